Source: an optimization exercise on an open RTL-to-GDS flow (aim: small area and a short achievable clock period). Production flows keep margins and buffers that such runs may drop. RTL that was checked went through simulation tests only; none was proved equivalent to the original. The runs stand in the order in which they began. Some may have run side by side, so a run need not build on the results above it, and the first need not be the original design. Not every run is shown, and edits may drop behaviour that the tests do not exercise. No functional check of the RTL was part of runs 1 to 3. No activity file was given, so power comes from the tool's default toggle rates.

$ cat design/flow/run.sh
#!/bin/bash
# synth_recipe.tcl (not shown) runs the flow's synth.tcl, then flattens the netlist and writes it again
# the make line also repeats each setting of config.mk as NAME=value (left out here)
make -C /OpenROAD-flow-scripts/flow DESIGN_CONFIG=/design/flow/config.mk WORK_HOME=/design/flow/orfs CLKGATE_MAP_FILE= SYNTH_SCRIPT=/design/flow/synth_recipe.tcl finish
$ cat design/flow/config.mk
export PLATFORM = sky130hd
export DESIGN_NAME = ALU
export DESIGN_NICKNAME = ALU
export VERILOG_FILES = /design/flow/design.v
export SDC_FILE = /design/flow/constraint.sdc
export NUM_CORES = 4
export LEC_CHECK = 0
export CAP_MARGIN = 20
export CORE_MARGIN = 2
export CORE_UTILIZATION = 40
export PLACE_DENSITY = 0.6
export SLEW_MARGIN = 20
$ cat design/flow/constraint.sdc
create_clock -name core_clock -period 9.5 [get_ports {clk_fake}]
set_input_delay 1.9000 -clock core_clock [delete_from_list [all_inputs] [get_ports {clk_fake}]]
set_output_delay 1.9000 -clock core_clock [all_outputs]
set_load 0.01 [all_outputs]
$ cat design/flow/design.v
module ALU(clk_fake, opCode, inA, inB, dataOut);
  parameter dataWidth = 128;
  localparam wordWidth = dataWidth / 4, hwordWidth = wordWidth / 2, dwordWidth = wordWidth * 2;
  input clk_fake;
  input [5: 0] opCode;
  input [dataWidth - 1: 0] inA, inB;
  output logic [dataWidth - 1: 0] dataOut;
  logic [dataWidth - 1: 0] dataOutReg1, dataOutReg2;
  always_ff @(posedge clk_fake)
  begin
    if(opCode == 6'd0)  
      begin
        dataOut[hwordWidth - 1: 0] <=
                inB[hwordWidth- 1: 0];
        dataOut[hwordWidth * 2 - 1: hwordWidth] <= 0;
        dataOut[hwordWidth * 3 - 1: hwordWidth *  2] <=
                inB[hwordWidth- 1: 0];
        dataOut[hwordWidth * 4 - 1: hwordWidth *  3] <= 0;
        dataOut[hwordWidth * 5 - 1: hwordWidth *  4] <=
                inB[hwordWidth- 1: 0];
        dataOut[hwordWidth * 6 - 1: hwordWidth *  5] <= 0;
        dataOut[hwordWidth * 7 - 1: hwordWidth *  6] <=
                inB[hwordWidth- 1: 0];
        dataOut[hwordWidth * 8 - 1: hwordWidth *  7] <= 0;
      end
    else if(opCode == 6'd2)  
      begin
        dataOut[wordWidth - 1: 0] <=
                inB[wordWidth- 1: 0];
        dataOut[wordWidth * 2 - 1: wordWidth] <=
                inB[wordWidth- 1: 0];
        dataOut[wordWidth * 3 - 1: wordWidth * 2] <=
                inB[wordWidth- 1: 0];
        dataOut[wordWidth * 4 - 1: wordWidth * 3] <=
                inB[wordWidth- 1: 0];
      end
    else if(opCode == 6'd4)  
      begin
        dataOut[hwordWidth - 1: 0] <= 
                inB[hwordWidth- 1: 0] + inA[hwordWidth - 1: 0];
        dataOut[hwordWidth * 2 - 1: hwordWidth] <= 
                inB[hwordWidth * 2 - 1: hwordWidth] + inA[hwordWidth * 2 - 1: hwordWidth];
        dataOut[hwordWidth * 3 - 1: hwordWidth *  2] <= 
                inB[hwordWidth * 3 - 1: hwordWidth *  2] + inA[hwordWidth * 3 - 1: hwordWidth *  2];
        dataOut[hwordWidth * 4 - 1: hwordWidth *  3] <= 
                inB[hwordWidth * 4 - 1: hwordWidth *  3] + inA[hwordWidth * 4 - 1: hwordWidth *  3];
        dataOut[hwordWidth * 5 - 1: hwordWidth *  4] <= 
                inB[hwordWidth * 5 - 1: hwordWidth *  4] + inA[hwordWidth * 5 - 1: hwordWidth *  4];
        dataOut[hwordWidth * 6 - 1: hwordWidth *  5] <= 
                inB[hwordWidth * 6 - 1: hwordWidth *  5] + inA[hwordWidth * 6 - 1: hwordWidth *  5];
        dataOut[hwordWidth * 7 - 1: hwordWidth *  6] <= 
                inB[hwordWidth * 7 - 1: hwordWidth *  6] + inA[hwordWidth * 7 - 1: hwordWidth *  6];
        dataOut[hwordWidth * 8 - 1: hwordWidth *  7] <= 
                inB[hwordWidth * 8 - 1: hwordWidth *  7] + inA[hwordWidth * 8 - 1: hwordWidth *  7];
      end
    else if(opCode == 6'd6)  
      begin
        dataOut[hwordWidth - 1: 0] <= 
                inB[hwordWidth- 1: 0] + inA[hwordWidth - 1: 0];
        dataOut[hwordWidth * 2 - 1: hwordWidth] <= 
                inB[hwordWidth- 1: 0] + inA[hwordWidth * 2 - 1: hwordWidth];
        dataOut[hwordWidth * 3 - 1: hwordWidth *  2] <= 
                inB[hwordWidth- 1: 0] + inA[hwordWidth * 3 - 1: hwordWidth *  2];
        dataOut[hwordWidth * 4 - 1: hwordWidth *  3] <= 
                inB[hwordWidth- 1: 0] + inA[hwordWidth * 4 - 1: hwordWidth *  3];
        dataOut[hwordWidth * 5 - 1: hwordWidth *  4] <= 
                inB[hwordWidth- 1: 0] + inA[hwordWidth * 5 - 1: hwordWidth *  4];
        dataOut[hwordWidth * 6 - 1: hwordWidth *  5] <= 
                inB[hwordWidth- 1: 0] + inA[hwordWidth * 6 - 1: hwordWidth *  5];
        dataOut[hwordWidth * 7 - 1: hwordWidth *  6] <= 
                inB[hwordWidth- 1: 0] + inA[hwordWidth * 7 - 1: hwordWidth *  6];
        dataOut[hwordWidth * 8 - 1: hwordWidth *  7] <= 
                inB[hwordWidth- 1: 0] + inA[hwordWidth * 8 - 1: hwordWidth *  7];
      end
    else if(opCode == 6'd12)  
      begin
        dataOut[hwordWidth - 1: 0] <= 
                inB[hwordWidth- 1: 0] - inA[hwordWidth - 1: 0];
        dataOut[hwordWidth * 2 - 1: hwordWidth] <= 
                inB[hwordWidth * 2 - 1: hwordWidth] - inA[hwordWidth * 2 - 1: hwordWidth];
        dataOut[hwordWidth * 3 - 1: hwordWidth *  2] <= 
                inB[hwordWidth * 3 - 1: hwordWidth *  2] - inA[hwordWidth * 3 - 1: hwordWidth *  2];
        dataOut[hwordWidth * 4 - 1: hwordWidth *  3] <= 
                inB[hwordWidth * 4 - 1: hwordWidth *  3] - inA[hwordWidth * 4 - 1: hwordWidth *  3];
        dataOut[hwordWidth * 5 - 1: hwordWidth *  4] <= 
                inB[hwordWidth * 5 - 1: hwordWidth *  4] - inA[hwordWidth * 5 - 1: hwordWidth *  4];
        dataOut[hwordWidth * 6 - 1: hwordWidth *  5] <= 
                inB[hwordWidth * 6 - 1: hwordWidth *  5] - inA[hwordWidth * 6 - 1: hwordWidth *  5];
        dataOut[hwordWidth * 7 - 1: hwordWidth *  6] <= 
                inB[hwordWidth * 7 - 1: hwordWidth *  6] - inA[hwordWidth * 7 - 1: hwordWidth *  6];
        dataOut[hwordWidth * 8 - 1: hwordWidth *  7] <= 
                inB[hwordWidth * 8 - 1: hwordWidth *  7] - inA[hwordWidth * 8 - 1: hwordWidth *  7];
      end
    else if(opCode == 6'd20)  
      begin
        dataOutReg1[wordWidth - 1: 0] <= 
                inB[hwordWidth- 1: 0] * inA[hwordWidth - 1: 0];
        dataOutReg1[wordWidth * 2 - 1: wordWidth] <= 
                inB[hwordWidth * 3 - 1: hwordWidth *  2] * inA[hwordWidth * 3 - 1: hwordWidth *  2];
        dataOutReg1[wordWidth * 3 - 1: wordWidth *  2] <= 
                inB[hwordWidth * 5 - 1: hwordWidth *  4] * inA[hwordWidth * 5 - 1: hwordWidth *  4];
        dataOutReg1[wordWidth * 4 - 1: wordWidth *  3] <= 
                inB[hwordWidth * 7 - 1: hwordWidth *  6] * inA[hwordWidth * 7 - 1: hwordWidth *  6];
        dataOut <= dataOutReg1;
      end
    else if(opCode == 6'd28)  
      begin
        dataOut <= inA | inB;
      end
    else if(opCode == 6'd30)  
      begin
        dataOut <= inA & inB;
      end
    else if(opCode == 4'b0101)  
      begin
      end
    else if(opCode == 4'b0110)  
      begin
      end
    else if(opCode == 4'b0111)  
      begin
      end
    else if(opCode == 4'b1000)  
      begin
      end
    else  
      begin
      end
  end
endmodule
==> results.cfg, run 1 <==
[status]
status = no timing/DRC/antenna violations

[grt]
grt_first_pass_wirelength_mm = 383
gr-usage-all-layers = 0.320
overflow = 0
grt_max_degree = 101
grt_pass1_vias = 57400
antenna_found_initial = 39

[logic_synthesis]
yosysMostFrequentCell = inv_1
synthTopCellsByCount = inv_1 (1297), ha_1 (897), nand2_1 (844)
ys.flop_type = edfxtp_1
syn_area_per_cell_um2 = 8.19
synth_area_um2 = 63000
synth_fp_nets = 9647
netlist_instances = 7688
ys_seq_area_frac = 0.112
yosysTopAreaCell = fa_1
synth_edf_count = 192
ys_types = 92
yosys_warnings = 1
ys_seq_elements = 256
synth.top_cell.area_share = 0.254
synthTopCellsByArea = fa_1 (25%), ha_1 (18%), edfxtp_1 (9.2%), inv_1 (7.7%), nand2_1 (5.0%)
async_flop_share = 0

[sta]
rsz0062_at_grt = false
max_slew.worst_pin.slew_ns = 1.22
finalHoldViolCount = 0
relSlewSlack = 0.188
fin_worst_skew_ns = 0.0590
setup_tns_ns = 0
clock.fmax_mhz = 114
finalMaxSlewViolations = 0
fin_crit_ns = 8.77
min_period_over_period = 0.923
setup_viol = 0

[place]
gp_congestion = 1.02
io_buffers = 390
placed_area_um2 = 70000
dp_hpwl_mm = 212

[clock_network]
numCtsBuffers = 42
insertion_delay_ns = 0.65
cts.hold.buffers_added = 0
cts_buffer_depth = 3
cts_root_buf = clkbuf_16
post_cts_buffers = 0
htree_levels = 2
cts_tree = built
clk_pin_slew_ns = 0.06
cts_resized = 0
cts.sinks = 256

[die]
pin_count = 391
core_um2 = 156000
fp.dieH_um = 401
fp.dieW_um = 401
dieArea_um2 = 161000
rows = 145
start_util = 0.403

[cells_and_area]
area_growth_pct = 13.5
fin_area_um2 = 71500
drive_above_1_share = 0.0484
finalNetCount = 9975
fillers = 15400

[detailed_routing]
ant_nets = 0
drt_iter0_drc = 6303
first_pass_iters = 6
vias = 58200
drt-total-wl_mm = 261
routedWlPerCell_um = 25.8
vias_per_cell = 5.75
drc_errors = 0

[critical_path]
worstSetupStartpointType = input port
arrival_ns = 9.15
crit_fanout = 9
critPathRequiredTime_ns = 9.89
critPathCaptureType = flip-flop
crit_type = in2reg
reg2regPathDepth = 4

[pwr]
combinationalPowerShare = 0.818
vdd_drop_max_uv = 470
p_int_w = 0.0102
leakage_nw = 34.1
powerDensity_nw_per_um2 = 305
pwr-share-seq = 0.105
netSwitchingPower_w = 0.0116
swShare = 0.534
p_clk_frac = 0.078

[min_path]
whs_path_depth = 1
min_path_type = reg2reg

[job]
maxCapViolations = 0
==> layout by cell type (no fill, tap or decap), drive strengths merged, types with 14 or more instances in the layout <==
master	instances
nand2b	56
clkdlybuf4s50	377
o21bai	57
nand2	844
o31a	17
nor4	14
clkinv	48
nor3	113
or3	32
fa	799
o21a	26
edfxtp	192
buf	239
nor2b	38
xor2	109
o21ai	358
and3	37
nor2	796
or2	21
nand4	20
o22ai	25
a31oi	54
a21oi	452
clkbuf	53
ha	897
a22oi	19
a211oi	103
o221ai	28
diode	21
nand3	79
o211ai	174
o31ai	18
inv	1310
a21o	94
dfxtp	64
xnor2	256
a221oi	26
==> power by group through the flow <==
| stage | clock [W] | sequential (W) | combinational, W |
|---|---|---|---|
| after floorplan | 0 | 0.00222 | 0.0121 |
| after global routing | 0.00175 | 0.00228 | 0.0198 |
| after global placement | 0 | 0.00229 | 0.0174 |
| after detailed placement | 0 | 0.00229 | 0.0175 |
| final | 0.00169 | 0.00228 | 0.0178 |
| after CTS | 0.00172 | 0.00227 | 0.0177 |
==> worst max-delay path: stages <==
cell	delay [ns]
clkdlybuf4s50_1	0.80
ha_1	0.45
fa_1	0.48
inv_1	0.08
fa_1	0.43
fa_1	0.53
inv_1	0.06
fa_1	0.49
fa_1	0.50
inv_1	0.05
fa_1	0.47
inv_1	0.04
ha_1	0.37
and3_1	0.18
nand4_1	0.14
a2111oi_1	0.60
o211ai_1	0.35
a21oi_1	0.32
a41oi_1	0.18
a211oi_1	0.35
a21o_1	0.17
a21oi_1	0.08
xnor2_1	0.13
==> cell families (layout without fill, tap and decap cells) <==
| family | count (synthesis) | in the layout | synth area share |
|---|---|---|---|
| and+or+nand+nor | 2092 | 2092 | 0.140 |
| adders and majority gates | 1696 | 1696 | 0.432 |
| buffers and inverters | 1670 | 2032 | 0.100 |
| AOI/OAI and AO/OA | 1595 | 1595 | 0.162 |
| xor gates and xnor gates | 365 | 365 | 0.0508 |
| DFF | 256 | 256 | 0.112 |
| muxes | 14 | 14 | 0.00227 |
| other | 0 | 21 | 0 |
==> worst paths after layout <==
| kind | slack [ns] | start | endpoint |
|---|---|---|---|
| setup reg to reg | 7.25 | dataOutReg1[75] | dataOut[75] |
| hold reg to reg | 0.52 | dataOut[85] | dataOut[85] |
| setup / recovery | 0.73 | inB[38] | dataOutReg1[63] |
| hold / removal | 0.52 | dataOut[85] | dataOut[85] |
==> state kept, by name, indices dropped and copies added (netlist names) <==
signal,count
dataOut,128
dataOutReg1,128
==> cell type report <==
class                           instances  area [um2]  share of cell area
Antenna cell                           21        52.6            0.000735
Sequential cell                       256        7050              0.0986
Inverter                             1338        5030              0.0704
Tap cell                             2058        2570              0.0360
Timing Repair Buffer                  616        5590              0.0782
Multi-Input combinational cell       5762       49700               0.696
Clock buffer                           53        1210              0.0169
Clock inverter                         25         239             0.00334
==> metrics by stage <==
stage | setup slack (ns) | util | hold WS, ns | instances | power [W]
2_1_floorplan | 1.42 | - | 0.467 | 7688 | 0.0143
3_3_place_gp | 0.453 | 0.448 | 0.484 | 10000 | 0.0197
3_5_place_dp | 0.224 | 0.448 | 0.499 | 10000 | 0.0198
4_1_cts | 0.877 | 0.457 | 0.524 | 10100 | 0.0217
5_1_grt | 0.302 | 0.457 | 0.532 | 10100 | 0.0238
6_report | 0.733 | 0.457 | 0.519 | 10100 | 0.0218
==> metal layers <==
| layer | wire [um] | vias to the layer above | global-route usage |
|---|---|---|---|
| met5 | 109 | - | 0 |
| met4 | 12900 | 20 | 0.142 |
| met3 | 27700 | 522 | 0.0710 |
| met2 | 110000 | 3032 | 0.471 |
| met1 | 111000 | 28800 | 0.449 |
| li1 | - | 25900 | - |
--- run 2: outline of the changes from run 1 ---
design/flow/design.v: 130 -> 1637 lines; modules unchanged: 0
  ALU: edited, 130 -> 1637 lines, shown in part
==> module ALU as of run 2, first 38 of 1637 lines <==
module ALU(clk_fake, opCode, inA, inB, dataOut);
  input clk_fake;
  input [5:0] opCode;
  input [127:0] inA, inB;
  output logic [127:0] dataOut;
  wire [15:0] ma0 = inA[15:0];
  wire [15:0] mb0 = inB[15:0];
  wire [15:0] ma1 = inA[47:32];
  wire [15:0] mb1 = inB[47:32];
  wire [15:0] ma2 = inA[79:64];
  wire [15:0] mb2 = inB[79:64];
  wire [15:0] ma3 = inA[111:96];
  wire [15:0] mb3 = inB[111:96];
  wire bn0_0 = mb0[1];
  wire bo0_0 = mb0[0] ^ 1'b0;
  wire bt0_0 = (mb0[1] & ~mb0[0] & ~1'b0) | (~mb0[1] & mb0[0] & 1'b0);
  wire pp0_0_0 = ((bo0_0 & ma0[0])) ^ bn0_0;
  wire pp0_0_1 = ((bo0_0 & ma0[1]) | (bt0_0 & ma0[0])) ^ bn0_0;
  wire pp0_0_2 = ((bo0_0 & ma0[2]) | (bt0_0 & ma0[1])) ^ bn0_0;
  wire pp0_0_3 = ((bo0_0 & ma0[3]) | (bt0_0 & ma0[2])) ^ bn0_0;
  wire pp0_0_4 = ((bo0_0 & ma0[4]) | (bt0_0 & ma0[3])) ^ bn0_0;
  wire pp0_0_5 = ((bo0_0 & ma0[5]) | (bt0_0 & ma0[4])) ^ bn0_0;
  wire pp0_0_6 = ((bo0_0 & ma0[6]) | (bt0_0 & ma0[5])) ^ bn0_0;
  wire pp0_0_7 = ((bo0_0 & ma0[7]) | (bt0_0 & ma0[6])) ^ bn0_0;
  wire pp0_0_8 = ((bo0_0 & ma0[8]) | (bt0_0 & ma0[7])) ^ bn0_0;
  wire pp0_0_9 = ((bo0_0 & ma0[9]) | (bt0_0 & ma0[8])) ^ bn0_0;
  wire pp0_0_10 = ((bo0_0 & ma0[10]) | (bt0_0 & ma0[9])) ^ bn0_0;
  wire pp0_0_11 = ((bo0_0 & ma0[11]) | (bt0_0 & ma0[10])) ^ bn0_0;
  wire pp0_0_12 = ((bo0_0 & ma0[12]) | (bt0_0 & ma0[11])) ^ bn0_0;
  wire pp0_0_13 = ((bo0_0 & ma0[13]) | (bt0_0 & ma0[12])) ^ bn0_0;
  wire pp0_0_14 = ((bo0_0 & ma0[14]) | (bt0_0 & ma0[13])) ^ bn0_0;
  wire pp0_0_15 = ((bo0_0 & ma0[15]) | (bt0_0 & ma0[14])) ^ bn0_0;
  wire pp0_0_16 = ((bt0_0 & ma0[15])) ^ bn0_0;
  wire ns0_0 = ~bn0_0;
  wire bn0_1 = mb0[3];
  wire bo0_1 = mb0[2] ^ mb0[1];
  wire bt0_1 = (mb0[3] & ~mb0[2] & ~mb0[1]) | (~mb0[3] & mb0[2] & mb0[1]);
  wire pp0_1_0 = ((bo0_1 & ma0[0])) ^ bn0_1;
==> results.cfg, run 2 <==
[clock_network]
cts.sinks = 496
cts_buffer_depth = 3
insertion_delay_ns = 0.71
htree_levels = 2
cts.hold.buffers_added = 0
post_cts_buffers = 0
cts_root_buf = clkbuf_16
cts_resized = 0
numCtsBuffers = 61
cts_tree = built
clk_pin_slew_ns = 0.07

[sta]
clock.fmax_mhz = 164
setup_viol = 0
min_period_over_period = 0.641
finalHoldViolCount = 0
rsz0062_at_grt = false
setup_tns_ns = 0
fin_crit_ns = 6.09
fin_worst_skew_ns = 0.0282
max_slew.worst_pin.slew_ns = 1.28
finalMaxSlewViolations = 0
relSlewSlack = 0.147
setup_ws_ns = 3.41

[die]
fp.dieH_um = 375
core_um2 = 137000
start_util = 0.401
dieArea_um2 = 140000
rows = 136
fp.dieW_um = 375
pin_count = 391

[detailed_routing]
vias = 54500
drt_iter0_drc = 6841
drc_errors = 0
routedWlPerCell_um = 26.6
ant_nets = 0
first_pass_iters = 6
vias_per_cell = 6.12
drt-total-wl_mm = 237

[cells_and_area]
finalCoreUtilization = 0.450
fin_area_um2 = 61600
area_growth_pct = 12.0
final_cell_mix = nand2_1 (890), a21oi_1 (733), o21ai_0 (681)
finalNetCount = 7969
largest_reg_flops = 128
drive_above_1_share = 0.0524
regMostFlops = dataOut
final_cell_count_no_fill = 8912
fillers = 13700
final_common_cell = nand2_1

[critical_path]
arrival_ns = 6.51
crit_type = in2reg
crit_fanout = 83
critPathRequiredTime_ns = 9.92
critPathCaptureType = flip-flop
worstSetupStartpointType = input port

[pwr]
vdd_drop_max_uv = 188
leakage_nw = 24.5
powerDensity_nw_per_um2 = 221

[grt]
gr-usage-all-layers = 0.326
antenna_found_initial = 12
grt_pass1_vias = 50200
grt_max_degree = 228
overflow = 0
grt_first_pass_wirelength_mm = 346

[logic_synthesis]
synth_edf_count = 128
async_flop_share = 0
ys_seq_area_frac = 0.204
syn_area_per_cell_um2 = 7.61
synth_fp_nets = 8137
synthTopCellsByCount = nand2_1 (892), a21oi_1 (733), o21ai_0 (681)
yosys_warnings = 1
ys.flop_type = dfxtp_1
ys_seq_elements = 496
ys_types = 87
yosysTopAreaCell = fa_1
netlist_instances = 7230
yosysMostFrequentCell = nand2_1
synthTopCellsByArea = fa_1 (16%), dfxtp_1 (13%), edfxtp_1 (7.0%), a21oi_1 (6.7%), o21ai_0 (6.2%)
synth.top_cell.area_share = 0.160
synth_area_um2 = 55000

[place]
dp_cells = 8792
placed_area_um2 = 59400
dpl_worst_slack_ns = 2.80
dp_hpwl_mm = 170
gp_congestion = 0.961
io_buffers = 390

[min_path]
min_path_type = reg2reg

[job]
maxCapViolations = 0

[status]
status = no timing/DRC/antenna violations
==> run 2: changes by cell type in the layout (fill, tap and decap cells not counted), sizes merged, moves of 214 or more <==
cell,change
dfxtp,+304
fa,-359
a221oi,+216
a21oi,+283
ha,-693
o21ai,+355
inv,-897
o22ai,+214
==> run 2: where the power goes <==
| group | internal [W] | total [W] | leakage, nW | switching (W) |
|---|---|---|---|---|
| clock network | 0.00152 | 0.00260 | 1.08 | 0.00108 |
| logic | 0.00307 | 0.00784 | 19.1 | 0.00477 |
| registers | 0.00284 | 0.00319 | 4.30 | 0.000345 |
==> run 2: per-stage QoR <==
stage,power (W),hold slack (ns)
after global routing,0.0145,1.12
after floorplan,0.00819,0.954
after CTS,0.0135,1.08
final,0.0136,1.08
after global placement,0.0109,1.03
after detailed placement,0.0109,1.06
==> run 2: routing by layer <==
metal	wire length [um]	global-route usage
met4	8780	0.107
met5	29	0
met3	25200	0.0774
met1	101000	0.463
met2	102000	0.486
==> run 2: critical path, stage by stage <==
cell	delay [ns]
buf_4	0.63
inv_6	0.44
nor2_2	0.96
a21oi_1	0.06
o21ai_0	0.21
ha_1	0.34
and2_1	0.23
a221o_1	0.35
and2b_4	0.18
nor3_2	0.20
o21a_2	0.23
o21a_4	0.17
o21ai_4	0.07
a31oi_1	0.22
xor2_1	0.16
o21ai_1	0.08
==> run 2: cells by family (layout without fill, tap and decap cells) <==
group | count (synthesis) | after routing | share of synthesized area
AOI/OAI and AO/OA | 2505 | 2505 | 0.279
and+or+nand+nor | 1871 | 1871 | 0.141
buffers and inverters | 1205 | 1090 | 0.0836
adders and majority gates | 787 | 787 | 0.233
DFF | 496 | 496 | 0.204
xor gates and xnor gates | 315 | 315 | 0.0502
muxes | 51 | 51 | 0.00965
other | 0 | 3 | 0
==> run 2: cell type report <==
type	count	area [um2]	share of cell area
Sequential cell	496	11200	0.182
Timing Repair Buffer	565	5170	0.0840
Tap cell	1794	2240	0.0364
Clock buffer	76	1740	0.0283
Inverter	409	1540	0.0250
Clock inverter	40	440	0.00715
Antenna cell	3	7.51	0.000122
Multi-Input combinational cell	5529	39200	0.637
==> run 2: worst paths after layout <==
check,start,to,slack (ns),cells after the start
min,mr3_1[31],dataOut[127],1.08,5
max,opCode[1],dataOut[62],3.41,16
max reg2reg,mr0_0[2],dataOut[30],5.24,14
min reg2reg,mr3_1[31],dataOut[127],1.08,5
==> run 3, diff against run 2 <==
--- a/design/flow/design.v
+++ b/design/flow/design.v
@@ -399,9 +399,68 @@
   wire fc0_202 = (ns0_6 & pp0_8_13) | (ns0_6 & hc0_150) | (pp0_8_13 & hc0_150);
   wire hs0_203 = 1'b1 ^ pp0_8_14;
   wire hc0_204 = 1'b1 & pp0_8_14;
-  wire [31:0] mt0_0 = {hc0_204, fc0_202, fc0_200, fc0_198, fc0_196, fc0_194, fc0_192, fc0_190, fc0_188, fc0_186, fc0_184, fc0_182, fc0_180, fc0_178, fc0_176, fc0_174, fc0_172, fc0_170, fc0_168, fc0_166, fc0_164, fc0_162, fc0_160, fc0_158, fc0_156, hc0_154, hc0_152, hs0_151, pp0_0_3, bn0_1, pp0_0_1, bn0_0};
-  wire [31:0] mt0_1 = {ns0_7, hs0_203, fs0_201, fs0_199, fs0_197, fs0_195, fs0_193, fs0_191, fs0_189, fs0_187, fs0_185, fs0_183, fs0_181, fs0_179, fs0_177, fs0_175, fs0_173, fs0_171, fs0_169, fs0_167, fs0_165, fs0_163, fs0_161, fs0_159, fs0_157, fs0_155, hs0_153, pp0_1_2, pp0_1_1, pp0_0_2, 1'b0, pp0_0_0};
-  wire [31:0] mt0_2 = {pp0_8_15, pp0_7_16, pp0_7_15, fc0_148, fs0_147, fs0_143, fc0_138, fs0_137, fs0_133, fs0_129, fs0_125, fs0_121, fs0_117, fs0_113, fs0_109, fs0_105, fs0_101, fs0_97, fs0_93, fs0_89, fs0_85, fs0_81, fs0_75, fs0_71, hs0_69, hs0_67, pp0_2_1, pp0_2_0, 1'b0, pp0_1_0, 1'b0, 1'b0};
+  wire hs0_205 = bn0_1 ^ pp0_0_2;
+  wire hc0_206 = bn0_1 & pp0_0_2;
+  wire hs0_207 = pp0_0_3 ^ pp0_1_1;
+  wire hc0_208 = pp0_0_3 & pp0_1_1;
+  wire fs0_209 = pp0_1_2 ^ pp0_2_0 ^ hs0_151;
+  wire fc0_210 = (pp0_1_2 & pp0_2_0) | (pp0_1_2 & hs0_151) | (pp0_2_0 & hs0_151);
+  wire fs0_211 = pp0_2_1 ^ hc0_152 ^ hs0_153;
+  wire fc0_212 = (pp0_2_1 & hc0_152) | (pp0_2_1 & hs0_153) | (hc0_152 & hs0_153);
+  wire fs0_213 = hc0_154 ^ hs0_67 ^ fs0_155;
+  wire fc0_214 = (hc0_154 & hs0_67) | (hc0_154 & fs0_155) | (hs0_67 & fs0_155);
+  wire fs0_215 = hs0_69 ^ fc0_156 ^ fs0_157;
+  wire fc0_216 = (hs0_69 & fc0_156) | (hs0_69 & fs0_157) | (fc0_156 & fs0_157);
+  wire fs0_217 = fs0_71 ^ fc0_158 ^ fs0_159;
+  wire fc0_218 = (fs0_71 & fc0_158) | (fs0_71 & fs0_159) | (fc0_158 & fs0_159);
+  wire fs0_219 = fs0_75 ^ fc0_160 ^ fs0_161;
+  wire fc0_220 = (fs0_75 & fc0_160) | (fs0_75 & fs0_161) | (fc0_160 & fs0_161);
+  wire fs0_221 = fs0_81 ^ fc0_162 ^ fs0_163;
+  wire fc0_222 = (fs0_81 & fc0_162) | (fs0_81 & fs0_163) | (fc0_162 & fs0_163);
+  wire fs0_223 = fs0_85 ^ fc0_164 ^ fs0_165;
+  wire fc0_224 = (fs0_85 & fc0_164) | (fs0_85 & fs0_165) | (fc0_164 & fs0_165);
+  wire fs0_225 = fs0_89 ^ fc0_166 ^ fs0_167;
+  wire fc0_226 = (fs0_89 & fc0_166) | (fs0_89 & fs0_167) | (fc0_166 & fs0_167);
+  wire fs0_227 = fs0_93 ^ fc0_168 ^ fs0_169;
+  wire fc0_228 = (fs0_93 & fc0_168) | (fs0_93 & fs0_169) | (fc0_168 & fs0_169);
+  wire fs0_229 = fs0_97 ^ fc0_170 ^ fs0_171;
+  wire fc0_230 = (fs0_97 & fc0_170) | (fs0_97 & fs0_171) | (fc0_170 & fs0_171);
+  wire fs0_231 = fs0_101 ^ fc0_172 ^ fs0_173;
+  wire fc0_232 = (fs0_101 & fc0_172) | (fs0_101 & fs0_173) | (fc0_172 & fs0_173);
+  wire fs0_233 = fs0_105 ^ fc0_174 ^ fs0_175;
+  wire fc0_234 = (fs0_105 & fc0_174) | (fs0_105 & fs0_175) | (fc0_174 & fs0_175);
+  wire fs0_235 = fs0_109 ^ fc0_176 ^ fs0_177;
+  wire fc0_236 = (fs0_109 & fc0_176) | (fs0_109 & fs0_177) | (fc0_176 & fs0_177);
+  wire fs0_237 = fs0_113 ^ fc0_178 ^ fs0_179;
+  wire fc0_238 = (fs0_113 & fc0_178) | (fs0_113 & fs0_179) | (fc0_178 & fs0_179);
+  wire fs0_239 = fs0_117 ^ fc0_180 ^ fs0_181;
+  wire fc0_240 = (fs0_117 & fc0_180) | (fs0_117 & fs0_181) | (fc0_180 & fs0_181);
+  wire fs0_241 = fs0_121 ^ fc0_182 ^ fs0_183;
+  wire fc0_242 = (fs0_121 & fc0_182) | (fs0_121 & fs0_183) | (fc0_182 & fs0_183);
+  wire fs0_243 = fs0_125 ^ fc0_184 ^ fs0_185;
+  wire fc0_244 = (fs0_125 & fc0_184) | (fs0_125 & fs0_185) | (fc0_184 & fs0_185);
+  wire fs0_245 = fs0_129 ^ fc0_186 ^ fs0_187;
+  wire fc0_246 = (fs0_129 & fc0_186) | (fs0_129 & fs0_187) | (fc0_186 & fs0_187);
+  wire fs0_247 = fs0_133 ^ fc0_188 ^ fs0_189;
+  wire fc0_248 = (fs0_133 & fc0_188) | (fs0_133 & fs0_189) | (fc0_188 & fs0_189);
+  wire fs0_249 = fs0_137 ^ fc0_190 ^ fs0_191;
+  wire fc0_250 = (fs0_137 & fc0_190) | (fs0_137 & fs0_191) | (fc0_190 & fs0_191);
+  wire fs0_251 = fc0_138 ^ fs0_193 ^ fc0_192;
+  wire fc0_252 = (fc0_138 & fs0_193) | (fc0_138 & fc0_192) | (fs0_193 & fc0_192);
+  wire fs0_253 = fs0_143 ^ fc0_194 ^ fs0_195;
+  wire fc0_254 = (fs0_143 & fc0_194) | (fs0_143 & fs0_195) | (fc0_194 & fs0_195);
+  wire fs0_255 = fs0_147 ^ fc0_196 ^ fs0_197;
+  wire fc0_256 = (fs0_147 & fc0_196) | (fs0_147 & fs0_197) | (fc0_196 & fs0_197);
+  wire fs0_257 = fc0_148 ^ fs0_199 ^ fc0_198;
+  wire fc0_258 = (fc0_148 & fs0_199) | (fc0_148 & fc0_198) | (fs0_199 & fc0_198);
+  wire fs0_259 = pp0_7_15 ^ fs0_201 ^ fc0_200;
+  wire fc0_260 = (pp0_7_15 & fs0_201) | (pp0_7_15 & fc0_200) | (fs0_201 & fc0_200);
+  wire fs0_261 = hs0_203 ^ pp0_7_16 ^ fc0_202;
+  wire fc0_262 = (hs0_203 & pp0_7_16) | (hs0_203 & fc0_202) | (pp0_7_16 & fc0_202);
+  wire fs0_263 = ns0_7 ^ pp0_8_15 ^ hc0_204;
+  wire fc0_264 = (ns0_7 & pp0_8_15) | (ns0_7 & hc0_204) | (pp0_8_15 & hc0_204);
+  wire [31:0] mt0_0 = {fc0_262, fc0_260, fc0_258, fc0_256, fc0_254, fc0_252, fc0_250, fc0_248, fc0_246, fc0_244, fc0_242, fc0_240, fc0_238, fc0_236, fc0_234, fc0_232, fc0_230, fc0_228, fc0_226, fc0_224, fc0_222, fc0_220, fc0_218, fc0_216, fc0_214, fc0_212, fc0_210, hc0_208, hc0_206, hs0_205, pp0_0_1, bn0_0};
+  wire [31:0] mt0_1 = {fs0_263, fs0_261, fs0_259, fs0_257, fs0_255, fs0_253, fs0_251, fs0_249, fs0_247, fs0_245, fs0_243, fs0_241, fs0_239, fs0_237, fs0_235, fs0_233, fs0_231, fs0_229, fs0_227, fs0_225, fs0_223, fs0_221, fs0_219, fs0_217, fs0_215, fs0_213, fs0_211, fs0_209, hs0_207, pp0_1_0, 1'b0, pp0_0_0};
   wire bn1_0 = mb1[1];
   wire bo1_0 = mb1[0] ^ 1'b0;
   wire bt1_0 = (mb1[1] & ~mb1[0] & ~1'b0) | (~mb1[1] & mb1[0] & 1'b0);
@@ -790,9 +849,68 @@
   wire fc1_202 = (ns1_6 & pp1_8_13) | (ns1_6 & hc1_150) | (pp1_8_13 & hc1_150);
   wire hs1_203 = 1'b1 ^ pp1_8_14;
   wire hc1_204 = 1'b1 & pp1_8_14;
-  wire [31:0] mt1_0 = {hc1_204, fc1_202, fc1_200, fc1_198, fc1_196, fc1_194, fc1_192, fc1_190, fc1_188, fc1_186, fc1_184, fc1_182, fc1_180, fc1_178, fc1_176, fc1_174, fc1_172, fc1_170, fc1_168, fc1_166, fc1_164, fc1_162, fc1_160, fc1_158, fc1_156, hc1_154, hc1_152, hs1_151, pp1_0_3, bn1_1, pp1_0_1, bn1_0};
-  wire [31:0] mt1_1 = {ns1_7, hs1_203, fs1_201, fs1_199, fs1_197, fs1_195, fs1_193, fs1_191, fs1_189, fs1_187, fs1_185, fs1_183, fs1_181, fs1_179, fs1_177, fs1_175, fs1_173, fs1_171, fs1_169, fs1_167, fs1_165, fs1_163, fs1_161, fs1_159, fs1_157, fs1_155, hs1_153, pp1_1_2, pp1_1_1, pp1_0_2, 1'b0, pp1_0_0};
-  wire [31:0] mt1_2 = {pp1_8_15, pp1_7_16, pp1_7_15, fc1_148, fs1_147, fs1_143, fc1_138, fs1_137, fs1_133, fs1_129, fs1_125, fs1_121, fs1_117, fs1_113, fs1_109, fs1_105, fs1_101, fs1_97, fs1_93, fs1_89, fs1_85, fs1_81, fs1_75, fs1_71, hs1_69, hs1_67, pp1_2_1, pp1_2_0, 1'b0, pp1_1_0, 1'b0, 1'b0};
+  wire hs1_205 = bn1_1 ^ pp1_0_2;
+  wire hc1_206 = bn1_1 & pp1_0_2;
+  wire hs1_207 = pp1_0_3 ^ pp1_1_1;
+  wire hc1_208 = pp1_0_3 & pp1_1_1;
+  wire fs1_209 = pp1_1_2 ^ pp1_2_0 ^ hs1_151;
+  wire fc1_210 = (pp1_1_2 & pp1_2_0) | (pp1_1_2 & hs1_151) | (pp1_2_0 & hs1_151);
+  wire fs1_211 = pp1_2_1 ^ hc1_152 ^ hs1_153;
+  wire fc1_212 = (pp1_2_1 & hc1_152) | (pp1_2_1 & hs1_153) | (hc1_152 & hs1_153);
+  wire fs1_213 = hc1_154 ^ hs1_67 ^ fs1_155;
+  wire fc1_214 = (hc1_154 & hs1_67) | (hc1_154 & fs1_155) | (hs1_67 & fs1_155);
+  wire fs1_215 = hs1_69 ^ fc1_156 ^ fs1_157;
+  wire fc1_216 = (hs1_69 & fc1_156) | (hs1_69 & fs1_157) | (fc1_156 & fs1_157);
+  wire fs1_217 = fs1_71 ^ fc1_158 ^ fs1_159;
+  wire fc1_218 = (fs1_71 & fc1_158) | (fs1_71 & fs1_159) | (fc1_158 & fs1_159);
+  wire fs1_219 = fs1_75 ^ fc1_160 ^ fs1_161;
+  wire fc1_220 = (fs1_75 & fc1_160) | (fs1_75 & fs1_161) | (fc1_160 & fs1_161);
+  wire fs1_221 = fs1_81 ^ fc1_162 ^ fs1_163;
+  wire fc1_222 = (fs1_81 & fc1_162) | (fs1_81 & fs1_163) | (fc1_162 & fs1_163);
+  wire fs1_223 = fs1_85 ^ fc1_164 ^ fs1_165;
+  wire fc1_224 = (fs1_85 & fc1_164) | (fs1_85 & fs1_165) | (fc1_164 & fs1_165);
+  wire fs1_225 = fs1_89 ^ fc1_166 ^ fs1_167;
+  wire fc1_226 = (fs1_89 & fc1_166) | (fs1_89 & fs1_167) | (fc1_166 & fs1_167);
+  wire fs1_227 = fs1_93 ^ fc1_168 ^ fs1_169;
+  wire fc1_228 = (fs1_93 & fc1_168) | (fs1_93 & fs1_169) | (fc1_168 & fs1_169);
+  wire fs1_229 = fs1_97 ^ fc1_170 ^ fs1_171;
+  wire fc1_230 = (fs1_97 & fc1_170) | (fs1_97 & fs1_171) | (fc1_170 & fs1_171);
+  wire fs1_231 = fs1_101 ^ fc1_172 ^ fs1_173;
+  wire fc1_232 = (fs1_101 & fc1_172) | (fs1_101 & fs1_173) | (fc1_172 & fs1_173);
+  wire fs1_233 = fs1_105 ^ fc1_174 ^ fs1_175;
+  wire fc1_234 = (fs1_105 & fc1_174) | (fs1_105 & fs1_175) | (fc1_174 & fs1_175);
+  wire fs1_235 = fs1_109 ^ fc1_176 ^ fs1_177;
+  wire fc1_236 = (fs1_109 & fc1_176) | (fs1_109 & fs1_177) | (fc1_176 & fs1_177);
+  wire fs1_237 = fs1_113 ^ fc1_178 ^ fs1_179;
+  wire fc1_238 = (fs1_113 & fc1_178) | (fs1_113 & fs1_179) | (fc1_178 & fs1_179);
+  wire fs1_239 = fs1_117 ^ fc1_180 ^ fs1_181;
+  wire fc1_240 = (fs1_117 & fc1_180) | (fs1_117 & fs1_181) | (fc1_180 & fs1_181);
+  wire fs1_241 = fs1_121 ^ fc1_182 ^ fs1_183;
+  wire fc1_242 = (fs1_121 & fc1_182) | (fs1_121 & fs1_183) | (fc1_182 & fs1_183);
+  wire fs1_243 = fs1_125 ^ fc1_184 ^ fs1_185;
+  wire fc1_244 = (fs1_125 & fc1_184) | (fs1_125 & fs1_185) | (fc1_184 & fs1_185);
+  wire fs1_245 = fs1_129 ^ fc1_186 ^ fs1_187;
+  wire fc1_246 = (fs1_129 & fc1_186) | (fs1_129 & fs1_187) | (fc1_186 & fs1_187);
+  wire fs1_247 = fs1_133 ^ fc1_188 ^ fs1_189;
+  wire fc1_248 = (fs1_133 & fc1_188) | (fs1_133 & fs1_189) | (fc1_188 & fs1_189);
+  wire fs1_249 = fs1_137 ^ fc1_190 ^ fs1_191;
+  wire fc1_250 = (fs1_137 & fc1_190) | (fs1_137 & fs1_191) | (fc1_190 & fs1_191);
+  wire fs1_251 = fc1_138 ^ fs1_193 ^ fc1_192;
+  wire fc1_252 = (fc1_138 & fs1_193) | (fc1_138 & fc1_192) | (fs1_193 & fc1_192);
+  wire fs1_253 = fs1_143 ^ fc1_194 ^ fs1_195;
+  wire fc1_254 = (fs1_143 & fc1_194) | (fs1_143 & fs1_195) | (fc1_194 & fs1_195);
+  wire fs1_255 = fs1_147 ^ fc1_196 ^ fs1_197;
+  wire fc1_256 = (fs1_147 & fc1_196) | (fs1_147 & fs1_197) | (fc1_196 & fs1_197);
+  wire fs1_257 = fc1_148 ^ fs1_199 ^ fc1_198;
+  wire fc1_258 = (fc1_148 & fs1_199) | (fc1_148 & fc1_198) | (fs1_199 & fc1_198);
+  wire fs1_259 = pp1_7_15 ^ fs1_201 ^ fc1_200;
+  wire fc1_260 = (pp1_7_15 & fs1_201) | (pp1_7_15 & fc1_200) | (fs1_201 & fc1_200);
+  wire fs1_261 = hs1_203 ^ pp1_7_16 ^ fc1_202;
+  wire fc1_262 = (hs1_203 & pp1_7_16) | (hs1_203 & fc1_202) | (pp1_7_16 & fc1_202);
+  wire fs1_263 = ns1_7 ^ pp1_8_15 ^ hc1_204;
+  wire fc1_264 = (ns1_7 & pp1_8_15) | (ns1_7 & hc1_204) | (pp1_8_15 & hc1_204);
+  wire [31:0] mt1_0 = {fc1_262, fc1_260, fc1_258, fc1_256, fc1_254, fc1_252, fc1_250, fc1_248, fc1_246, fc1_244, fc1_242, fc1_240, fc1_238, fc1_236, fc1_234, fc1_232, fc1_230, fc1_228, fc1_226, fc1_224, fc1_222, fc1_220, fc1_218, fc1_216, fc1_214, fc1_212, fc1_210, hc1_208, hc1_206, hs1_205, pp1_0_1, bn1_0};
+  wire [31:0] mt1_1 = {fs1_263, fs1_261, fs1_259, fs1_257, fs1_255, fs1_253, fs1_251, fs1_249, fs1_247, fs1_245, fs1_243, fs1_241, fs1_239, fs1_237, fs1_235, fs1_233, fs1_231, fs1_229, fs1_227, fs1_225, fs1_223, fs1_221, fs1_219, fs1_217, fs1_215, fs1_213, fs1_211, fs1_209, hs1_207, pp1_1_0, 1'b0, pp1_0_0};
   wire bn2_0 = mb2[1];
   wire bo2_0 = mb2[0] ^ 1'b0;
   wire bt2_0 = (mb2[1] & ~mb2[0] & ~1'b0) | (~mb2[1] & mb2[0] & 1'b0);
@@ -1181,9 +1299,68 @@
   wire fc2_202 = (ns2_6 & pp2_8_13) | (ns2_6 & hc2_150) | (pp2_8_13 & hc2_150);
   wire hs2_203 = 1'b1 ^ pp2_8_14;
   wire hc2_204 = 1'b1 & pp2_8_14;
-  wire [31:0] mt2_0 = {hc2_204, fc2_202, fc2_200, fc2_198, fc2_196, fc2_194, fc2_192, fc2_190, fc2_188, fc2_186, fc2_184, fc2_182, fc2_180, fc2_178, fc2_176, fc2_174, fc2_172, fc2_170, fc2_168, fc2_166, fc2_164, fc2_162, fc2_160, fc2_158, fc2_156, hc2_154, hc2_152, hs2_151, pp2_0_3, bn2_1, pp2_0_1, bn2_0};
-  wire [31:0] mt2_1 = {ns2_7, hs2_203, fs2_201, fs2_199, fs2_197, fs2_195, fs2_193, fs2_191, fs2_189, fs2_187, fs2_185, fs2_183, fs2_181, fs2_179, fs2_177, fs2_175, fs2_173, fs2_171, fs2_169, fs2_167, fs2_165, fs2_163, fs2_161, fs2_159, fs2_157, fs2_155, hs2_153, pp2_1_2, pp2_1_1, pp2_0_2, 1'b0, pp2_0_0};
-  wire [31:0] mt2_2 = {pp2_8_15, pp2_7_16, pp2_7_15, fc2_148, fs2_147, fs2_143, fc2_138, fs2_137, fs2_133, fs2_129, fs2_125, fs2_121, fs2_117, fs2_113, fs2_109, fs2_105, fs2_101, fs2_97, fs2_93, fs2_89, fs2_85, fs2_81, fs2_75, fs2_71, hs2_69, hs2_67, pp2_2_1, pp2_2_0, 1'b0, pp2_1_0, 1'b0, 1'b0};
+  wire hs2_205 = bn2_1 ^ pp2_0_2;
+  wire hc2_206 = bn2_1 & pp2_0_2;
+  wire hs2_207 = pp2_0_3 ^ pp2_1_1;
+  wire hc2_208 = pp2_0_3 & pp2_1_1;
+  wire fs2_209 = pp2_1_2 ^ pp2_2_0 ^ hs2_151;
+  wire fc2_210 = (pp2_1_2 & pp2_2_0) | (pp2_1_2 & hs2_151) | (pp2_2_0 & hs2_151);
+  wire fs2_211 = pp2_2_1 ^ hc2_152 ^ hs2_153;
+  wire fc2_212 = (pp2_2_1 & hc2_152) | (pp2_2_1 & hs2_153) | (hc2_152 & hs2_153);
+  wire fs2_213 = hc2_154 ^ hs2_67 ^ fs2_155;
+  wire fc2_214 = (hc2_154 & hs2_67) | (hc2_154 & fs2_155) | (hs2_67 & fs2_155);
+  wire fs2_215 = hs2_69 ^ fc2_156 ^ fs2_157;
+  wire fc2_216 = (hs2_69 & fc2_156) | (hs2_69 & fs2_157) | (fc2_156 & fs2_157);
+  wire fs2_217 = fs2_71 ^ fc2_158 ^ fs2_159;
+  wire fc2_218 = (fs2_71 & fc2_158) | (fs2_71 & fs2_159) | (fc2_158 & fs2_159);
+  wire fs2_219 = fs2_75 ^ fc2_160 ^ fs2_161;
+  wire fc2_220 = (fs2_75 & fc2_160) | (fs2_75 & fs2_161) | (fc2_160 & fs2_161);
+  wire fs2_221 = fs2_81 ^ fc2_162 ^ fs2_163;
+  wire fc2_222 = (fs2_81 & fc2_162) | (fs2_81 & fs2_163) | (fc2_162 & fs2_163);
+  wire fs2_223 = fs2_85 ^ fc2_164 ^ fs2_165;
+  wire fc2_224 = (fs2_85 & fc2_164) | (fs2_85 & fs2_165) | (fc2_164 & fs2_165);
+  wire fs2_225 = fs2_89 ^ fc2_166 ^ fs2_167;
+  wire fc2_226 = (fs2_89 & fc2_166) | (fs2_89 & fs2_167) | (fc2_166 & fs2_167);
+  wire fs2_227 = fs2_93 ^ fc2_168 ^ fs2_169;
+  wire fc2_228 = (fs2_93 & fc2_168) | (fs2_93 & fs2_169) | (fc2_168 & fs2_169);
+  wire fs2_229 = fs2_97 ^ fc2_170 ^ fs2_171;
+  wire fc2_230 = (fs2_97 & fc2_170) | (fs2_97 & fs2_171) | (fc2_170 & fs2_171);
+  wire fs2_231 = fs2_101 ^ fc2_172 ^ fs2_173;
+  wire fc2_232 = (fs2_101 & fc2_172) | (fs2_101 & fs2_173) | (fc2_172 & fs2_173);
+  wire fs2_233 = fs2_105 ^ fc2_174 ^ fs2_175;
+  wire fc2_234 = (fs2_105 & fc2_174) | (fs2_105 & fs2_175) | (fc2_174 & fs2_175);
+  wire fs2_235 = fs2_109 ^ fc2_176 ^ fs2_177;
+  wire fc2_236 = (fs2_109 & fc2_176) | (fs2_109 & fs2_177) | (fc2_176 & fs2_177);
+  wire fs2_237 = fs2_113 ^ fc2_178 ^ fs2_179;
+  wire fc2_238 = (fs2_113 & fc2_178) | (fs2_113 & fs2_179) | (fc2_178 & fs2_179);
+  wire fs2_239 = fs2_117 ^ fc2_180 ^ fs2_181;
+  wire fc2_240 = (fs2_117 & fc2_180) | (fs2_117 & fs2_181) | (fc2_180 & fs2_181);
+  wire fs2_241 = fs2_121 ^ fc2_182 ^ fs2_183;
+  wire fc2_242 = (fs2_121 & fc2_182) | (fs2_121 & fs2_183) | (fc2_182 & fs2_183);
+  wire fs2_243 = fs2_125 ^ fc2_184 ^ fs2_185;
+  wire fc2_244 = (fs2_125 & fc2_184) | (fs2_125 & fs2_185) | (fc2_184 & fs2_185);
+  wire fs2_245 = fs2_129 ^ fc2_186 ^ fs2_187;
+  wire fc2_246 = (fs2_129 & fc2_186) | (fs2_129 & fs2_187) | (fc2_186 & fs2_187);
+  wire fs2_247 = fs2_133 ^ fc2_188 ^ fs2_189;
+  wire fc2_248 = (fs2_133 & fc2_188) | (fs2_133 & fs2_189) | (fc2_188 & fs2_189);
+  wire fs2_249 = fs2_137 ^ fc2_190 ^ fs2_191;
+  wire fc2_250 = (fs2_137 & fc2_190) | (fs2_137 & fs2_191) | (fc2_190 & fs2_191);
+  wire fs2_251 = fc2_138 ^ fs2_193 ^ fc2_192;
+  wire fc2_252 = (fc2_138 & fs2_193) | (fc2_138 & fc2_192) | (fs2_193 & fc2_192);
+  wire fs2_253 = fs2_143 ^ fc2_194 ^ fs2_195;
+  wire fc2_254 = (fs2_143 & fc2_194) | (fs2_143 & fs2_195) | (fc2_194 & fs2_195);
+  wire fs2_255 = fs2_147 ^ fc2_196 ^ fs2_197;
+  wire fc2_256 = (fs2_147 & fc2_196) | (fs2_147 & fs2_197) | (fc2_196 & fs2_197);
+  wire fs2_257 = fc2_148 ^ fs2_199 ^ fc2_198;
+  wire fc2_258 = (fc2_148 & fs2_199) | (fc2_148 & fc2_198) | (fs2_199 & fc2_198);
+  wire fs2_259 = pp2_7_15 ^ fs2_201 ^ fc2_200;
+  wire fc2_260 = (pp2_7_15 & fs2_201) | (pp2_7_15 & fc2_200) | (fs2_201 & fc2_200);
+  wire fs2_261 = hs2_203 ^ pp2_7_16 ^ fc2_202;
+  wire fc2_262 = (hs2_203 & pp2_7_16) | (hs2_203 & fc2_202) | (pp2_7_16 & fc2_202);
+  wire fs2_263 = ns2_7 ^ pp2_8_15 ^ hc2_204;
+  wire fc2_264 = (ns2_7 & pp2_8_15) | (ns2_7 & hc2_204) | (pp2_8_15 & hc2_204);
+  wire [31:0] mt2_0 = {fc2_262, fc2_260, fc2_258, fc2_256, fc2_254, fc2_252, fc2_250, fc2_248, fc2_246, fc2_244, fc2_242, fc2_240, fc2_238, fc2_236, fc2_234, fc2_232, fc2_230, fc2_228, fc2_226, fc2_224, fc2_222, fc2_220, fc2_218, fc2_216, fc2_214, fc2_212, fc2_210, hc2_208, hc2_206, hs2_205, pp2_0_1, bn2_0};
+  wire [31:0] mt2_1 = {fs2_263, fs2_261, fs2_259, fs2_257, fs2_255, fs2_253, fs2_251, fs2_249, fs2_247, fs2_245, fs2_243, fs2_241, fs2_239, fs2_237, fs2_235, fs2_233, fs2_231, fs2_229, fs2_227, fs2_225, fs2_223, fs2_221, fs2_219, fs2_217, fs2_215, fs2_213, fs2_211, fs2_209, hs2_207, pp2_1_0, 1'b0, pp2_0_0};
   wire bn3_0 = mb3[1];
   wire bo3_0 = mb3[0] ^ 1'b0;
   wire bt3_0 = (mb3[1] & ~mb3[0] & ~1'b0) | (~mb3[1] & mb3[0] & 1'b0);
@@ -1572,40 +1749,87 @@
   wire fc3_202 = (ns3_6 & pp3_8_13) | (ns3_6 & hc3_150) | (pp3_8_13 & hc3_150);
   wire hs3_203 = 1'b1 ^ pp3_8_14;
   wire hc3_204 = 1'b1 & pp3_8_14;
-  wire [31:0] mt3_0 = {hc3_204, fc3_202, fc3_200, fc3_198, fc3_196, fc3_194, fc3_192, fc3_190, fc3_188, fc3_186, fc3_184, fc3_182, fc3_180, fc3_178, fc3_176, fc3_174, fc3_172, fc3_170, fc3_168, fc3_166, fc3_164, fc3_162, fc3_160, fc3_158, fc3_156, hc3_154, hc3_152, hs3_151, pp3_0_3, bn3_1, pp3_0_1, bn3_0};
-  wire [31:0] mt3_1 = {ns3_7, hs3_203, fs3_201, fs3_199, fs3_197, fs3_195, fs3_193, fs3_191, fs3_189, fs3_187, fs3_185, fs3_183, fs3_181, fs3_179, fs3_177, fs3_175, fs3_173, fs3_171, fs3_169, fs3_167, fs3_165, fs3_163, fs3_161, fs3_159, fs3_157, fs3_155, hs3_153, pp3_1_2, pp3_1_1, pp3_0_2, 1'b0, pp3_0_0};
-  wire [31:0] mt3_2 = {pp3_8_15, pp3_7_16, pp3_7_15, fc3_148, fs3_147, fs3_143, fc3_138, fs3_137, fs3_133, fs3_129, fs3_125, fs3_121, fs3_117, fs3_113, fs3_109, fs3_105, fs3_101, fs3_97, fs3_93, fs3_89, fs3_85, fs3_81, fs3_75, fs3_71, hs3_69, hs3_67, pp3_2_1, pp3_2_0, 1'b0, pp3_1_0, 1'b0, 1'b0};
-  logic [31:0] mr0_0, mr0_1, mr0_2, mr1_0, mr1_1, mr1_2, mr2_0, mr2_1, mr2_2, mr3_0, mr3_1, mr3_2;
+  wire hs3_205 = bn3_1 ^ pp3_0_2;
+  wire hc3_206 = bn3_1 & pp3_0_2;
+  wire hs3_207 = pp3_0_3 ^ pp3_1_1;
+  wire hc3_208 = pp3_0_3 & pp3_1_1;
+  wire fs3_209 = pp3_1_2 ^ pp3_2_0 ^ hs3_151;
+  wire fc3_210 = (pp3_1_2 & pp3_2_0) | (pp3_1_2 & hs3_151) | (pp3_2_0 & hs3_151);
+  wire fs3_211 = pp3_2_1 ^ hc3_152 ^ hs3_153;
+  wire fc3_212 = (pp3_2_1 & hc3_152) | (pp3_2_1 & hs3_153) | (hc3_152 & hs3_153);
+  wire fs3_213 = hc3_154 ^ hs3_67 ^ fs3_155;
+  wire fc3_214 = (hc3_154 & hs3_67) | (hc3_154 & fs3_155) | (hs3_67 & fs3_155);
+  wire fs3_215 = hs3_69 ^ fc3_156 ^ fs3_157;
+  wire fc3_216 = (hs3_69 & fc3_156) | (hs3_69 & fs3_157) | (fc3_156 & fs3_157);
+  wire fs3_217 = fs3_71 ^ fc3_158 ^ fs3_159;
+  wire fc3_218 = (fs3_71 & fc3_158) | (fs3_71 & fs3_159) | (fc3_158 & fs3_159);
+  wire fs3_219 = fs3_75 ^ fc3_160 ^ fs3_161;
+  wire fc3_220 = (fs3_75 & fc3_160) | (fs3_75 & fs3_161) | (fc3_160 & fs3_161);
+  wire fs3_221 = fs3_81 ^ fc3_162 ^ fs3_163;
+  wire fc3_222 = (fs3_81 & fc3_162) | (fs3_81 & fs3_163) | (fc3_162 & fs3_163);
+  wire fs3_223 = fs3_85 ^ fc3_164 ^ fs3_165;
+  wire fc3_224 = (fs3_85 & fc3_164) | (fs3_85 & fs3_165) | (fc3_164 & fs3_165);
+  wire fs3_225 = fs3_89 ^ fc3_166 ^ fs3_167;
+  wire fc3_226 = (fs3_89 & fc3_166) | (fs3_89 & fs3_167) | (fc3_166 & fs3_167);
+  wire fs3_227 = fs3_93 ^ fc3_168 ^ fs3_169;
+  wire fc3_228 = (fs3_93 & fc3_168) | (fs3_93 & fs3_169) | (fc3_168 & fs3_169);
+  wire fs3_229 = fs3_97 ^ fc3_170 ^ fs3_171;
+  wire fc3_230 = (fs3_97 & fc3_170) | (fs3_97 & fs3_171) | (fc3_170 & fs3_171);
+  wire fs3_231 = fs3_101 ^ fc3_172 ^ fs3_173;
+  wire fc3_232 = (fs3_101 & fc3_172) | (fs3_101 & fs3_173) | (fc3_172 & fs3_173);
+  wire fs3_233 = fs3_105 ^ fc3_174 ^ fs3_175;
+  wire fc3_234 = (fs3_105 & fc3_174) | (fs3_105 & fs3_175) | (fc3_174 & fs3_175);
+  wire fs3_235 = fs3_109 ^ fc3_176 ^ fs3_177;
+  wire fc3_236 = (fs3_109 & fc3_176) | (fs3_109 & fs3_177) | (fc3_176 & fs3_177);
+  wire fs3_237 = fs3_113 ^ fc3_178 ^ fs3_179;
+  wire fc3_238 = (fs3_113 & fc3_178) | (fs3_113 & fs3_179) | (fc3_178 & fs3_179);
+  wire fs3_239 = fs3_117 ^ fc3_180 ^ fs3_181;
+  wire fc3_240 = (fs3_117 & fc3_180) | (fs3_117 & fs3_181) | (fc3_180 & fs3_181);
+  wire fs3_241 = fs3_121 ^ fc3_182 ^ fs3_183;
+  wire fc3_242 = (fs3_121 & fc3_182) | (fs3_121 & fs3_183) | (fc3_182 & fs3_183);
+  wire fs3_243 = fs3_125 ^ fc3_184 ^ fs3_185;
+  wire fc3_244 = (fs3_125 & fc3_184) | (fs3_125 & fs3_185) | (fc3_184 & fs3_185);
+  wire fs3_245 = fs3_129 ^ fc3_186 ^ fs3_187;
+  wire fc3_246 = (fs3_129 & fc3_186) | (fs3_129 & fs3_187) | (fc3_186 & fs3_187);
+  wire fs3_247 = fs3_133 ^ fc3_188 ^ fs3_189;
+  wire fc3_248 = (fs3_133 & fc3_188) | (fs3_133 & fs3_189) | (fc3_188 & fs3_189);
+  wire fs3_249 = fs3_137 ^ fc3_190 ^ fs3_191;
+  wire fc3_250 = (fs3_137 & fc3_190) | (fs3_137 & fs3_191) | (fc3_190 & fs3_191);
+  wire fs3_251 = fc3_138 ^ fs3_193 ^ fc3_192;
+  wire fc3_252 = (fc3_138 & fs3_193) | (fc3_138 & fc3_192) | (fs3_193 & fc3_192);
+  wire fs3_253 = fs3_143 ^ fc3_194 ^ fs3_195;
+  wire fc3_254 = (fs3_143 & fc3_194) | (fs3_143 & fs3_195) | (fc3_194 & fs3_195);
+  wire fs3_255 = fs3_147 ^ fc3_196 ^ fs3_197;
+  wire fc3_256 = (fs3_147 & fc3_196) | (fs3_147 & fs3_197) | (fc3_196 & fs3_197);
+  wire fs3_257 = fc3_148 ^ fs3_199 ^ fc3_198;
+  wire fc3_258 = (fc3_148 & fs3_199) | (fc3_148 & fc3_198) | (fs3_199 & fc3_198);
+  wire fs3_259 = pp3_7_15 ^ fs3_201 ^ fc3_200;
+  wire fc3_260 = (pp3_7_15 & fs3_201) | (pp3_7_15 & fc3_200) | (fs3_201 & fc3_200);
+  wire fs3_261 = hs3_203 ^ pp3_7_16 ^ fc3_202;
+  wire fc3_262 = (hs3_203 & pp3_7_16) | (hs3_203 & fc3_202) | (pp3_7_16 & fc3_202);
+  wire fs3_263 = ns3_7 ^ pp3_8_15 ^ hc3_204;
+  wire fc3_264 = (ns3_7 & pp3_8_15) | (ns3_7 & hc3_204) | (pp3_8_15 & hc3_204);
+  wire [31:0] mt3_0 = {fc3_262, fc3_260, fc3_258, fc3_256, fc3_254, fc3_252, fc3_250, fc3_248, fc3_246, fc3_244, fc3_242, fc3_240, fc3_238, fc3_236, fc3_234, fc3_232, fc3_230, fc3_228, fc3_226, fc3_224, fc3_222, fc3_220, fc3_218, fc3_216, fc3_214, fc3_212, fc3_210, hc3_208, hc3_206, hs3_205, pp3_0_1, bn3_0};
+  wire [31:0] mt3_1 = {fs3_263, fs3_261, fs3_259, fs3_257, fs3_255, fs3_253, fs3_251, fs3_249, fs3_247, fs3_245, fs3_243, fs3_241, fs3_239, fs3_237, fs3_235, fs3_233, fs3_231, fs3_229, fs3_227, fs3_225, fs3_223, fs3_221, fs3_219, fs3_217, fs3_215, fs3_213, fs3_211, fs3_209, hs3_207, pp3_1_0, 1'b0, pp3_0_0};
+  logic [31:0] mr0_0, mr0_1, mr1_0, mr1_1, mr2_0, mr2_1, mr3_0, mr3_1;
   always_ff @(posedge clk_fake) begin
     mr0_0 <= mt0_0;
     mr0_1 <= mt0_1;
-    mr0_2 <= mt0_2;
     mr1_0 <= mt1_0;
     mr1_1 <= mt1_1;
-    mr1_2 <= mt1_2;
     mr2_0 <= mt2_0;
     mr2_1 <= mt2_1;
-    mr2_2 <= mt2_2;
     mr3_0 <= mt3_0;
     mr3_1 <= mt3_1;
-    mr3_2 <= mt3_2;
   end
-  wire [31:0] mq0_0s = mr0_0 ^ mr0_1 ^ mr0_2;
-  wire [31:0] mq0_0c = {(mr0_0[30:0] & mr0_1[30:0]) | (mr0_0[30:0] & mr0_2[30:0]) | (mr0_1[30:0] & mr0_2[30:0]), 1'b0};
-  wire [31:0] ms0 = mq0_0s;
-  wire [31:0] mc0 = mq0_0c;
-  wire [31:0] mq1_0s = mr1_0 ^ mr1_1 ^ mr1_2;
-  wire [31:0] mq1_0c = {(mr1_0[30:0] & mr1_1[30:0]) | (mr1_0[30:0] & mr1_2[30:0]) | (mr1_1[30:0] & mr1_2[30:0]), 1'b0};
-  wire [31:0] ms1 = mq1_0s;
-  wire [31:0] mc1 = mq1_0c;
-  wire [31:0] mq2_0s = mr2_0 ^ mr2_1 ^ mr2_2;
-  wire [31:0] mq2_0c = {(mr2_0[30:0] & mr2_1[30:0]) | (mr2_0[30:0] & mr2_2[30:0]) | (mr2_1[30:0] & mr2_2[30:0]), 1'b0};
-  wire [31:0] ms2 = mq2_0s;
-  wire [31:0] mc2 = mq2_0c;
-  wire [31:0] mq3_0s = mr3_0 ^ mr3_1 ^ mr3_2;
-  wire [31:0] mq3_0c = {(mr3_0[30:0] & mr3_1[30:0]) | (mr3_0[30:0] & mr3_2[30:0]) | (mr3_1[30:0] & mr3_2[30:0]), 1'b0};
-  wire [31:0] ms3 = mq3_0s;
-  wire [31:0] mc3 = mq3_0c;
+  wire [31:0] ms0 = mr0_0;
+  wire [31:0] mc0 = mr0_1;
+  wire [31:0] ms1 = mr1_0;
+  wire [31:0] mc1 = mr1_1;
+  wire [31:0] ms2 = mr2_0;
+  wire [31:0] mc2 = mr2_1;
+  wire [31:0] ms3 = mr3_0;
+  wire [31:0] mc3 = mr3_1;
   wire op_sub = opCode[3];
   wire op_imm = opCode[1];
   wire op_mul = opCode[4];
==> results.cfg, run 3 <==
[grt]
antenna_found_initial = 15
grt_pass1_vias = 50300
grt_first_pass_wirelength_mm = 340
grt_max_degree = 194
gr-usage-all-layers = 0.331
overflow = 0

[die]
start_util = 0.404
fp.dieW_um = 369
rows = 133
core_um2 = 132000
pin_count = 391
dieArea_um2 = 136000
fp.dieH_um = 369

[critical_path]
reg2reg_from = mr0_0[11]
arrival_ns = 6.68
crit_fanout = 54
crit_type = in2reg
reg2regPathDepth = 12
regToRegSetupSlack_ns = 5.75
cp-endpoint = dataOut[62]
startpoint = inB[7]
worstSetupStartpointType = input port
regToRegEndpoint = dataOut[16]
critPathCaptureType = flip-flop
critPathRequiredTime_ns = 9.86

[clock_network]
htree_levels = 2
cts_buffer_depth = 3
cts_tree = built
cts.hold.buffers_added = 0
numCtsBuffers = 51
clk_pin_slew_ns = 0.07
cts.sinks = 380
cts_root_buf = clkbuf_16
cts_resized = 0
insertion_delay_ns = 0.69
post_cts_buffers = 0

[sta]
fin_crit_ns = 6.32
relSlewSlack = 0.0969
rsz0062_at_grt = false
min_period_over_period = 0.665
setup_viol = 0
finalMaxSlewViolations = 0
max_slew.worst_pin.slew_ns = 1.35
fin_worst_skew_ns = 0.0451
finalHoldViolCount = 0
setup_tns_ns = 0
clock.fmax_mhz = 158

[detailed_routing]
vias = 55500
drt_iter0_drc = 7605
drt-total-wl_mm = 233
drc_errors = 0
vias_per_cell = 6.16
ant_nets = 0
routedWlPerCell_um = 25.8
first_pass_iters = 7

[place]
dp_hpwl_mm = 169
io_buffers = 390
gp_congestion = 0.995

[cells_and_area]
regArea_um2 = 8890
finalNetCount = 8112
final_cell_mix = nand2_1 (950), a21oi_1 (799), o21ai_0 (761)
final_common_cell = nand2_1
regMostFlops = dataOut
fillers = 13400
largest_reg_flops = 128
area_growth_pct = 11.7
multi_input_area_um2 = 39400
drive_above_1_share = 0.0492

[logic_synthesis]
synth.top_cell.area_share = 0.164
syn_area_per_cell_um2 = 7.20
synth_fp_nets = 8295
ys.flop_type = dfxtp_1
ys_seq_elements = 380
ys_seq_area_frac = 0.167
yosysMostFrequentCell = nand2_1
synth_edf_count = 128
ys_types = 89
async_flop_share = 0
yosys_warnings = 1
synth_area_um2 = 53200
netlist_instances = 7392
yosysTopAreaCell = fa_1
synthTopCellsByCount = nand2_1 (952), a21oi_1 (799), nor2_1 (766)
synthTopCellsByArea = fa_1 (16%), dfxtp_1 (9.5%), a21oi_1 (7.5%), edfxtp_1 (7.2%), o21ai_0 (7.2%)

[pwr]
vdd_drop_max_uv = 137
fin_total_pwr_w = 0.0115
powerDensity_nw_per_um2 = 194
leakage_nw = 23.8

[job]
maxCapViolations = 0

[min_path]
min_path_type = reg2reg

[status]
status = no timing/DRC/antenna violations
==> run 3: report_power, final <==
group	internal [W]	total, W	switching, W
Combinational	0.00263	0.00678	0.00415
Sequential	0.00229	0.00252	0.000228
Clock	0.00130	0.00220	0.000907
==> run 3: routing by layer <==
metal  GRT usage  wire (um)  vias to the layer above
li1            -          -                    25100
met1       0.459      97000                    26900
met2       0.488      98800                     3071
met3      0.0801      25600                      443
met4       0.143      11400                        4
met5           0         21                        -
==> run 3: critical path: stages <==
cell	delay, ns
buf_2	0.07
buf_4	0.47
clkinv_1	0.55
nor2_2	0.98
a21oi_1	0.06
o21ai_0	0.22
ha_1	0.31
and4_1	0.24
a21oi_1	0.14
nand2_1	0.06
a21oi_1	0.46
o2111ai_1	0.28
a31oi_1	0.42
o21ai_0	0.16
xnor2_1	0.16
o221ai_1	0.12
==> run 3: worst min path at each step <==
stage,start,to,slack [ns],cells after the start
detailed placement,mr0_0[29],dataOut[30],0.93,5
floorplan,mr3_1[31],dataOut[127],0.80,5
global placement,mr0_0[31],dataOut[31],0.93,5
finish,mr0_1[29],dataOut[30],0.97,5
CTS,mr3_1[31],dataOut[127],0.96,4
global route,mr3_1[31],dataOut[127],1.04,4
==> run 3: per-stage QoR <==
stage / area (um2) / utilization / cells / hold slack [ns] / setup slack, ns
2_1_floorplan: 53200 / - / 7392 / 0.801 / 1.14
3_3_place_gp: 57500 / 0.436 / 8909 / 0.926 / 2.77
3_5_place_dp: 57500 / 0.436 / 8909 / 0.928 / 2.76
4_1_cts: 59400 / 0.451 / 9004 / 0.958 / 3.41
5_1_grt: 59400 / 0.451 / 9006 / 1.04 / 2.93
6_report: 59400 / 0.451 / 9011 / 0.967 / 3.18
==> run 3: final cells by class <==
class                   instances  area share
repair buffers                564      0.0860
diodes                          5    0.000211
well taps                    1755      0.0369
clock buffers                  68      0.0268
inverters                     503      0.0319
flip-flops and latches        380       0.150
clock inverters                27     0.00495
multi-input cells            5709       0.664
==> run 3: logic make-up (layout without fill, tap and decap cells) <==
logic type      Yosys count  after routing  share of synthesized area
flops                   380            380                      0.167
mux                      30             30                    0.00588
buf+inv                1303           1162                     0.0928
simple gates           2020           2020                      0.155
xor+xnor                328            328                     0.0540
other cells               0              5                          0
fa+ha+maj               755            755                      0.234
compound gates         2576           2576                      0.292
--- run 4: outline of the changes from run 3 ---
design/flow/design.v: 1861 -> 2856 lines; modules unchanged: 0
  ALU: edited, 1861 -> 2856 lines, shown in part
==> module ALU as of run 4, first 53 of 2856 lines <==
module ALU(clk_fake, opCode, inA, inB, dataOut);
  input clk_fake;
  input [5:0] opCode;
  input [127:0] inA, inB;
  output logic [127:0] dataOut;
  wire [15:0] ma0 = inA[15:0];
  wire [15:0] mb0 = inB[15:0];
  wire [15:0] ma1 = inA[47:32];
  wire [15:0] mb1 = inB[47:32];
  wire [15:0] ma2 = inA[79:64];
  wire [15:0] mb2 = inB[79:64];
  wire [15:0] ma3 = inA[111:96];
  wire [15:0] mb3 = inB[111:96];
  wire pp0_0_0 = ma0[0] & mb0[0];
  wire pp0_0_1 = ma0[1] & mb0[0];
  wire pp0_0_2 = ma0[2] & mb0[0];
  wire pp0_0_3 = ma0[3] & mb0[0];
  wire pp0_0_4 = ma0[4] & mb0[0];
  wire pp0_0_5 = ma0[5] & mb0[0];
  wire pp0_0_6 = ma0[6] & mb0[0];
  wire pp0_0_7 = ma0[7] & mb0[0];
  wire pp0_0_8 = ma0[8] & mb0[0];
  wire pp0_0_9 = ma0[9] & mb0[0];
  wire pp0_0_10 = ma0[10] & mb0[0];
  wire pp0_0_11 = ma0[11] & mb0[0];
  wire pp0_0_12 = ma0[12] & mb0[0];
  wire pp0_0_13 = ma0[13] & mb0[0];
  wire pp0_0_14 = ma0[14] & mb0[0];
  wire pp0_0_15 = ma0[15] & mb0[0];
  wire pp0_1_0 = ma0[0] & mb0[1];
  wire pp0_1_1 = ma0[1] & mb0[1];
  wire pp0_1_2 = ma0[2] & mb0[1];
  wire pp0_1_3 = ma0[3] & mb0[1];
  wire pp0_1_4 = ma0[4] & mb0[1];
  wire pp0_1_5 = ma0[5] & mb0[1];
  wire pp0_1_6 = ma0[6] & mb0[1];
  wire pp0_1_7 = ma0[7] & mb0[1];
  wire pp0_1_8 = ma0[8] & mb0[1];
  wire pp0_1_9 = ma0[9] & mb0[1];
  wire pp0_1_10 = ma0[10] & mb0[1];
  wire pp0_1_11 = ma0[11] & mb0[1];
  wire pp0_1_12 = ma0[12] & mb0[1];
  wire pp0_1_13 = ma0[13] & mb0[1];
  wire pp0_1_14 = ma0[14] & mb0[1];
  wire pp0_1_15 = ma0[15] & mb0[1];
  wire pp0_2_0 = ma0[0] & mb0[2];
  wire pp0_2_1 = ma0[1] & mb0[2];
  wire pp0_2_2 = ma0[2] & mb0[2];
  wire pp0_2_3 = ma0[3] & mb0[2];
  wire pp0_2_4 = ma0[4] & mb0[2];
  wire pp0_2_5 = ma0[5] & mb0[2];
  wire pp0_2_6 = ma0[6] & mb0[2];
  wire pp0_2_7 = ma0[7] & mb0[2];
--- a/design/flow/config.mk
+++ b/design/flow/config.mk
@@ -9,4 +9,6 @@
 export CORE_MARGIN = 2
 export CORE_UTILIZATION = 40
 export PLACE_DENSITY = 0.6
+export SETUP_SLACK_MARGIN = 5
 export SLEW_MARGIN = 20
+export TNS_END_PERCENT = 0
==> results.cfg, run 4 <==
[clock_network]
cts.sinks = 372
insertion_delay_ns = 0.66
cts.hold.buffers_added = 0
cts_tree = built
htree_levels = 2
numCtsBuffers = 50
cts_buffer_depth = 3
clk_pin_slew_ns = 0.07
cts_root_buf = clkbuf_16

[logic_synthesis]
ys_seq_area_frac = 0.179
netlist_instances = 5487
synth.top_cell.area_share = 0.333
synthTopCellsByCount = fa_1 (812), inv_1 (795), and2_1 (757)
yosysTopAreaCell = fa_1
synth_edf_count = 128
syn_area_per_cell_um2 = 8.89
ys.flop_type = dfxtp_1
async_flop_share = 0
ys_seq_elements = 372
yosysMostFrequentCell = fa_1
synth_area_um2 = 48800
yosys_warnings = 1
synth_fp_nets = 6782
ys_types = 78
synthTopCellsByArea = fa_1 (33%), dfxtp_1 (10%), and2_1 (9.7%), edfxtp_1 (7.9%), inv_1 (6.1%)

[status]
status = no timing/DRC/antenna violations

[die]
fp.dieH_um = 353
pin_count = 391
dieArea_um2 = 125000
core_um2 = 121000
start_util = 0.402
fp.dieW_um = 353
rows = 128

[pwr]
powerDensity_nw_per_um2 = 191
vdd_drop_max_uv = 121
leakage_nw = 27.7
fin_total_pwr_w = 0.0117

[critical_path]
crit_type = in2reg
critPathRequiredTime_ns = 9.91
cp_slowest_stage_delay_ns = 0.56
arrival_ns = 5.11
cp_slowest_cell = or4b_4
worstSetupStartpointType = input port
regToRegSetupSlack_ns = 4.97
path_cells = clkbuf_16 -> buf_16 -> buf_6 -> buf_6 -> buf_4 -> xnor2_2 -> o21ai_2 -> ha_4 -> a21oi_2 -> inv_1 -> a221o_1 -> or4b_4 -> a31oi_4 -> xnor2_2 -> o21ai_1 -> mux2_4
critPathCaptureType = flip-flop
crit_fanout = 6

[sta]
rsz0062_at_grt = true
max_slew.worst_pin.slew_ns = 1.15
finalMaxSlewViolations = 0
min_period_over_period = 0.495
setup_tns_ns = 0
holdWs_ns = 0.883
setup_viol = 0
finalHoldViolCount = 0
fin_worst_skew_ns = 0.0320
fin_crit_ns = 4.70
clock.fmax_mhz = 213
relSlewSlack = 0.233

[grt]
grt_first_pass_wirelength_mm = 305
overflow = 0
grt_pass1_vias = 44400
gr-usage-all-layers = 0.334
antenna_found_initial = 23
grt_max_degree = 125

[place]
io_buffers = 390
dp_hpwl_mm = 135
placed_area_um2 = 54200
dp_cells = 7240
gp_congestion = 0.964

[job]
maxCapViolations = 0

[detailed_routing]
drc_errors = 0
drt-total-wl_mm = 210
vias_per_cell = 5.66
ant_nets = 0
drt_iter0_drc = 4453
vias = 43200
routedWlPerCell_um = 27.5
first_pass_iters = 7

[cells_and_area]
finalNetCount = 7255
largest_reg_flops = 128
final_cell_count_no_fill = 7633
final_cell_mix = inv_1 (787), fa_1 (760), and2_1 (748)
area_growth_pct = 25.2
drive_above_1_share = 0.121
final_common_cell = inv_1
regMostFlops = dataOut
fin_area_um2 = 61100
fillers = 11400

[min_path]
min_path_type = reg2reg
## run 4: cell count changes after synthesis, sizes merged, moves of 173 or more
cell / previous run / this run
fa: 436 / 812
inv: 493 / 795
a21oi: 799 / 345
a221oi: 178 / 5
nor2: 767 / 175
o22ai: 239 / 15
and2: 75 / 757
o21ai: 767 / 372
clkbuf: 660 / 337
nand2: 953 / 615
## run 4: worst max-delay path, delay by kind of cell
kind / cells / cell delay, ns
buffers and inverters: 6 / 0.83
multiplexers: 1 / 0.27
AO/OA/AOI/OAI: 5 / 1.03
adder cells (fa/ha/maj): 1 / 0.24
XOR/XNOR: 2 / 0.27
AND/OR/NAND/NOR: 1 / 0.56
## run 4: cells by family after synthesis
family	share of synthesized area
and+or+nand+nor	0.174
buffers and inverters	0.0895
AOI/OAI and AO/OA	0.114
adders and majority gates	0.397
xor gates and xnor gates	0.0425
DFF	0.179
muxes	0.00382
## run 4: final timing paths
| check | from | end | cells past startpoint |
|---|---|---|---|
| setup / recovery | opCode[3] | dataOut[79] | 16 |
| setup reg to reg | mr2_0[8] | dataOut[95] | 18 |
| hold reg to reg | mr0_1[30] | dataOut[31] | 4 |
| hold / removal | mr0_1[30] | dataOut[31] | 4 |
## run 4: area by class of cell
| class | instances | area [um2] | share of cell area |
|---|---|---|---|
| Antenna cell | 6 | 15.0 | 0.000246 |
| Clock buffer | 75 | 1460 | 0.0239 |
| Clock inverter | 19 | 183 | 0.00299 |
| Inverter | 796 | 3010 | 0.0493 |
| Multi-Input combinational cell | 3960 | 36400 | 0.595 |
| Sequential cell | 372 | 8730 | 0.143 |
| Tap cell | 1625 | 2030 | 0.0333 |
| Timing Repair Buffer | 778 | 9270 | 0.152 |
| Timing Repair inverter | 2 | 32.5 | 0.000532 |
## run 4: power breakdown
| group | internal (W) | total [W] | switching [W] |
|---|---|---|---|
| sequential | 0.00225 | 0.00248 | 0.000233 |
| clock | 0.00114 | 0.00197 | 0.000829 |
| combinational | 0.00307 | 0.00724 | 0.00417 |
## run 4: metal layers
layer  part of all wire  global-route usage  routed length (um)
met1               0.37               0.422               78000
met2               0.43               0.497               89700
met3               0.13               0.122               28300
met4              0.067               0.184               14100
met5            0.00069                   0                 144
## run 4: what timing repair did
action | CTS | global route
setup buffers | 204 | 33
endpoints found under the hold margin | 0 | 0
pin swaps | 79 | 54
gates cloned | 56 | 0
resized for setup | 721 | 95
endpoints found under the setup margin | 418 | 158
## run 4: through the flow
stage / utilization / setup slack [ns]
2_1_floorplan: - / 3.23
3_3_place_gp: 0.446 / 3.16
3_5_place_dp: 0.446 / 3.06
4_1_cts: 0.499 / 4.90
5_1_grt: 0.503 / 4.74
6_report: 0.503 / 4.80
==> run 5, diff against run 4 <==
==> design/flow/flow/run.sh (new file) <==
#!/bin/bash
# The standard layout (standard.sh, ORFS synthesis to finish), except that the
# port buffers are sky130_fd_sc_hd__buf_2 instead of the slow delay cell ORFS picks.
# Every port still gets its own buffer.  The full tool output goes to standard.log.
set -o pipefail
bash standard.sh "BUFFER_PORTS_ARGS=-buffer_cell sky130_fd_sc_hd__buf_2" finish > standard.log 2>&1
==> design/flow/standard.sh (new file) <==
#!/bin/bash
# synth_recipe.tcl (not shown) runs the flow's synth.tcl, then flattens the netlist and writes it again
# the make line also repeats each setting of config.mk as NAME=value (left out here)
make -C /OpenROAD-flow-scripts/flow DESIGN_CONFIG=/design/flow/config.mk WORK_HOME=/design/flow/orfs CLKGATE_MAP_FILE= SYNTH_SCRIPT=/design/flow/synth_recipe.tcl "${@:-finish}"
removed: design/flow/run.sh
==> results.cfg, run 5 <==
[cells_and_area]
largest_reg_flops = 128
multi_input_area_um2 = 36100
regMostFlops = dataOut
drive_above_1_share = 0.119
final_common_cell = fa_1
fillers = 11900
regArea_um2 = 8730
area_growth_pct = 13.1
final_cell_mix = fa_1 (807), inv_1 (793), and2_1 (750)
finalCoreUtilization = 0.455
finalNetCount = 6963

[detailed_routing]
vias = 41200
drt_iter0_drc = 3967
routedWlPerCell_um = 26.3
drt-total-wl_mm = 193
drc_errors = 0
first_pass_iters = 6
vias_per_cell = 5.61
ant_nets = 0

[clock_network]
cts_buffer_depth = 3
insertion_delay_ns = 0.64
cts_tree = built
htree_levels = 2
clk_pin_slew_ns = 0.06
cts.hold.buffers_added = 0
cts.sinks = 372
numCtsBuffers = 48
cts_root_buf = clkbuf_16

[status]
status = no timing/DRC/antenna violations

[logic_synthesis]
synth_edf_count = 128
synthTopCellsByArea = fa_1 (33%), dfxtp_1 (10%), and2_1 (9.7%), edfxtp_1 (7.9%), inv_1 (6.1%)
synth_fp_nets = 6782
synth.top_cell.area_share = 0.333
async_flop_share = 0
yosysTopAreaCell = fa_1
yosysMostFrequentCell = fa_1
syn_area_per_cell_um2 = 8.89
ys_types = 78
ys_seq_area_frac = 0.179
netlist_instances = 5487
synth_area_um2 = 48800
synthTopCellsByCount = fa_1 (812), inv_1 (795), and2_1 (757)
ys.flop_type = dfxtp_1
yosys_warnings = 1
ys_seq_elements = 372

[pwr]
powerDensity_nw_per_um2 = 202
vdd_drop_max_uv = 130
leakage_nw = 25.3

[grt]
grt_pass1_vias = 42400
antenna_found_initial = 31
gr-usage-all-layers = 0.307
grt_first_pass_wirelength_mm = 283
grt_max_degree = 125
overflow = 0

[place]
dp_hpwl_mm = 134
gp_congestion = 0.950
io_buffers = 390

[sta]
fin_worst_skew_ns = 0.0342
clock.fmax_mhz = 215
fin_crit_ns = 4.66
setup_viol = 0
setup_tns_ns = 0
finalHoldViolCount = 0
min_period_over_period = 0.490
finalMaxSlewViolations = 0
relSlewSlack = 0.304
rsz0062_at_grt = true
max_slew.worst_pin.slew_ns = 1.04

[critical_path]
crit_fanout = 10
critPathCaptureType = flip-flop
startpoint = opCode[1]
worstSetupStartpointType = input port
arrival_ns = 4.99
critPathRequiredTime_ns = 9.83
reg2reg_from = mr2_0[8]
crit_type = in2reg

[die]
rows = 128
dieArea_um2 = 125000
fp.dieH_um = 353
fp.dieW_um = 353
start_util = 0.402
core_um2 = 121000
pin_count = 391

[min_path]
min_from = mr3_0[30]
min_path_type = reg2reg

[job]
maxCapViolations = 0
## run 5: cell count changes in the layout (fill, tap and decap cells not counted), sizes merged
cell           before  now
clkinvlp            1    2
clkbuf             83   71
diode               6   18
dlygate4sd2        50    0
buf               380  466
dlymetal6s2s       10    0
inv               800  803
clkinv             13   15
clkdlybuf4s18       1    0
clkdlybuf4s15      28    0
bufbuf             51   14
clkdlybuf4s50     250    0
## run 5: path summary, 6_finish.rpt
| kind | to | slack [ns] | cells after the start |
|---|---|---|---|
| setup reg to reg | dataOut[95] | 5.09 | 18 |
| setup / recovery | dataOut[84] | 4.84 | 14 |
| hold reg to reg | dataOut[127] | 0.89 | 4 |
| hold / removal | dataOut[127] | 0.89 | 4 |
## run 5: per-stage QoR
| stage | area, um2 | power (W) | setup slack, ns | std cells | hold WS (ns) |
|---|---|---|---|---|---|
| after floorplan | 48900 | 0.00686 | 3.23 | 5487 | 0.821 |
| after global placement | 51700 | 0.00881 | 2.85 | 7174 | 0.862 |
| after detailed placement | 51700 | 0.00886 | 2.71 | 7174 | 0.882 |
| after CTS | 54700 | 0.0110 | 4.93 | 7303 | 0.893 |
| after global routing | 55200 | 0.0121 | 4.76 | 7339 | 0.969 |
| final | 55200 | 0.0112 | 4.84 | 7349 | 0.889 |
## run 5: timing repair
item,4_1_cts,5_1_grt
setup buffers,21,26
gates cloned,20,2
pin swaps,15,37
resized for setup,161,64
setup endpoints to repair,281,107
## run 5: cells by family (layout without fill, tap and decap cells)
kind of cell | count (synthesis) | count (layout) | share of synthesized area
simple gates | 1674 | 1674 | 0.174
buf+inv | 1155 | 1374 | 0.0895
fa+ha+maj | 1070 | 1070 | 0.397
compound gates | 962 | 962 | 0.114
flops | 372 | 372 | 0.179
xor+xnor | 237 | 237 | 0.0425
mux | 17 | 17 | 0.00382
other cells | 0 | 18 | 0
## run 5: critical path, cell delays in order
cell      delay [ns]
buf_16          0.15
buf_16          0.16
buf_4           0.23
o21ai_0         0.13
nor2_1          0.14
a21oi_1         0.08
ha_1            0.25
o41a_1          0.49
a21oi_1         0.26
o21bai_1        0.09
a21oi_1         0.22
xnor2_1         0.16
a21oi_1         0.15
o21ai_0         0.55
## run 5: final cells by class
| cell class | instances | share of cell area |
|---|---|---|
| Multi-Input combinational cell | 3960 | 0.654 |
| Sequential cell | 372 | 0.158 |
| Timing Repair Buffer | 488 | 0.0658 |
| Inverter | 796 | 0.0547 |
| Tap cell | 1625 | 0.0368 |
| Clock buffer | 63 | 0.0251 |
| Clock inverter | 25 | 0.00433 |
| Antenna cell | 18 | 0.000816 |
| Timing Repair inverter | 2 | 0.000589 |
## run 5: per-layer routing
layer	vias to the layer above	part of all wire	global-route usage	wire length [um]
li1	17500	-	-	-
met1	20800	0.39	0.397	75000
met2	2338	0.43	0.459	82600
met3	536	0.12	0.100	23900
met4	16	0.059	0.161	11500
met5	-	0.00055	0	107
## run 5: where the power goes
group / total [W] / switching, W / internal (W) / leakage [nW]
clock network: 0.00194 / 0.000827 / 0.00112 / 0.803
registers: 0.00248 / 0.000229 / 0.00225 / 3.24
logic: 0.00674 / 0.00398 / 0.00276 / 21.2
total: 0.0112 / 0.00504 / 0.00613 / 25.3
--- run 6: outline of the changes from run 5 ---
design/flow/design.v: 2856 -> 3014 lines; modules unchanged: 0
  ALU: edited, 2856 -> 3006 lines, shown in part
  fadd: new, 4 lines
  hadd: new, 4 lines
==> module ALU, changes in run 6, first 47 of 5803 lines <==
@@ -5,2815 +5,2967 @@
   output logic [127:0] dataOut;
   wire [15:0] ma0 = inA[15:0];
   wire [15:0] mb0 = inB[15:0];
+  wire pp0_0_0 = ~(ma0[0] & mb0[0]);
+  wire pp0_0_1 = ~(ma0[1] & mb0[0]);
+  wire pp0_0_2 = ~(ma0[2] & mb0[0]);
+  wire pp0_0_3 = ~(ma0[3] & mb0[0]);
+  wire pp0_0_4 = ~(ma0[4] & mb0[0]);
+  wire pp0_0_5 = ~(ma0[5] & mb0[0]);
+  wire pp0_0_6 = ~(ma0[6] & mb0[0]);
+  wire pp0_0_7 = ~(ma0[7] & mb0[0]);
+  wire pp0_0_8 = ~(ma0[8] & mb0[0]);
+  wire pp0_0_9 = ~(ma0[9] & mb0[0]);
+  wire pp0_0_10 = ~(ma0[10] & mb0[0]);
+  wire pp0_0_11 = ~(ma0[11] & mb0[0]);
+  wire pp0_0_12 = ~(ma0[12] & mb0[0]);
+  wire pp0_0_13 = ~(ma0[13] & mb0[0]);
+  wire pp0_0_14 = ~(ma0[14] & mb0[0]);
+  wire pp0_0_15 = ~(ma0[15] & mb0[0]);
+  wire pp0_1_0 = ~(ma0[0] & mb0[1]);
+  wire pp0_1_1 = ~(ma0[1] & mb0[1]);
+  wire pp0_1_2 = ~(ma0[2] & mb0[1]);
+  wire pp0_1_3 = ~(ma0[3] & mb0[1]);
+  wire pp0_1_4 = ~(ma0[4] & mb0[1]);
+  wire pp0_1_5 = ~(ma0[5] & mb0[1]);
+  wire pp0_1_6 = ~(ma0[6] & mb0[1]);
+  wire pp0_1_7 = ~(ma0[7] & mb0[1]);
+  wire pp0_1_8 = ~(ma0[8] & mb0[1]);
+  wire pp0_1_9 = ~(ma0[9] & mb0[1]);
+  wire pp0_1_10 = ~(ma0[10] & mb0[1]);
+  wire pp0_1_11 = ~(ma0[11] & mb0[1]);
+  wire pp0_1_12 = ~(ma0[12] & mb0[1]);
+  wire pp0_1_13 = ~(ma0[13] & mb0[1]);
+  wire pp0_1_14 = ~(ma0[14] & mb0[1]);
+  wire pp0_1_15 = ~(ma0[15] & mb0[1]);
+  wire pp0_2_0 = ~(ma0[0] & mb0[2]);
+  wire pp0_2_1 = ~(ma0[1] & mb0[2]);
+  wire pp0_2_2 = ~(ma0[2] & mb0[2]);
+  wire pp0_2_3 = ~(ma0[3] & mb0[2]);
+  wire pp0_2_4 = ~(ma0[4] & mb0[2]);
+  wire pp0_2_5 = ~(ma0[5] & mb0[2]);
+  wire pp0_2_6 = ~(ma0[6] & mb0[2]);
+  wire pp0_2_7 = ~(ma0[7] & mb0[2]);
+  wire pp0_2_8 = ~(ma0[8] & mb0[2]);
+  wire pp0_2_9 = ~(ma0[9] & mb0[2]);
+  wire pp0_2_10 = ~(ma0[10] & mb0[2]);
==> module fadd as of run 6 <==
module fadd(input a, input b, input c, output s, output co);
  assign s = a ^ b ^ c;
  assign co = (a & b) | (a & c) | (b & c);
endmodule
==> module hadd as of run 6 <==
module hadd(input a, input b, output s, output co);
  assign s = a ^ b;
  assign co = a & b;
endmodule
--- a/design/flow/config.mk
+++ b/design/flow/config.mk
@@ -7,8 +7,9 @@
 export LEC_CHECK = 0
 export CAP_MARGIN = 20
 export CORE_MARGIN = 2
-export CORE_UTILIZATION = 40
-export PLACE_DENSITY = 0.6
+export CORE_UTILIZATION = 55
+export PLACE_DENSITY = 0.7
 export SETUP_SLACK_MARGIN = 5
 export SLEW_MARGIN = 20
+export SYNTH_HIERARCHICAL = 1
 export TNS_END_PERCENT = 0
==> results.cfg, run 6 <==
[status]
status = no timing/DRC/antenna violations

[logic_synthesis]
synthMuxAreaShare = 0.00312
synthTopCellsByCount = nand2_1 (1220), fa_1 (812), a21oi_1 (398)
synth_fp_nets = 6118
yosys_warnings = 7
yosysMostFrequentCell = nand2_1
ys_seq_elements = 368
ys.flop_type = dfxtp_1
synth_edf_count = 128
synth_area_um2 = 44200
synthTopCellsByArea = fa_1 (37%), dfxtp_1 (11%), nand2_1 (10%), edfxtp_1 (8.7%), ha_1 (5.3%)
ys_types = 80
synth_xor_area_frac = 0.0474
ys_seq_area_frac = 0.196
syn_area_per_cell_um2 = 9.09
synth_top_family_by_area = adder cells
synth.top_cell.area_share = 0.368
async_flop_share = 0
yosysTopAreaCell = fa_1
synth_compound_area_frac = 0.128
synth_fa_ha_area_frac = 0.425
synth-simple-area-share = 0.150
netlist_instances = 4855

[grt]
grt_first_pass_wirelength_mm = 253
overflow = 0
grt_max_degree = 129
antenna_found_initial = 16
grt_pass1_vias = 40300
gr-usage-all-layers = 0.418

[clock_network]
cts_root_buf = clkbuf_16
insertion_delay_ns = 0.62
cts_tree = built
cts.hold.buffers_added = 0
cts.sinks = 368
htree_levels = 2
numCtsBuffers = 46
cts_buffer_depth = 3
clk_pin_slew_ns = 0.06

[sta]
fin_worst_skew_ns = 0.0214
rsz0062_at_grt = true
relSlewSlack = 0.156
clock.fmax_mhz = 218
setup_tns_ns = 0
setup_viol = 0
finalMaxSlewViolations = 0
min_period_over_period = 0.484
max_slew.worst_pin.slew_ns = 1.26
finalHoldViolCount = 0
fin_crit_ns = 4.60

[critical_path]
cp_slowest_stage_delay_ns = 0.48
path_cells = buf_2 -> nand2_1 -> fa_1 -> fa_1 -> fa_1 -> fa_1 -> fa_1 -> fa_1
crit_fanout = 18
critPathRequiredTime_ns = 9.98
cp-endpoint = mr1_21_0
cp_num_buf_inv = 1
reg2reg_from = mr0_10_1
crit_family = adder cells
path_depth = 8
worstSetupStartpointType = input port
crit_type = in2reg
path_common_cell = fa_1
reg2regPathDepth = 18
startpoint = inA[36]
cp_slowest_cell = fa_1
regToRegEndpoint = dataOut[31]
regToRegSetupSlack_ns = 5.06
arrival_ns = 5.08
critPathCaptureType = flip-flop

[cells_and_area]
regMostFlops = dataOut
final_common_cell = nand2_1
finalCoreUtilization = 0.618
finalNetCount = 6207
final_cell_mix = nand2_1 (1206), fa_1 (811), a21oi_1 (388)
area_growth_pct = 11.0
largest_reg_flops = 128
drive_above_1_share = 0.117

[pwr]
pwr-share-seq = 0.229
p_int_w = 0.00596
leakage_nw = 19.4
netSwitchingPower_w = 0.00469
powerDensity_nw_per_um2 = 217
combinationalPowerShare = 0.599
p_clk_frac = 0.173
swShare = 0.440
vdd_drop_max_uv = 141

[detailed_routing]
first_pass_iters = 9
vias_per_cell = 6.44
drc_errors = 0
ant_nets = 0
routedWlPerCell_um = 28.4
drt_iter0_drc = 4381
drt-total-wl_mm = 172
vias = 38900

[place]
io_buffers = 390
dp_hpwl_mm = 117
gp_congestion = 0.983

[die]
rows = 103
fp.dieH_um = 287
start_util = 0.557
core_um2 = 79300
fp.dieW_um = 287
dieArea_um2 = 82600
pin_count = 391

[job]
maxCapViolations = 0

[min_path]
min_path_type = reg2reg
-- run 6: cell count changes after synthesis, moves of 23 or more --
cell | previous run | this run
nand2_1 | 615 | 1220
o21ai_0 | 351 | 269
xnor2_1 | 180 | 105
and2_1 | 757 | 5
nor2_1 | 174 | 315
inv_1 | 795 | 182
ha_1 | 220 | 188
a21oi_1 | 336 | 398
clkbuf_1 | 337 | 314
buf_1 | 13 | 84
xor2_1 | 57 | 134
-- run 6: logic make-up (layout without fill, tap and decap cells) --
family | Yosys count | in the layout
xor gates and xnor gates | 239 | 239
other | 0 | 7
adders and majority gates | 1017 | 1017
DFF | 368 | 368
buffers and inverters | 586 | 712
and+or+nand+nor | 1669 | 1670
muxes | 13 | 13
AOI/OAI and AO/OA | 963 | 963
-- run 6: worst min path at each step --
stage	start	end	slack (ns)	depth (start not counted)
floorplan	mr1_30_1	dataOut[62]	0.87	4
global placement	mr2_25_0	dataOut[89]	0.98	4
detailed placement	mr0_27_1	dataOut[28]	0.99	4
CTS	mr2_30_0	dataOut[94]	1.01	4
global route	mr2_30_0	dataOut[94]	1.06	4
finish	mr2_25_0	dataOut[89]	1.01	4
-- run 6: through the flow --
stage	hold slack (ns)	std cells	worst slack, ns	total power, W	cell area (um2)
global placement	0.980	5914	3.10	0.00844	46200
CTS	1.01	6025	4.97	0.0105	48800
floorplan	0.872	4855	3.04	0.00668	44200
detailed placement	0.993	5914	3.17	0.00852	46200
global route	1.06	6032	4.81	0.0114	49000
finish	1.01	6039	4.90	0.0107	49000
-- run 6: what timing repair did --
item	CTS	global route
buffers inserted	9	4
pin swaps	5	8
setup endpoints to repair	256	143
gates cloned	16	1
gates resized for setup	168	36
-- run 6: metal layers --
| metal | vias up | routed length [um] | share of wire | GRT usage |
|---|---|---|---|---|
| met1 | 19100 | 59800 | 0.35 | 0.514 |
| met2 | 3128 | 74800 | 0.44 | 0.628 |
| met3 | 664 | 25400 | 0.15 | 0.162 |
| li1 | 16000 | - | - | - |
| met5 | - | 108 | 0.00063 | 0 |
| met4 | 16 | 11500 | 0.067 | 0.242 |
-- run 6: cell type report --
cell class	instances	area (um2)
fill	6695	30200
timing repair buffer	443	3230
clock inverter	20	173
tap	1050	1310
inverter	183	699
clock buffer	66	1360
antenna	7	17.5
sequential	368	8650
multi-input combinational	3902	33600
-- run 6: modules after synthesis (local to each module, per instance) --
module  flops+latches  copies in the design
ALU               368                     1
fadd                0                   804
-- run 6: worst reg2reg max path: cells and delay by family (launching register included) --
family / cells / cell delay (ns)
simple gates: 3 / 0.47
xor+xnor: 1 / 0.16
compound gates: 10 / 2.10
buf+inv: 1 / 0.04
flops: 1 / 0.32
fa+ha+maj: 3 / 1.08
-- run 6: power by group through the flow --
stage | Combinational, W | Sequential (W) | Clock, W
2_1_floorplan | 0.00429 | 0.00239 | 0
3_3_place_gp | 0.00598 | 0.00246 | 0
4_1_cts | 0.00621 | 0.00243 | 0.00185
3_5_place_dp | 0.00606 | 0.00246 | 0
5_1_grt | 0.00705 | 0.00248 | 0.00191
6_report | 0.00638 | 0.00244 | 0.00184
## Run 7: large edit since run 6, in outline
design/flow/design.v: 3014 -> 3023 lines; modules unchanged: 2
  ALU: edited, 3006 -> 3015 lines, shown in part
==> module ALU, changes in run 7, first 29 of 2832 lines <==
@@ -302,357 +302,353 @@
   wire fs0_39, fc0_40;
   fadd u_fs0_39 (.a(fc0_26), .b(fs0_35), .c(fs0_37), .s(fs0_39), .co(fc0_40));
   wire fs0_41, fc0_42;
-  fadd u_fs0_41 (.a(fc0_28), .b(fs0_39), .c(fc0_30), .s(fs0_41), .co(fc0_42));
+  fadd u_fs0_41 (.a(pp0_0_8), .b(pp0_1_7), .c(pp0_2_6), .s(fs0_41), .co(fc0_42));
   wire fs0_43, fc0_44;
-  fadd u_fs0_43 (.a(pp0_0_8), .b(pp0_1_7), .c(pp0_2_6), .s(fs0_43), .co(fc0_44));
+  fadd u_fs0_43 (.a(pp0_3_5), .b(pp0_4_4), .c(pp0_5_3), .s(fs0_43), .co(fc0_44));
   wire fs0_45, fc0_46;
-  fadd u_fs0_45 (.a(pp0_3_5), .b(pp0_4_4), .c(pp0_5_3), .s(fs0_45), .co(fc0_46));
+  fadd u_fs0_45 (.a(pp0_6_2), .b(pp0_7_1), .c(pp0_8_0), .s(fs0_45), .co(fc0_46));
   wire fs0_47, fc0_48;
-  fadd u_fs0_47 (.a(pp0_6_2), .b(pp0_7_1), .c(pp0_8_0), .s(fs0_47), .co(fc0_48));
+  fadd u_fs0_47 (.a(fc0_32), .b(fc0_34), .c(fs0_41), .s(fs0_47), .co(fc0_48));
   wire fs0_49, fc0_50;
-  fadd u_fs0_49 (.a(fc0_32), .b(fc0_34), .c(fs0_43), .s(fs0_49), .co(fc0_50));
+  fadd u_fs0_49 (.a(fs0_43), .b(fs0_45), .c(fc0_36), .s(fs0_49), .co(fc0_50));
   wire fs0_51, fc0_52;
-  fadd u_fs0_51 (.a(fs0_45), .b(fs0_47), .c(fc0_36), .s(fs0_51), .co(fc0_52));
+  fadd u_fs0_51 (.a(fc0_38), .b(fs0_47), .c(fs0_49), .s(fs0_51), .co(fc0_52));
   wire fs0_53, fc0_54;
-  fadd u_fs0_53 (.a(fc0_38), .b(fs0_49), .c(fs0_51), .s(fs0_53), .co(fc0_54));
+  fadd u_fs0_53 (.a(pp0_0_9), .b(pp0_1_8), .c(pp0_2_7), .s(fs0_53), .co(fc0_54));
   wire fs0_55, fc0_56;
-  fadd u_fs0_55 (.a(pp0_0_9), .b(pp0_1_8), .c(pp0_2_7), .s(fs0_55), .co(fc0_56));
+  fadd u_fs0_55 (.a(pp0_3_6), .b(pp0_4_5), .c(pp0_5_4), .s(fs0_55), .co(fc0_56));
   wire fs0_57, fc0_58;
-  fadd u_fs0_57 (.a(pp0_3_6), .b(pp0_4_5), .c(pp0_5_4), .s(fs0_57), .co(fc0_58));
==> results.cfg, run 7 <==
[logic_synthesis]
ys_types = 78
yosysTopAreaCell = fa_1
synth.top_cell.area_share = 0.364
ys_seq_area_frac = 0.198
async_flop_share = 0
syn_area_per_cell_um2 = 9.05
synth_edf_count = 128
synth_fp_nets = 6180
synth_area_um2 = 44500
yosys_warnings = 7
ys.flop_type = dfxtp_1
netlist_instances = 4913
ys_seq_elements = 376
synthTopCellsByCount = nand2_1 (1331), fa_1 (808), o21ai_0 (389)
yosysMostFrequentCell = nand2_1
synthTopCellsByArea = fa_1 (36%), nand2_1 (11%), dfxtp_1 (11%), edfxtp_1 (8.6%), ha_1 (5.5%)

[sta]
max_slew.worst_pin.slew_ns = 1.32
setup_viol = 0
fin_worst_skew_ns = 0.0213
setup_ws_ns = 4.77
rsz0062_at_grt = true
fin_crit_ns = 4.73
finalMaxSlewViolations = 0
min_period_over_period = 0.498
relSlewSlack = 0.118
setup_tns_ns = 0
finalHoldViolCount = 0
clock.fmax_mhz = 211

[critical_path]
crit_type = in2reg
critPathCaptureType = flip-flop
startpoint = opCode[4]
critPathRequiredTime_ns = 9.83
crit_fanout = 33
worstSetupStartpointType = input port
reg2reg_from = mr0_14_0
arrival_ns = 5.06

[cells_and_area]
fillers = 6825
regMostFlops = dataOut
area_growth_pct = 11.5
largest_reg_flops = 128
finalCoreUtilization = 0.618
finalNetCount = 6306
final_cell_mix = nand2_1 (1319), fa_1 (804), o21ai_0 (380)
final_common_cell = nand2_1
drive_above_1_share = 0.129

[detailed_routing]
drt-total-wl_mm = 169
drc_errors = 0
vias_per_cell = 6.36
drt_iter0_drc = 4829
vias = 39100
ant_nets = 0
first_pass_iters = 8
routedWlPerCell_um = 27.5

[clock_network]
clk_pin_slew_ns = 0.06
cts.sinks = 376
cts_buffer_depth = 3
numCtsBuffers = 46
cts_tree = built
htree_levels = 2
cts_root_buf = clkbuf_16
cts.hold.buffers_added = 0
insertion_delay_ns = 0.62

[place]
gp_congestion = 1.01
dp_hpwl_mm = 117
io_buffers = 390
dpl_worst_slack_ns = 3.12

[grt]
grt_first_pass_wirelength_mm = 249
grt_max_degree = 129
antenna_found_initial = 16
gr-usage-all-layers = 0.407
grt_pass1_vias = 39700
overflow = 0

[die]
fp.dieW_um = 288
pin_count = 391
start_util = 0.554
fp.dieH_um = 288
dieArea_um2 = 83200
core_um2 = 80300
rows = 104

[pwr]
swShare = 0.441
netSwitchingPower_w = 0.00482
p_clk_frac = 0.173
pwr-share-seq = 0.226
powerDensity_nw_per_um2 = 220
combinationalPowerShare = 0.601
vdd_drop_max_uv = 127
leakage_nw = 19.8
p_int_w = 0.00611

[status]
status = no timing/DRC/antenna violations

[min_path]
min_from = mr2_26_0
min_path_type = reg2reg

[job]
maxCapViolations = 0
==> run 7: final timing paths <==
check | depth (start not counted) | to | slack [ns]
setup / recovery | 17 | dataOut[31] | 4.77
hold / removal | 4 | dataOut[90] | 0.96
setup reg to reg | 19 | dataOut[31] | 5.09
hold reg to reg | 4 | dataOut[90] | 0.96
==> run 7: final cells by class <==
type,instances,area (um2),area share
multi-input combinational,3943,33800,0.682
timing repair buffer,478,3250,0.0655
clock inverter,21,205,0.00414
tap,1060,1330,0.0267
antenna,10,25.0,0.000505
clock buffer,64,1380,0.0277
sequential,376,8810,0.178
timing repair inverter,1,8.76,0.000177
inverter,193,753,0.0152
==> run 7: worst max-delay path, cell delays in order <==
cell       delay (ns)
buf_16           0.14
inv_16           0.08
a211oi_4         0.27
o2111ai_4        0.21
nand2_4          0.16
nor2_2           0.09
fa_2             0.38
a21o_1           0.19
a21o_1           0.21
a21oi_2          0.16
o21ai_2          0.09
a221o_1          0.37
nor3_2           0.22
o21bai_1         0.11
a21oi_2          0.17
xor2_1           0.16
o211ai_1         0.09
==> run 7: logic make-up (layout without fill, tap and decap cells) <==
group	Yosys count	after routing	share of synthesized area
other	0	10	0
AO/OA/AOI/OAI	982	982	0.129
adder cells (fa/ha/maj)	1022	1022	0.423
XOR/XNOR	240	240	0.0473
multiplexers	14	14	0.00340
buffers and inverters	594	757	0.0504
flip-flops	376	376	0.198
AND/OR/NAND/NOR	1685	1685	0.149
==> run 7: through the flow <==
stage | area, um2 | cells | total power (W) | hold WS (ns)
final | 49600 | 6146 | 0.0109 | 0.962
after global routing | 49600 | 6139 | 0.0117 | 1.02
after CTS | 49200 | 6114 | 0.0107 | 0.958
after detailed placement | 46600 | 5993 | 0.00865 | 0.943
after global placement | 46600 | 5993 | 0.00853 | 0.927
after floorplan | 44500 | 4913 | 0.00674 | 0.856
==> run 7: power groups by stage <==
stage          clock network, W  registers (W)  logic [W]
6_report                0.00189        0.00247    0.00657
5_1_grt                 0.00196        0.00251    0.00727
4_1_cts                 0.00190        0.00247    0.00637
3_5_place_dp                  0        0.00250    0.00615
3_3_place_gp                  0        0.00250    0.00604
2_1_floorplan                 0        0.00244    0.00430
==> run 7: per-module statistics from Yosys, one instance, submodules excluded <==
| module | cells | area, um2 | copies in the design |
|---|---|---|---|
| fadd | 1 | 20.0 | 800 |
| ALU | 4113 | 28500 | 1 |
==> run 7: what timing repair did <==
| action | 4_1_cts | 5_1_grt |
|---|---|---|
| buffers inserted | 21 | 21 |
| pin swaps | 14 | 27 |
| endpoints found under the setup margin | 246 | 212 |
| gates resized for setup | 117 | 38 |
| gates cloned | 15 | 0 |
==> run 7: metal layers <==
layer,global-route usage,vias to the layer above,part of all wire
li1,-,16200,-
met1,0.528,19200,0.36
met2,0.605,3131,0.43
met3,0.136,575,0.15
met4,0.220,10,0.064
met5,0,-,0.00041
--- run 8: outline of the changes from run 7 ---
design/flow/design.v: 3023 -> 3015 lines; modules unchanged: 2
  ALU: edited, 3015 -> 3007 lines, shown in part
==> module ALU, changes in run 8, first 29 of 2807 lines <==
@@ -302,353 +302,357 @@
   wire fs0_39, fc0_40;
   fadd u_fs0_39 (.a(fc0_26), .b(fs0_35), .c(fs0_37), .s(fs0_39), .co(fc0_40));
   wire fs0_41, fc0_42;
-  fadd u_fs0_41 (.a(pp0_0_8), .b(pp0_1_7), .c(pp0_2_6), .s(fs0_41), .co(fc0_42));
+  fadd u_fs0_41 (.a(fc0_28), .b(fs0_39), .c(fc0_30), .s(fs0_41), .co(fc0_42));
   wire fs0_43, fc0_44;
-  fadd u_fs0_43 (.a(pp0_3_5), .b(pp0_4_4), .c(pp0_5_3), .s(fs0_43), .co(fc0_44));
+  fadd u_fs0_43 (.a(pp0_0_8), .b(pp0_1_7), .c(pp0_2_6), .s(fs0_43), .co(fc0_44));
   wire fs0_45, fc0_46;
-  fadd u_fs0_45 (.a(pp0_6_2), .b(pp0_7_1), .c(pp0_8_0), .s(fs0_45), .co(fc0_46));
+  fadd u_fs0_45 (.a(pp0_3_5), .b(pp0_4_4), .c(pp0_5_3), .s(fs0_45), .co(fc0_46));
   wire fs0_47, fc0_48;
-  fadd u_fs0_47 (.a(fc0_32), .b(fc0_34), .c(fs0_41), .s(fs0_47), .co(fc0_48));
+  fadd u_fs0_47 (.a(pp0_6_2), .b(pp0_7_1), .c(pp0_8_0), .s(fs0_47), .co(fc0_48));
   wire fs0_49, fc0_50;
-  fadd u_fs0_49 (.a(fs0_43), .b(fs0_45), .c(fc0_36), .s(fs0_49), .co(fc0_50));
+  fadd u_fs0_49 (.a(fc0_32), .b(fc0_34), .c(fs0_43), .s(fs0_49), .co(fc0_50));
   wire fs0_51, fc0_52;
-  fadd u_fs0_51 (.a(fc0_38), .b(fs0_47), .c(fs0_49), .s(fs0_51), .co(fc0_52));
+  fadd u_fs0_51 (.a(fs0_45), .b(fs0_47), .c(fc0_36), .s(fs0_51), .co(fc0_52));
   wire fs0_53, fc0_54;
-  fadd u_fs0_53 (.a(pp0_0_9), .b(pp0_1_8), .c(pp0_2_7), .s(fs0_53), .co(fc0_54));
+  fadd u_fs0_53 (.a(fc0_38), .b(fs0_49), .c(fs0_51), .s(fs0_53), .co(fc0_54));
   wire fs0_55, fc0_56;
-  fadd u_fs0_55 (.a(pp0_3_6), .b(pp0_4_5), .c(pp0_5_4), .s(fs0_55), .co(fc0_56));
+  fadd u_fs0_55 (.a(pp0_0_9), .b(pp0_1_8), .c(pp0_2_7), .s(fs0_55), .co(fc0_56));
   wire fs0_57, fc0_58;
-  fadd u_fs0_57 (.a(pp0_6_3), .b(pp0_7_2), .c(pp0_8_1), .s(fs0_57), .co(fc0_58));
==> design/flow/flow/run.sh (replaced) <==
#!/bin/bash
# The standard layout (standard.sh, ORFS synthesis to finish), except that the
# port buffers are sky130_fd_sc_hd__buf_1 instead of the slow delay cell ORFS picks.
# Every port still gets its own buffer.  The full tool output goes to standard.log.
set -o pipefail
bash standard.sh "BUFFER_PORTS_ARGS=-buffer_cell sky130_fd_sc_hd__buf_1" finish > standard.log 2>&1
==> results.cfg, run 8 <==
[clock_network]
clk_pin_slew_ns = 0.06
cts.sinks = 368
cts_buffer_depth = 3
cts.hold.buffers_added = 0
htree_levels = 2
cts_root_buf = clkbuf_16
numCtsBuffers = 47
insertion_delay_ns = 0.63
cts_tree = built

[sta]
min_period_over_period = 0.497
finalHoldViolCount = 0
fin_worst_skew_ns = 0.0331
setup_viol = 0
clock.fmax_mhz = 212
finalMaxSlewViolations = 0
rsz0062_at_grt = true
relSlewSlack = 0.143
setup_ws_ns = 4.78
setup_tns_ns = 0
fin_crit_ns = 4.72
max_slew.worst_pin.slew_ns = 1.28

[grt]
gr-usage-all-layers = 0.404
grt_first_pass_wirelength_mm = 247
grt_max_degree = 90
overflow = 0
antenna_found_initial = 13
grt_pass1_vias = 40000

[place]
dp_hpwl_mm = 116
gp_congestion = 0.980
dpl_worst_slack_ns = 3.30
io_buffers = 390

[critical_path]
cp_slowest_stage_delay_ns = 0.77
reg2reg_from = mr1_9_0
crit_family = buffers and inverters
worstSetupStartpointType = input port
cp_num_buf_inv = 4
regToRegEndpoint = dataOut[61]
regToRegSetupSlack_ns = 5.03
arrival_ns = 4.95
reg2regPathDepth = 21
critPathRequiredTime_ns = 9.72
crit_type = in2reg
path_cells = clkbuf_4 -> buf_4 -> inv_2 -> buf_4 -> nand2_1 -> o21ai_0
critPathCaptureType = flip-flop
path_common_cell = buf_4
cp_slowest_cell = buf_4
crit_fanout = 62

[logic_synthesis]
syn_area_per_cell_um2 = 9.03
ys_types = 80
ys_seq_elements = 368
async_flop_share = 0
yosysMostFrequentCell = nand2_1
synthTopCellsByArea = fa_1 (37%), dfxtp_1 (11%), nand2_1 (10%), edfxtp_1 (8.7%), ha_1 (5.3%)
synthTopCellsByCount = nand2_1 (1232), fa_1 (812), a21oi_1 (408)
synth_fp_nets = 6159
yosys_warnings = 7
ys_seq_area_frac = 0.196
ys.flop_type = dfxtp_1
netlist_instances = 4896
synth_edf_count = 128
synth.top_cell.area_share = 0.367
yosysTopAreaCell = fa_1
synth_area_um2 = 44200

[min_path]
holdPathEnd = dataOut[94]
min_path_type = reg2reg
whs_path_depth = 4
min_from = mr2_30_1

[die]
dieArea_um2 = 82700
fp.dieH_um = 288
start_util = 0.558
core_um2 = 79300
pin_count = 391
fp.dieW_um = 288
rows = 103

[detailed_routing]
ant_nets = 0
drt_iter0_drc = 4765
vias_per_cell = 6.34
routedWlPerCell_um = 27.1
vias = 39300
drc_errors = 0
first_pass_iters = 6
drt-total-wl_mm = 168

[pwr]
leakage_nw = 18.8
powerDensity_nw_per_um2 = 223
fin_total_pwr_w = 0.0110
vdd_drop_max_uv = 157

[cells_and_area]
area_growth_pct = 11.3
final_common_cell = nand2_1
largest_reg_flops = 128
finalCoreUtilization = 0.621
regMostFlops = dataOut
drive_above_1_share = 0.0634
finalNetCount = 6362
final_cell_mix = nand2_1 (1220), fa_1 (811), a21oi_1 (403)

[job]
maxCapViolations = 0

[status]
status = no timing/DRC/antenna violations
[run 8: where the power goes]
group	internal [W]	leakage [nW]	switching (W)
Sequential	0.00222	3.21	0.000227
Clock	0.00116	0.817	0.000837
Combinational	0.00273	14.8	0.00382
[run 8: worst max path at each step]
stage                          from            to  slack, ns  cells after the start
after floorplan           opCode[3]    dataOut[0]       3.04                      7
after global placement    opCode[1]   dataOut[95]       3.34                     16
after detailed placement  opCode[1]   dataOut[93]       3.30                     16
after CTS                 opCode[3]  dataOut[109]       4.79                     16
after global routing      opCode[3]  dataOut[127]       4.71                     14
final                     opCode[2]   dataOut[64]       4.78                      6
[run 8: logic make-up after synthesis]
| logic type | Yosys count | share of synthesized area |
|---|---|---|
| compound gates | 994 | 0.130 |
| fa+ha+maj | 1021 | 0.425 |
| xor+xnor | 238 | 0.0471 |
| mux | 7 | 0.00170 |
| simple gates | 1669 | 0.149 |
| buf+inv | 599 | 0.0510 |
| flops | 368 | 0.196 |
[run 8: Yosys stat by module, one instance, submodules excluded]
module	copies in the design	flip-flops and latches	area, um2
ALU	1	368	28100
fadd	804	0	20.0
[run 8: final cells by class]
cell class	instances	area [um2]
repair inverters	1	11.3
multi-input cells	3929	33600
inverters	198	769
diodes	8	20.0
flip-flops and latches	368	8650
repair buffers	554	3240
fillers	6721	30000
clock buffers	57	1320
well taps	1050	1310
clock inverters	31	363
[run 8: metrics by stage]
step / cells / area, um2 / hold slack, ns
finish: 6196 / 49200 / 0.922
global route: 6189 / 49200 / 0.970
CTS: 6175 / 48800 / 0.928
detailed placement: 6079 / 46700 / 0.914
global placement: 6079 / 46700 / 0.895
floorplan: 4896 / 44300 / 0.827
[run 8: repair_timing]
action	4_1_cts	5_1_grt
setup endpoints to repair	273	178
pin swaps	1	10
resized for setup	65	51
gates cloned	6	9
setup buffers	2	3
[run 8: metal layers]
metal | track usage | part of all wire | wire (um)
met3 | 0.136 | 0.14 | 23600
met4 | 0.237 | 0.068 | 11500
met1 | 0.519 | 0.36 | 60200
met5 | 0 | 0.00038 | 64
met2 | 0.595 | 0.43 | 72900
[run 8: worst register-to-register path, stage by stage (launching register included)]
cell	delay, ns
dfxtp_1	0.32
inv_1	0.08
ha_4	0.26
ha_1	0.31
a21o_1	0.17
a21o_1	0.18
a221oi_2	0.30
o21ai_2	0.12
o21a_1	0.17
o21ai_0	0.16
a31oi_1	0.14
fa_2	0.38
a21o_1	0.18
a21oi_2	0.17
o21bai_1	0.09
a21oi_2	0.20
o311ai_1	0.14
a21oi_1	0.27
o21bai_1	0.09
a21oi_1	0.17
xor2_1	0.16
o221ai_1	0.13
==> run 9, diff against run 8 <==
--- a/design/flow/design.v
+++ b/design/flow/design.v
@@ -2979,7 +2979,7 @@
   assign mc[2] = mc2;
   assign ms[3] = ms3;
   assign mc[3] = mc3;
-  logic [127:0] sum, prod;
+  logic [127:0] sum;
   genvar g;
   generate for (g = 0; g < 4; g = g + 1) begin : lane
     wire [15:0] al = inA[32*g +: 16], ah = inA[32*g+16 +: 16];
@@ -2991,14 +2991,13 @@
     wire [15:0] yh = op_mul ? mc[g][31:16] : bh;
     wire [16:0] mlo = {1'b0, ms[g][15:0]} + {1'b0, mc[g][15:0]};
     wire ch = op_mul ? mlo[16] : op_sub;
-    assign prod[32*g +: 32] = sum[32*g +: 32];
     wire [16:0] sl = {xl, op_sub} + {yl, op_sub};
     wire [16:0] sh = {xh, ch} + {yh, ch};
     assign sum[32*g +: 32] = {sh[16:1], sl[16:1]};
   end endgenerate
   wire [127:0] ld = opCode[1] ? {4{inB[31:0]}} : {4{16'h0000, inB[15:0]}};
   wire [127:0] lg = opCode[1] ? (inA & inB) : (inA | inB);
-  wire [127:0] res = ~opCode[2] ? ld : ~opCode[4] ? sum : ~opCode[3] ? prod : lg;
+  wire [127:0] res = ~opCode[2] ? ld : (opCode[4] & opCode[3]) ? lg : sum;
   wire valid = (opCode == 6'd0) || (opCode == 6'd2) || (opCode == 6'd4) ||
                (opCode == 6'd6) || (opCode == 6'd12) || (opCode == 6'd20) ||
                (opCode == 6'd28) || (opCode == 6'd30);
==> design/flow/flow/run.sh (replaced) <==
#!/bin/bash
# The standard layout (standard.sh, ORFS synthesis to finish), except that the
# port buffers are sky130_fd_sc_hd__buf_2 instead of the slow delay cell ORFS picks.
# Every port still gets its own buffer.  The full tool output goes to standard.log.
set -o pipefail
bash standard.sh "BUFFER_PORTS_ARGS=-buffer_cell sky130_fd_sc_hd__buf_2" finish > standard.log 2>&1
--- a/design/flow/config.mk
+++ b/design/flow/config.mk
@@ -5,9 +5,11 @@
 export SDC_FILE = /design/flow/constraint.sdc
 export NUM_CORES = 4
 export LEC_CHECK = 0
-export CAP_MARGIN = 20
+export CAP_MARGIN = 30
 export CORE_MARGIN = 2
 export CORE_UTILIZATION = 55
+export CTS_CLUSTER_DIAMETER = 90
+export CTS_CLUSTER_SIZE = 40
 export PLACE_DENSITY = 0.7
 export SETUP_SLACK_MARGIN = 5
 export SLEW_MARGIN = 20
==> results.cfg, run 9 <==
[detailed_routing]
ant_nets = 0
drc_errors = 0
vias_per_cell = 6.46
drt_iter0_drc = 4348
first_pass_iters = 8
routedWlPerCell_um = 28.4
drt-total-wl_mm = 170
vias = 38800

[pwr]
powerDensity_nw_per_um2 = 212
leakage_nw = 19.2
fin_total_pwr_w = 0.0103
vdd_drop_max_uv = 158

[cells_and_area]
regMostFlops = dataOut
final_common_cell = nand2_1
largest_reg_flops = 128
final_cell_mix = nand2_1 (1206), fa_1 (811), a21oi_1 (391)
drive_above_1_share = 0.116
finalCoreUtilization = 0.613
fillers = 6756
area_growth_pct = 10.0
finalNetCount = 6192

[critical_path]
crit_family = adder cells
crit_type = in2reg
arrival_ns = 5.13
critPathRequiredTime_ns = 10.01
path_common_cell = fa_1
critPathCaptureType = flip-flop
cp_slowest_cell = fa_1
cp_num_buf_inv = 1
cp_slowest_stage_delay_ns = 0.49
worstSetupStartpointType = input port
path_cells = buf_2 -> nand2_1 -> fa_1 -> fa_1 -> fa_1 -> fa_1 -> fa_1 -> fa_1
crit_fanout = 18

[logic_synthesis]
syn_area_per_cell_um2 = 9.09
ys_types = 80
synth_top_family_by_area = adder cells
netlist_instances = 4855
synth_fa_ha_area_frac = 0.425
yosys_warnings = 7
synthTopCellsByCount = nand2_1 (1220), fa_1 (812), a21oi_1 (398)
synth.top_cell.area_share = 0.368
yosysTopAreaCell = fa_1
synth_compound_area_frac = 0.128
yosysMostFrequentCell = nand2_1
async_flop_share = 0
synth-simple-area-share = 0.150
ys.flop_type = dfxtp_1
ys_seq_area_frac = 0.196
synth_xor_area_frac = 0.0474
synthTopCellsByArea = fa_1 (37%), dfxtp_1 (11%), nand2_1 (10%), edfxtp_1 (8.7%), ha_1 (5.3%)
synth_fp_nets = 6118
synthMuxAreaShare = 0.00312
synth_area_um2 = 44200
ys_seq_elements = 368
synth_edf_count = 128

[min_path]
min_path_type = reg2reg

[grt]
overflow = 0
grt_max_degree = 129
gr-usage-all-layers = 0.413
grt_first_pass_wirelength_mm = 251
antenna_found_initial = 11
grt_pass1_vias = 39900

[sta]
finalHoldViolCount = 0
setup_tns_ns = 0
relSlewSlack = 0.251
clock.fmax_mhz = 217
max_slew.worst_pin.slew_ns = 1.12
setup_viol = 0
fin_crit_ns = 4.62
fin_worst_skew_ns = 0.0170
rsz0062_at_grt = true
min_period_over_period = 0.486
finalMaxSlewViolations = 0

[place]
gp_congestion = 0.983
io_buffers = 390
dp_hpwl_mm = 118

[clock_network]
cts_root_buf = clkbuf_16
cts_tree = built
htree_levels = 1
numCtsBuffers = 29
insertion_delay_ns = 0.65
cts.sinks = 368
cts.hold.buffers_added = 0
clk_pin_slew_ns = 0.10
cts_buffer_depth = 3

[die]
start_util = 0.557
rows = 103
core_um2 = 79300
dieArea_um2 = 82600
pin_count = 391
fp.dieW_um = 287
fp.dieH_um = 287

[status]
status = no timing/DRC/antenna violations

[job]
maxCapViolations = 0
==> run 9: cell types whose count changed in the layout (fill, tap and decap cells not counted), sizes merged, moves of 9 or more <==
cell    delta
a211oi    -10
a21oi     -15
buf      -140
nand2     -12
nand3      -9
o21ai     -45
==> run 9: modules after synthesis (local to each module, per instance) <==
module / cells inside / cell area [um2] / times used / flops+latches
fadd: 1 / 20.0 / 804 / 0
ALU: 4051 / 28100 / 1 / 368
==> run 9: cells by family (layout without fill, tap and decap cells) <==
group / Yosys count / after routing
flops: 368 / 368
fa+ha+maj: 1017 / 1017
xor+xnor: 239 / 239
simple gates: 1669 / 1670
mux: 13 / 13
buf+inv: 586 / 682
compound gates: 963 / 963
other cells: 0 / 5
==> run 9: worst reg2reg max path, stage by stage, from the launching register on <==
cell and delay [ns]:
dfxtp_1 0.32, inv_1 0.04, ha_1 0.33, ha_1 0.32
nor4b_1 0.16, a311oi_1 0.25, a21oi_1 0.23, nor2_1 0.15
nor2_1 0.06, fa_2 0.36, a21o_1 0.19, a21oi_2 0.15
o21ba_2 0.14, o21ai_0 0.14, a221o_1 0.39, a2111o_1 0.43
a31oi_2 0.18, xor2_1 0.16, o221ai_1 0.13
==> run 9: cell type report <==
| type | count | area, um2 | area share |
|---|---|---|---|
| Timing Repair Buffer | 445 | 3170 | 0.0653 |
| Antenna cell | 5 | 12.5 | 0.000258 |
| Clock buffer | 31 | 776 | 0.0160 |
| Clock inverter | 23 | 390 | 0.00804 |
| Inverter | 183 | 699 | 0.0144 |
| Tap cell | 1050 | 1310 | 0.0270 |
| Multi-Input combinational cell | 3902 | 33600 | 0.691 |
| Sequential cell | 368 | 8650 | 0.178 |
==> run 9: final timing paths <==
check                           slack, ns  startpoint          end  cells after the start
worst min-delay path                 0.99    mr2_25_0  dataOut[89]                      4
worst max register to register       5.08    mr1_11_0  dataOut[63]                     18
worst max-delay path                 4.88     inA[35]     mr1_21_0                      8
worst min register to register       0.99    mr2_25_0  dataOut[89]                      4
==> run 9: stage by stage <==
stage | instance area [um2] | setup WS [ns] | std cells | hold WS, ns
final | 48600 | 4.88 | 6007 | 0.990
after global placement | 46200 | 3.10 | 5914 | 0.980
after global routing | 48600 | 4.81 | 6003 | 1.07
after detailed placement | 46200 | 3.17 | 5921 | 0.994
after floorplan | 44200 | 3.04 | 4855 | 0.872
after CTS | 48300 | 4.95 | 5998 | 0.995
==> run 9: what timing repair did <==
item                       in CTS  in global routing
gates cloned                   14                  2
buffers inserted                9                  0
resized for setup             119                 70
pin swaps                       5                  4
setup endpoints to repair     249                 64
==> run 9: power breakdown <==
group | internal [W] | switching [W] | total (W)
registers | 0.00221 | 0.000218 | 0.00243
logic | 0.00268 | 0.00368 | 0.00636
clock network | 0.000697 | 0.000830 | 0.00153
==> run 9: per-layer routing <==
| layer | vias to the layer above | wire, um | track usage |
|---|---|---|---|
| met3 | 659 | 26000 | 0.156 |
| li1 | 15900 | - | - |
| met2 | 3106 | 73700 | 0.621 |
| met1 | 19100 | 59300 | 0.514 |
| met4 | 12 | 11300 | 0.229 |
| met5 | - | 78 | 0 |
==> run 10, diff against run 9 <==
--- a/design/flow/config.mk
+++ b/design/flow/config.mk
@@ -5,6 +5,7 @@
 export SDC_FILE = /design/flow/constraint.sdc
 export NUM_CORES = 4
 export LEC_CHECK = 0
+export ABC_AREA = 1
 export CAP_MARGIN = 30
 export CORE_MARGIN = 2
 export CORE_UTILIZATION = 55
==> results.cfg, run 10 <==
[status]
status = no timing/DRC/antenna violations

[pwr]
pwr-share-seq = 0.233
powerDensity_nw_per_um2 = 217
p_clk_frac = 0.128
leakage_nw = 19.9
combinationalPowerShare = 0.639
vdd_drop_max_uv = 147
swShare = 0.481
netSwitchingPower_w = 0.00504
p_int_w = 0.00543

[critical_path]
regToRegEndpoint = dataOut[27]
cp_num_buf_inv = 3
crit_fanout = 79
worstSetupStartpointType = input port
reg2regPathDepth = 19
cp_slowest_stage_delay_ns = 0.89
crit_family = buffers and inverters
regToRegSetupSlack_ns = 5.90
path_cells = buf_16 -> buf_16 -> nand2_8 -> inv_4 -> o21ai_0 -> o21ai_0
reg2reg_from = mr0_13_0
arrival_ns = 4.92
critPathRequiredTime_ns = 9.77
crit_type = in2reg
critPathCaptureType = flip-flop
cp_slowest_cell = o21ai_0

[min_path]
holdPathEnd = dataOut[89]
min_from = mr2_25_0
whs_path_depth = 5
min_path_type = reg2reg

[cells_and_area]
regMostFlops = dataOut
final_common_cell = nand2_1
fin_area_um2 = 48300
largest_reg_flops = 128
final_cell_mix = nand2_1 (1623), fa_1 (812), buf_2 (309)
area_growth_pct = 7.92
regArea_um2 = 8650
drive_above_1_share = 0.105
multi_input_area_um2 = 33600
finalNetCount = 6448
fillers = 7062

[die]
dieArea_um2 = 83700
start_util = 0.556
fp.dieW_um = 289
rows = 104
pin_count = 391
fp.dieH_um = 289
core_um2 = 80500

[logic_synthesis]
synth_edf_count = 128
syn_area_per_cell_um2 = 8.74
netlist_instances = 5119
synthTopCellsByCount = nand2_1 (1627), fa_1 (812), a21oi_1 (298)
async_flop_share = 0
ys_seq_elements = 368
synth_fp_nets = 6382
synth.top_cell.area_share = 0.363
synthTopCellsByArea = fa_1 (36%), nand2_1 (14%), dfxtp_1 (11%), edfxtp_1 (8.6%), ha_1 (5.3%)
synth_area_um2 = 44800
yosysTopAreaCell = fa_1
yosysMostFrequentCell = nand2_1
yosys_warnings = 7
ys.flop_type = dfxtp_1
ys_seq_area_frac = 0.193
ys_types = 54

[sta]
fin_crit_ns = 4.64
max_slew.worst_pin.slew_ns = 1.08
min_period_over_period = 0.489
rsz0062_at_grt = true
relSlewSlack = 0.270
setup_tns_ns = 0
clock.fmax_mhz = 215
setup_ws_ns = 4.86
fin_worst_skew_ns = 0.0252
setup_viol = 0
finalHoldViolCount = 0
finalMaxSlewViolations = 0

[detailed_routing]
routedWlPerCell_um = 26.9
first_pass_iters = 6
drc_errors = 0
drt-total-wl_mm = 169
vias = 39300
vias_per_cell = 6.26
drt_iter0_drc = 4551
ant_nets = 0

[clock_network]
post_cts_buffers = 0
numCtsBuffers = 26
cts.sinks = 368
clk_pin_slew_ns = 0.10
cts_tree = built
htree_levels = 1
cts.hold.buffers_added = 0
cts_buffer_depth = 3
insertion_delay_ns = 0.63
cts_root_buf = clkbuf_16

[place]
io_buffers = 390
placed_area_um2 = 46800
gp_congestion = 0.988
dp_hpwl_mm = 123
dpl_worst_slack_ns = 3.56

[grt]
grt_max_degree = 129
overflow = 0
gr-usage-all-layers = 0.403
grt_pass1_vias = 39900
antenna_found_initial = 16
grt_first_pass_wirelength_mm = 249

[job]
maxCapViolations = 0
-- run 10: cell types whose count changed in the layout (fill, tap and decap cells not counted), sizes merged, moves of 96 or more --
cell / delta
a21oi: -97
inv: +96
nand2: +413
nand3: +118
nor2: -100
xor2: -96
-- run 10: worst max path at each step --
| stage | slack, ns | to | cells past startpoint | from |
|---|---|---|---|---|
| after global placement | 3.62 | dataOut[40] | 15 | opCode[1] |
| after floorplan | 3.57 | dataOut[0] | 6 | opCode[1] |
| final | 4.86 | dataOut[48] | 6 | opCode[4] |
| after global routing | 4.87 | mr0_22_1 | 8 | inA[8] |
| after CTS | 4.92 | mr3_21_0 | 8 | inB[99] |
| after detailed placement | 3.56 | dataOut[40] | 15 | opCode[1] |
-- run 10: layout make-up --
| cell class | instances | area share |
|---|---|---|
| Clock buffer | 30 | 0.0147 |
| Inverter | 282 | 0.0228 |
| Clock inverter | 18 | 0.00536 |
| Multi-Input combinational cell | 4087 | 0.696 |
| Timing Repair inverter | 1 | 0.000233 |
| Timing Repair Buffer | 419 | 0.0543 |
| Antenna cell | 6 | 0.000311 |
| Sequential cell | 368 | 0.179 |
| Tap cell | 1060 | 0.0275 |
-- run 10: cells by family after synthesis --
family / share of synthesized area
fa+ha+maj: 0.421
compound gates: 0.0989
simple gates: 0.178
xor+xnor: 0.0350
flops: 0.193
buf+inv: 0.0582
mux: 0.0152
-- run 10: per-module statistics from Yosys (local to each module, per instance) --
| module | copies in the design | cells inside | area [um2] | flops+latches |
|---|---|---|---|---|
| fadd | 804 | 1 | 20.0 | 0 |
| ALU | 1 | 4315 | 28700 | 368 |
-- run 10: tightest hold or removal path, cell delays in order, from the launching register on --
cell and delay, ns:
dfxtp_1 0.31, mux2i_1 0.13, ha_1 0.22, xor2_1 0.09
nor2_1 0.08, o21ai_1 0.06
-- run 10: power groups by stage --
| stage | sequential, W | combinational (W) | clock, W |
|---|---|---|---|
| final | 0.00244 | 0.00669 | 0.00134 |
| after global routing | 0.00247 | 0.00748 | 0.00140 |
| after CTS | 0.00243 | 0.00653 | 0.00135 |
| after detailed placement | 0.00246 | 0.00646 | 0 |
| after global placement | 0.00246 | 0.00638 | 0 |
| after floorplan | 0.00238 | 0.00450 | 0 |
-- run 10: layer usage --
metal	share of wire	global-route usage	vias to the layer above
met2	0.42	0.581	2975
met5	0.00074	0	-
met4	0.062	0.210	18
met3	0.15	0.160	559
li1	-	-	16500
met1	0.36	0.525	19200
-- run 10: timing repair --
action,CTS,global route
gates resized for setup,65,72
endpoints found under the setup margin,264,110
gates cloned,0,3
-- run 10: per-stage QoR --
| step | hold WS [ns] | power (W) | util | cells |
|---|---|---|---|---|
| after floorplan | 0.875 | 0.00688 | - | 5119 |
| after global placement | 0.940 | 0.00884 | 0.581 | 6211 |
| after detailed placement | 0.996 | 0.00892 | 0.581 | 6214 |
| after CTS | 1.03 | 0.0103 | 0.596 | 6262 |
| after global routing | 1.11 | 0.0114 | 0.599 | 6267 |
| final | 1.04 | 0.0105 | 0.600 | 6271 |
==> run 11, diff against run 10 <==
--- a/design/flow/design.v
+++ b/design/flow/design.v
@@ -2979,7 +2979,7 @@
   assign mc[2] = mc2;
   assign ms[3] = ms3;
   assign mc[3] = mc3;
-  logic [127:0] sum;
+  logic [127:0] sum, prod;
   genvar g;
   generate for (g = 0; g < 4; g = g + 1) begin : lane
     wire [15:0] al = inA[32*g +: 16], ah = inA[32*g+16 +: 16];
@@ -2991,13 +2991,40 @@
     wire [15:0] yh = op_mul ? mc[g][31:16] : bh;
     wire [16:0] mlo = {1'b0, ms[g][15:0]} + {1'b0, mc[g][15:0]};
     wire ch = op_mul ? mlo[16] : op_sub;
-    wire [16:0] sl = {xl, op_sub} + {yl, op_sub};
-    wire [16:0] sh = {xh, ch} + {yh, ch};
-    assign sum[32*g +: 32] = {sh[16:1], sl[16:1]};
+    assign prod[32*g +: 32] = sum[32*g +: 32];
+    wire [15:0] pl = xl ^ yl, gl = xl & yl;
+    wire [16:0] Gl0 = {gl, op_sub};
+    wire [16:0] Pl0 = {pl, 1'b0};
+    wire [16:0] Gl1 = {Gl0[16], Gl0[15] | (Pl0[15] & Gl0[14]), Gl0[14], Gl0[13] | (Pl0[13] & Gl0[12]), Gl0[12], Gl0[11] | (Pl0[11] & Gl0[10]), Gl0[10], Gl0[9] | (Pl0[9] & Gl0[8]), Gl0[8], Gl0[7] | (Pl0[7] & Gl0[6]), Gl0[6], Gl0[5] | (Pl0[5] & Gl0[4]), Gl0[4], Gl0[3] | (Pl0[3] & Gl0[2]), Gl0[2], Gl0[1] | (Pl0[1] & Gl0[0]), Gl0[0]};
+    wire [16:0] Pl1 = {Pl0[16], Pl0[15] & Pl0[14], Pl0[14], Pl0[13] & Pl0[12], Pl0[12], Pl0[11] & Pl0[10], Pl0[10], Pl0[9] & Pl0[8], Pl0[8], Pl0[7] & Pl0[6], Pl0[6], Pl0[5] & Pl0[4], Pl0[4], Pl0[3] & Pl0[2], Pl0[2], Pl0[1] & Pl0[0], Pl0[0]};
+    wire [16:0] Gl2 = {Gl1[16], Gl1[15] | (Pl1[15] & Gl1[13]), Gl1[14] | (Pl1[14] & Gl1[13]), Gl1[13], Gl1[12], Gl1[11] | (Pl1[11] & Gl1[9]), Gl1[10] | (Pl1[10] & Gl1[9]), Gl1[9], Gl1[8], Gl1[7] | (Pl1[7] & Gl1[5]), Gl1[6] | (Pl1[6] & Gl1[5]), Gl1[5], Gl1[4], Gl1[3] | (Pl1[3] & Gl1[1]), Gl1[2] | (Pl1[2] & Gl1[1]), Gl1[1], Gl1[0]};
+    wire [16:0] Pl2 = {Pl1[16], Pl1[15] & Pl1[13], Pl1[14] & Pl1[13], Pl1[13], Pl1[12], Pl1[11] & Pl1[9], Pl1[10] & Pl1[9], Pl1[9], Pl1[8], Pl1[7] & Pl1[5], Pl1[6] & Pl1[5], Pl1[5], Pl1[4], Pl1[3] & Pl1[1], Pl1[2] & Pl1[1], Pl1[1], Pl1[0]};
+    wire [16:0] Gl3 = {Gl2[16], Gl2[15] | (Pl2[15] & Gl2[11]), Gl2[14] | (Pl2[14] & Gl2[11]), Gl2[13] | (Pl2[13] & Gl2[11]), Gl2[12] | (Pl2[12] & Gl2[11]), Gl2[11], Gl2[10], Gl2[9], Gl2[8], Gl2[7] | (Pl2[7] & Gl2[3]), Gl2[6] | (Pl2[6] & Gl2[3]), Gl2[5] | (Pl2[5] & Gl2[3]), Gl2[4] | (Pl2[4] & Gl2[3]), Gl2[3], Gl2[2], Gl2[1], Gl2[0]};
+    wire [16:0] Pl3 = {Pl2[16], Pl2[15] & Pl2[11], Pl2[14] & Pl2[11], Pl2[13] & Pl2[11], Pl2[12] & Pl2[11], Pl2[11], Pl2[10], Pl2[9], Pl2[8], Pl2[7] & Pl2[3], Pl2[6] & Pl2[3], Pl2[5] & Pl2[3], Pl2[4] & Pl2[3], Pl2[3], Pl2[2], Pl2[1], Pl2[0]};
+    wire [16:0] Gl4 = {Gl3[16], Gl3[15] | (Pl3[15] & Gl3[7]), Gl3[14] | (Pl3[14] & Gl3[7]), Gl3[13] | (Pl3[13] & Gl3[7]), Gl3[12] | (Pl3[12] & Gl3[7]), Gl3[11] | (Pl3[11] & Gl3[7]), Gl3[10] | (Pl3[10] & Gl3[7]), Gl3[9] | (Pl3[9] & Gl3[7]), Gl3[8] | (Pl3[8] & Gl3[7]), Gl3[7], Gl3[6], Gl3[5], Gl3[4], Gl3[3], Gl3[2], Gl3[1], Gl3[0]};
+    wire [16:0] Pl4 = {Pl3[16], Pl3[15] & Pl3[7], Pl3[14] & Pl3[7], Pl3[13] & Pl3[7], Pl3[12] & Pl3[7], Pl3[11] & Pl3[7], Pl3[10] & Pl3[7], Pl3[9] & Pl3[7], Pl3[8] & Pl3[7], Pl3[7], Pl3[6], Pl3[5], Pl3[4], Pl3[3], Pl3[2], Pl3[1], Pl3[0]};
+    wire [16:0] Gl5 = {Gl4[16] | (Pl4[16] & Gl4[15]), Gl4[15], Gl4[14], Gl4[13], Gl4[12], Gl4[11], Gl4[10], Gl4[9], Gl4[8], Gl4[7], Gl4[6], Gl4[5], Gl4[4], Gl4[3], Gl4[2], Gl4[1], Gl4[0]};
+    wire [16:0] Pl5 = {Pl4[16] & Pl4[15], Pl4[15], Pl4[14], Pl4[13], Pl4[12], Pl4[11], Pl4[10], Pl4[9], Pl4[8], Pl4[7], Pl4[6], Pl4[5], Pl4[4], Pl4[3], Pl4[2], Pl4[1], Pl4[0]};
+    wire [15:0] sl = pl ^ Gl5[15:0];
+    wire [15:0] ph = xh ^ yh, gh = xh & yh;
+    wire [16:0] Gh0 = {gh, ch};
+    wire [16:0] Ph0 = {ph, 1'b0};
+    wire [16:0] Gh1 = {Gh0[16], Gh0[15] | (Ph0[15] & Gh0[14]), Gh0[14], Gh0[13] | (Ph0[13] & Gh0[12]), Gh0[12], Gh0[11] | (Ph0[11] & Gh0[10]), Gh0[10], Gh0[9] | (Ph0[9] & Gh0[8]), Gh0[8], Gh0[7] | (Ph0[7] & Gh0[6]), Gh0[6], Gh0[5] | (Ph0[5] & Gh0[4]), Gh0[4], Gh0[3] | (Ph0[3] & Gh0[2]), Gh0[2], Gh0[1] | (Ph0[1] & Gh0[0]), Gh0[0]};
+    wire [16:0] Ph1 = {Ph0[16], Ph0[15] & Ph0[14], Ph0[14], Ph0[13] & Ph0[12], Ph0[12], Ph0[11] & Ph0[10], Ph0[10], Ph0[9] & Ph0[8], Ph0[8], Ph0[7] & Ph0[6], Ph0[6], Ph0[5] & Ph0[4], Ph0[4], Ph0[3] & Ph0[2], Ph0[2], Ph0[1] & Ph0[0], Ph0[0]};
+    wire [16:0] Gh2 = {Gh1[16], Gh1[15] | (Ph1[15] & Gh1[13]), Gh1[14] | (Ph1[14] & Gh1[13]), Gh1[13], Gh1[12], Gh1[11] | (Ph1[11] & Gh1[9]), Gh1[10] | (Ph1[10] & Gh1[9]), Gh1[9], Gh1[8], Gh1[7] | (Ph1[7] & Gh1[5]), Gh1[6] | (Ph1[6] & Gh1[5]), Gh1[5], Gh1[4], Gh1[3] | (Ph1[3] & Gh1[1]), Gh1[2] | (Ph1[2] & Gh1[1]), Gh1[1], Gh1[0]};
+    wire [16:0] Ph2 = {Ph1[16], Ph1[15] & Ph1[13], Ph1[14] & Ph1[13], Ph1[13], Ph1[12], Ph1[11] & Ph1[9], Ph1[10] & Ph1[9], Ph1[9], Ph1[8], Ph1[7] & Ph1[5], Ph1[6] & Ph1[5], Ph1[5], Ph1[4], Ph1[3] & Ph1[1], Ph1[2] & Ph1[1], Ph1[1], Ph1[0]};
+    wire [16:0] Gh3 = {Gh2[16], Gh2[15] | (Ph2[15] & Gh2[11]), Gh2[14] | (Ph2[14] & Gh2[11]), Gh2[13] | (Ph2[13] & Gh2[11]), Gh2[12] | (Ph2[12] & Gh2[11]), Gh2[11], Gh2[10], Gh2[9], Gh2[8], Gh2[7] | (Ph2[7] & Gh2[3]), Gh2[6] | (Ph2[6] & Gh2[3]), Gh2[5] | (Ph2[5] & Gh2[3]), Gh2[4] | (Ph2[4] & Gh2[3]), Gh2[3], Gh2[2], Gh2[1], Gh2[0]};
+    wire [16:0] Ph3 = {Ph2[16], Ph2[15] & Ph2[11], Ph2[14] & Ph2[11], Ph2[13] & Ph2[11], Ph2[12] & Ph2[11], Ph2[11], Ph2[10], Ph2[9], Ph2[8], Ph2[7] & Ph2[3], Ph2[6] & Ph2[3], Ph2[5] & Ph2[3], Ph2[4] & Ph2[3], Ph2[3], Ph2[2], Ph2[1], Ph2[0]};
+    wire [16:0] Gh4 = {Gh3[16], Gh3[15] | (Ph3[15] & Gh3[7]), Gh3[14] | (Ph3[14] & Gh3[7]), Gh3[13] | (Ph3[13] & Gh3[7]), Gh3[12] | (Ph3[12] & Gh3[7]), Gh3[11] | (Ph3[11] & Gh3[7]), Gh3[10] | (Ph3[10] & Gh3[7]), Gh3[9] | (Ph3[9] & Gh3[7]), Gh3[8] | (Ph3[8] & Gh3[7]), Gh3[7], Gh3[6], Gh3[5], Gh3[4], Gh3[3], Gh3[2], Gh3[1], Gh3[0]};
+    wire [16:0] Ph4 = {Ph3[16], Ph3[15] & Ph3[7], Ph3[14] & Ph3[7], Ph3[13] & Ph3[7], Ph3[12] & Ph3[7], Ph3[11] & Ph3[7], Ph3[10] & Ph3[7], Ph3[9] & Ph3[7], Ph3[8] & Ph3[7], Ph3[7], Ph3[6], Ph3[5], Ph3[4], Ph3[3], Ph3[2], Ph3[1], Ph3[0]};
+    wire [16:0] Gh5 = {Gh4[16] | (Ph4[16] & Gh4[15]), Gh4[15], Gh4[14], Gh4[13], Gh4[12], Gh4[11], Gh4[10], Gh4[9], Gh4[8], Gh4[7], Gh4[6], Gh4[5], Gh4[4], Gh4[3], Gh4[2], Gh4[1], Gh4[0]};
+    wire [16:0] Ph5 = {Ph4[16] & Ph4[15], Ph4[15], Ph4[14], Ph4[13], Ph4[12], Ph4[11], Ph4[10], Ph4[9], Ph4[8], Ph4[7], Ph4[6], Ph4[5], Ph4[4], Ph4[3], Ph4[2], Ph4[1], Ph4[0]};
+    wire [15:0] sh = ph ^ Gh5[15:0];
+    assign sum[32*g +: 32] = {sh, sl};
   end endgenerate
   wire [127:0] ld = opCode[1] ? {4{inB[31:0]}} : {4{16'h0000, inB[15:0]}};
   wire [127:0] lg = opCode[1] ? (inA & inB) : (inA | inB);
-  wire [127:0] res = ~opCode[2] ? ld : (opCode[4] & opCode[3]) ? lg : sum;
+  wire [127:0] res = ~opCode[2] ? ld : ~opCode[4] ? sum : ~opCode[3] ? prod : lg;
   wire valid = (opCode == 6'd0) || (opCode == 6'd2) || (opCode == 6'd4) ||
                (opCode == 6'd6) || (opCode == 6'd12) || (opCode == 6'd20) ||
                (opCode == 6'd28) || (opCode == 6'd30);
--- a/design/flow/config.mk
+++ b/design/flow/config.mk
@@ -5,7 +5,6 @@
 export SDC_FILE = /design/flow/constraint.sdc
 export NUM_CORES = 4
 export LEC_CHECK = 0
-export ABC_AREA = 1
 export CAP_MARGIN = 30
 export CORE_MARGIN = 2
 export CORE_UTILIZATION = 55
==> results.cfg, run 11 <==
[clock_network]
cts_buffer_depth = 3
cts.sinks = 368
numCtsBuffers = 29
cts.hold.buffers_added = 0
insertion_delay_ns = 0.64
cts_root_buf = clkbuf_16
clk_pin_slew_ns = 0.09
htree_levels = 1
cts_tree = built

[pwr]
p_int_w = 0.00537
p_clk_frac = 0.148
netSwitchingPower_w = 0.00429
swShare = 0.444
leakage_nw = 19.1
powerDensity_nw_per_um2 = 202
combinationalPowerShare = 0.601
vdd_drop_max_uv = 157
pwr-share-seq = 0.251

[logic_synthesis]
ys_seq_elements = 368
netlist_instances = 4749
yosysTopAreaCell = fa_1
ys_seq_area_frac = 0.198
synth_edf_count = 128
yosys_warnings = 7
async_flop_share = 0
yosysMostFrequentCell = nand2_1
synthTopCellsByArea = fa_1 (38%), dfxtp_1 (11%), nand2_1 (10%), edfxtp_1 (8.8%), ha_1 (5.2%)
syn_area_per_cell_um2 = 9.19
ys.flop_type = dfxtp_1
synth.top_cell.area_share = 0.384
synthTopCellsByCount = nand2_1 (1190), fa_1 (836), a21oi_1 (389)
synth_area_um2 = 43600
ys_types = 66
synth_fp_nets = 6028

[grt]
antenna_found_initial = 9
gr-usage-all-layers = 0.393
grt_first_pass_wirelength_mm = 238
overflow = 0
grt_pass1_vias = 38400
grt_max_degree = 129

[sta]
relSlewSlack = 0.243
finalMaxSlewViolations = 0
holdWs_ns = 0.972
finalHoldViolCount = 0
setup_ws_ns = 4.90
rsz0062_at_grt = true
clock.fmax_mhz = 217
fin_worst_skew_ns = 0.0218
min_period_over_period = 0.484
setup_tns_ns = 0
max_slew.worst_pin.slew_ns = 1.13
setup_viol = 0
fin_crit_ns = 4.60

[critical_path]
worstSetupStartpointType = input port
critPathCaptureType = flip-flop
reg2regPathDepth = 24
arrival_ns = 5.12
crit_fanout = 18
critPathRequiredTime_ns = 10.02
crit_type = in2reg

[status]
status = no timing/DRC/antenna violations

[detailed_routing]
ant_nets = 0
first_pass_iters = 6
drt_iter0_drc = 4464
vias_per_cell = 6.32
drt-total-wl_mm = 161
routedWlPerCell_um = 27.2
drc_errors = 0
vias = 37300

[place]
dp_hpwl_mm = 112
placed_area_um2 = 45700
dpl_worst_slack_ns = 3.12
gp_congestion = 0.969
io_buffers = 390

[cells_and_area]
fin_area_um2 = 47800
drive_above_1_share = 0.115
regMostFlops = dataOut
area_growth_pct = 9.64
finalNetCount = 6101
fillers = 6743
largest_reg_flops = 128
finalCoreUtilization = 0.607
final_common_cell = nand2_1
final_cell_mix = nand2_1 (1174), fa_1 (835), a21oi_1 (385)

[die]
core_um2 = 78700
rows = 103
dieArea_um2 = 81600
pin_count = 391
fp.dieW_um = 286
fp.dieH_um = 286
start_util = 0.554

[min_path]
min_path_type = reg2reg
whs_path_depth = 4

[job]
maxCapViolations = 0
-- run 11: cell count changes after synthesis, moves of 42 or more --
cell	previous run	this run
o21ai_1	11	53
nand3_1	132	16
inv_1	274	216
xor2_1	38	125
a21oi_1	298	389
xnor2_1	141	96
a21o_1	12	56
a22oi_1	62	11
nand2_1	1627	1190
buf_2	70	15
mux2i_1	68	1
clkbuf_1	225	317
nor2_1	214	314
-- run 11: per-layer routing --
layer	vias to the layer above	share of wire	track usage	routed length [um]
met5	-	0.00054	0	86
met4	12	0.067	0.225	10700
met1	18300	0.35	0.505	56600
li1	15400	-	-	-
met2	2960	0.43	0.578	68700
met3	589	0.15	0.141	24600
-- run 11: per-module statistics from Yosys (local to each module, per instance) --
module  times used  flops+latches  cells inside
ALU              1            368          3945
fadd           804              0             1
-- run 11: what timing repair did --
action,4_1_cts,5_1_grt
hold endpoints to repair,0,0
pin swaps,3,11
buffers inserted,1,12
endpoints found under the setup margin,135,94
cloned,9,4
gates resized for setup,70,67
-- run 11: cell families after synthesis --
family	after synthesis	synth area share
AND/OR/NAND/NOR	1605	0.143
adder cells (fa/ha/maj)	1027	0.438
AO/OA/AOI/OAI	903	0.121
buffers and inverters	617	0.0535
flip-flops	368	0.198
XOR/XNOR	221	0.0444
multiplexers	8	0.00204
-- run 11: worst max-delay path: stages --
cell,delay (ns)
buf_2,0.44
nand2_1,0.16
fa_1,0.52
fa_1,0.42
fa_1,0.41
fa_1,0.42
fa_1,0.39
fa_1,0.45
-- run 11: metrics by stage --
stage	std cells	total power, W
after floorplan	4749	0.00637
after global placement	5812	0.00793
after detailed placement	5815	0.00804
after CTS	5878	0.00954
after global routing	5894	0.0105
final	5899	0.00966
-- run 11: worst paths after layout --
path | from | endpoint | slack (ns)
setup / recovery | inA[46] | mr1_21_0 | 4.90
hold / removal | mr0_30_1 | dataOut[30] | 0.97
setup reg to reg | mr0_8_0 | dataOut[24] | 5.09
hold reg to reg | mr0_30_1 | dataOut[30] | 0.97
-- run 11: final cells by class --
class,count,area [um2],share of cell area
clock inverters,23,353,0.00738
clock buffers,30,729,0.0153
flip-flops and latches,368,8650,0.181
inverters,217,841,0.0176
well taps,1050,1310,0.0275
repair buffers,442,3010,0.0630
multi-input cells,3764,32900,0.688
diodes,5,12.5,0.000262
-- run 11: power by group through the flow --
| stage | Combinational (W) | Sequential [W] | Clock (W) |
|---|---|---|---|
| global placement | 0.00549 | 0.00245 | 0 |
| finish | 0.00581 | 0.00242 | 0.00143 |
| floorplan | 0.00398 | 0.00239 | 0 |
| global route | 0.00650 | 0.00246 | 0.00149 |
| CTS | 0.00568 | 0.00242 | 0.00144 |
| detailed placement | 0.00559 | 0.00245 | 0 |
## Run 12: large edit since run 11, in outline
design/flow/design.v: 3041 -> 3049 lines; modules unchanged: 2
  ALU: edited, 3033 -> 3041 lines, shown in part
==> module ALU, changes in run 12, first 29 of 2807 lines <==
@@ -302,357 +302,353 @@
   wire fs0_39, fc0_40;
   fadd u_fs0_39 (.a(fc0_26), .b(fs0_35), .c(fs0_37), .s(fs0_39), .co(fc0_40));
   wire fs0_41, fc0_42;
-  fadd u_fs0_41 (.a(fc0_28), .b(fs0_39), .c(fc0_30), .s(fs0_41), .co(fc0_42));
+  fadd u_fs0_41 (.a(pp0_0_8), .b(pp0_1_7), .c(pp0_2_6), .s(fs0_41), .co(fc0_42));
   wire fs0_43, fc0_44;
-  fadd u_fs0_43 (.a(pp0_0_8), .b(pp0_1_7), .c(pp0_2_6), .s(fs0_43), .co(fc0_44));
+  fadd u_fs0_43 (.a(pp0_3_5), .b(pp0_4_4), .c(pp0_5_3), .s(fs0_43), .co(fc0_44));
   wire fs0_45, fc0_46;
-  fadd u_fs0_45 (.a(pp0_3_5), .b(pp0_4_4), .c(pp0_5_3), .s(fs0_45), .co(fc0_46));
+  fadd u_fs0_45 (.a(pp0_6_2), .b(pp0_7_1), .c(pp0_8_0), .s(fs0_45), .co(fc0_46));
   wire fs0_47, fc0_48;
-  fadd u_fs0_47 (.a(pp0_6_2), .b(pp0_7_1), .c(pp0_8_0), .s(fs0_47), .co(fc0_48));
+  fadd u_fs0_47 (.a(fc0_32), .b(fc0_34), .c(fs0_41), .s(fs0_47), .co(fc0_48));
   wire fs0_49, fc0_50;
-  fadd u_fs0_49 (.a(fc0_32), .b(fc0_34), .c(fs0_43), .s(fs0_49), .co(fc0_50));
+  fadd u_fs0_49 (.a(fs0_43), .b(fs0_45), .c(fc0_36), .s(fs0_49), .co(fc0_50));
   wire fs0_51, fc0_52;
-  fadd u_fs0_51 (.a(fs0_45), .b(fs0_47), .c(fc0_36), .s(fs0_51), .co(fc0_52));
+  fadd u_fs0_51 (.a(fc0_38), .b(fs0_47), .c(fs0_49), .s(fs0_51), .co(fc0_52));
   wire fs0_53, fc0_54;
-  fadd u_fs0_53 (.a(fc0_38), .b(fs0_49), .c(fs0_51), .s(fs0_53), .co(fc0_54));
+  fadd u_fs0_53 (.a(pp0_0_9), .b(pp0_1_8), .c(pp0_2_7), .s(fs0_53), .co(fc0_54));
   wire fs0_55, fc0_56;
-  fadd u_fs0_55 (.a(pp0_0_9), .b(pp0_1_8), .c(pp0_2_7), .s(fs0_55), .co(fc0_56));
+  fadd u_fs0_55 (.a(pp0_3_6), .b(pp0_4_5), .c(pp0_5_4), .s(fs0_55), .co(fc0_56));
   wire fs0_57, fc0_58;
-  fadd u_fs0_57 (.a(pp0_3_6), .b(pp0_4_5), .c(pp0_5_4), .s(fs0_57), .co(fc0_58));
==> results.cfg, run 12 <==
[logic_synthesis]
ys_types = 61
synthTopCellsByArea = fa_1 (38%), dfxtp_1 (11%), nand2_1 (10%), edfxtp_1 (8.8%), ha_1 (5.4%)
synth_area_um2 = 43900
ys.flop_type = dfxtp_1
synth_xor_area_frac = 0.0449
synth.top_cell.area_share = 0.379
synth_top_family_by_area = adder cells
yosysMostFrequentCell = nand2_1
synthMuxAreaShare = 0.00248
synth_compound_area_frac = 0.118
ys_seq_elements = 376
async_flop_share = 0
syn_area_per_cell_um2 = 9.15
synth_fa_ha_area_frac = 0.435
synthTopCellsByCount = nand2_1 (1201), fa_1 (832), a21oi_1 (394)
synth-simple-area-share = 0.146
synth_fp_nets = 6079
yosysTopAreaCell = fa_1
synth_edf_count = 128
netlist_instances = 4796
yosys_warnings = 7
ys_seq_area_frac = 0.201

[critical_path]
critPathCaptureType = flip-flop
startpoint = inB[101]
cp_num_buf_inv = 1
arrival_ns = 5.04
critPathRequiredTime_ns = 10.02
worstSetupStartpointType = input port
crit_type = in2reg
reg2reg_from = mr0_7_1
path_cells = buf_2 -> nand2_1 -> fa_1 -> fa_1 -> fa_1 -> fa_1 -> fa_1
path_common_cell = fa_1
regToRegSetupSlack_ns = 5.14
reg2regPathDepth = 23
crit_family = adder cells
crit_fanout = 18
cp_slowest_stage_delay_ns = 0.53
cp_slowest_cell = fa_1
regToRegEndpoint = dataOut[23]
cp-endpoint = mr3_17_1
path_depth = 7

[grt]
gr-usage-all-layers = 0.402
grt_first_pass_wirelength_mm = 243
overflow = 0
antenna_found_initial = 9
grt_max_degree = 129
grt_pass1_vias = 38700

[cells_and_area]
regMostFlops = dataOut
drive_above_1_share = 0.119
fillers = 6732
multi_input_area_um2 = 33000
largest_reg_flops = 128
final_cell_mix = nand2_1 (1187), fa_1 (828), a21oi_1 (381)
regArea_um2 = 8810
final_common_cell = nand2_1
area_growth_pct = 9.64
finalNetCount = 6167

[clock_network]
htree_levels = 1
insertion_delay_ns = 0.64
cts_tree = built
numCtsBuffers = 27
cts_buffer_depth = 3
cts.sinks = 376
clk_pin_slew_ns = 0.11
cts_root_buf = clkbuf_16

[sta]
finalHoldViolCount = 0
rsz0062_at_grt = true
clock.fmax_mhz = 222
fin_crit_ns = 4.51
min_period_over_period = 0.475
fin_worst_skew_ns = 0.0285
setup_viol = 0
setup_tns_ns = 0
relSlewSlack = 0.178
max_slew.worst_pin.slew_ns = 1.23
finalMaxSlewViolations = 0

[place]
dp_hpwl_mm = 115
io_buffers = 390
gp_congestion = 0.999

[detailed_routing]
drt-total-wl_mm = 167
drc_errors = 0
vias_per_cell = 6.40
drt_iter0_drc = 4612
ant_nets = 0
routedWlPerCell_um = 28.0
vias = 38200
first_pass_iters = 9

[min_path]
min_path_type = reg2reg

[pwr]
vdd_drop_max_uv = 149
fin_total_pwr_w = 0.0100
leakage_nw = 19.2
powerDensity_nw_per_um2 = 208

[die]
core_um2 = 79000
start_util = 0.556
dieArea_um2 = 82100
fp.dieH_um = 287
rows = 103
fp.dieW_um = 287
pin_count = 391

[status]
status = no timing/DRC/antenna violations

[job]
maxCapViolations = 0
[run 12: stage by stage]
| step | instances | setup slack [ns] | util | area, um2 | hold slack (ns) |
|---|---|---|---|---|---|
| detailed placement | 5864 | 3.10 | 0.582 | 46000 | 0.915 |
| finish | 5963 | 4.99 | 0.609 | 48100 | 0.936 |
| floorplan | 4796 | 3.45 | - | 44100 | 0.838 |
| global placement | 5859 | 3.16 | 0.581 | 45900 | 0.897 |
| global route | 5958 | 4.84 | 0.609 | 48100 | 1.04 |
| CTS | 5922 | 4.89 | 0.601 | 47500 | 0.935 |
[run 12: area by class of cell]
class	count	area share
timing repair inverter	1	0.000234
tap	1050	0.0273
antenna	8	0.000416
inverter	219	0.0177
clock buffer	28	0.0146
clock inverter	22	0.00642
multi-input combinational	3801	0.686
sequential	376	0.183
timing repair buffer	458	0.0640
[run 12: what timing repair did]
| action | in CTS | in global routing |
|---|---|---|
| setup buffers | 0 | 24 |
| resized for setup | 60 | 74 |
| hold buffers | 0 | 0 |
| setup endpoints to repair | 249 | 165 |
| hold endpoints to repair | 0 | 0 |
| pin swaps | 0 | 11 |
| gates cloned | 8 | 9 |
[run 12: tightest hold or removal path: stages, from the launching register on]
cell and delay, ns:
dfxtp_1 0.31, a21oi_1 0.14, ha_1 0.17, xnor2_1 0.07, o21ai_0 0.14
[run 12: worst min path at each step]
stage | to | slack [ns] | cells after the start | from
detailed placement | dataOut[62] | 0.91 | 4 | mr1_30_0
CTS | dataOut[62] | 0.93 | 4 | mr1_30_0
global placement | dataOut[62] | 0.90 | 4 | mr1_30_0
global route | dataOut[62] | 1.04 | 4 | mr1_30_0
floorplan | dataOut[0] | 0.84 | 4 | mr0_0_0
finish | dataOut[62] | 0.94 | 4 | mr1_30_0
[run 12: per-layer routing]
metal	vias up	global-route usage	part of all wire
li1	15600	-	-
met1	18800	0.517	0.35
met2	3068	0.586	0.43
met3	643	0.146	0.15
met4	8	0.233	0.071
met5	-	0	0.00029
[run 12: Yosys stat by module (local to each module, per instance)]
module / flops+latches / copies in the design / cell area (um2)
fadd: 0 / 800 / 20.0
ALU: 376 / 1 / 27900
[run 12: power breakdown]
part | switching, W | internal, W
Sequential | 0.000233 | 0.00226
Clock | 0.000789 | 0.000601
Combinational | 0.00352 | 0.00260
[run 12: kinds of logic (layout without fill, tap and decap cells)]
| logic type | after synthesis | count (layout) |
|---|---|---|
| AO/OA/AOI/OAI | 911 | 911 |
| XOR/XNOR | 225 | 225 |
| adder cells (fa/ha/maj) | 1028 | 1028 |
| buffers and inverters | 619 | 728 |
| flip-flops | 376 | 376 |
| multiplexers | 10 | 10 |
| other | 0 | 8 |
| AND/OR/NAND/NOR | 1627 | 1627 |

port drivers added, routing unchanged:
The flow's constraints put no driver on any port. The routed layouts listed below were extracted and timed again, unchanged, in two steps.
Step 1, drivers: a clkbuf_16 drives clk_fake and a buf_2 each remaining input, both assumed.
Step 2 times the ports against the registers' clock, not the clock port: input delays grow and output delays shrink by t, the midpoint of the rising clock arrivals with the driver on.
a / b / c = ideal / step 1 / step 2; a / b = the first two.
| run | shift t [ns] | setup WS [ns] | worst hold slack (ns) | slew at the worst register clock pin (ns) | pins driven straight from the clock port |
|---|---|---|---|---|---|
| run 1 | 0.696 | 0.733 / 0.786 / 0.090 | 0.519 / 0.519 / 0.519 | 0.07 / 0.07 | 1 |
| run 2 | 0.765 | 3.409 / 3.431 / 2.666 | 1.080 / 1.080 / 1.080 | 0.07 / 0.07 | 1 |
| run 3 | 0.744 | 3.182 / 3.241 / 2.498 | 0.967 / 0.967 / 0.967 | 0.07 / 0.07 | 1 |
| run 4 | 0.713 | 4.799 / 4.669 / 3.956 | 0.883 / 0.883 / 0.883 | 0.07 / 0.07 | 1 |
| run 5 | 0.701 | 4.844 / 4.640 / 3.939 | 0.889 / 0.889 / 0.889 | 0.07 / 0.07 | 1 |
| run 6 | 0.681 | 4.904 / 4.749 / 4.068 | 1.008 / 1.008 / 1.008 | 0.07 / 0.07 | 1 |
| run 7 | 0.675 | 4.768 / 4.565 / 3.890 | 0.962 / 0.962 / 0.962 | 0.07 / 0.07 | 1 |
| run 8 | 0.688 | 4.777 / 4.736 / 4.048 | 0.922 / 0.922 / 0.922 | 0.07 / 0.07 | 1 |
| run 9 | 0.709 | 4.882 / 4.739 / 4.030 | 0.990 / 0.990 / 0.990 | 0.11 / 0.11 | 1 |
| run 10 | 0.685 | 4.858 / 4.802 / 4.117 | 1.035 / 1.035 / 1.035 | 0.10 / 0.10 | 1 |
| run 11 | 0.706 | 4.898 / 4.744 / 4.037 | 0.972 / 0.972 / 0.972 | 0.10 / 0.10 | 1 |
| run 12 | 0.701 | 4.987 / 4.855 / 4.154 | 0.936 / 0.936 / 0.936 | 0.11 / 0.11 | 1 |
After both steps setup and hold are still met in every run listed. For run 5, which loses most, drivers alone change the setup slack by -0.204 ns; drivers and shift together by -0.905 ns.
